Context: an optimization exercise on an open-source flow, tuned for small area. The choices shown serve that exercise and are no tape-out recipe.
RTL that was checked went through simulation tests only; none was proved equivalent to the original.
Runs are listed by start time; runs that overlapped did not see each other's results, and the first one shown may already differ from the original design.
Not every run is shown, and edits may drop behaviour that the tests do not exercise.
The RTL of runs 7, 12 to 14 and 17 was laid out without a check of its function.
The clock port is modelled as an ideal driver; clocking choices that lean on that would not hold on a real chip.
Power is estimated from default activity; no workload was simulated.

`design/flow/config.mk`:
```
export PLATFORM = sky130hd
export DESIGN_NAME = basys3
export DESIGN_NICKNAME = basys3
export VERILOG_FILES = /design/flow/design.v
export SDC_FILE = /design/flow/constraint.sdc
export NUM_CORES = 4
export LEC_CHECK = 0
export CAP_MARGIN = 20
export CORE_MARGIN = 2
export CORE_UTILIZATION = 40
export SLEW_MARGIN = 20
```
`design/flow/constraint.sdc`:
```
create_clock -name core_clock -period 10.0 [get_ports {clk}]
set_input_delay 2.0000 -clock core_clock [delete_from_list [all_inputs] [get_ports {clk}]]
set_output_delay 2.0000 -clock core_clock [all_outputs]
set_load 0.01 [all_outputs]
```
`design/flow/design.v`:
```
module encoder16to4 (
    input  [15:0] in,
    output [3:0] out
    );
    assign out = (in[15]) ? 4'd15 :
                 (in[14]) ? 4'd14 :
                 (in[13]) ? 4'd13 :
                 (in[12]) ? 4'd12 :
                 (in[11]) ? 4'd11 :
                 (in[10]) ? 4'd10 :
                 (in[9])  ? 4'd9  :
                 (in[8])  ? 4'd8  :
                 (in[7])  ? 4'd7  :
                 (in[6])  ? 4'd6  :
                 (in[5])  ? 4'd5  :
                 (in[4])  ? 4'd4  :
                 (in[3])  ? 4'd3  :
                 (in[2])  ? 4'd2  :
                 (in[1])  ? 4'd1  :
                 (in[0])  ? 4'd0  : 4'd0;
endmodule
`timescale 1ns / 1ps
module inputs(
    input clk,
    input rst,
    input [15:0] sw,
    output reg [15:0] sw_posedge
    );
    reg [1:0] shift_reg [15:0];   
    reg [15:0] sw_debounced;
    reg [15:0] sw_debounced_prev;
    integer i;
    always @(posedge clk) begin
        if (rst) begin
            for (i = 0; i < 16; i = i + 1)
                shift_reg[i] <= 2'b00;
            sw_debounced <= 16'h0000;
            sw_debounced_prev <= 16'h0000;
            sw_posedge <= 16'h0000;
        end
        else begin
        shift_reg[0]  <= {shift_reg[0][0], sw[0]};
        shift_reg[1]  <= {shift_reg[1][0], sw[1]};
        shift_reg[2]  <= {shift_reg[2][0], sw[2]};
        shift_reg[3]  <= {shift_reg[3][0], sw[3]};
        shift_reg[4]  <= {shift_reg[4][0], sw[4]};
        shift_reg[5]  <= {shift_reg[5][0], sw[5]};
        shift_reg[6]  <= {shift_reg[6][0], sw[6]};
        shift_reg[7]  <= {shift_reg[7][0], sw[7]};
        shift_reg[8]  <= {shift_reg[8][0], sw[8]};
        shift_reg[9]  <= {shift_reg[9][0], sw[9]};
        shift_reg[10] <= {shift_reg[10][0], sw[10]};
        shift_reg[11] <= {shift_reg[11][0], sw[11]};
        shift_reg[12] <= {shift_reg[12][0], sw[12]};
        shift_reg[13] <= {shift_reg[13][0], sw[13]};
        shift_reg[14] <= {shift_reg[14][0], sw[14]};
        shift_reg[15] <= {shift_reg[15][0], sw[15]};
        sw_debounced[0]  <= (shift_reg[0]  == 2'b11) ? 1 : (shift_reg[0]  == 2'b00) ? 0 : sw_debounced[0];
        sw_debounced[1]  <= (shift_reg[1]  == 2'b11) ? 1 : (shift_reg[1]  == 2'b00) ? 0 : sw_debounced[1];
        sw_debounced[2]  <= (shift_reg[2]  == 2'b11) ? 1 : (shift_reg[2]  == 2'b00) ? 0 : sw_debounced[2];
        sw_debounced[3]  <= (shift_reg[3]  == 2'b11) ? 1 : (shift_reg[3]  == 2'b00) ? 0 : sw_debounced[3];
        sw_debounced[4]  <= (shift_reg[4]  == 2'b11) ? 1 : (shift_reg[4]  == 2'b00) ? 0 : sw_debounced[4];
        sw_debounced[5]  <= (shift_reg[5]  == 2'b11) ? 1 : (shift_reg[5]  == 2'b00) ? 0 : sw_debounced[5];
        sw_debounced[6]  <= (shift_reg[6]  == 2'b11) ? 1 : (shift_reg[6]  == 2'b00) ? 0 : sw_debounced[6];
        sw_debounced[7]  <= (shift_reg[7]  == 2'b11) ? 1 : (shift_reg[7]  == 2'b00) ? 0 : sw_debounced[7];
        sw_debounced[8]  <= (shift_reg[8]  == 2'b11) ? 1 : (shift_reg[8]  == 2'b00) ? 0 : sw_debounced[8];
        sw_debounced[9]  <= (shift_reg[9]  == 2'b11) ? 1 : (shift_reg[9]  == 2'b00) ? 0 : sw_debounced[9];
        sw_debounced[10] <= (shift_reg[10] == 2'b11) ? 1 : (shift_reg[10] == 2'b00) ? 0 : sw_debounced[10];
        sw_debounced[11] <= (shift_reg[11] == 2'b11) ? 1 : (shift_reg[11] == 2'b00) ? 0 : sw_debounced[11];
        sw_debounced[12] <= (shift_reg[12] == 2'b11) ? 1 : (shift_reg[12] == 2'b00) ? 0 : sw_debounced[12];
        sw_debounced[13] <= (shift_reg[13] == 2'b11) ? 1 : (shift_reg[13] == 2'b00) ? 0 : sw_debounced[13];
        sw_debounced[14] <= (shift_reg[14] == 2'b11) ? 1 : (shift_reg[14] == 2'b00) ? 0 : sw_debounced[14];
        sw_debounced[15] <= (shift_reg[15] == 2'b11) ? 1 : (shift_reg[15] == 2'b00) ? 0 : sw_debounced[15];
        sw_posedge <= sw_debounced & ~sw_debounced_prev;
        sw_debounced_prev <= sw_debounced;
        end
    end
endmodule
`timescale 1ns / 1ps
module clock(
    input clk,
    input rst,
    input reset,
    output reg clk_display,
    output reg clk_blink
    );
    reg [31:0] countDisplay;
    reg [31:0] countBlink;
    parameter DIV_DISPLAY  = 98;       
    parameter DIV_BLINK   = 48_828;   
    always @(posedge clk) begin
        if (rst || reset) begin
            countDisplay <= 0;
            clk_display  <= 0;
        end else begin
            if (countDisplay == DIV_DISPLAY - 1) begin
                countDisplay <= 0;
                clk_display <= 1;
            end else begin
                countDisplay <= countDisplay + 1;
                clk_display <= 0;
            end
        end
    end
    always @(posedge clk) begin
        if (rst || reset) begin
            countBlink <= 0;
            clk_blink  <= 0;
        end else begin
            if (countBlink == DIV_BLINK - 1) begin
                countBlink <= 0;
                clk_blink <= 1;
            end else begin
                countBlink <= countBlink + 1;
                clk_blink <= 0;
            end
        end
    end
endmodule
`timescale 1ns / 1ps
module counter(
    input clk,
    input rst,
    input reset,
    input inc_counter,
    output [3:0] w_ones,
    output [3:0] w_high_score
    );
    reg [3:0] ones;
    reg [3:0] high_score;
    always @(posedge clk) begin
        if (rst) begin
            ones <= 1;
            high_score <= 1;
        end
        else begin
        if (reset) begin
            ones <= 1;   
        end
        if (inc_counter) begin
            if (ones == 8)
                ones <= 1;
            else
                ones <= ones + 1;
        end
        if (ones > high_score) begin
            high_score <= ones;
        end
        end
    end
    assign w_ones = ones;
    assign w_high_score = high_score;
endmodule
`timescale 1ns / 1ps
module seq_gen(
    input clk,
    input rst,
    input clk_blink,
    input reset,
    input start_seq,
    input[3:0] level,
    output[15:0] led
    );
    reg[3:0] index;   
    reg[15:0] led_reg;
    reg playing_seq;
    function [31:0] sequences;
        input [3:0] lvl;
        case (lvl)
            4'd0: sequences = 32'h00000009;
            4'd1: sequences = 32'h000000a2;
            4'd2: sequences = 32'h00000f65;
            4'd3: sequences = 32'h000084a6;
            4'd4: sequences = 32'h000cc027;
            4'd5: sequences = 32'h0014b91a;
            4'd6: sequences = 32'h082ba092;
            4'd7: sequences = 32'h849ea746;
            default: sequences = 32'h00000000;
        endcase
    endfunction
    always @(posedge clk) begin
        if (rst) begin
            index <= 0;
            led_reg <= 0;
            playing_seq <= 0;
        end
        else if (reset) begin
            index <= 0;
            led_reg <= 0;
        end
        else if (start_seq) begin
            playing_seq <= 1;
        end
        else if (clk_blink && playing_seq) begin
            led_reg <= 0;
            if (index > level) begin
                playing_seq <= 0;
                index <= 0;
            end
            else begin
                led_reg[(sequences(level) >> (index * 4)) & 4'hF] <= 1'b1;
                index <= index + 1;
            end
        end
    end
    assign led = led_reg;
endmodule
module player_seq(
    input clk,
    input rst,
    input restart,
    input[15:0] sw,
    input [3:0] level,
    output reg correct,
    output reg incorrect
    );
    reg[3:0] index;  
    reg[31:0] player_input;
    wire[3:0] encoded_sw;
    function [31:0] sequences;
        input [3:0] lvl;
        case (lvl)
            4'd0: sequences = 32'h00000009;
            4'd1: sequences = 32'h000000a2;
            4'd2: sequences = 32'h00000f65;
            4'd3: sequences = 32'h000084a6;
            4'd4: sequences = 32'h000cc027;
            4'd5: sequences = 32'h0014b91a;
            4'd6: sequences = 32'h082ba092;
            4'd7: sequences = 32'h849ea746;
            default: sequences = 32'h00000000;
        endcase
    endfunction
    encoder16to4 encoder_(
        .in (sw),
        .out (encoded_sw)
    );
    always @(posedge clk) begin
        if (rst) begin
            player_input <= 32'h00000000;
            index <= 0;
            correct <= 0;
            incorrect <= 0;
        end
        else begin
        if (restart) begin
            player_input <= 32'h00000000;
            index <= 0;
        end
        else if (index > level) begin
            player_input <= 32'h00000000;
            index <= 0;
            correct <= ((player_input >> (32 - 4*(level+1))) == sequences(level));
            incorrect <= ((player_input >> (32 - 4*(level+1))) != sequences(level));
        end
        else if (sw) begin
            player_input <= (encoded_sw << 28) | (player_input >> 4);
            index <= index + 1;
        end
        if (correct) begin
            correct <= 0;
        end
        if (incorrect) begin
            incorrect <= 0;
        end
        end
    end
endmodule
module tone_generator(
    input clk,
    input rst,
    input correct,
    input incorrect,
    output sound
    );
    parameter DIV_CORRECT = (1 << 5);      
    parameter DIV_INCORRECT = (1 << 8);    
    parameter DIV_PLAYSOUND = 24_414;      
    reg [32:0] sound_counter;
    reg [32:0] play_counter;
    reg play_enable;
    reg sound_enable;
    reg sound_sel;   
    always @(posedge clk) begin
        if (rst) begin
            sound_counter <= 0;
            play_counter <= 0;
            play_enable <= 0;
            sound_enable <= 0;
            sound_sel <= 0;
        end
        else begin
        if (correct) begin
            play_enable <= 1;
            sound_sel <= 1;
        end
        if (incorrect) begin
            play_enable <= 1;
            sound_sel <= 0;
        end
        if (play_counter == DIV_PLAYSOUND - 1) begin
            play_counter <= 0;
            play_enable <= 0;
            sound_counter <= 0;
            sound_enable <= 0;
        end
        if (play_enable) begin
            if (sound_sel) begin
                if (sound_counter == DIV_CORRECT - 1) begin
                    sound_enable <= ~sound_enable;
                    sound_counter <= 0;
                end
                else begin
                    sound_counter <= sound_counter + 1;
                end
            end
            else begin
                if (sound_counter == DIV_INCORRECT - 1) begin
                    sound_enable <= ~sound_enable;
                    sound_counter <= 0;
                end
                else begin
                    sound_counter <= sound_counter + 1;
                end
            end
            play_counter <= play_counter + 1;
        end
        else begin
            sound_counter <= 0;
            play_counter <= 0;
        end
        end
    end
    assign sound = (play_enable & sound_enable);
endmodule
`timescale 1ns / 1ps
`timescale 1ns / 1ps
module seg7_control(
    input clk,
    input rst,
    input clk_display,
    input reset,
    input [3:0] ones,
    output reg [0:6] seg,        
    output reg [3:0] digit       
    );
    parameter CLEAR = 7'b111_1111;   
    parameter ZERO  = 7'b000_0001;   
    parameter ONE   = 7'b100_1111;   
    parameter TWO   = 7'b001_0010;   
    parameter THREE = 7'b000_0110;   
    parameter FOUR  = 7'b100_1100;   
    parameter FIVE  = 7'b010_0100;   
    parameter SIX   = 7'b010_0000;   
    parameter SEVEN = 7'b000_1111;   
    parameter EIGHT = 7'b000_0000;   
    parameter NINE  = 7'b000_0100;   
    parameter L     = 7'b111_0001;
    parameter V     = 7'b100_0001;
    reg [1:0] digit_select;      
    always @(posedge clk) begin
        if(rst || reset) begin
            digit_select <= 0;
        end
        else if (clk_display)
            digit_select <=  digit_select + 1;
    end
    always @(digit_select) begin
        case(digit_select) 
            2'b00 : digit = 4'b1110;    
            2'b01 : digit = 4'b1101;    
            2'b10 : digit = 4'b1011;    
            2'b11 : digit = 4'b0111;    
        endcase
    end
    always @*
        case(digit_select)
            2'b00 : begin        
                case(ones)
                    4'b0000 : seg = ZERO;
                    4'b0001 : seg = ONE;
                    4'b0010 : seg = TWO;
                    4'b0011 : seg = THREE;
                    4'b0100 : seg = FOUR;
                    4'b0101 : seg = FIVE;
                    4'b0110 : seg = SIX;
                    4'b0111 : seg = SEVEN;
                    4'b1000 : seg = EIGHT;
                    4'b1001 : seg = NINE;
                    default : seg = CLEAR;
                endcase
            end
            2'b01 : begin        
                seg = L;
            end
            2'b10 : begin        
                seg = V;
            end
            2'b11 : begin        
                seg = L;
            end
        endcase
endmodule
`timescale 1ns / 1ps
`timescale 1ns / 1ps
module seg7_2_control(
    input [3:0] ones,
    output reg [0:6] seg        
    );
    parameter CLEAR = 7'b111_1111;    
    parameter ZERO  = ~7'b000_0001;   
    parameter ONE   = ~7'b100_1111;   
    parameter TWO   = ~7'b001_0010;   
    parameter THREE = ~7'b000_0110;   
    parameter FOUR  = ~7'b100_1100;   
    parameter FIVE  = ~7'b010_0100;   
    parameter SIX   = ~7'b010_0000;   
    parameter SEVEN = ~7'b000_1111;   
    parameter EIGHT = ~7'b000_0000;   
    parameter NINE  = ~7'b000_0100;   
    always @*
        case(ones)
            4'b0000 : seg = ZERO;
            4'b0001 : seg = ONE;
            4'b0010 : seg = TWO;
            4'b0011 : seg = THREE;
            4'b0100 : seg = FOUR;
            4'b0101 : seg = FIVE;
            4'b0110 : seg = SIX;
            4'b0111 : seg = SEVEN;
            4'b1000 : seg = EIGHT;
            4'b1001 : seg = NINE;
            default : seg = ~CLEAR;
        endcase
endmodule
`timescale 1ns / 1ps
module basys3(
    input clk,
    input rst,
    input [15:0] sw,
    input btn0,
    output [15:0] led,
    output [0:6] seg,
    output [3:0] digit,
    output sound,
    output [0:6] seg2,
    output seg2_sel
    );
    wire [15:0] sw_posedge;
    wire w_display;
    wire w_blink;
    wire [3:0] w_ones;
    wire [3:0] level;
    wire [3:0] w_high_score;
    reg start_seq;
    wire restart_input;
    wire reset_game;
    wire next_level;
    assign level = w_ones - 1;
    assign restart_input = btn0;
    always @(posedge clk) begin
        if (rst) begin
            start_seq <= 1;
        end
        else begin
            if (reset_game || next_level) begin
                start_seq <= 1;
            end
            if (start_seq) begin
                start_seq <= 0;
            end
        end
    end
    inputs inputs_(
        .clk (clk),
        .rst (rst),
        .sw (sw),
        .sw_posedge (sw_posedge)
    );
    clock clock_(
        .clk (clk),
        .rst (rst),
        .reset (reset_game),
        .clk_display (w_display),
        .clk_blink (w_blink)
    );
    seq_gen seq_gen_(
        .clk (clk),
        .rst (rst),
        .clk_blink (w_blink),
        .reset (reset_game),
        .start_seq (start_seq),
        .level (level),
        .led (led)
    );
    player_seq player_seq_(
        .clk (clk),
        .rst (rst),
        .restart (restart_input),
        .sw (sw_posedge),
        .level (level),
        .correct (next_level),
        .incorrect (reset_game)
    );
    tone_generator buzzer(
      .clk (clk),
      .rst (rst),
      .correct (next_level),
      .incorrect (reset_game),
      .sound (sound)
    );
    counter counter_ (
        .clk            (clk),
        .rst            (rst),
        .reset          (reset_game),
        .inc_counter    (next_level),
        .w_ones         (w_ones),
        .w_high_score   (w_high_score)
    );
    seg7_control seg7_(
        .clk (clk),
        .rst (rst),
        .clk_display (w_display),
        .reset (reset_game),
        .ones (w_ones),
        .seg (seg),
        .digit (digit)
    );
    seg7_2_control seg7_2(
        .ones (w_high_score),
        .seg (seg2)
    );
    assign seg2_sel = 0;
endmodule
```
`design/flow/run.sh`:
```
#!/bin/bash
# synth_recipe.tcl (not shown) runs the flow's synth.tcl, then flattens the netlist and writes it again
# the make line also repeats each setting of config.mk as NAME=value (left out here)
make -C /OpenROAD-flow-scripts/flow DESIGN_CONFIG=/design/flow/config.mk WORK_HOME=/design/flow/orfs CLKGATE_MAP_FILE= SYNTH_SCRIPT=/design/flow/synth_recipe.tcl finish
```
==> results of run 1 <==
worst paths after layout:
check | start | endpoint | cells after the start
worst max register to register | counter_.ones[0] | player_seq_.correct | 16
worst max-delay path | counter_.ones[0] | player_seq_.correct | 16
worst min register to register | inputs_.sw_debounced_prev[9] | inputs_.sw_posedge[9] | 1
worst min-delay path | inputs_.sw_debounced_prev[9] | inputs_.sw_posedge[9] | 1
power by group through the flow:
stage	logic (uW)	registers (uW)	clock network [uW]
CTS	61.1	1210	1250
finish	60.6	1210	1210
global route	69.3	1210	1300
floorplan	43.4	1230	0
global placement	60.2	1240	0
detailed placement	60.6	1240	0
layer usage:
layer,routed length [um],global-route usage,up-vias
li1,-,-,5993
met1,16400,0.247,5519
met2,15300,0.291,197
met3,1490,0.0307,46
met4,653,0.0475,0
met5,0,0,-
through the flow:
stage | area (um^2) | util | hold slack (ns)
2_1_floorplan | 14600 | - | 0.367
3_3_place_gp | 15500 | 0.426 | 0.372
3_5_place_dp | 15500 | 0.426 | 0.372
4_1_cts | 16600 | 0.457 | 0.382
5_1_grt | 16600 | 0.457 | 0.390
6_report | 16600 | 0.457 | 0.380
synthesized netlist by cell type, types with 43 or more instances:
cell      number
nor2_1       204
nor2b_1       76
clkbuf_1      54
nand3_1       64
dfxtp_1      299
mux2i_1       43
xor2_1        64
nand2_1      169
inv_1         51
o21ai_0       69
a21oi_1      101
ha_1          69
area by class of cell:
class	instances	area share
Timing Repair Buffer	63	0.0366
Multi-Input combinational cell	1270	0.489
Tap cell	468	0.0352
Sequential cell	299	0.360
Inverter	53	0.0120
Clock inverter	6	0.00444
Clock buffer	55	0.0627
logic make-up after synthesis:
| kind of cell | synth area share |
|---|---|
| other cells | 0.000256 |
| simple gates | 0.250 |
| compound gates | 0.127 |
| xor+xnor | 0.0645 |
| fa+ha+maj | 0.0590 |
| flops | 0.409 |
| buf+inv | 0.0367 |
| mux | 0.0533 |
worst max-delay path: stages (launching register included):
cell and delay [ns]:
dfxtp_2 0.31, buf_4 0.52, inv_2 0.38, ha_1 0.37
inv_1 0.21, ha_1 0.70, buf_4 0.43, inv_1 0.20
ha_1 0.32, nor4_2 0.53, nand3_1 0.20, mux2i_4 0.25
o21ai_2 0.20, o311ai_0 0.41, o2111ai_1 0.23, a2111oi_2 0.33
and4_1 0.25
==> key figures, run 1 <==
GRT
  • Global-route wire length before repair: 56.7 mm
  • GRT overflow: 0
  • Overall routing resource usage: 0.180
  • Via count of the first global-routing pass: 11100
  • Number of antenna violations at the first check in global routing: 0
  • Maximum number of pins on one net before global-route repair: 64

Worst setup path
  • Crit path arrival time: 6.38 ns
  • Critical Path RT: 10.46 ns
  • Worst setup path category: reg2reg
  • Critical Path Sink Type: flop
  • Critical Path Source Type: flop
  • Biggest fanout along the worst timing path: 55
  • Register-to-Register Setup Slack: 4.08 ns

Logic synthesis
  • Proportion of netlist area held by the largest area contributor: 0.409
  • Main flop type after synthesis: dfxtp_1
  • Post-synthesis net count: 1786
  • Cell taking the most area after synthesis: dfxtp_1
  • Synthesized flop and latch total: 299
  • Count of synthesis-stage warnings from yosys: 10
  • Synthesized instance count: 1698
  • Proportion of synthesized chip area in sequential cells: 0.409
  • Synth top area cells: dfxtp_1 (41%), ha_1 (5.9%), nor2_1 (5.2%), nand2_1 (4.3%), xor2_1 (3.8%)
  • Number of different library cells in the post-synthesis netlist: 89
  • Post-Syn Area: 14600 um^2
  • Average instance area after synthesis: 8.62 um^2
  • EDFF count, synth: 0
  • Share of synthesized flip-flops with an asynchronous set or reset: 0

Power
  • Switching part of the total power: 0.216
  • Internal portion of total power: 1950 uW
  • Part of the total power dissipated in the clock network: 0.488
  • Part of the total power dissipated in combinational logic: 0.024
  • Post-layout total power: 2480 uW
  • Sequential power share: 0.488
  • Static power due to leakage: 0.00594 uW
  • Power Density: 149 nW/um^2
  • Max rail drop VDD: 0.113 mV
  • Switch Pwr: 535 uW

Floorplanning
  • Placeable core region: 36300 um^2
  • Number of standard-cell rows in the floorplan: 70
  • Die ar.: 38100 um^2
  • Die extent in y: 195 um
  • Initial cell density of the core: 0.403
  • Ports: 55
  • Die width: 195 um

STA
  • Transition time at the pin with the least slew margin: 0.798 ns
  • Post-layout minimum cycle time: 5.92 ns
  • Clock Skews: 0.0179 ns
  • Highest attainable clock frequency: 169 MHz
  • Final WS setup: 4.08 ns
  • Final worst-path cycle share: 0.592
  • Sum of negative setup slack: 0 ns
  • Total of endpoints with negative setup slack in the final report: 0
  • Unrepaired setup endpoints after global routing: false
  • Worst slew margin: 0.468
  • Final Max Slew Viols: 0
  • Hold Violations, Final: 0

Placement
  • Count of port buffers added during placement: 53
  • Final weighted congestion in routability-driven placement: 0.887
  • Cell Count Post-Placement: 2152
  • Dpl ws: 4.14 ns
  • HPWL after DPL: 23.8 mm

Final layout
  • Number of cells in the finished layout apart from fillers: 2214
  • Area of the multi-input gates: 8120 um^2
  • Leading cell types in the layout, fill and taps excluded: dfxtp_1 (298), nor2_1 (204), nand2_1 (167)
  • Ratio of cells with drive above 1 in the final layout: 0.0653
  • Filler cells: 3571
  • Largest regs: buzzer.play_counter x33, buzzer.sound_counter x33
  • Register Area: 5990 um^2
  • Area growth, synth to finish: 13.5%
  • Most common cell after layout, fill and taps aside: dfxtp_1
  • Number of diodes added for antenna fixing: 0
  • Net total in the final layout: 1810

Routing
  • Average vias per placed instance: 5.31
  • Routed via count: 11800
  • Remaining antenna violation count: 0
  • First-pass iteration count of the detailed router: 5
  • Number of DRC markers after the initial detailed-route iteration: 556
  • Remaining design rule violation count: 0
  • WL/cell: 15.3 um
  • Detailed Route WL: 33.8 mm

Clock tree
  • Max H-tree Level: 2
  • CTS tree: done
  • CTS Hold Bufs: 0
  • Number of sinks driven by the clock tree: 299
  • Clock transition at the registers of the reported paths: 0.06 ns
  • Max Buffers Root-to-Sink: 3
  • Resize count post-CTS: 0
  • Cell chosen for the clock root: clkbuf_16
  • TritonCTS Buffers: 35
  • Post-CTS Repair Setup Buffers: 0
  • Insertion delay to the later sink of the worst-skew pair: 0.53 ns

Hold path
  • Path category of the worst min-delay check: reg2reg

Outcome
  • Outcome: complete, no violations

Job
  • Max_cap viols: 0
==> run 2, diff against run 1 <==
==> design/flow/design.v (replaced) <==
module encoder16to4 (
    input  [15:0] in,
    output [3:0] out
    );
    assign out = (in[15]) ? 4'd15 :
                 (in[14]) ? 4'd14 :
                 (in[13]) ? 4'd13 :
                 (in[12]) ? 4'd12 :
                 (in[11]) ? 4'd11 :
                 (in[10]) ? 4'd10 :
                 (in[9])  ? 4'd9  :
                 (in[8])  ? 4'd8  :
                 (in[7])  ? 4'd7  :
                 (in[6])  ? 4'd6  :
                 (in[5])  ? 4'd5  :
                 (in[4])  ? 4'd4  :
                 (in[3])  ? 4'd3  :
                 (in[2])  ? 4'd2  :
                 (in[1])  ? 4'd1  : 4'd0;
endmodule
`timescale 1ns / 1ps
module inputs(
    input clk,
    input rst,
    input [15:0] sw,
    output press,
    output [3:0] key
    );
    reg [15:0] s1;
    reg [15:0] d;
    reg [2:0] v;
    reg [3:0] k1, k2, k3;
    wire [15:0] rise = sw & s1 & ~d;
    wire [3:0] enc;
    encoder16to4 encoder_(
        .in (rise),
        .out (enc)
    );
    always @(posedge clk) begin
        if (rst) begin
            s1 <= 16'h0000;
            d <= 16'h0000;
            v <= 3'b000;
        end
        else begin
            s1 <= sw;
            d <= (sw & s1) | (d & (sw | s1));
            v <= {v[1:0], |rise};
        end
        k1 <= enc;
        k2 <= k1;
        k3 <= k2;
    end
    assign press = v[2];
    assign key = k3;
endmodule
`timescale 1ns / 1ps
module clock(
    input clk,
    input rst,
    input reset,
    output clk_display,
    output clk_blink
    );
    reg [6:0]  cd;
    reg [15:0] cb;
    localparam [6:0]  D_PULSE = 7'b1111101,  D_MASK = 7'b1101111;
    localparam [15:0] B_PULSE = 16'b0100111010101111, B_MASK = 16'b1111111110110111;
    assign clk_display = (cd & D_MASK) == (D_PULSE & D_MASK);
    assign clk_blink   = (cb & B_MASK) == (B_PULSE & B_MASK);
    always @(posedge clk) begin
        if (rst || reset)
            cd <= 7'd0;
        else if (clk_display)
            cd <= 7'd1;
        else
            cd <= {cd[5:0], ~(cd[6] ^ cd[2])};
    end
    always @(posedge clk) begin
        if (rst || reset)
            cb <= 16'd0;
        else if (clk_blink)
            cb <= 16'd1;
        else
            cb <= {cb[14:0], ~(cb[15] ^ cb[8])};
    end
endmodule
`timescale 1ns / 1ps
module counter(
    input clk,
    input rst,
    input judged,
    input miss,
    output reg [2:0] level,
    output [2:0] level_next,
    output reg [2:0] high
    );
    assign level_next = judged ? (miss ? 3'd0 : level + 3'd1) : level;
    always @(posedge clk) begin
        if (rst) begin
            level <= 0;
            high <= 0;
        end
        else begin
            level <= level_next;
            if (level > high)
                high <= level;
        end
    end
endmodule
`timescale 1ns / 1ps
module seq_table(
    input [2:0] lvl,
    input [2:0] idx,
    output reg [3:0] step
    );
    always @* begin
        case ({lvl, idx})
            6'o00: step = 4'h9;
            6'o10: step = 4'h2;  6'o11: step = 4'ha;
            6'o20: step = 4'h5;  6'o21: step = 4'h6;  6'o22: step = 4'hf;
            6'o30: step = 4'h6;  6'o31: step = 4'ha;  6'o32: step = 4'h4;  6'o33: step = 4'h8;
            6'o40: step = 4'h7;  6'o41: step = 4'h2;  6'o42: step = 4'h0;  6'o43: step = 4'hc;
            6'o44: step = 4'hc;
            6'o50: step = 4'ha;  6'o51: step = 4'h1;  6'o52: step = 4'h9;  6'o53: step = 4'hb;
            6'o54: step = 4'h4;  6'o55: step = 4'h1;
            6'o60: step = 4'h2;  6'o61: step = 4'h9;  6'o62: step = 4'h0;  6'o63: step = 4'ha;
            6'o64: step = 4'hb;  6'o65: step = 4'h2;  6'o66: step = 4'h8;
            6'o70: step = 4'h6;  6'o71: step = 4'h4;  6'o72: step = 4'h7;  6'o73: step = 4'ha;
            6'o74: step = 4'he;  6'o75: step = 4'h9;  6'o76: step = 4'h4;  6'o77: step = 4'h8;
            default: step = 4'h0;
        endcase
    end
endmodule
module seq_gen(
    input clk,
    input rst,
    input clk_blink,
    input reset,
    input start_seq,
    input [2:0] level,
    output [15:0] led
    );
    reg [3:0] index;   
    reg [3:0] num;
    reg lit;
    reg playing_seq;
    wire [3:0] step;
    seq_table table_(
        .lvl (level),
        .idx (index[2:0]),
        .step (step)
    );
    always @(posedge clk) begin
        if (rst) begin
            index <= 0;
            lit <= 0;
            playing_seq <= 0;
        end
        else if (reset) begin
            index <= 0;
            lit <= 0;
        end
        else if (start_seq) begin
            playing_seq <= 1;
        end
        else if (clk_blink && playing_seq) begin
            if (index > {1'b0, level}) begin
                lit <= 0;
                playing_seq <= 0;
                index <= 0;
            end
            else begin
                lit <= 1;
                num <= step;
                index <= index + 1;
            end
        end
    end
    assign led = {15'd0, lit} << num;
endmodule
module player_seq(
    input clk,
    input rst,
    input restart,
    input press,
    input [3:0] key,
    input [2:0] level,
    input [2:0] level_next,
    output reg judged,
    output reg miss
    );
    reg [3:0] index;  
    wire [3:0] step;
    seq_table table_(
        .lvl (level_next),
        .idx (index[2:0]),
        .step (step)
    );
    always @(posedge clk) begin
        if (rst || restart) begin
            index <= 0;
            judged <= 0;
            miss <= 0;
        end
        else if (index > {1'b0, level}) begin
            index <= 0;
            judged <= 1;
        end
        else begin
            judged <= 0;
            if (press) begin
                index <= index + 1;
                miss <= (miss & ~judged) | (key != step);
            end
            else if (judged) begin
                miss <= 0;
            end
        end
    end
endmodule
module tone_generator(
    input clk,
    input rst,
    input correct,
    input incorrect,
    output sound
    );
    localparam [14:0] P_END = 15'b101000100100010, P_MASK = 15'b110111011111111;
    localparam [8:0]  S_HI  = 9'b001001000,        S_HI_MASK = 9'b101110111;
    localparam [8:0]  S_LO  = 9'b111110011,        S_LO_MASK = 9'b100110111;
    reg [8:0]  sound_counter;
    reg [14:0] play_counter;
    reg play_enable;
    reg sound_enable;
    reg sound_sel;   
    wire s_hi = (sound_counter & S_HI_MASK) == (S_HI & S_HI_MASK);
    wire s_lo = (sound_counter & S_LO_MASK) == (S_LO & S_LO_MASK);
    wire hit = sound_sel ? s_hi : s_lo;
    wire play_end = play_enable && ((play_counter & P_MASK) == (P_END & P_MASK));
    always @(posedge clk) begin
        if (!play_enable || hit)
            sound_counter <= 9'd0;
        else if (s_lo)
            sound_counter <= 9'h1ff;
        else
            sound_counter <= {sound_counter[7:0], ~(sound_counter[8] ^ sound_counter[3])};
        if (!play_enable)
            play_counter <= 15'd0;
        else
            play_counter <= {play_counter[13:0], ~(play_counter[14] ^ play_counter[13])};
    end
    always @(posedge clk) begin
        if (rst) begin
            play_enable <= 0;
            sound_enable <= 0;
            sound_sel <= 0;
        end
        else begin
            if (correct) begin
                play_enable <= 1;
                sound_sel <= 1;
            end
            if (incorrect) begin
                play_enable <= 1;
                sound_sel <= 0;
            end
            if (play_end) begin
                play_enable <= 0;
                sound_enable <= 0;
            end
            if (play_enable && hit)
                sound_enable <= ~sound_enable;
        end
    end
    assign sound = play_enable & sound_enable;
endmodule
`timescale 1ns / 1ps
module seg7_control(
    input clk,
    input rst,
    input clk_display,
    input reset,
    input [2:0] level,
    output reg [0:6] seg,        
    output reg [3:0] digit       
    );
    parameter L     = 7'b111_0001;
    parameter V     = 7'b100_0001;
    reg [1:0] digit_select;
    always @(posedge clk) begin
        if (rst || reset)
            digit_select <= 0;
        else if (clk_display)
            digit_select <= digit_select + 1;
    end
    always @* begin
        case (digit_select)
            2'b00 : digit = 4'b1110;
            2'b01 : digit = 4'b1101;
            2'b10 : digit = 4'b1011;
            2'b11 : digit = 4'b0111;
        endcase
    end
    always @* begin
        case (digit_select)
            2'b00 : begin
                case (level)
                    3'd0 : seg = 7'b100_1111;   
                    3'd1 : seg = 7'b001_0010;   
                    3'd2 : seg = 7'b000_0110;   
                    3'd3 : seg = 7'b100_1100;   
                    3'd4 : seg = 7'b010_0100;   
                    3'd5 : seg = 7'b010_0000;   
                    3'd6 : seg = 7'b000_1111;   
                    3'd7 : seg = 7'b000_0000;   
                endcase
            end
            2'b01 : seg = L;
            2'b10 : seg = V;
            2'b11 : seg = L;
        endcase
    end
endmodule
`timescale 1ns / 1ps
module seg7_2_control(
    input [2:0] level,
    output reg [0:6] seg
    );
    always @* begin
        case (level)
            3'd0 : seg = ~7'b100_1111;   
            3'd1 : seg = ~7'b001_0010;   
            3'd2 : seg = ~7'b000_0110;   
            3'd3 : seg = ~7'b100_1100;   
            3'd4 : seg = ~7'b010_0100;   
            3'd5 : seg = ~7'b010_0000;   
            3'd6 : seg = ~7'b000_1111;   
            3'd7 : seg = ~7'b000_0000;   
        endcase
    end
endmodule
`timescale 1ns / 1ps
module basys3(
    input clk,
    input rst,
    input [15:0] sw,
    input btn0,
    output [15:0] led,
    output [0:6] seg,
    output [3:0] digit,
    output sound,
    output [0:6] seg2,
    output seg2_sel
    );
    wire       press;
    wire [3:0] key;
    wire       w_display;
    wire       w_blink;
    wire [2:0] level;
    wire [2:0] level_next;
    wire [2:0] high;
    wire       judged;
    wire       miss;
    wire       next_level = judged & ~miss;
    wire       reset_game = judged & miss;
    reg start_seq;
    always @(posedge clk)
        start_seq <= rst | judged;
    inputs inputs_(
        .clk (clk),
        .rst (rst),
        .sw (sw),
        .press (press),
        .key (key)
    );
    clock clock_(
        .clk (clk),
        .rst (rst),
        .reset (reset_game),
        .clk_display (w_display),
        .clk_blink (w_blink)
    );
    seq_gen seq_gen_(
        .clk (clk),
        .rst (rst),
        .clk_blink (w_blink),
        .reset (reset_game),
        .start_seq (start_seq),
        .level (level),
        .led (led)
    );
    player_seq player_seq_(
        .clk (clk),
        .rst (rst),
        .restart (btn0),
        .press (press),
        .key (key),
        .level (level),
        .level_next (level_next),
        .judged (judged),
        .miss (miss)
    );
    tone_generator buzzer(
        .clk (clk),
        .rst (rst),
        .correct (next_level),
        .incorrect (reset_game),
        .sound (sound)
    );
    counter counter_(
        .clk (clk),
        .rst (rst),
        .judged (judged),
        .miss (miss),
        .level (level),
        .level_next (level_next),
        .high (high)
    );
    seg7_control seg7_(
        .clk (clk),
        .rst (rst),
        .clk_display (w_display),
        .reset (reset_game),
        .level (level),
        .seg (seg),
        .digit (digit)
    );
    seg7_2_control seg7_2(
        .level (high),
        .seg (seg2)
    );
    assign seg2_sel = 0;
endmodule
==> run 2 against run 1 <==
Effect of this change: synthesized cell count decreased by 62%; synthesized area decreased by 59%; power decreased by 49%; clock power decreased by 46%; non-clock buffer count decreased by 7; wire length decreased by 66%; design area decreased by 56%; critical path type is now reg2out; critical endpoint is now led[0]; largest cell class unchanged.
==> key figures, run 2 <==
Hold path
  • Capture endpoint of the worst hold path: inputs_.k3[2]
  • Hold Crit Depth: 0
  • Path category of the worst min-delay check: reg2reg
  • Critical hold path startpoint: inputs_.k2[2]

Placement
  • Final weighted congestion in routability-driven placement: 0.823
  • Dpl ws: 6.16 ns
  • Area post-placement: 6620 um^2
  • HPWL after DPL: 8.07 mm
  • Count of port buffers added during placement: 53

Outcome
  • Outcome: complete, no violations

Job
  • Max_cap viols: 0

Worst setup path
  • Crit path arrival time: 2.07 ns
  • Delay contributed by the slowest stage of the critical path: 0.56 ns
  • Cells traversed along the worst timing path: or3b_2, nor3_1, clkdlybuf4s50_1
  • Worst reg2reg path depth: 8
  • Critical Path RT: 8.00 ns
  • Critical Path Sink Type: primary output
  • Launch point of the worst reg-to-reg path: counter_.level[1]
  • Register-to-Register Setup Slack: 7.10 ns
  • Worst setup path startpoint: seq_gen_.num[2]
  • Biggest fanout along the worst timing path: 4
  • RR Endpoint: seg2[3]
  • Critical Path Source Type: flop
  • Worst setup path category: reg2out
  • Slowest stage cell on the critical path: clkdlybuf4s50_1

Final layout
  • Number of diodes added for antenna fixing: 0
  • Largest regs: clock_.cb x16, inputs_.d x16, inputs_.s1 x16
  • Ratio of cells with drive above 1 in the final layout: 0.0733
  • Leading cell types in the layout, fill and taps excluded: dfxtp_1 (132), nor2_1 (68), clkdlybuf4s50_1 (52)
  • Most common cell after layout, fill and taps aside: dfxtp_1
  • Area growth, synth to finish: 21.3%
  • Post-route standard cell area excluding fillers: 7260 um^2
  • Net total in the final layout: 753

GRT
  • Global-route wire length before repair: 19.4 mm
  • Overall routing resource usage: 0.148
  • GRT overflow: 0
  • Via count of the first global-routing pass: 4312
  • Maximum number of pins on one net before global-route repair: 53
  • Number of antenna violations at the first check in global routing: 0

Logic synthesis
  • Post-synthesis net count: 706
  • Adder-Cell Fraction of Synth Area: 0.0794
  • Count of synthesis-stage warnings from yosys: 10
  • Proportion of synthesized chip area in sequential cells: 0.462
  • EDFF count, synth: 4
  • Basic-gate share of the synthesized area counting and, or, nand and nor cells: 0.216
  • Share of synthesized flip-flops with an asynchronous set or reset: 0
  • Post-Syn Area: 5980 um^2
  • Number of different library cells in the post-synthesis netlist: 71
  • Post-synthesis compound-gate area fraction: 0.146
  • Cell taking the most area after synthesis: dfxtp_1
  • Synthesized flop and latch total: 136
  • Synthesized instance count: 649
  • Combinational family with the most area after synthesis: simple AND/OR/NAND/NOR gates
  • Most common cell in the synthesized netlist: dfxtp_1
  • Average instance area after synthesis: 9.22 um^2
  • XOR/XNOR Fraction of Synth Area: 0.0161
  • Synth top area cells: dfxtp_1 (44%), ha_1 (7.9%), and2_1 (4.4%), nor2_1 (4.3%), a21oi_1 (3.4%)
  • Multiplexer share of the synthesized area: 0.0378
  • Main flop type after synthesis: dfxtp_1
  • Commonest cells in the netlist: dfxtp_1 (132), nor2_1 (68), and2_1 (42)
  • Proportion of netlist area held by the largest area contributor: 0.442

Clock tree
  • CTS Hold Bufs: 0
  • Resize count post-CTS: 0
  • Max Buffers Root-to-Sink: 2
  • Number of sinks driven by the clock tree: 136
  • TritonCTS Buffers: 17
  • Post-CTS Repair Setup Buffers: 0
  • Max H-tree Level: 4
  • CTS tree: done
  • Clock transition at the registers of the reported paths: 0.06 ns
  • Cell chosen for the clock root: clkbuf_16
  • Insertion delay to the later sink of the worst-skew pair: 0.41 ns

STA
  • Transition time at the pin with the least slew margin: 0.765 ns
  • Final WS setup: 5.93 ns
  • Final Max Slew Viols: 0
  • Total of endpoints with negative setup slack in the final report: 0
  • Highest attainable clock frequency: 246 MHz
  • Final worst-path cycle share: 0.407
  • Sum of negative setup slack: 0 ns
  • Post-layout minimum cycle time: 4.07 ns
  • Unrepaired setup endpoints after global routing: false
  • Clock Skews: 0.0112 ns
  • Worst slew margin: 0.489
  • Hold Violations, Final: 0

Power
  • Max rail drop VDD: 0.0926 mV
  • Post-layout total power: 1270 uW
  • Static power due to leakage: 0.00280 uW
  • Power Density: 174 nW/um^2

Floorplanning
  • Ports: 55
  • Placeable core region: 14600 um^2
  • Number of standard-cell rows in the floorplan: 44
  • Die ar.: 16000 um^2
  • Die width: 126 um
  • Die extent in y: 126 um
  • Initial cell density of the core: 0.410

Routing
  • Number of DRC markers after the initial detailed-route iteration: 228
  • Remaining design rule violation count: 0
  • First-pass iteration count of the detailed router: 4
  • Routed via count: 4567
  • Remaining antenna violation count: 0
  • Average vias per placed instance: 5.11
  • WL/cell: 12.8 um
  • Detailed Route WL: 11.5 mm
run 2: cell types whose count changed in the layout (fill, tap and decap cells not counted), moves of 51 or more:
| cell | delta |
|---|---|
| a21oi_1 | -60 |
| dfxtp_1 | -166 |
| nand2_1 | -128 |
| nand3_1 | -53 |
| nor2_1 | -136 |
| nor2b_1 | -51 |
| xor2_1 | -59 |
run 2: final cells by class:
class | instances | area [um^2]
clock buffer | 22 | 495
clock inverter | 10 | 139
fill | 1315 | 7330
inverter | 31 | 116
multi-input combinational | 454 | 2970
sequential | 136 | 2760
tap | 184 | 230
timing repair buffer | 56 | 548
run 2: power breakdown:
group	internal [uW]	total, uW	switching, uW
Combinational	21.7	45.0	23.2
Clock	427	650	223
Sequential	562	570	7.95
run 2: through the flow:
stage / instances / hold slack (ns) / util
3_3_place_gp: 861 / 0.310 / 0.454
2_1_floorplan: 649 / 0.310 / -
6_report: 893 / 0.316 / 0.497
4_1_cts: 893 / 0.319 / 0.497
3_5_place_dp: 861 / 0.312 / 0.454
5_1_grt: 893 / 0.328 / 0.497
run 2: worst max-delay path by stage:
stage / to / slack, ns
finish: led[0] / 5.93
global route: seg[1] / 5.75
CTS: led[0] / 5.90
detailed placement: seq_gen_.num[0] / 6.16
global placement: seq_gen_.num[0] / 6.24
floorplan: led[0] / 6.83
run 2: cell families (layout without fill, tap and decap cells):
logic type               after synthesis  after routing
AO/OA/AOI/OAI                        137            137
XOR/XNOR                              11             11
adder cells (fa/ha/maj)               38             38
buffers and inverters                 59            119
flip-flops                           136            136
multiplexers                          22             22
other                                  1              1
AND/OR/NAND/NOR                      245            245
run 2: worst max-delay path: cells and delay by family, from the launching register on:
kind	cells	cell delay, ns
buffers and inverters	1	0.56
flip-flops	1	0.41
AND/OR/NAND/NOR	2	0.68
run 2: routing by layer:
layer	routed length [um]	part of all wire	vias to the layer above	track usage
met5	0	0	-	0
met4	129	0.011	0	0.0524
met3	435	0.038	15	0.0418
met2	5420	0.47	87	0.247
met1	5480	0.48	2129	0.184
li1	-	-	2336	-
==> run 3, diff against run 2 <==
==> design/flow/flow/run.sh (new file) <==
#!/bin/bash
# Standard layout, with port buffers of the smallest buffer and a clock tree
# of small buffers without dummy loads.
set -euo pipefail
export BUFFER_PORTS_ARGS="-buffer_cell sky130_fd_sc_hd__buf_1"
export CTS_ARGS="-sink_clustering_enable -repair_clock_nets -dont_use_dummy_load -buf_list sky130_fd_sc_hd__clkbuf_2 sky130_fd_sc_hd__clkbuf_4 -sink_clustering_size 16"
bash standard.sh > standard_flow.log 2>&1
==> design/flow/standard.sh (new file) <==
#!/bin/bash
# synth_recipe.tcl (not shown) runs the flow's synth.tcl, then flattens the netlist and writes it again
# the make line also repeats each setting of config.mk as NAME=value (left out here)
make -C /OpenROAD-flow-scripts/flow DESIGN_CONFIG=/design/flow/config.mk WORK_HOME=/design/flow/orfs CLKGATE_MAP_FILE= SYNTH_SCRIPT=/design/flow/synth_recipe.tcl "${@:-finish}"
--- a/design/flow/config.mk
+++ b/design/flow/config.mk
@@ -7,5 +7,5 @@
 export LEC_CHECK = 0
 export CAP_MARGIN = 20
 export CORE_MARGIN = 2
-export CORE_UTILIZATION = 40
+export CORE_UTILIZATION = 60
 export SLEW_MARGIN = 20
removed: design/flow/run.sh
==> run 3 against run 2 <==
Effect of this change: synthesized area stayed put; the run now fails in clock tree synthesis; synthesized cell count unchanged.
==> key figures, run 3 <==
Placement
  • Dpl ws: 6.16 ns
  • Final weighted congestion in routability-driven placement: 0.875
  • HPWL after DPL: 8.04 mm
  • Count of port buffers added during placement: 53
  • Cell Count Post-Placement: 809
  • Area post-placement: 6230 um^2

Logic synthesis
  • Proportion of netlist area held by the largest area contributor: 0.442
  • Synth top area cells: dfxtp_1 (44%), ha_1 (7.9%), and2_1 (4.4%), nor2_1 (4.3%), a21oi_1 (3.4%)
  • Commonest cells in the netlist: dfxtp_1 (132), nor2_1 (68), and2_1 (42)
  • Synthesized flop and latch total: 136
  • Main flop type after synthesis: dfxtp_1
  • Share of synthesized flip-flops with an asynchronous set or reset: 0
  • Most common cell in the synthesized netlist: dfxtp_1
  • Number of different library cells in the post-synthesis netlist: 71
  • Post-Syn Area: 5980 um^2
  • Post-synthesis net count: 706
  • Cell taking the most area after synthesis: dfxtp_1
  • Count of synthesis-stage warnings from yosys: 10
  • Average instance area after synthesis: 9.22 um^2
  • EDFF count, synth: 4
  • Proportion of synthesized chip area in sequential cells: 0.462
  • Synthesized instance count: 649

Outcome
  • Error Message: [ERROR STA-0564] clock_tree_synthesis positional arguments not supported.
  • Outcome: aborted with a tool error
  • Last step reached: clock tree synthesis

Floorplanning
  • Initial cell density of the core: 0.615
  • Ports: 55
  • Die extent in y: 104 um
  • Number of standard-cell rows in the floorplan: 36
  • Die width: 104 um
[run 3: power groups by stage]
stage,clock (uW),combinational [uW],sequential [uW]
3_5_place_dp,0,40.4,582
3_3_place_gp,0,39.0,582
2_1_floorplan,0,31.5,579
[run 3: kinds of logic after synthesis]
kind of cell    synth area share
mux                       0.0378
xor+xnor                  0.0161
fa+ha+maj                 0.0794
compound gates             0.146
other cells             0.000627
flops                      0.462
simple gates               0.216
buf+inv                   0.0429
[run 3: worst max-delay path by stage]
stage,start,end,slack [ns],cells past startpoint
3_5_place_dp,rst,seq_gen_.num[3],6.16,5
2_1_floorplan,seq_gen_.num[2],led[0],6.83,2
3_3_place_gp,rst,seq_gen_.num[2],6.28,5
[run 3: through the flow]
step	power, uW	hold WS [ns]
detailed placement	623	0.312
floorplan	611	0.310
global placement	621	0.310
==> run 4, diff against run 3 <==
==> design/flow/flow/run.sh (replaced) <==
#!/bin/bash
# Standard layout, with port buffers of the smallest buffer and a clock tree
# of small buffers without dummy loads.
set -euo pipefail
export BUFFER_PORTS_ARGS="-buffer_cell sky130_fd_sc_hd__buf_1"
export CTS_ARGS="-sink_clustering_enable -repair_clock_nets -dont_use_dummy_load -buf_list {sky130_fd_sc_hd__clkbuf_2 sky130_fd_sc_hd__clkbuf_4} -sink_clustering_size 16"
bash standard.sh > standard_flow.log 2>&1
==> run 4 against run 3 <==
Effect of this change: synthesized cell count is the same; now clean on timing, DRC and antenna; synthesized area stayed put.
==> key figures, run 4 <==
Outcome
  • Outcome: complete, no violations

STA
  • Hold Violations, Final: 0
  • Final worst-path cycle share: 0.393
  • Total of endpoints with negative setup slack in the final report: 0
  • Transition time at the pin with the least slew margin: 0.930 ns
  • Clock Skews: 0.0413 ns
  • Post-layout minimum cycle time: 3.93 ns
  • Highest attainable clock frequency: 254 MHz
  • Sum of negative setup slack: 0 ns
  • Unrepaired setup endpoints after global routing: false
  • Worst slew margin: 0.376
  • Final Max Slew Viols: 0

Hold path
  • Critical hold path startpoint: inputs_.k2[3]
  • Hold Crit Depth: 0
  • Path category of the worst min-delay check: reg2reg
  • Capture endpoint of the worst hold path: inputs_.k3[3]

Power
  • Part of the total power dissipated in combinational logic: 0.048
  • Max rail drop VDD: 0.0965 mV
  • Post-layout total power: 837 uW
  • Switching part of the total power: 0.217
  • Part of the total power dissipated in the clock network: 0.272
  • Internal portion of total power: 656 uW
  • Sequential power share: 0.680
  • Power Density: 132 nW/um^2
  • Static power due to leakage: 0.00243 uW
  • Switch Pwr: 181 uW

Final layout
  • Number of cells in the finished layout apart from fillers: 826
  • Leading cell types in the layout, fill and taps excluded: dfxtp_1 (132), nor2_1 (68), buf_1 (52)
  • Area growth, synth to finish: 6.17%
  • Largest regs: clock_.cb x16, inputs_.d x16, inputs_.s1 x16
  • Net total in the final layout: 752
  • Post-route standard cell area excluding fillers: 6350 um^2
  • Most common cell after layout, fill and taps aside: dfxtp_1
  • Number of diodes added for antenna fixing: 0
  • Ratio of cells with drive above 1 in the final layout: 0.0534

Job
  • Max_cap viols: 0

Logic synthesis
  • Most common cell in the synthesized netlist: dfxtp_1
  • Proportion of synthesized chip area in sequential cells: 0.462
  • Proportion of netlist area held by the largest area contributor: 0.442
  • Cell taking the most area after synthesis: dfxtp_1
  • Synthesized instance count: 649
  • Post-synthesis net count: 706
  • Commonest cells in the netlist: dfxtp_1 (132), nor2_1 (68), and2_1 (42)
  • EDFF count, synth: 4
  • Count of synthesis-stage warnings from yosys: 10
  • Share of synthesized flip-flops with an asynchronous set or reset: 0
  • Main flop type after synthesis: dfxtp_1
  • Synthesized flop and latch total: 136
  • Number of different library cells in the post-synthesis netlist: 71
  • Synth top area cells: dfxtp_1 (44%), ha_1 (7.9%), and2_1 (4.4%), nor2_1 (4.3%), a21oi_1 (3.4%)
  • Post-Syn Area: 5980 um^2
  • Average instance area after synthesis: 9.22 um^2

Worst setup path
  • Critical Path RT: 8.00 ns
  • Slowest stage cell on the critical path: dfxtp_1
  • Worst setup path category: reg2out
  • Critical Path Sink Type: primary output
  • Register-to-Register Setup Slack: 6.95 ns
  • Launch point of the worst reg-to-reg path: counter_.level[0]
  • Crit path arrival time: 1.93 ns
  • Kind of cell adding the most delay to the critical path: flip-flops
  • RR Endpoint: seg2[3]
  • Critical Path Source Type: flop
  • Biggest fanout along the worst timing path: 8
  • Delay contributed by the slowest stage of the critical path: 0.45 ns
  • Worst reg2reg path depth: 13
  • Cells traversed along the worst timing path: inv_1, ha_1, nor3_1, a21oi_1, buf_1
  • Buffers & Inverters on Critical Path: 2

Clock tree
  • Max H-tree Level: 4
  • TritonCTS Buffers: 17
  • Resize count post-CTS: 0
  • Number of sinks driven by the clock tree: 136
  • Clock transition at the registers of the reported paths: 0.12 ns
  • CTS tree: done
  • Post-CTS Repair Setup Buffers: 0
  • CTS Hold Bufs: 0
  • Max Buffers Root-to-Sink: 2
  • Cell chosen for the clock root: clkbuf_4
  • Insertion delay to the later sink of the worst-skew pair: 0.51 ns

Placement
  • Cell Count Post-Placement: 809
  • Count of port buffers added during placement: 53
  • Area post-placement: 6230 um^2
  • Final weighted congestion in routability-driven placement: 0.875
  • HPWL after DPL: 8.04 mm

Floorplanning
  • Initial cell density of the core: 0.615
  • Die ar.: 10800 um^2
  • Placeable core region: 9730 um^2
  • Die width: 104 um
  • Ports: 55
  • Die extent in y: 104 um
  • Number of standard-cell rows in the floorplan: 36

Routing
  • First-pass iteration count of the detailed router: 5
  • Remaining design rule violation count: 0
  • Average vias per placed instance: 5.47
  • WL/cell: 13.5 um
  • Routed via count: 4521
  • Detailed Route WL: 11.2 mm
  • Remaining antenna violation count: 0
  • Number of DRC markers after the initial detailed-route iteration: 243

GRT
  • Number of antenna violations at the first check in global routing: 0
  • Overall routing resource usage: 0.218
  • Via count of the first global-routing pass: 4236
  • GRT overflow: 0
  • Global-route wire length before repair: 19.3 mm
  • Maximum number of pins on one net before global-route repair: 53
[run 4: power by group through the flow]
stage | Sequential [uW] | Clock [uW] | Combinational (uW)
after floorplan | 579 | 0 | 31.5
after global placement | 582 | 0 | 39.0
after detailed placement | 582 | 0 | 40.4
after CTS | 570 | 240 | 40.7
after global routing | 572 | 263 | 45.9
final | 570 | 228 | 40.1
[run 4: worst reg2reg max path: stages (launching register included)]
cell	delay, ns
dfxtp_1	0.31
buf_4	0.27
clkinv_1	0.36
ha_1	0.30
inv_1	0.05
a21o_1	0.10
a21oi_1	0.06
a31oi_1	0.34
mux2i_1	0.19
nor2_1	0.26
inv_1	0.11
ha_1	0.29
o21bai_1	0.16
a21boi_0	0.15
[run 4: kinds of logic after synthesis]
logic type                 after synthesis  synth area share
buffers and inverters                   59            0.0429
xor gates and xnor gates                11            0.0161
and+or+nand+nor                        245             0.216
AOI/OAI and AO/OA                      137             0.146
muxes                                   22            0.0378
adders and majority gates               38            0.0794
DFF                                    136             0.462
other                                    1          0.000627
[run 4: worst max path at each step]
stage,startpoint,end,slack [ns],cells after the start
2_1_floorplan,seq_gen_.num[2],led[0],6.83,2
3_3_place_gp,rst,seq_gen_.num[2],6.28,5
3_5_place_dp,rst,seq_gen_.num[3],6.16,5
4_1_cts,seg7_.digit_select[0],seg[1],6.03,5
5_1_grt,seg7_.digit_select[0],seg[1],5.91,5
6_report,seg7_.digit_select[0],seg[1],6.07,5
[run 4: final cells by class]
type	instances	area, um^2
well taps	133	166
repair buffers	55	215
fillers	850	3380
inverters	31	116
flip-flops and latches	136	2760
multi-input cells	454	2970
clock buffers	17	128
[run 4: stage by stage]
step | setup slack [ns] | utilization | hold slack (ns)
3_5_place_dp | 6.16 | 0.640 | 0.312
3_3_place_gp | 6.28 | 0.640 | 0.310
6_report | 6.07 | 0.653 | 0.284
4_1_cts | 6.03 | 0.653 | 0.282
2_1_floorplan | 6.83 | - | 0.310
5_1_grt | 5.91 | 0.653 | 0.275
[run 4: metal layers]
metal	up-vias	track usage	wire (um)
li1	2324	-	-
met1	2093	0.280	5200
met2	92	0.355	5290
met3	12	0.0570	530
met4	0	0.0753	156
met5	-	0	0
==> run 5, diff against run 4 <==
==> design/flow/flow/run.sh (replaced) <==
#!/bin/bash
# Standard layout, with port buffers of the smallest buffer and a clock tree
# of small buffers without dummy loads.
set -euo pipefail
export BUFFER_PORTS_ARGS="-buffer_cell sky130_fd_sc_hd__buf_1"
export CTS_ARGS="-sink_clustering_enable -repair_clock_nets -dont_use_dummy_load -buf_list {sky130_fd_sc_hd__clkbuf_8} -sink_clustering_size 40"
bash standard.sh > standard_flow.log 2>&1
--- a/design/flow/config.mk
+++ b/design/flow/config.mk
@@ -7,5 +7,5 @@
 export LEC_CHECK = 0
 export CAP_MARGIN = 20
 export CORE_MARGIN = 2
-export CORE_UTILIZATION = 60
+export CORE_UTILIZATION = 40
 export SLEW_MARGIN = 20
==> run 5 against run 4 <==
Effect of this change: via count down 1.4%; non-clock buffer count is the same; setup slack improved by 0.16 ns; power increased by 10%; core utilization is 21 points lower; largest power group unchanged; design area up 2.7%; register-to-register slack improved by 0.17 ns; sequential power barely moved; global-route usage down 6.6 points; synthesized area is the same.
==> key figures, run 5 <==
Outcome
  • Outcome: complete, no violations

Logic synthesis
  • Synthesized instance count: 649
  • Share of synthesized flip-flops with an asynchronous set or reset: 0
  • Post-Syn Area: 5980 um^2
  • Proportion of netlist area held by the largest area contributor: 0.442
  • Proportion of synthesized chip area in sequential cells: 0.462
  • Synthesized flop and latch total: 136
  • EDFF count, synth: 4
  • Cell taking the most area after synthesis: dfxtp_1
  • Synth top area cells: dfxtp_1 (44%), ha_1 (7.9%), and2_1 (4.4%), nor2_1 (4.3%), a21oi_1 (3.4%)
  • Post-synthesis net count: 706
  • Main flop type after synthesis: dfxtp_1
  • Number of different library cells in the post-synthesis netlist: 71
  • Commonest cells in the netlist: dfxtp_1 (132), nor2_1 (68), and2_1 (42)
  • Count of synthesis-stage warnings from yosys: 10
  • Most common cell in the synthesized netlist: dfxtp_1
  • Average instance area after synthesis: 9.22 um^2

Worst setup path
  • Critical Path Sink Type: primary output
  • Critical Path Source Type: flop
  • Kind of cell adding the most delay to the critical path: flip-flops
  • Cells traversed along the worst timing path: inv_1, ha_1, nor3_1, a21oi_1, buf_1
  • Crit path arrival time: 1.77 ns
  • Worst setup path startpoint: seg7_.digit_select[0]
  • Slowest stage cell on the critical path: dfxtp_1
  • Delay contributed by the slowest stage of the critical path: 0.46 ns
  • Launch point of the worst reg-to-reg path: counter_.level[1]
  • Biggest fanout along the worst timing path: 8
  • Buffers & Inverters on Critical Path: 2
  • Critical Path RT: 8.00 ns
  • Worst setup path category: reg2out

STA
  • Clock Skews: 0.0223 ns
  • Total of endpoints with negative setup slack in the final report: 0
  • Sum of negative setup slack: 0 ns
  • Final WS setup: 6.23 ns
  • Highest attainable clock frequency: 265 MHz
  • Final worst-path cycle share: 0.377
  • Final Max Slew Viols: 0
  • Worst slew margin: 0.379
  • Post-layout minimum cycle time: 3.77 ns
  • Hold Violations, Final: 0
  • Unrepaired setup endpoints after global routing: false
  • Transition time at the pin with the least slew margin: 0.925 ns
  • WHS: 0.322 ns

Placement
  • Cell Count Post-Placement: 860
  • Dpl ws: 6.14 ns
  • Final weighted congestion in routability-driven placement: 0.805
  • HPWL after DPL: 8.01 mm
  • Count of port buffers added during placement: 53

Clock tree
  • TritonCTS Buffers: 17
  • CTS Hold Bufs: 0
  • CTS tree: done
  • Max Buffers Root-to-Sink: 2
  • Clock transition at the registers of the reported paths: 0.06 ns
  • Post-CTS Repair Setup Buffers: 0
  • Insertion delay to the later sink of the worst-skew pair: 0.43 ns
  • Max H-tree Level: 4
  • Cell chosen for the clock root: clkbuf_8
  • Resize count post-CTS: 0
  • Number of sinks driven by the clock tree: 136

Final layout
  • Ratio of cells with drive above 1 in the final layout: 0.0534
  • Number of diodes added for antenna fixing: 0
  • Number of cells in the finished layout apart from fillers: 877
  • Net total in the final layout: 752
  • Leading cell types in the layout, fill and taps excluded: dfxtp_1 (132), nor2_1 (68), buf_1 (52)
  • Area growth, synth to finish: 9.01%
  • Largest regs: clock_.cb x16, inputs_.d x16, inputs_.s1 x16
  • Most common cell after layout, fill and taps aside: dfxtp_1

GRT
  • Met2 GRT Util: 0.247
  • GRT overflow: 0
  • Grt met1 use: 0.189
  • Met3 layer usage reported by global route: 0.0380
  • Maximum number of pins on one net before global-route repair: 53
  • Global-route wire length before repair: 19.8 mm
  • Most heavily used metal layer in global routing: met2
  • Via count of the first global-routing pass: 4373
  • Overall routing resource usage: 0.151
  • Number of antenna violations at the first check in global routing: 0

Power
  • Static power due to leakage: 0.00247 uW
  • Power Density: 142 nW/um^2
  • Post-layout total power: 925 uW
  • Max rail drop VDD: 0.112 mV

Floorplanning
  • Ports: 55
  • Number of standard-cell rows in the floorplan: 44
  • Die extent in y: 126 um
  • Die width: 126 um
  • Placeable core region: 14600 um^2
  • Initial cell density of the core: 0.410
  • Die ar.: 16000 um^2

Routing
  • Remaining antenna violation count: 0
  • Remaining design rule violation count: 0
  • Detailed Route WL: 11.2 mm
  • Routed via count: 4458
  • WL/cell: 12.7 um
  • Average vias per placed instance: 5.08
  • Number of DRC markers after the initial detailed-route iteration: 209
  • First-pass iteration count of the detailed router: 4

Hold path
  • Path category of the worst min-delay check: reg2reg
  • Critical hold path startpoint: inputs_.k2[3]

Job
  • Max_cap viols: 0
-- run 5: area by class of cell --
cell class	instances	area, um^2
sequential	136	2760
fill	1431	8070
tap	184	230
clock buffer	17	234
inverter	31	116
multi-input combinational	454	2970
timing repair buffer	55	215
-- run 5: report_power, final --
part           switching, uW  internal, uW  total [uW]
clock network            165           149         314
registers               7.94           562         570
logic                   23.9          16.8        40.7
total                    197           728         925
-- run 5: path summary, 6_finish.rpt --
kind | to | slack, ns | cells past startpoint
setup / recovery | seg[2] | 6.23 | 5
hold / removal | inputs_.k3[3] | 0.32 | 0
setup reg to reg | seg2[3] | 7.12 | 10
hold reg to reg | inputs_.k3[3] | 0.32 | 0
-- run 5: cells by family (layout without fill, tap and decap cells) --
kind of cell,after synthesis,count (layout),share of synthesized area
AND/OR/NAND/NOR,245,245,0.216
XOR/XNOR,11,11,0.0161
AO/OA/AOI/OAI,137,137,0.146
buffers and inverters,59,103,0.0429
flip-flops,136,136,0.462
multiplexers,22,22,0.0378
other,1,1,0.000627
adder cells (fa/ha/maj),38,38,0.0794
-- run 5: worst reg2reg max path: stages, from the launching register on --
cell	delay, ns
dfxtp_1	0.76
ha_1	0.38
a21o_1	0.16
a21oi_1	0.14
a31oi_1	0.11
mux2i_1	0.21
nor2_1	0.28
inv_1	0.11
ha_1	0.29
o21bai_1	0.16
a21boi_0	0.15
-- run 5: stage by stage --
| step | util | instance area (um^2) |
|---|---|---|
| floorplan | - | 5980 |
| global placement | 0.431 | 6290 |
| detailed placement | 0.431 | 6290 |
| CTS | 0.447 | 6520 |
| global route | 0.447 | 6520 |
| finish | 0.447 | 6520 |
-- run 5: routing by layer --
layer / part of all wire / wire length (um) / vias to the layer above
met5: 0 / 0 / -
met4: 0.022 / 242 / 0
met3: 0.036 / 406 / 20
met2: 0.46 / 5120 / 79
met1: 0.48 / 5400 / 2047
li1: - / - / 2312
==> run 6, diff against run 5 <==
==> design/flow/flow/run.sh (replaced) <==
#!/bin/bash
# Standard layout, with port buffers of the smallest buffer and a clock tree
# of small buffers without dummy loads.
set -euo pipefail
export BUFFER_PORTS_ARGS="-buffer_cell sky130_fd_sc_hd__buf_1"
export CTS_ARGS="-sink_clustering_enable -repair_clock_nets -dont_use_dummy_load -buf_list sky130_fd_sc_hd__clkbuf_4 -sink_clustering_size 20"
bash standard.sh > standard_flow.log 2>&1
==> run 6 against run 5 <==
Effect of this change: global-route usage fell by 0.090 points; synthesized cell count unchanged; core utilization down 0.71 points; combinational power about the same; via count rose by 0.25%; flip-flop and latch count did not move; critical endpoint unchanged; clock power down 26%; sequential power is essentially flat; largest cell class unchanged; die area unchanged.
==> key figures, run 6 <==
Outcome
  • Outcome: complete, no violations

Routing
  • First-pass iteration count of the detailed router: 4
  • Number of DRC markers after the initial detailed-route iteration: 206
  • Routed via count: 4469
  • Remaining design rule violation count: 0
  • Average vias per placed instance: 5.09
  • Detailed Route WL: 11.2 mm
  • Remaining antenna violation count: 0
  • WL/cell: 12.7 um

Worst setup path
  • Biggest fanout along the worst timing path: 8
  • Critical Path Sink Type: primary output
  • Worst reg2reg path depth: 10
  • Cells traversed along the worst timing path: inv_1, ha_1, nor3_1, a21oi_1, buf_1
  • Slowest stage cell on the critical path: dfxtp_1
  • Worst setup path startpoint: seg7_.digit_select[0]
  • Delay contributed by the slowest stage of the critical path: 0.47 ns
  • RR Endpoint: seg2[3]
  • Crit path arrival time: 1.85 ns
  • Register-to-Register Setup Slack: 7.11 ns
  • Launch point of the worst reg-to-reg path: counter_.level[1]
  • Kind of cell adding the most delay to the critical path: flip-flops
  • Crit path depth: 5
  • Buffers & Inverters on Critical Path: 2
  • Worst setup path category: reg2out
  • Critical Path RT: 8.00 ns
  • Critical Path Source Type: flop
  • Setup crit end: seg[2]

Logic synthesis
  • Commonest cells in the netlist: dfxtp_1 (132), nor2_1 (68), and2_1 (42)
  • Post-synthesis compound-gate area fraction: 0.146
  • Synth top area cells: dfxtp_1 (44%), ha_1 (7.9%), and2_1 (4.4%), nor2_1 (4.3%), a21oi_1 (3.4%)
  • Post-synthesis net count: 706
  • Combinational family with the most area after synthesis: simple AND/OR/NAND/NOR gates
  • Adder-Cell Fraction of Synth Area: 0.0794
  • Multiplexer share of the synthesized area: 0.0378
  • Count of synthesis-stage warnings from yosys: 10
  • Synthesized instance count: 649
  • Cell taking the most area after synthesis: dfxtp_1
  • Most common cell in the synthesized netlist: dfxtp_1
  • Proportion of synthesized chip area in sequential cells: 0.462
  • Proportion of netlist area held by the largest area contributor: 0.442
  • Average instance area after synthesis: 9.22 um^2
  • Share of synthesized flip-flops with an asynchronous set or reset: 0
  • Synthesized flop and latch total: 136
  • Number of different library cells in the post-synthesis netlist: 71
  • Main flop type after synthesis: dfxtp_1
  • Basic-gate share of the synthesized area counting and, or, nand and nor cells: 0.216
  • EDFF count, synth: 4
  • XOR/XNOR Fraction of Synth Area: 0.0161
  • Post-Syn Area: 5980 um^2

Power
  • Max rail drop VDD: 0.122 mV
  • Static power due to leakage: 0.00243 uW
  • Power Density: 131 nW/um^2

Floorplanning
  • Die ar.: 16000 um^2
  • Die extent in y: 126 um
  • Number of standard-cell rows in the floorplan: 44
  • Initial cell density of the core: 0.410
  • Placeable core region: 14600 um^2
  • Die width: 126 um
  • Ports: 55

Clock tree
  • Resize count post-CTS: 0
  • Cell chosen for the clock root: clkbuf_4
  • Insertion delay to the later sink of the worst-skew pair: 0.52 ns
  • Max Buffers Root-to-Sink: 2
  • Post-CTS Repair Setup Buffers: 0
  • CTS tree: done
  • CTS Hold Bufs: 0
  • Max H-tree Level: 4
  • Number of sinks driven by the clock tree: 136
  • TritonCTS Buffers: 17
  • Clock transition at the registers of the reported paths: 0.09 ns

Final layout
  • Net total in the final layout: 752
  • Leading cell types in the layout, fill and taps excluded: dfxtp_1 (132), nor2_1 (68), buf_1 (52)
  • Filler cells: 1447
  • Register Area: 2760 um^2
  • Area of the multi-input gates: 2970 um^2
  • Largest regs: clock_.cb x16, inputs_.d x16, inputs_.s1 x16
  • Number of cells in the finished layout apart from fillers: 878
  • Most common cell after layout, fill and taps aside: dfxtp_1
  • Area growth, synth to finish: 7.28%
  • Ratio of cells with drive above 1 in the final layout: 0.0534
  • Post-route standard cell area excluding fillers: 6420 um^2

STA
  • Post-layout minimum cycle time: 3.85 ns
  • Worst slew margin: 0.383
  • Hold Violations, Final: 0
  • Sum of negative setup slack: 0 ns
  • Clock Skews: 0.0324 ns
  • Total of endpoints with negative setup slack in the final report: 0
  • Unrepaired setup endpoints after global routing: false
  • Highest attainable clock frequency: 259 MHz
  • Transition time at the pin with the least slew margin: 0.919 ns
  • Final worst-path cycle share: 0.385
  • WHS: 0.323 ns
  • Final Max Slew Viols: 0

Placement
  • Count of port buffers added during placement: 53
  • Cell Count Post-Placement: 860
  • HPWL after DPL: 8.01 mm
  • Final weighted congestion in routability-driven placement: 0.805
  • Area post-placement: 6290 um^2

GRT
  • Maximum number of pins on one net before global-route repair: 53
  • GRT overflow: 0
  • Via count of the first global-routing pass: 4394
  • Number of antenna violations at the first check in global routing: 1
  • Overall routing resource usage: 0.150
  • Global-route wire length before repair: 19.8 mm

Job
  • Max_cap viols: 0

Hold path
  • Path category of the worst min-delay check: reg2reg
[run 6: changes by cell type in the layout (fill, tap and decap cells not counted), sizes merged]
| cell | previous run | this run |
|---|---|---|
| diode | 0 | 1 |
[run 6: logic make-up after synthesis]
| group | after synthesis |
|---|---|
| compound gates | 137 |
| xor+xnor | 11 |
| fa+ha+maj | 38 |
| buf+inv | 59 |
| flops | 136 |
| mux | 22 |
| other cells | 1 |
| simple gates | 245 |
[run 6: stage by stage]
step,total power [uW],utilization,setup slack (ns)
CTS,856,0.440,6.07
finish,842,0.440,6.15
detailed placement,623,0.431,6.14
global placement,621,0.431,6.25
floorplan,611,-,6.83
global route,888,0.440,5.90
[run 6: how the worst min path moves through the flow]
| stage | cells after the start | to | from |
|---|---|---|---|
| 2_1_floorplan | 0 | inputs_.k2[0] | inputs_.k1[0] |
| 3_3_place_gp | 0 | inputs_.k2[0] | inputs_.k1[0] |
| 3_5_place_dp | 0 | inputs_.k3[2] | inputs_.k2[2] |
| 4_1_cts | 0 | inputs_.k3[3] | inputs_.k2[3] |
| 5_1_grt | 0 | inputs_.k3[3] | inputs_.k2[3] |
| 6_report | 0 | inputs_.k3[3] | inputs_.k2[3] |
[run 6: per-layer routing]
metal	up-vias	global-route usage	part of all wire
li1	2323	-	-
met1	2046	0.188	0.48
met2	84	0.249	0.46
met3	16	0.0380	0.041
met4	0	0.0614	0.018
met5	-	0	0
[run 6: cell type report]
cell class	count	share of cell area
Tap cell	184	0.0359
Clock buffer	17	0.0199
Antenna cell	1	0.000390
Timing Repair Buffer	55	0.0335
Sequential cell	136	0.430
Multi-Input combinational cell	454	0.462
Inverter	31	0.0181
[run 6: worst register-to-register path: stages (launching register included)]
cell	delay, ns
dfxtp_1	0.77
ha_1	0.38
a21o_1	0.16
a21oi_1	0.14
a31oi_1	0.11
mux2i_1	0.21
nor2_1	0.28
inv_1	0.10
ha_1	0.29
o21bai_1	0.16
a21boi_0	0.15
[run 6: power by group]
group          switching (uW)  internal [uW]  total, uW
registers                7.88            561        569
logic                    23.9           16.8       40.7
clock network             154           77.6        232
==> run 7, diff against run 6 <==
--- a/design/flow/design.v
+++ b/design/flow/design.v
@@ -29,6 +29,7 @@
     reg [15:0] s1;
     reg [15:0] d;
     reg [2:0] v;
+    reg r1;
     reg [3:0] k1, k2, k3;
     wire [15:0] rise = sw & s1 & ~d;
     wire [3:0] enc;
@@ -37,16 +38,16 @@
         .out (enc)
     );
     always @(posedge clk) begin
-        if (rst) begin
-            s1 <= 16'h0000;
+        r1 <= rst;
+        if (rst || r1) begin
             d <= 16'h0000;
-            v <= 3'b000;
+            v <= {v[1:0], 1'b0} & {3{~rst}};
         end
         else begin
-            s1 <= sw;
             d <= (sw & s1) | (d & (sw | s1));
             v <= {v[1:0], |rise};
         end
+        s1 <= sw;
         k1 <= enc;
         k2 <= k1;
         k3 <= k2;
@@ -95,7 +96,11 @@
     output [2:0] level_next,
     output reg [2:0] high
     );
-    assign level_next = judged ? (miss ? 3'd0 : level + 3'd1) : level;
+    wire [2:0] level_inc = {level[2] ^ (level[1] & level[0]), level[1] ^ level[0], ~level[0]};
+    assign level_next = judged ? (miss ? 3'd0 : level_inc) : level;
+    wire above = (level[2] & ~high[2]) |
+                 (~(level[2] ^ high[2]) & ((level[1] & ~high[1]) |
+                                           (~(level[1] ^ high[1]) & level[0] & ~high[0])));
     always @(posedge clk) begin
         if (rst) begin
             level <= 0;
@@ -103,7 +108,7 @@
         end
         else begin
             level <= level_next;
-            if (level > high)
+            if (above)
                 high <= level;
         end
     end
@@ -112,25 +117,12 @@
 module seq_table(
     input [2:0] lvl,
     input [2:0] idx,
-    output reg [3:0] step
+    output [3:0] step
     );
-    always @* begin
-        case ({lvl, idx})
-            6'o00: step = 4'h9;
-            6'o10: step = 4'h2;  6'o11: step = 4'ha;
-            6'o20: step = 4'h5;  6'o21: step = 4'h6;  6'o22: step = 4'hf;
-            6'o30: step = 4'h6;  6'o31: step = 4'ha;  6'o32: step = 4'h4;  6'o33: step = 4'h8;
-            6'o40: step = 4'h7;  6'o41: step = 4'h2;  6'o42: step = 4'h0;  6'o43: step = 4'hc;
-            6'o44: step = 4'hc;
-            6'o50: step = 4'ha;  6'o51: step = 4'h1;  6'o52: step = 4'h9;  6'o53: step = 4'hb;
-            6'o54: step = 4'h4;  6'o55: step = 4'h1;
-            6'o60: step = 4'h2;  6'o61: step = 4'h9;  6'o62: step = 4'h0;  6'o63: step = 4'ha;
-            6'o64: step = 4'hb;  6'o65: step = 4'h2;  6'o66: step = 4'h8;
-            6'o70: step = 4'h6;  6'o71: step = 4'h4;  6'o72: step = 4'h7;  6'o73: step = 4'ha;
-            6'o74: step = 4'he;  6'o75: step = 4'h9;  6'o76: step = 4'h4;  6'o77: step = 4'h8;
-            default: step = 4'h0;
-        endcase
-    end
+    assign step[0] = (~idx[0] & ~lvl[0] & ~lvl[2]) | (idx[0] & lvl[0] & ~lvl[1] & lvl[2]) | (~idx[0] & idx[1] & ~idx[2] & lvl[0] & lvl[2]) | (idx[0] & ~idx[1] & idx[2] & lvl[0]) | (~idx[0] & ~idx[1] & ~idx[2] & ~lvl[0] & ~lvl[1]) | (~idx[0] & ~idx[1] & idx[2] & ~lvl[0] & lvl[1]) | (idx[0] & ~idx[1] & ~idx[2] & ~lvl[0] & lvl[1] & lvl[2]);
+    assign step[1] = (~idx[1] & lvl[0] & ~lvl[2]) | (~idx[0] & ~idx[1] & ~idx[2] & lvl[2]) | (~idx[0] & ~idx[1] & idx[2] & lvl[1]) | (idx[1] & ~idx[2] & lvl[0] & lvl[1] & lvl[2]) | (idx[0] & ~idx[1] & ~lvl[2]) | (idx[0] & idx[2] & ~lvl[0]) | (idx[1] & ~lvl[0] & ~lvl[2]) | (idx[0] & idx[1] & lvl[0] & ~lvl[1]) | (idx[0] & idx[1] & ~lvl[0] & lvl[1]) | (idx[0] & ~idx[1] & ~lvl[0] & ~lvl[1]);
+    assign step[2] = (~idx[0] & lvl[0] & lvl[1]) | (~lvl[0] & lvl[1] & ~lvl[2]) | (~idx[0] & idx[2] & ~lvl[1]) | (idx[0] & idx[1] & ~lvl[0] & ~lvl[1]) | (~idx[1] & ~idx[2] & lvl[0] & lvl[1] & lvl[2]) | (~idx[0] & ~idx[1] & ~lvl[0] & ~lvl[1] & lvl[2]);
+    assign step[3] = (idx[0] & idx[1]) | (~idx[0] & idx[2] & ~lvl[0]) | (idx[0] & lvl[0] & ~lvl[2]) | (~idx[1] & idx[2] & lvl[0] & lvl[1]) | (~idx[0] & ~idx[2] & lvl[0] & ~lvl[1] & lvl[2]) | (~lvl[0] & ~lvl[1] & ~lvl[2]) | (idx[1] & ~lvl[0] & ~lvl[2]) | (idx[0] & ~idx[2] & ~lvl[0] & lvl[1] & lvl[2]);
 endmodule
 module seq_gen(
     input clk,
@@ -143,9 +135,16 @@
     );
     reg [3:0] index;   
     reg [3:0] num;
-    reg lit;
     reg playing_seq;
     wire [3:0] step;
+    wire done = index[3] |
+                (index[2] & ~level[2]) |
+                (~(index[2] ^ level[2]) & ((index[1] & ~level[1]) |
+                                           (~(index[1] ^ level[1]) & index[0] & ~level[0])));
+    wire [3:0] index_inc = {index[3] ^ (index[2] & index[1] & index[0]),
+                            index[2] ^ (index[1] & index[0]),
+                            index[1] ^ index[0],
+                            ~index[0]};
     seq_table table_(
         .lvl (level),
         .idx (index[2:0]),
@@ -154,30 +153,26 @@
     always @(posedge clk) begin
         if (rst) begin
             index <= 0;
-            lit <= 0;
             playing_seq <= 0;
         end
         else if (reset) begin
             index <= 0;
-            lit <= 0;
         end
         else if (start_seq) begin
             playing_seq <= 1;
         end
         else if (clk_blink && playing_seq) begin
-            if (index > {1'b0, level}) begin
-                lit <= 0;
+            if (done) begin
                 playing_seq <= 0;
                 index <= 0;
             end
             else begin
-                lit <= 1;
                 num <= step;
-                index <= index + 1;
+                index <= index_inc;
             end
         end
     end
-    assign led = {15'd0, lit} << num;
+    assign led = {15'd0, |index} << num;
 endmodule
 module player_seq(
     input clk,
@@ -190,27 +185,33 @@
     output reg judged,
     output reg miss
     );
-    reg [3:0] index;  
+    reg [2:0] index;  
+    reg over;
     wire [3:0] step;
     seq_table table_(
         .lvl (level_next),
-        .idx (index[2:0]),
+        .idx (index),
         .step (step)
     );
+    wire last = (index == level_next);
+    wire [2:0] index_inc = {index[2] ^ (index[1] & index[0]), index[1] ^ index[0], ~index[0]};
     always @(posedge clk) begin
         if (rst || restart) begin
             index <= 0;
+            over <= 0;
             judged <= 0;
             miss <= 0;
         end
-        else if (index > {1'b0, level}) begin
+        else if (over) begin
             index <= 0;
+            over <= 0;
             judged <= 1;
         end
         else begin
             judged <= 0;
             if (press) begin
-                index <= index + 1;
+                index <= index_inc;
+                over <= last;
                 miss <= (miss & ~judged) | (key != step);
             end
             else if (judged) begin
@@ -282,63 +283,48 @@
     input clk_display,
     input reset,
     input [2:0] level,
-    output reg [0:6] seg,        
-    output reg [3:0] digit       
+    output [0:6] seg,        
+    output [3:0] digit       
     );
-    parameter L     = 7'b111_0001;
-    parameter V     = 7'b100_0001;
     reg [1:0] digit_select;
     always @(posedge clk) begin
         if (rst || reset)
             digit_select <= 0;
         else if (clk_display)
-            digit_select <= digit_select + 1;
-    end
-    always @* begin
-        case (digit_select)
-            2'b00 : digit = 4'b1110;
-            2'b01 : digit = 4'b1101;
-            2'b10 : digit = 4'b1011;
-            2'b11 : digit = 4'b0111;
-        endcase
-    end
-    always @* begin
-        case (digit_select)
-            2'b00 : begin
-                case (level)
-                    3'd0 : seg = 7'b100_1111;   
-                    3'd1 : seg = 7'b001_0010;   
-                    3'd2 : seg = 7'b000_0110;   
-                    3'd3 : seg = 7'b100_1100;   
-                    3'd4 : seg = 7'b010_0100;   
-                    3'd5 : seg = 7'b010_0000;   
-                    3'd6 : seg = 7'b000_1111;   
-                    3'd7 : seg = 7'b000_0000;   
-                endcase
-            end
-            2'b01 : seg = L;
-            2'b10 : seg = V;
-            2'b11 : seg = L;
-        endcase
+            digit_select <= {digit_select[1] ^ digit_select[0], ~digit_select[0]};
     end
+    wire ones = ~digit_select[0] & ~digit_select[1];
+    assign digit[0] = ~ones;
+    assign digit[1] = ~(digit_select[0] & ~digit_select[1]);
+    assign digit[2] = ~(~digit_select[0] & digit_select[1]);
+    assign digit[3] = ~(digit_select[0] & digit_select[1]);
+    wire p0 = (~level[0] & ~level[1] & ~level[2]) | (level[0] & level[1] & ~level[2]);
+    wire p1 = (~level[1] & level[2]);
+    wire p2 = (level[0] & ~level[1] & ~level[2]);
+    wire p3 = (~level[0] & ~level[1] & ~level[2]) | (level[0] & level[1] & ~level[2]) | (~level[0] & level[1] & level[2]);
+    wire p4 = (~level[0]) | (level[1] & ~level[2]);
+    wire p5 = (~level[1] & ~level[2]) | (~level[0] & level[1]);
+    wire p6 = (~level[0] & ~level[1] & ~level[2]) | (~level[0] & level[1] & level[2]);
+    assign seg[0] = ones ? p0 : 1'b1;
+    assign seg[1] = ones ? p1 : digit_select[0];
+    assign seg[2] = ones ? p2 : digit_select[0];
+    assign seg[3] = ones & p3;
+    assign seg[4] = ones & p4;
+    assign seg[5] = ones & p5;
+    assign seg[6] = ones ? p6 : 1'b1;
 endmodule
 `timescale 1ns / 1ps
 module seg7_2_control(
     input [2:0] level,
-    output reg [0:6] seg
+    output [0:6] seg
     );
-    always @* begin
-        case (level)
-            3'd0 : seg = ~7'b100_1111;   
-            3'd1 : seg = ~7'b001_0010;   
-            3'd2 : seg = ~7'b000_0110;   
-            3'd3 : seg = ~7'b100_1100;   
-            3'd4 : seg = ~7'b010_0100;   
-            3'd5 : seg = ~7'b010_0000;   
-            3'd6 : seg = ~7'b000_1111;   
-            3'd7 : seg = ~7'b000_0000;   
-        endcase
-    end
+    assign seg[0] = (level[2]) | (~level[0] & level[1]) | (level[0] & ~level[1]);
+    assign seg[1] = (~level[2]) | (level[1]);
+    assign seg[2] = (level[1]) | (~level[0]) | (level[2]);
+    assign seg[3] = (level[0] & level[2]) | (level[0] & ~level[1]) | (~level[1] & level[2]) | (~level[0] & level[1] & ~level[2]);
+    assign seg[4] = (level[0] & ~level[1]) | (level[0] & level[2]);
+    assign seg[5] = (~level[1] & level[2]) | (level[0] & level[1]);
+    assign seg[6] = (level[0]) | (~level[1] & level[2]) | (level[1] & ~level[2]);
 endmodule
 `timescale 1ns / 1ps
 module basys3(
--- a/design/flow/config.mk
+++ b/design/flow/config.mk
@@ -5,6 +5,7 @@
 export SDC_FILE = /design/flow/constraint.sdc
 export NUM_CORES = 4
 export LEC_CHECK = 0
+export ABC_AREA = 1
 export CAP_MARGIN = 20
 export CORE_MARGIN = 2
 export CORE_UTILIZATION = 40
==> run 7 against run 6 <==
Effect of this change: still clean on timing, DRC and antenna; critical path type unchanged; clock power decreased by 6%; hold slack got worse by 0.023 ns; clock skew increased by 0.0014 ns; non-clock buffer count decreased by 2; global-route usage increased by 0.75 points; register-to-register slack improved by 0.21 ns; setup slack got worse by 0.25 ns; synthesized cell count increased by 8.0%; largest power group unchanged.
==> key figures, run 7 <==
Hold path
  • Critical hold path startpoint: inputs_.k2[2]
  • Capture endpoint of the worst hold path: inputs_.k3[2]
  • Hold Crit Depth: 0
  • Path category of the worst min-delay check: reg2reg

STA
  • Final WS setup: 5.89 ns
  • Final worst-path cycle share: 0.411
  • Final Max Slew Viols: 0
  • Sum of negative setup slack: 0 ns
  • Post-layout minimum cycle time: 4.11 ns
  • Worst slew margin: 0.579
  • Transition time at the pin with the least slew margin: 0.631 ns
  • Highest attainable clock frequency: 243 MHz
  • Clock Skews: 0.0338 ns
  • Unrepaired setup endpoints after global routing: false
  • Total of endpoints with negative setup slack in the final report: 0
  • Hold Violations, Final: 0

Clock tree
  • TritonCTS Buffers: 17
  • Max H-tree Level: 4
  • Cell chosen for the clock root: clkbuf_4
  • Number of sinks driven by the clock tree: 122
  • Resize count post-CTS: 0
  • CTS Hold Bufs: 0
  • Max Buffers Root-to-Sink: 2
  • Insertion delay to the later sink of the worst-skew pair: 0.50 ns
  • CTS tree: done
  • Clock transition at the registers of the reported paths: 0.10 ns
  • Post-CTS Repair Setup Buffers: 0

Power
  • Max rail drop VDD: 0.0980 mV
  • Static power due to leakage: 0.00247 uW
  • Power Density: 134 nW/um^2

Placement
  • Count of port buffers added during placement: 53
  • Final weighted congestion in routability-driven placement: 0.890
  • HPWL after DPL: 7.84 mm
  • Cell Count Post-Placement: 910
  • Dpl ws: 6.29 ns

Logic synthesis
  • Post-Syn Area: 5240 um^2
  • Average instance area after synthesis: 7.47 um^2
  • Synth top area cells: dfxtp_1 (45%), nand2_1 (9.2%), nor2_1 (8.7%), inv_1 (7.7%), ha_1 (5.7%)
  • Post-synthesis net count: 744
  • Main flop type after synthesis: dfxtp_1
  • Share of synthesized flip-flops with an asynchronous set or reset: 0
  • EDFF count, synth: 4
  • Proportion of synthesized chip area in sequential cells: 0.474
  • Most common cell in the synthesized netlist: nand2_1
  • Commonest cells in the netlist: nand2_1 (129), nor2_1 (121), dfxtp_1 (118)
  • Count of synthesis-stage warnings from yosys: 8
  • Synthesized flop and latch total: 122
  • Synthesized instance count: 701
  • Proportion of netlist area held by the largest area contributor: 0.451
  • Number of different library cells in the post-synthesis netlist: 41
  • Cell taking the most area after synthesis: dfxtp_1

Floorplanning
  • Placeable core region: 12700 um^2
  • Initial cell density of the core: 0.412
  • Number of standard-cell rows in the floorplan: 41
  • Ports: 55
  • Die extent in y: 118 um
  • Die ar.: 14000 um^2
  • Die width: 118 um

Worst setup path
  • Launch point of the worst reg-to-reg path: counter_.level[0]
  • Critical Path Source Type: flop
  • Biggest fanout along the worst timing path: 11
  • Critical Path RT: 8.00 ns
  • Worst reg2reg path depth: 13
  • RR Endpoint: player_seq_.miss
  • Worst setup path category: reg2out
  • Critical Path Sink Type: primary output
  • Crit path arrival time: 2.11 ns
  • Register-to-Register Setup Slack: 7.32 ns

Final layout
  • Most common cell after layout, fill and taps aside: nand2_1
  • Number of diodes added for antenna fixing: 0
  • Area growth, synth to finish: 8.69%
  • Number of cells in the finished layout apart from fillers: 927
  • Register Area: 2480 um^2
  • Filler cells: 1341
  • Leading cell types in the layout, fill and taps excluded: nand2_1 (129), nor2_1 (121), dfxtp_1 (118)
  • Net total in the final layout: 800
  • Largest regs: clock_.cb x16, inputs_.d x16, inputs_.s1 x16
  • Ratio of cells with drive above 1 in the final layout: 0.0384
  • Area of the multi-input gates: 2260 um^2

Routing
  • Detailed Route WL: 10.6 mm
  • Remaining antenna violation count: 0
  • Average vias per placed instance: 4.84
  • WL/cell: 11.4 um
  • Routed via count: 4491
  • Number of DRC markers after the initial detailed-route iteration: 171
  • First-pass iteration count of the detailed router: 5
  • Remaining design rule violation count: 0

GRT
  • GRT overflow: 0
  • Number of antenna violations at the first check in global routing: 0
  • Maximum number of pins on one net before global-route repair: 20
  • Overall routing resource usage: 0.158
  • Global-route wire length before repair: 18.1 mm
  • Via count of the first global-routing pass: 4133

Job
  • Max_cap viols: 0

Outcome
  • Outcome: complete, no violations
==> run 7: cell types whose count changed after synthesis, moves of 18 or more <==
cell | before | now
nand2_1 | 39 | 129
inv_1 | 30 | 108
nor2_1 | 68 | 121
and2_1 | 42 | 0
nor2b_1 | 25 | 0
nand3_1 | 11 | 29
==> run 7: worst max-delay path by stage <==
stage                      startpoint               to  slack (ns)  depth (start not counted)
floorplan           seq_gen_.index[0]           led[0]        6.62                          6
global placement                  rst  seq_gen_.num[0]        6.42                          4
detailed placement                rst  seq_gen_.num[2]        6.29                          4
CTS                 seq_gen_.index[0]          led[15]        5.85                          6
global route        seq_gen_.index[0]           led[5]        5.63                          6
finish              seq_gen_.index[0]          led[15]        5.89                          6
==> run 7: layout make-up <==
type                            instances  share of cell area
Clock buffer                           17              0.0224
Inverter                              110              0.0725
Multi-Input combinational cell        453               0.396
Sequential cell                       122               0.436
Tap cell                              172              0.0378
Timing Repair Buffer                   53              0.0349
==> run 7: worst max-delay path, cell delays in order (launching register included) <==
cell,delay (ns)
dfxtp_1,0.57
inv_1,0.16
ha_1,0.24
nand2_1,0.20
nand4_1,0.15
nor2_1,0.13
buf_1,0.17
==> run 7: routing by layer <==
metal	global-route usage	wire, um	vias up
met3	0.0463	543	14
met4	0.0677	172	0
met5	0	0	-
met2	0.260	4850	123
li1	-	-	2340
met1	0.191	5030	2014
==> run 7: logic make-up (layout without fill, tap and decap cells) <==
family | count (synthesis) | in the layout | share of synthesized area
and+or+nand+nor | 323 | 323 | 0.259
AOI/OAI and AO/OA | 105 | 105 | 0.114
buffers and inverters | 126 | 180 | 0.0953
DFF | 122 | 122 | 0.474
adders and majority gates | 24 | 24 | 0.0573
other | 1 | 1 | 0.000716
==> run 7: stage by stage <==
step | power (uW) | utilization | instance area (um^2) | hold slack, ns
after detailed placement | 555 | 0.438 | 5570 | 0.312
after CTS | 773 | 0.448 | 5690 | 0.300
after global placement | 553 | 0.438 | 5570 | 0.312
final | 761 | 0.448 | 5690 | 0.301
after global routing | 802 | 0.448 | 5690 | 0.300
after floorplan | 543 | - | 5240 | 0.310
==> run 7: where the power goes <==
part           leakage (uW)  switching [uW]  internal, uW
clock             0.0000782             140          77.6
combinational       0.00139            22.8          11.9
sequential          0.00100            5.86           503
==> run 8, diff against run 7 <==
--- a/design/flow/design.v
+++ b/design/flow/design.v
@@ -96,11 +96,7 @@
     output [2:0] level_next,
     output reg [2:0] high
     );
-    wire [2:0] level_inc = {level[2] ^ (level[1] & level[0]), level[1] ^ level[0], ~level[0]};
-    assign level_next = judged ? (miss ? 3'd0 : level_inc) : level;
-    wire above = (level[2] & ~high[2]) |
-                 (~(level[2] ^ high[2]) & ((level[1] & ~high[1]) |
-                                           (~(level[1] ^ high[1]) & level[0] & ~high[0])));
+    assign level_next = judged ? (miss ? 3'd0 : level + 3'd1) : level;
     always @(posedge clk) begin
         if (rst) begin
             level <= 0;
@@ -108,7 +104,7 @@
         end
         else begin
             level <= level_next;
-            if (above)
+            if (level > high)
                 high <= level;
         end
     end
@@ -137,14 +133,6 @@
     reg [3:0] num;
     reg playing_seq;
     wire [3:0] step;
-    wire done = index[3] |
-                (index[2] & ~level[2]) |
-                (~(index[2] ^ level[2]) & ((index[1] & ~level[1]) |
-                                           (~(index[1] ^ level[1]) & index[0] & ~level[0])));
-    wire [3:0] index_inc = {index[3] ^ (index[2] & index[1] & index[0]),
-                            index[2] ^ (index[1] & index[0]),
-                            index[1] ^ index[0],
-                            ~index[0]};
     seq_table table_(
         .lvl (level),
         .idx (index[2:0]),
@@ -162,13 +150,13 @@
             playing_seq <= 1;
         end
         else if (clk_blink && playing_seq) begin
-            if (done) begin
+            if (index > {1'b0, level}) begin
                 playing_seq <= 0;
                 index <= 0;
             end
             else begin
                 num <= step;
-                index <= index_inc;
+                index <= index + 1;
             end
         end
     end
@@ -185,33 +173,27 @@
     output reg judged,
     output reg miss
     );
-    reg [2:0] index;  
-    reg over;
+    reg [3:0] index;  
     wire [3:0] step;
     seq_table table_(
         .lvl (level_next),
-        .idx (index),
+        .idx (index[2:0]),
         .step (step)
     );
-    wire last = (index == level_next);
-    wire [2:0] index_inc = {index[2] ^ (index[1] & index[0]), index[1] ^ index[0], ~index[0]};
     always @(posedge clk) begin
         if (rst || restart) begin
             index <= 0;
-            over <= 0;
             judged <= 0;
             miss <= 0;
         end
-        else if (over) begin
+        else if (index > {1'b0, level}) begin
             index <= 0;
-            over <= 0;
             judged <= 1;
         end
         else begin
             judged <= 0;
             if (press) begin
-                index <= index_inc;
-                over <= last;
+                index <= index + 1;
                 miss <= (miss & ~judged) | (key != step);
             end
             else if (judged) begin
@@ -291,7 +273,7 @@
         if (rst || reset)
             digit_select <= 0;
         else if (clk_display)
-            digit_select <= {digit_select[1] ^ digit_select[0], ~digit_select[0]};
+            digit_select <= digit_select + 1;
     end
     wire ones = ~digit_select[0] & ~digit_select[1];
     assign digit[0] = ~ones;
--- a/design/flow/config.mk
+++ b/design/flow/config.mk
@@ -5,7 +5,6 @@
 export SDC_FILE = /design/flow/constraint.sdc
 export NUM_CORES = 4
 export LEC_CHECK = 0
-export ABC_AREA = 1
 export CAP_MARGIN = 20
 export CORE_MARGIN = 2
 export CORE_UTILIZATION = 40
==> run 8 against run 7 <==
Effect of this change: clock-buffer cell count did not move; fmax fell by 6.9%; first-iteration DRC count rose by 18%; cell count fell by 13%; sequential share of layout area fell by 0.11 points; global-route usage fell by 1.0 points; critical path type unchanged; critical endpoint is now led[0]; highest routed layer unchanged.
==> key figures, run 8 <==
STA
  • Hold Violations, Final: 0
  • Transition time at the pin with the least slew margin: 0.892 ns
  • Final Max Slew Viols: 0
  • Highest attainable clock frequency: 227 MHz
  • Sum of negative setup slack: 0 ns
  • Final WS setup: 5.59 ns
  • Total of endpoints with negative setup slack in the final report: 0
  • Unrepaired setup endpoints after global routing: false
  • Clock Skews: 0.0367 ns
  • Post-layout minimum cycle time: 4.41 ns
  • Worst slew margin: 0.405
  • Final worst-path cycle share: 0.441

Logic synthesis
  • Main flop type after synthesis: dfxtp_1
  • Synthesized instance count: 585
  • Cell taking the most area after synthesis: dfxtp_1
  • EDFF count, synth: 4
  • Number of different library cells in the post-synthesis netlist: 60
  • Post-Syn Area: 5240 um^2
  • Most common cell in the synthesized netlist: dfxtp_1
  • Proportion of synthesized chip area in sequential cells: 0.474
  • Average instance area after synthesis: 8.96 um^2
  • Post-synthesis net count: 632
  • Synthesized flop and latch total: 122
  • Synth top area cells: dfxtp_1 (45%), ha_1 (6.7%), and2_1 (5.1%), nand2_1 (4.6%), o21ai_0 (3.7%)
  • Count of synthesis-stage warnings from yosys: 8
  • Share of synthesized flip-flops with an asynchronous set or reset: 0
  • Proportion of netlist area held by the largest area contributor: 0.451
  • Commonest cells in the netlist: dfxtp_1 (118), nand2_1 (64), nor2_1 (48)

Clock tree
  • TritonCTS Buffers: 17
  • CTS Hold Bufs: 0
  • Max Buffers Root-to-Sink: 2
  • Post-CTS Repair Setup Buffers: 0
  • Resize count post-CTS: 0
  • Insertion delay to the later sink of the worst-skew pair: 0.53 ns
  • CTS tree: done
  • Cell chosen for the clock root: clkbuf_4
  • Number of sinks driven by the clock tree: 122
  • Clock transition at the registers of the reported paths: 0.11 ns
  • Max H-tree Level: 4

Power
  • Part of the total power dissipated in the clock network: 0.288
  • Switching part of the total power: 0.221
  • Static power due to leakage: 0.00219 uW
  • Switch Pwr: 168 uW
  • Sequential power share: 0.669
  • Max rail drop VDD: 0.103 mV
  • Part of the total power dissipated in combinational logic: 0.043
  • Internal portion of total power: 593 uW
  • Power Density: 133 nW/um^2

Worst setup path
  • Critical Path RT: 8.00 ns
  • Cells traversed along the worst timing path: inv_1, ha_1, nor3b_1, or2_2, nor4_1, buf_1
  • Crit path arrival time: 2.41 ns
  • RR Endpoint: player_seq_.miss
  • Critical Path Sink Type: primary output
  • Worst setup path startpoint: seq_gen_.index[0]
  • Launch point of the worst reg-to-reg path: counter_.level[0]
  • Worst reg2reg path depth: 8
  • Kind of cell adding the most delay to the critical path: simple AND/OR/NAND/NOR gates
  • Delay contributed by the slowest stage of the critical path: 0.52 ns
  • Register-to-Register Setup Slack: 6.86 ns
  • Worst setup path category: reg2out
  • Biggest fanout along the worst timing path: 10
  • Critical Path Source Type: flop
  • Slowest stage cell on the critical path: dfxtp_1
  • Buffers & Inverters on Critical Path: 2

GRT
  • Global-route wire length before repair: 16.9 mm
  • GRT overflow: 0
  • Overall routing resource usage: 0.148
  • Maximum number of pins on one net before global-route repair: 30
  • Number of antenna violations at the first check in global routing: 0
  • Via count of the first global-routing pass: 3780

Final layout
  • Largest regs: clock_.cb x16, inputs_.d x16, inputs_.s1 x16
  • Net total in the final layout: 687
  • Area growth, synth to finish: 8.95%
  • Most common cell after layout, fill and taps aside: dfxtp_1
  • Filler cells: 1299
  • Leading cell types in the layout, fill and taps excluded: dfxtp_1 (118), nand2_1 (64), buf_1 (53)
  • Number of cells in the finished layout apart from fillers: 810
  • Number of diodes added for antenna fixing: 0
  • Ratio of cells with drive above 1 in the final layout: 0.0455

Outcome
  • Outcome: complete, no violations

Floorplanning
  • Initial cell density of the core: 0.412
  • Placeable core region: 12700 um^2
  • Die extent in y: 118 um
  • Number of standard-cell rows in the floorplan: 41
  • Die width: 118 um
  • Die ar.: 14000 um^2
  • Ports: 55

Placement
  • Count of port buffers added during placement: 53
  • HPWL after DPL: 7.17 mm
  • Final weighted congestion in routability-driven placement: 0.883
  • Dpl ws: 6.12 ns
  • Cell Count Post-Placement: 793

Routing
  • Routed via count: 4079
  • Average vias per placed instance: 5.04
  • WL/cell: 12.2 um
  • First-pass iteration count of the detailed router: 5
  • Number of DRC markers after the initial detailed-route iteration: 202
  • Remaining design rule violation count: 0
  • Remaining antenna violation count: 0
  • Detailed Route WL: 9.85 mm

Hold path
  • Path category of the worst min-delay check: reg2reg
  • Capture endpoint of the worst hold path: inputs_.k3[0]
  • Critical hold path startpoint: inputs_.k2[0]
  • Hold Crit Depth: 0

Job
  • Max_cap viols: 0
run 8: changes by cell type after synthesis, moves of 9 or more:
cell | previous run | this run
nand4_1 | 16 | 7
nor2_1 | 121 | 48
nand2b_1 | 0 | 9
inv_1 | 108 | 26
nand3_1 | 29 | 14
nand2_1 | 129 | 64
and2_1 | 0 | 43
run 8: cell families after synthesis:
| group | share of synthesized area |
|---|---|
| AND/OR/NAND/NOR | 0.255 |
| adder cells (fa/ha/maj) | 0.0669 |
| other | 0.000716 |
| XOR/XNOR | 0.0167 |
| flip-flops | 0.474 |
| buffers and inverters | 0.0339 |
| multiplexers | 0.0153 |
| AO/OA/AOI/OAI | 0.137 |
run 8: power by group through the flow:
stage / registers [uW] / clock network [uW] / logic [uW]
2_1_floorplan: 519 / 0 / 23.4
3_3_place_gp: 520 / 0 / 32.3
3_5_place_dp: 521 / 0 / 33.0
4_1_cts: 510 / 232 / 33.1
5_1_grt: 512 / 250 / 37.9
6_report: 509 / 219 / 32.5
run 8: per-stage QoR:
stage	util	total power [uW]	hold slack (ns)	instance area [um^2]
detailed placement	0.439	554	0.312	5580
finish	0.449	761	0.333	5710
global route	0.449	800	0.333	5710
global placement	0.439	552	0.313	5580
floorplan	-	542	0.310	5240
CTS	0.449	775	0.333	5710
run 8: area by class of cell:
cell class                 count  area [um^2]  share of cell area
multi-input combinational    419         2580               0.452
inverter                      26         97.6              0.0171
timing repair buffer          54          206              0.0362
clock buffer                  17          128              0.0224
tap                          172          215              0.0377
sequential                   122         2480               0.435
run 8: layer usage:
layer	track usage	part of all wire
met4	0.0714	0.021
met3	0.0454	0.056
met5	0	0
met2	0.222	0.44
met1	0.192	0.49
run 8: worst max path at each step:
stage	to	slack (ns)	cells after the start
6_report	led[0]	5.59	6
5_1_grt	seg[3]	5.35	5
4_1_cts	led[0]	5.56	6
3_5_place_dp	led[0]	6.12	6
3_3_place_gp	seg[6]	6.20	5
2_1_floorplan	led[0]	6.33	5
==> run 9, diff against run 8 <==
==> design/flow/flow/run.sh (replaced) <==
#!/bin/bash
# Standard layout, with port buffers of the smallest buffer and a clock tree
# of small buffers without dummy loads.
set -euo pipefail
export BUFFER_PORTS_ARGS="-buffer_cell sky130_fd_sc_hd__buf_1"
export CTS_ARGS="-sink_clustering_enable -repair_clock_nets -dont_use_dummy_load -buf_list {sky130_fd_sc_hd__clkbuf_8} -sink_clustering_size 35 -sink_clustering_max_diameter 200 -sink_clustering_levels 1"
bash standard.sh > standard_flow.log 2>&1
==> run 9 against run 8 <==
Effect of this change: still clean; clock power increased by 37%; hold slack worse by 0.0065 ns; first-iteration DRC count shrank 14%; synthesized area unchanged; clock-buffer cell count is the same; clock skew fell by 0.013 ns; die area is the same; non-clock buffer count stayed put; register-to-register slack is essentially flat; critical path depth unchanged; critical path type unchanged; largest power group unchanged.
==> key figures, run 9 <==
Outcome
  • Outcome: complete, no violations

Logic synthesis
  • Number of different library cells in the post-synthesis netlist: 60
  • Count of synthesis-stage warnings from yosys: 8
  • Cell taking the most area after synthesis: dfxtp_1
  • Average instance area after synthesis: 8.96 um^2
  • Post-Syn Area: 5240 um^2
  • Main flop type after synthesis: dfxtp_1
  • Share of synthesized flip-flops with an asynchronous set or reset: 0
  • Post-synthesis net count: 632
  • Proportion of netlist area held by the largest area contributor: 0.451
  • Synthesized flop and latch total: 122
  • EDFF count, synth: 4
  • Commonest cells in the netlist: dfxtp_1 (118), nand2_1 (64), nor2_1 (48)
  • Most common cell in the synthesized netlist: dfxtp_1
  • Synthesized instance count: 585
  • Proportion of synthesized chip area in sequential cells: 0.474
  • Synth top area cells: dfxtp_1 (45%), ha_1 (6.7%), and2_1 (5.1%), nand2_1 (4.6%), o21ai_0 (3.7%)

Worst setup path
  • Critical Path Source Type: flop
  • Crit path arrival time: 2.33 ns
  • Launch point of the worst reg-to-reg path: counter_.level[0]
  • Critical Path RT: 8.00 ns
  • Register-to-Register Setup Slack: 6.85 ns
  • Biggest fanout along the worst timing path: 10
  • Worst setup path category: reg2out
  • Worst reg2reg path depth: 8
  • Critical Path Sink Type: primary output
  • RR Endpoint: player_seq_.miss

Clock tree
  • CTS Hold Bufs: 0
  • Insertion delay to the later sink of the worst-skew pair: 0.43 ns
  • CTS tree: done
  • Post-CTS Repair Setup Buffers: 0
  • Cell chosen for the clock root: clkbuf_8
  • Max Buffers Root-to-Sink: 2
  • Resize count post-CTS: 0
  • TritonCTS Buffers: 17
  • Clock transition at the registers of the reported paths: 0.07 ns
  • Max H-tree Level: 4
  • Number of sinks driven by the clock tree: 122

Final layout
  • Net total in the final layout: 687
  • Most common cell after layout, fill and taps aside: dfxtp_1
  • Area growth, synth to finish: 11.0%
  • Largest regs: clock_.cb x16, inputs_.d x16, inputs_.s1 x16
  • Number of cells in the finished layout apart from fillers: 810
  • Leading cell types in the layout, fill and taps excluded: dfxtp_1 (118), nand2_1 (64), buf_1 (53)
  • Ratio of cells with drive above 1 in the final layout: 0.0455
  • Number of diodes added for antenna fixing: 0

GRT
  • Met3 layer usage reported by global route: 0.0454
  • Grt met1 use: 0.194
  • GRT overflow: 0
  • Overall routing resource usage: 0.149
  • Most heavily used metal layer in global routing: met2
  • Maximum number of pins on one net before global-route repair: 30
  • Met2 GRT Util: 0.225
  • Via count of the first global-routing pass: 3804
  • Global-route wire length before repair: 17.1 mm
  • Number of antenna violations at the first check in global routing: 0

STA
  • Worst slew margin: 0.403
  • Unrepaired setup endpoints after global routing: false
  • Post-layout minimum cycle time: 4.33 ns
  • Hold Violations, Final: 0
  • Clock Skews: 0.0240 ns
  • Highest attainable clock frequency: 231 MHz
  • Final worst-path cycle share: 0.433
  • Final Max Slew Viols: 0
  • Sum of negative setup slack: 0 ns
  • Total of endpoints with negative setup slack in the final report: 0
  • Transition time at the pin with the least slew margin: 0.894 ns
  • WHS: 0.326 ns

Routing
  • Average vias per placed instance: 5.05
  • WL/cell: 12.2 um
  • First-pass iteration count of the detailed router: 4
  • Remaining design rule violation count: 0
  • Number of DRC markers after the initial detailed-route iteration: 174
  • Remaining antenna violation count: 0
  • Routed via count: 4094
  • Detailed Route WL: 9.87 mm

Hold path
  • Capture endpoint of the worst hold path: inputs_.k3[0]
  • Hold Crit Depth: 0
  • Critical hold path startpoint: inputs_.k2[0]
  • Path category of the worst min-delay check: reg2reg

Floorplanning
  • Initial cell density of the core: 0.412
  • Ports: 55
  • Number of standard-cell rows in the floorplan: 41
  • Die extent in y: 118 um
  • Die ar.: 14000 um^2
  • Die width: 118 um
  • Placeable core region: 12700 um^2

Job
  • Max_cap viols: 0

Power
  • Sequential power share: 0.606
  • Switching part of the total power: 0.210
  • Static power due to leakage: 0.00223 uW
  • Max rail drop VDD: 0.115 mV
  • Power Density: 145 nW/um^2
  • Part of the total power dissipated in the clock network: 0.356
  • Part of the total power dissipated in combinational logic: 0.039
  • Switch Pwr: 177 uW
  • Internal portion of total power: 666 uW
  • Post-layout total power: 843 uW

Placement
  • HPWL after DPL: 7.17 mm
  • Cell Count Post-Placement: 793
  • Count of port buffers added during placement: 53
  • Final weighted congestion in routability-driven placement: 0.883
## run 9: cell counts after synthesis
Identical to the previous run, type by type.
## run 9: metal layers
layer / wire length (um) / vias to the layer above
met5: 0 / -
met1: 4770 / 1837
li1: - / 2125
met4: 170 / 0
met2: 4330 / 115
met3: 599 / 17
## run 9: power by group through the flow
stage | Clock [uW] | Combinational (uW) | Sequential (uW)
6_report | 300 | 32.6 | 510
5_1_grt | 335 | 38.0 | 512
3_5_place_dp | 0 | 33.0 | 521
2_1_floorplan | 0 | 23.4 | 519
3_3_place_gp | 0 | 32.3 | 520
4_1_cts | 315 | 33.1 | 510
## run 9: worst max-delay path: stages, from the launching register on
cell,delay [ns]
dfxtp_1,0.52
inv_1,0.20
ha_1,0.29
nor3b_1,0.18
or2_2,0.34
nor4_1,0.20
buf_1,0.19
## run 9: how the worst max path moves through the flow
stage / startpoint / slack [ns] / to
4_1_cts: seq_gen_.index[0] / 5.66 / led[0]
5_1_grt: counter_.level[0] / 5.46 / seg[3]
3_3_place_gp: counter_.level[0] / 6.20 / seg[6]
6_report: seq_gen_.index[0] / 5.67 / led[0]
3_5_place_dp: seq_gen_.index[0] / 6.12 / led[0]
2_1_floorplan: seq_gen_.index[0] / 6.33 / led[0]
## run 9: per-stage QoR
step | util | area, um^2 | setup slack (ns)
CTS | 0.457 | 5820 | 5.66
global route | 0.457 | 5820 | 5.46
global placement | 0.439 | 5580 | 6.20
detailed placement | 0.439 | 5580 | 6.12
finish | 0.457 | 5820 | 5.67
floorplan | - | 5240 | 6.33
## run 9: logic make-up after synthesis
family	count (synthesis)	share of synthesized area
and+or+nand+nor	251	0.255
DFF	122	0.474
AOI/OAI and AO/OA	121	0.137
buffers and inverters	44	0.0339
adders and majority gates	28	0.0669
xor gates and xnor gates	10	0.0167
muxes	8	0.0153
other	1	0.000716
## run 9: cell type report
class | instances | area [um^2]
Sequential cell | 122 | 2480
Timing Repair Buffer | 54 | 206
Tap cell | 172 | 215
Clock buffer | 17 | 234
Fill cell | 1284 | 6910
Multi-Input combinational cell | 419 | 2580
Inverter | 26 | 97.6
==> run 10, diff against run 9 <==
==> design/flow/flow/run.sh (replaced) <==
#!/bin/bash
# Standard layout, with port buffers of the smallest buffer and a clock tree
# of small buffers without dummy loads.
set -euo pipefail
export BUFFER_PORTS_ARGS="-buffer_cell sky130_fd_sc_hd__buf_1"
export CTS_ARGS="-repair_clock_nets -dont_use_dummy_load -buf_list {sky130_fd_sc_hd__clkbuf_8 sky130_fd_sc_hd__clkbuf_16} -distance_between_buffers 500"
bash standard.sh > standard_flow.log 2>&1
==> run 10 against run 9 <==
Effect of this change: synthesized cell count stayed put; clock skew hardly changed; combinational power hardly changed; critical path type unchanged; power is 19% higher; setup slack better by 0.025 ns; flip-flop and latch count stayed put; wire length hardly changed; sequential share of layout area is 1.4 points lower; largest power group unchanged; cell count stayed put; register-to-register slack better by 0.02 ns.
==> key figures, run 10 <==
Outcome
  • Outcome: complete, no violations

STA
  • Post-layout minimum cycle time: 4.30 ns
  • Sum of negative setup slack: 0 ns
  • Worst slew margin: 0.403
  • Hold Violations, Final: 0
  • Final WS setup: 5.70 ns
  • Transition time at the pin with the least slew margin: 0.894 ns
  • Highest attainable clock frequency: 232 MHz
  • Final worst-path cycle share: 0.430
  • Unrepaired setup endpoints after global routing: false
  • WHS: 0.324 ns
  • Final Max Slew Viols: 0
  • Total of endpoints with negative setup slack in the final report: 0
  • Clock Skews: 0.0235 ns

Logic synthesis
  • EDFF count, synth: 4
  • Post-synthesis net count: 632
  • Share of synthesized flip-flops with an asynchronous set or reset: 0
  • Combinational family with the most area after synthesis: simple AND/OR/NAND/NOR gates
  • Synthesized flop and latch total: 122
  • Commonest cells in the netlist: dfxtp_1 (118), nand2_1 (64), nor2_1 (48)
  • Most common cell in the synthesized netlist: dfxtp_1
  • Synth top area cells: dfxtp_1 (45%), ha_1 (6.7%), and2_1 (5.1%), nand2_1 (4.6%), o21ai_0 (3.7%)
  • Main flop type after synthesis: dfxtp_1
  • Proportion of synthesized chip area in sequential cells: 0.474
  • Number of different library cells in the post-synthesis netlist: 60
  • Average instance area after synthesis: 8.96 um^2
  • Post-Syn Area: 5240 um^2
  • XOR/XNOR Fraction of Synth Area: 0.0167
  • Count of synthesis-stage warnings from yosys: 8
  • Basic-gate share of the synthesized area counting and, or, nand and nor cells: 0.255
  • Multiplexer share of the synthesized area: 0.0153
  • Synthesized instance count: 585
  • Cell taking the most area after synthesis: dfxtp_1
  • Post-synthesis compound-gate area fraction: 0.137
  • Adder-Cell Fraction of Synth Area: 0.0669
  • Proportion of netlist area held by the largest area contributor: 0.451

Floorplanning
  • Die ar.: 14000 um^2
  • Die width: 118 um
  • Placeable core region: 12700 um^2
  • Die extent in y: 118 um
  • Ports: 55
  • Initial cell density of the core: 0.412
  • Number of standard-cell rows in the floorplan: 41

Clock tree
  • Clock transition at the registers of the reported paths: 0.05 ns
  • Max Buffers Root-to-Sink: 2
  • Insertion delay to the later sink of the worst-skew pair: 0.41 ns
  • Cell chosen for the clock root: clkbuf_16
  • CTS Hold Bufs: 0
  • Number of sinks driven by the clock tree: 122
  • TritonCTS Buffers: 17
  • Max H-tree Level: 4
  • CTS tree: done
  • Resize count post-CTS: 0
  • Post-CTS Repair Setup Buffers: 0

Routing
  • Detailed Route WL: 9.87 mm
  • First-pass iteration count of the detailed router: 4
  • Routed via count: 4074
  • Remaining antenna violation count: 0
  • WL/cell: 12.2 um
  • Remaining design rule violation count: 0
  • Average vias per placed instance: 5.03
  • Number of DRC markers after the initial detailed-route iteration: 186

Power
  • Max rail drop VDD: 0.0999 mV
  • Static power due to leakage: 0.00232 uW
  • Power Density: 167 nW/um^2

Final layout
  • Largest regs: clock_.cb x16, inputs_.d x16, inputs_.s1 x16
  • Post-layout util: 0.472
  • Leading cell types in the layout, fill and taps excluded: dfxtp_1 (118), nand2_1 (64), buf_1 (53)
  • Area growth, synth to finish: 14.6%
  • Net total in the final layout: 687
  • Number of diodes added for antenna fixing: 0
  • Most common cell after layout, fill and taps aside: dfxtp_1
  • Ratio of cells with drive above 1 in the final layout: 0.0455

Placement
  • Dpl ws: 6.12 ns
  • HPWL after DPL: 7.17 mm
  • Final weighted congestion in routability-driven placement: 0.883
  • Count of port buffers added during placement: 53

Worst setup path
  • Critical Path Source Type: flop
  • Critical Path Sink Type: primary output
  • Worst reg2reg path depth: 8
  • Biggest fanout along the worst timing path: 10
  • Critical Path RT: 8.00 ns
  • Crit path arrival time: 2.30 ns
  • Register-to-Register Setup Slack: 6.87 ns
  • Launch point of the worst reg-to-reg path: counter_.level[0]
  • RR Endpoint: player_seq_.miss
  • Worst setup path startpoint: seq_gen_.index[0]
  • Worst setup path category: reg2out

Job
  • Max_cap viols: 0

GRT
  • Global-route wire length before repair: 17.0 mm
  • Maximum number of pins on one net before global-route repair: 30
  • Number of antenna violations at the first check in global routing: 0
  • Via count of the first global-routing pass: 3792
  • GRT overflow: 0
  • Overall routing resource usage: 0.150

Hold path
  • Capture endpoint of the worst hold path: inputs_.k2[1]
  • Critical hold path startpoint: inputs_.k1[1]
  • Hold Crit Depth: 0
  • Path category of the worst min-delay check: reg2reg
==> run 10: cell types whose count changed in the layout (fill, tap and decap cells not counted) <==
cell       change
clkbuf_16     +17
clkbuf_8      -17
==> run 10: layer usage <==
layer  global-route usage  part of all wire
met1                0.192              0.49
met2                0.225              0.45
met3               0.0598             0.056
met4               0.0632             0.012
met5                    0                 0
==> run 10: layout make-up <==
cell class                      count  area, um^2
Multi-Input combinational cell    419        2580
Sequential cell                   122        2480
Tap cell                          172         215
Clock buffer                       17         425
Inverter                           26        97.6
Fill cell                        1261        6720
Timing Repair Buffer               54         206
==> run 10: cell families after synthesis <==
family,Yosys count
fa+ha+maj,28
other cells,1
mux,8
flops,122
compound gates,121
xor+xnor,10
buf+inv,44
simple gates,251
==> run 10: worst max path at each step <==
stage / endpoint / slack [ns] / cells past startpoint
6_report: led[0] / 5.70 / 6
5_1_grt: seg[3] / 5.48 / 5
4_1_cts: led[0] / 5.68 / 6
3_5_place_dp: led[0] / 6.12 / 6
3_3_place_gp: seg[6] / 6.20 / 5
2_1_floorplan: led[0] / 6.33 / 5
==> run 10: report_power, final <==
group / leakage, uW / internal, uW / total [uW] / switching (uW)
clock: 0.000209 / 291 / 461 / 170
combinational: 0.00111 / 13.5 / 32.5 / 19.1
sequential: 0.00100 / 505 / 512 / 6.95
total: 0.00232 / 810 / 1010 / 196
==> run 10: worst max-delay path, cell delays in order, from the launching register on <==
cell and delay (ns):
dfxtp_1 0.51, inv_1 0.20, ha_1 0.29, nor3b_1 0.19, or2_2 0.34, nor4_1 0.20
buf_1 0.19
==> run 10: metrics by stage <==
stage / cells / power (uW) / cell area, um^2
2_1_floorplan: 585 / 542 / 5240
3_3_place_gp: 793 / 552 / 5580
3_5_place_dp: 793 / 554 / 5580
4_1_cts: 810 / 1020 / 6010
5_1_grt: 810 / 1050 / 6010
6_report: 810 / 1010 / 6010
==> run 11, diff against run 10 <==
==> design/flow/flow/run.sh (replaced) <==
#!/bin/bash
# Standard layout, with port buffers of the smallest buffer and a clock tree
# of small buffers without dummy loads.
set -euo pipefail
export BUFFER_PORTS_ARGS="-buffer_cell sky130_fd_sc_hd__buf_1"
export CTS_ARGS="-sink_clustering_enable -repair_clock_nets -dont_use_dummy_load -buf_list sky130_fd_sc_hd__clkbuf_8 -sink_clustering_size 30"
export PRE_CTS_TCL="$(pwd)/flow/pre_cts.tcl"
bash standard.sh > standard_flow.log 2>&1
==> design/flow/flow/pre_cts.tcl (new file) <==
configure_cts_characterization -max_cap 0.12 -max_slew 0.12
==> run 11 against run 10 <==
Effect of this change: power down 16%; first-iteration DRC count down 6.5%; clock skew is essentially flat; setup slack lost 0.025 ns; register-to-register slack worse by 0.02 ns; largest cell class unchanged; clock power decreased by 35%; critical path depth unchanged; cell count did not move; sequential share of layout area is 1.4 points higher; sequential power is essentially flat; non-clock buffer count unchanged.
==> key figures, run 11 <==
Outcome
  • Outcome: complete, no violations

Routing
  • Total length of routed met3 wires: 599 um
  • First-pass iteration count of the detailed router: 4
  • Routed via count: 4094
  • WL/cell: 12.2 um
  • Detailed Route WL: 9.87 mm
  • Number of DRC markers after the initial detailed-route iteration: 174
  • Met2 Routed Length: 4.33 mm
  • Total routed wire length on the met1 layer: 4.77 mm
  • Highest routed metal layer: met4
  • Average vias per placed instance: 5.05
  • Remaining antenna violation count: 0
  • Remaining design rule violation count: 0

Floorplanning
  • Ports: 55
  • Die width: 118 um
  • Die ar.: 14000 um^2
  • Number of standard-cell rows in the floorplan: 41
  • Initial cell density of the core: 0.412
  • Placeable core region: 12700 um^2
  • Die extent in y: 118 um

STA
  • Final worst-path cycle share: 0.433
  • Hold Violations, Final: 0
  • Worst slew margin: 0.403
  • Highest attainable clock frequency: 231 MHz
  • WHS: 0.326 ns
  • Unrepaired setup endpoints after global routing: false
  • Clock Skews: 0.0240 ns
  • Final Max Slew Viols: 0
  • Transition time at the pin with the least slew margin: 0.894 ns
  • Sum of negative setup slack: 0 ns
  • Post-layout minimum cycle time: 4.33 ns
  • Total of endpoints with negative setup slack in the final report: 0

Placement
  • HPWL after DPL: 7.17 mm
  • Final weighted congestion in routability-driven placement: 0.883
  • Count of port buffers added during placement: 53

Clock tree
  • Insertion delay to the later sink of the worst-skew pair: 0.43 ns
  • CTS tree: done
  • Number of sinks driven by the clock tree: 122
  • Post-CTS Repair Setup Buffers: 0
  • Resize count post-CTS: 0
  • CTS Hold Bufs: 0
  • Clock transition at the registers of the reported paths: 0.07 ns
  • TritonCTS Buffers: 17

Final layout
  • Number of diodes added for antenna fixing: 0
  • Area of the multi-input gates: 2580 um^2
  • Most common cell after layout, fill and taps aside: dfxtp_1
  • Filler cells: 1284
  • Area growth, synth to finish: 11.0%
  • Register Area: 2480 um^2
  • Leading cell types in the layout, fill and taps excluded: dfxtp_1 (118), nand2_1 (64), buf_1 (53)
  • Largest regs: clock_.cb x16, inputs_.d x16, inputs_.s1 x16
  • Ratio of cells with drive above 1 in the final layout: 0.0455
  • Net total in the final layout: 687

Logic synthesis
  • Post-Syn Area: 5240 um^2
  • Commonest cells in the netlist: dfxtp_1 (118), nand2_1 (64), nor2_1 (48)
  • Most common cell in the synthesized netlist: dfxtp_1
  • Post-synthesis net count: 632
  • Number of different library cells in the post-synthesis netlist: 60
  • Count of synthesis-stage warnings from yosys: 8
  • Cell taking the most area after synthesis: dfxtp_1
  • Synthesized flop and latch total: 122
  • Synth top area cells: dfxtp_1 (45%), ha_1 (6.7%), and2_1 (5.1%), nand2_1 (4.6%), o21ai_0 (3.7%)
  • Proportion of netlist area held by the largest area contributor: 0.451
  • Synthesized instance count: 585
  • Share of synthesized flip-flops with an asynchronous set or reset: 0
  • Main flop type after synthesis: dfxtp_1
  • EDFF count, synth: 4
  • Proportion of synthesized chip area in sequential cells: 0.474
  • Average instance area after synthesis: 8.96 um^2

Job
  • Max_cap viols: 0

Power
  • Max rail drop VDD: 0.115 mV
  • Power Density: 145 nW/um^2
  • Static power due to leakage: 0.00223 uW

Worst setup path
  • Worst setup path category: reg2out
  • Buffers & Inverters on Critical Path: 2
  • Delay contributed by the slowest stage of the critical path: 0.52 ns
  • Critical Path Source Type: flop
  • Crit path arrival time: 2.33 ns
  • Cells traversed along the worst timing path: inv_1, ha_1, nor3b_1, or2_2, nor4_1, buf_1
  • Kind of cell adding the most delay to the critical path: simple AND/OR/NAND/NOR gates
  • Critical Path Sink Type: primary output
  • Slowest stage cell on the critical path: dfxtp_1
  • Biggest fanout along the worst timing path: 10
  • Critical Path RT: 8.00 ns
  • Register-to-Register Setup Slack: 6.85 ns

Hold path
  • Path category of the worst min-delay check: reg2reg

GRT
  • GRT overflow: 0
  • Overall routing resource usage: 0.149
  • Global-route wire length before repair: 17.1 mm
  • Maximum number of pins on one net before global-route repair: 30
  • Via count of the first global-routing pass: 3804
  • Number of antenna violations at the first check in global routing: 0
[run 11: metrics by stage]
stage	instance area, um^2	utilization	cells	setup WS (ns)	total power [uW]
finish	5820	0.457	810	5.67	843
floorplan	5240	-	585	6.33	542
global route	5820	0.457	810	5.46	885
detailed placement	5580	0.439	793	6.12	554
CTS	5820	0.457	810	5.66	858
global placement	5580	0.439	793	6.20	552
[run 11: path summary, 6_finish.rpt]
| kind | end | cells past startpoint | start |
|---|---|---|---|
| setup reg to reg | player_seq_.miss | 8 | counter_.level[0] |
| hold / removal | inputs_.k3[0] | 0 | inputs_.k2[0] |
| setup / recovery | led[0] | 6 | seq_gen_.index[0] |
| hold reg to reg | inputs_.k3[0] | 0 | inputs_.k2[0] |
[run 11: final cells by class]
| type | count | share of cell area |
|---|---|---|
| timing repair buffer | 54 | 0.0355 |
| inverter | 26 | 0.0168 |
| multi-input combinational | 419 | 0.444 |
| clock buffer | 17 | 0.0402 |
| tap | 172 | 0.0370 |
| sequential | 122 | 0.427 |
[run 11: logic make-up (layout without fill, tap and decap cells)]
logic type                 Yosys count  count (layout)  synth area share
xor gates and xnor gates            10              10            0.0167
DFF                                122             122             0.474
adders and majority gates           28              28            0.0669
muxes                                8               8            0.0153
and+or+nand+nor                    251             251             0.255
other                                1               1          0.000716
AOI/OAI and AO/OA                  121             121             0.137
buffers and inverters               44              97            0.0339
[run 11: power by group]
group / leakage (uW) / switching, uW / internal (uW) / total [uW]
registers: 0.00100 / 6.89 / 504 / 510
clock network: 0.000122 / 151 / 149 / 300
logic: 0.00111 / 19.1 / 13.5 / 32.6
total: 0.00223 / 177 / 666 / 843
[run 11: per-layer routing]
metal	vias to the layer above	track usage
li1	2125	-
met1	1837	0.194
met3	17	0.0454
met5	-	0
met4	0	0.0677
met2	115	0.225
==> run 12, diff against run 11 <==
--- a/design/flow/design.v
+++ b/design/flow/design.v
@@ -63,27 +63,21 @@
     output clk_display,
     output clk_blink
     );
-    reg [6:0]  cd;
-    reg [15:0] cb;
-    localparam [6:0]  D_PULSE = 7'b1111101,  D_MASK = 7'b1101111;
-    localparam [15:0] B_PULSE = 16'b0100111010101111, B_MASK = 16'b1111111110110111;
+    localparam [6:0]  D_PULSE = 7'b1111101,  D_MASK = 7'b1101111,  D_INV = 7'b1010101;
+    localparam [15:0] B_PULSE = 16'b0100111010101111, B_MASK = 16'b1111111110110111,
+                      B_INV = 16'b1010101010101010;
+    reg [6:0]  cd_q;
+    reg [15:0] cb_q;
+    wire [6:0]  cd = cd_q ^ D_INV;
+    wire [15:0] cb = cb_q ^ B_INV;
     assign clk_display = (cd & D_MASK) == (D_PULSE & D_MASK);
     assign clk_blink   = (cb & B_MASK) == (B_PULSE & B_MASK);
+    wire clear = rst | reset;
+    wire [6:0]  cd_next = (clear | clk_display) ? {6'd0, ~clear} : {cd[5:0], ~(cd[6] ^ cd[2])};
+    wire [15:0] cb_next = (clear | clk_blink) ? {15'd0, ~clear} : {cb[14:0], ~(cb[15] ^ cb[8])};
     always @(posedge clk) begin
-        if (rst || reset)
-            cd <= 7'd0;
-        else if (clk_display)
-            cd <= 7'd1;
-        else
-            cd <= {cd[5:0], ~(cd[6] ^ cd[2])};
-    end
-    always @(posedge clk) begin
-        if (rst || reset)
-            cb <= 16'd0;
-        else if (clk_blink)
-            cb <= 16'd1;
-        else
-            cb <= {cb[14:0], ~(cb[15] ^ cb[8])};
+        cd_q <= cd_next ^ D_INV;
+        cb_q <= cb_next ^ B_INV;
     end
 endmodule
 `timescale 1ns / 1ps
@@ -212,8 +206,12 @@
     localparam [14:0] P_END = 15'b101000100100010, P_MASK = 15'b110111011111111;
     localparam [8:0]  S_HI  = 9'b001001000,        S_HI_MASK = 9'b101110111;
     localparam [8:0]  S_LO  = 9'b111110011,        S_LO_MASK = 9'b100110111;
-    reg [8:0]  sound_counter;
-    reg [14:0] play_counter;
+    localparam [8:0]  S_INV = 9'b101010101;
+    localparam [14:0] P_INV = 15'b101010101010101;
+    reg [8:0]  sound_q;
+    reg [14:0] play_q;
+    wire [8:0]  sound_counter = sound_q ^ S_INV;
+    wire [14:0] play_counter = play_q ^ P_INV;
     reg play_enable;
     reg sound_enable;
     reg sound_sel;   
@@ -221,17 +219,14 @@
     wire s_lo = (sound_counter & S_LO_MASK) == (S_LO & S_LO_MASK);
     wire hit = sound_sel ? s_hi : s_lo;
     wire play_end = play_enable && ((play_counter & P_MASK) == (P_END & P_MASK));
+    wire [8:0] sound_next = (!play_enable || hit) ? 9'd0 :
+                            s_lo ? 9'h1ff :
+                            {sound_counter[7:0], ~(sound_counter[8] ^ sound_counter[3])};
+    wire [14:0] play_next = !play_enable ? 15'd0 :
+                            {play_counter[13:0], ~(play_counter[14] ^ play_counter[13])};
     always @(posedge clk) begin
-        if (!play_enable || hit)
-            sound_counter <= 9'd0;
-        else if (s_lo)
-            sound_counter <= 9'h1ff;
-        else
-            sound_counter <= {sound_counter[7:0], ~(sound_counter[8] ^ sound_counter[3])};
-        if (!play_enable)
-            play_counter <= 15'd0;
-        else
-            play_counter <= {play_counter[13:0], ~(play_counter[14] ^ play_counter[13])};
+        sound_q <= sound_next ^ S_INV;
+        play_q <= play_next ^ P_INV;
     end
     always @(posedge clk) begin
         if (rst) begin
@@ -268,18 +263,19 @@
     output [0:6] seg,        
     output [3:0] digit       
     );
-    reg [1:0] digit_select;
+    reg [1:0] g;
     always @(posedge clk) begin
         if (rst || reset)
-            digit_select <= 0;
+            g <= 2'b00;
         else if (clk_display)
-            digit_select <= digit_select + 1;
+            g <= {g[0], ~g[1]};
     end
-    wire ones = ~digit_select[0] & ~digit_select[1];
+    wire ones = ~g[0] & ~g[1];
+    wire v = g[0] & g[1];
     assign digit[0] = ~ones;
-    assign digit[1] = ~(digit_select[0] & ~digit_select[1]);
-    assign digit[2] = ~(~digit_select[0] & digit_select[1]);
-    assign digit[3] = ~(digit_select[0] & digit_select[1]);
+    assign digit[1] = ~(g[0] & ~g[1]);
+    assign digit[2] = ~v;
+    assign digit[3] = ~(~g[0] & g[1]);
     wire p0 = (~level[0] & ~level[1] & ~level[2]) | (level[0] & level[1] & ~level[2]);
     wire p1 = (~level[1] & level[2]);
     wire p2 = (level[0] & ~level[1] & ~level[2]);
@@ -288,8 +284,8 @@
     wire p5 = (~level[1] & ~level[2]) | (~level[0] & level[1]);
     wire p6 = (~level[0] & ~level[1] & ~level[2]) | (~level[0] & level[1] & level[2]);
     assign seg[0] = ones ? p0 : 1'b1;
-    assign seg[1] = ones ? p1 : digit_select[0];
-    assign seg[2] = ones ? p2 : digit_select[0];
+    assign seg[1] = ones ? p1 : ~v;
+    assign seg[2] = ones ? p2 : ~v;
     assign seg[3] = ones & p3;
     assign seg[4] = ones & p4;
     assign seg[5] = ones & p5;
==> design/flow/flow/run.sh (replaced) <==
#!/bin/bash
# Standard layout, with port buffers of the smallest buffer and a clock tree
# of small buffers without dummy loads.
set -euo pipefail
export BUFFER_PORTS_ARGS="-buffer_cell sky130_fd_sc_hd__buf_1"
export CTS_ARGS="-sink_clustering_enable -repair_clock_nets -dont_use_dummy_load -buf_list sky130_fd_sc_hd__clkbuf_4 -sink_clustering_size 20"
bash standard.sh > standard_flow.log 2>&1
removed: design/flow/flow/pre_cts.tcl
==> run 12 against run 11 <==
Effect of this change: still clean on timing, DRC and antenna; cell count fell by 1.6%; fmax fell by 5.0%; flip-flop and latch count did not move; critical path depth fell by 1; register-to-register slack got worse by 0.18 ns; synthesized cell count fell by 1.5%; largest cell class unchanged.
==> key figures, run 12 <==
GRT
  • Overall routing resource usage: 0.150
  • Global-route wire length before repair: 16.4 mm
  • Maximum number of pins on one net before global-route repair: 25
  • Via count of the first global-routing pass: 3753
  • GRT overflow: 0
  • Number of antenna violations at the first check in global routing: 1

Final layout
  • Largest regs: clock_.cb_q x16, inputs_.d x16, inputs_.s1 x16
  • Most common cell after layout, fill and taps aside: dfxtp_1
  • Number of cells in the finished layout apart from fillers: 797
  • Leading cell types in the layout, fill and taps excluded: dfxtp_1 (118), nor2_1 (73), nand2_1 (71)
  • Area growth, synth to finish: 8.77%
  • Ratio of cells with drive above 1 in the final layout: 0.0465
  • Net total in the final layout: 669

Clock tree
  • CTS Hold Bufs: 0
  • Post-CTS Repair Setup Buffers: 0
  • Clock transition at the registers of the reported paths: 0.08 ns
  • Number of sinks driven by the clock tree: 122
  • Cell chosen for the clock root: clkbuf_4
  • Resize count post-CTS: 0
  • Max Buffers Root-to-Sink: 2
  • Insertion delay to the later sink of the worst-skew pair: 0.49 ns
  • CTS tree: done
  • Max H-tree Level: 4
  • TritonCTS Buffers: 17

Routing
  • Remaining design rule violation count: 0
  • First-pass iteration count of the detailed router: 4
  • Number of DRC markers after the initial detailed-route iteration: 251
  • Detailed Route WL: 9.76 mm
  • Met2 Routed Length: 4.52 mm
  • Routed via count: 4031
  • Highest routed metal layer: met4
  • Average vias per placed instance: 5.06
  • Remaining antenna violation count: 0
  • Total length of routed met3 wires: 519 um
  • WL/cell: 12.2 um
  • Total routed wire length on the met1 layer: 4.56 mm

Logic synthesis
  • Post-synthesis net count: 619
  • Most common cell in the synthesized netlist: dfxtp_1
  • Main flop type after synthesis: dfxtp_1
  • Share of synthesized flip-flops with an asynchronous set or reset: 0
  • Number of different library cells in the post-synthesis netlist: 62
  • Cell taking the most area after synthesis: dfxtp_1
  • Count of synthesis-stage warnings from yosys: 8
  • EDFF count, synth: 4
  • Proportion of netlist area held by the largest area contributor: 0.461
  • Commonest cells in the netlist: dfxtp_1 (118), nor2_1 (73), nand2_1 (71)
  • Average instance area after synthesis: 8.89 um^2
  • Post-Syn Area: 5120 um^2
  • Synth top area cells: dfxtp_1 (46%), ha_1 (5.9%), nor2_1 (5.4%), nand2_1 (5.2%), a21oi_1 (3.8%)
  • Proportion of synthesized chip area in sequential cells: 0.485
  • Synthesized instance count: 576
  • Synthesized flop and latch total: 122

STA
  • Sum of negative setup slack: 0 ns
  • Unrepaired setup endpoints after global routing: false
  • Post-layout minimum cycle time: 4.55 ns
  • Clock Skews: 0.0443 ns
  • Highest attainable clock frequency: 220 MHz
  • Transition time at the pin with the least slew margin: 0.841 ns
  • Total of endpoints with negative setup slack in the final report: 0
  • Final Max Slew Viols: 0
  • Hold Violations, Final: 0
  • WHS: 0.332 ns
  • Worst slew margin: 0.438
  • Final worst-path cycle share: 0.455

Worst setup path
  • Critical Path Source Type: flop
  • Crit path arrival time: 2.55 ns
  • Biggest fanout along the worst timing path: 24
  • Worst setup path category: reg2out
  • Critical Path Sink Type: primary output
  • Critical Path RT: 8.00 ns

Placement
  • Final weighted congestion in routability-driven placement: 0.799
  • Cell Count Post-Placement: 779
  • HPWL after DPL: 7.09 mm
  • Count of port buffers added during placement: 53

Floorplanning
  • Die extent in y: 117 um
  • Placeable core region: 12600 um^2
  • Ports: 55
  • Die width: 117 um
  • Initial cell density of the core: 0.407
  • Die ar.: 13700 um^2
  • Number of standard-cell rows in the floorplan: 41

Power
  • Power Density: 136 nW/um^2
  • Static power due to leakage: 0.00202 uW
  • Max rail drop VDD: 0.0964 mV

Outcome
  • Outcome: complete, no violations

Job
  • Max_cap viols: 0

Hold path
  • Path category of the worst min-delay check: reg2reg
run 12: cell count changes in the layout (fill, tap and decap cells not counted), moves of 4 or more:
cell | previous run | this run
nor3_1 | 18 | 12
nand2b_1 | 9 | 17
nand2_1 | 64 | 71
nor2b_1 | 8 | 16
and2_1 | 43 | 7
nand3b_1 | 9 | 13
clkbuf_8 | 17 | 0
inv_1 | 26 | 14
nor2_1 | 48 | 73
ha_1 | 28 | 24
nand3_1 | 14 | 7
clkbuf_4 | 0 | 17
run 12: kinds of logic (layout without fill, tap and decap cells):
| family | Yosys count | in the layout | share of synthesized area |
|---|---|---|---|
| multiplexers | 7 | 7 | 0.0142 |
| adder cells (fa/ha/maj) | 24 | 24 | 0.0587 |
| flip-flops | 122 | 122 | 0.485 |
| other | 1 | 2 | 0.000732 |
| XOR/XNOR | 12 | 12 | 0.0205 |
| buffers and inverters | 36 | 84 | 0.0288 |
| AO/OA/AOI/OAI | 122 | 122 | 0.145 |
| AND/OR/NAND/NOR | 252 | 252 | 0.247 |
run 12: per-layer routing:
| metal | vias up | track usage |
|---|---|---|
| met5 | - | 0 |
| met4 | 0 | 0.0588 |
| met3 | 10 | 0.0510 |
| met2 | 106 | 0.245 |
| met1 | 1827 | 0.183 |
| li1 | 2088 | - |
run 12: cell type report:
| cell class | count | area [um^2] |
|---|---|---|
| Antenna cell | 1 | 2.50 |
| Clock buffer | 17 | 128 |
| Fill cell | 1267 | 7000 |
| Inverter | 14 | 52.6 |
| Multi-Input combinational cell | 418 | 2490 |
| Sequential cell | 122 | 2480 |
| Tap cell | 172 | 215 |
| Timing Repair Buffer | 53 | 199 |
run 12: worst paths after layout:
path                startpoint  slack, ns                to  depth (start not counted)
min              inputs_.k1[1]       0.33     inputs_.k2[1]                          0
max reg2reg  counter_.level[0]       6.67  player_seq_.miss                          9
min reg2reg      inputs_.k1[1]       0.33     inputs_.k2[1]                          0
max          counter_.level[0]       5.45            seg[0]                          5
run 12: stage by stage:
stage           util  total power, uW  worst slack [ns]  instance area [um^2]
6_report       0.443              760              5.45                  5570
5_1_grt        0.443              801              5.21                  5570
4_1_cts        0.443              773              5.40                  5570
3_5_place_dp   0.433              553              5.93                  5440
3_3_place_gp   0.433              552              5.99                  5440
2_1_floorplan      -              542              6.25                  5120
run 12: power by group:
| group | internal (uW) | switching (uW) |
|---|---|---|
| clock | 77.9 | 140 |
| sequential | 503 | 7.03 |
| combinational | 12.8 | 19.5 |
run 12: worst max-delay path, stage by stage, from the launching register on:
cell and delay, ns:
dfxtp_1 0.88, inv_1 0.34, ha_1 0.31, nor2b_1 0.14, or3_1 0.31, buf_1 0.13
==> run 13, diff against run 12 <==
==> design/flow/flow/run.sh (replaced) <==
#!/bin/bash
# Standard layout, with port buffers of the smallest buffer and a clock tree
# of small buffers without dummy loads.
set -euo pipefail
export BUFFER_PORTS_ARGS="-buffer_cell sky130_fd_sc_hd__buf_1"
export CTS_ARGS="-sink_clustering_enable -repair_clock_nets -dont_use_dummy_load -buf_list sky130_fd_sc_hd__clkbuf_4 -root_buf sky130_fd_sc_hd__clkbuf_8 -sink_clustering_size 20"
bash standard.sh > standard_flow.log 2>&1
==> run 13 against run 12 <==
Effect of this change: largest cell class unchanged; synthesized area unchanged; clock-buffer cell count unchanged; clock power rose by 3%; global-route usage unchanged; highest routed layer unchanged; clock skew up 0.0015 ns; still clean; hold slack hardly changed; sequential share of layout area barely moved; power up 0.77%; via count grew 0.12%; die area is the same; critical endpoint unchanged.
==> key figures, run 13 <==
Outcome
  • Outcome: complete, no violations

Placement
  • Final weighted congestion in routability-driven placement: 0.799
  • Count of port buffers added during placement: 53
  • HPWL after DPL: 7.09 mm

GRT
  • Via count of the first global-routing pass: 3753
  • Global-route wire length before repair: 16.4 mm
  • Maximum number of pins on one net before global-route repair: 25
  • Met3 layer usage reported by global route: 0.0510
  • Grt met1 use: 0.183
  • Number of antenna violations at the first check in global routing: 0
  • Met2 GRT Util: 0.245
  • Most heavily used metal layer in global routing: met2
  • Overall routing resource usage: 0.150
  • GRT overflow: 0

Clock tree
  • Cell chosen for the clock root: clkbuf_8
  • CTS Hold Bufs: 0
  • CTS tree: done
  • Resize count post-CTS: 0
  • Insertion delay to the later sink of the worst-skew pair: 0.40 ns
  • Max Buffers Root-to-Sink: 2
  • Clock transition at the registers of the reported paths: 0.08 ns
  • Post-CTS Repair Setup Buffers: 0
  • Number of sinks driven by the clock tree: 122
  • TritonCTS Buffers: 17
  • Max H-tree Level: 4

STA
  • Sum of negative setup slack: 0 ns
  • Hold Violations, Final: 0
  • Highest attainable clock frequency: 224 MHz
  • Worst slew margin: 0.437
  • Unrepaired setup endpoints after global routing: false
  • Final worst-path cycle share: 0.447
  • Final Max Slew Viols: 0
  • Total of endpoints with negative setup slack in the final report: 0
  • Transition time at the pin with the least slew margin: 0.843 ns
  • Clock Skews: 0.0457 ns
  • Post-layout minimum cycle time: 4.47 ns

Logic synthesis
  • Synthesized instance count: 576
  • Count of synthesis-stage warnings from yosys: 8
  • Synthesized flop and latch total: 122
  • Post-Syn Area: 5120 um^2
  • Number of different library cells in the post-synthesis netlist: 62
  • Cell taking the most area after synthesis: dfxtp_1
  • Main flop type after synthesis: dfxtp_1
  • Post-synthesis compound-gate area fraction: 0.145
  • Synth top area cells: dfxtp_1 (46%), ha_1 (5.9%), nor2_1 (5.4%), nand2_1 (5.2%), a21oi_1 (3.8%)
  • EDFF count, synth: 4
  • Combinational family with the most area after synthesis: simple AND/OR/NAND/NOR gates
  • Basic-gate share of the synthesized area counting and, or, nand and nor cells: 0.247
  • Average instance area after synthesis: 8.89 um^2
  • Adder-Cell Fraction of Synth Area: 0.0587
  • Post-synthesis net count: 619
  • Proportion of netlist area held by the largest area contributor: 0.461
  • XOR/XNOR Fraction of Synth Area: 0.0205
  • Multiplexer share of the synthesized area: 0.0142
  • Proportion of synthesized chip area in sequential cells: 0.485
  • Share of synthesized flip-flops with an asynchronous set or reset: 0
  • Commonest cells in the netlist: dfxtp_1 (118), nor2_1 (73), nand2_1 (71)
  • Most common cell in the synthesized netlist: dfxtp_1

Routing
  • Detailed Route WL: 9.76 mm
  • Number of DRC markers after the initial detailed-route iteration: 242
  • Remaining design rule violation count: 0
  • First-pass iteration count of the detailed router: 5
  • WL/cell: 12.3 um
  • Average vias per placed instance: 5.07
  • Routed via count: 4036
  • Remaining antenna violation count: 0

Power
  • Max rail drop VDD: 0.0975 mV
  • Power Density: 137 nW/um^2
  • Static power due to leakage: 0.00202 uW

Hold path
  • Critical hold path startpoint: inputs_.k1[1]
  • Path category of the worst min-delay check: reg2reg

Worst setup path
  • Critical Path Sink Type: primary output
  • Crit path arrival time: 2.47 ns
  • Launch point of the worst reg-to-reg path: counter_.level[0]
  • Critical Path Source Type: flop
  • Worst setup path category: reg2out
  • Critical Path RT: 8.00 ns
  • Worst setup path startpoint: counter_.level[0]
  • Biggest fanout along the worst timing path: 24

Final layout
  • Leading cell types in the layout, fill and taps excluded: dfxtp_1 (118), nor2_1 (73), nand2_1 (71)
  • Filler cells: 1266
  • Post-layout util: 0.443
  • Number of diodes added for antenna fixing: 0
  • Area growth, synth to finish: 8.85%
  • Most common cell after layout, fill and taps aside: dfxtp_1
  • Largest regs: clock_.cb_q x16, inputs_.d x16, inputs_.s1 x16
  • Net total in the final layout: 669
  • Ratio of cells with drive above 1 in the final layout: 0.0465

Floorplanning
  • Ports: 55
  • Placeable core region: 12600 um^2
  • Number of standard-cell rows in the floorplan: 41
  • Die ar.: 13700 um^2
  • Die width: 117 um
  • Initial cell density of the core: 0.407
  • Die extent in y: 117 um

Job
  • Max_cap viols: 0
-- run 13: changes by cell type in the layout (fill, tap and decap cells not counted) --
cell / delta
clkbuf_4: -1
diode_2: -1
clkbuf_8: +1
-- run 13: cell type report --
type	instances	area, um^2	area share
Clock buffer	17	134	0.0240
Inverter	14	52.6	0.00943
Multi-Input combinational cell	418	2490	0.447
Sequential cell	122	2480	0.445
Tap cell	172	215	0.0386
Timing Repair Buffer	53	199	0.0357
-- run 13: final timing paths --
kind,endpoint,slack (ns),depth (start not counted)
setup reg to reg,player_seq_.miss,6.66,9
setup / recovery,seg[0],5.53,5
hold reg to reg,inputs_.k2[1],0.33,0
hold / removal,inputs_.k2[1],0.33,0
-- run 13: report_power, final --
part	internal [uW]	switching, uW	leakage, uW	total, uW
Clock	83.3	140	0.0000808	224
Combinational	12.8	19.5	0.000936	32.3
Sequential	503	7.04	0.00100	510
-- run 13: logic make-up after synthesis --
logic type / after synthesis
other: 1
adders and majority gates: 24
muxes: 7
and+or+nand+nor: 252
buffers and inverters: 36
DFF: 122
xor gates and xnor gates: 12
AOI/OAI and AO/OA: 122
-- run 13: stage by stage --
stage / total power [uW] / hold WS [ns] / setup slack [ns] / std cells / cell area, um^2
after detailed placement: 553 / 0.312 / 5.93 / 779 / 5440
after CTS: 778 / 0.335 / 5.51 / 796 / 5570
final: 766 / 0.332 / 5.53 / 796 / 5570
after global placement: 552 / 0.311 / 5.99 / 779 / 5440
after global routing: 806 / 0.332 / 5.32 / 796 / 5570
after floorplan: 542 / 0.310 / 6.25 / 576 / 5120
-- run 13: critical path, stage by stage (launching register included) --
cell and delay [ns]:
dfxtp_1 0.88, inv_1 0.34, ha_1 0.31, nor2b_1 0.14, or3_1 0.31, buf_1 0.13
-- run 13: per-layer routing --
metal | vias up | wire length [um]
li1 | 2089 | -
met1 | 1837 | 4570
met2 | 100 | 4510
met3 | 10 | 518
met4 | 0 | 160
met5 | - | 0
==> run 14, diff against run 13 <==
--- a/design/flow/design.v
+++ b/design/flow/design.v
@@ -90,7 +90,11 @@
     output [2:0] level_next,
     output reg [2:0] high
     );
-    assign level_next = judged ? (miss ? 3'd0 : level + 3'd1) : level;
+    wire [2:0] level_inc = {level[2] ^ (level[1] & level[0]), level[1] ^ level[0], ~level[0]};
+    assign level_next = judged ? (miss ? 3'd0 : level_inc) : level;
+    wire above = (level[2] & ~high[2]) |
+                 (~(level[2] ^ high[2]) & ((level[1] & ~high[1]) |
+                                           (~(level[1] ^ high[1]) & level[0] & ~high[0])));
     always @(posedge clk) begin
         if (rst) begin
             level <= 0;
@@ -98,7 +102,7 @@
         end
         else begin
             level <= level_next;
-            if (level > high)
+            if (above)
                 high <= level;
         end
     end
@@ -127,6 +131,14 @@
     reg [3:0] num;
     reg playing_seq;
     wire [3:0] step;
+    wire done = index[3] |
+                (index[2] & ~level[2]) |
+                (~(index[2] ^ level[2]) & ((index[1] & ~level[1]) |
+                                           (~(index[1] ^ level[1]) & index[0] & ~level[0])));
+    wire [3:0] index_inc = {index[3] ^ (index[2] & index[1] & index[0]),
+                            index[2] ^ (index[1] & index[0]),
+                            index[1] ^ index[0],
+                            ~index[0]};
     seq_table table_(
         .lvl (level),
         .idx (index[2:0]),
@@ -144,13 +156,13 @@
             playing_seq <= 1;
         end
         else if (clk_blink && playing_seq) begin
-            if (index > {1'b0, level}) begin
+            if (done) begin
                 playing_seq <= 0;
                 index <= 0;
             end
             else begin
                 num <= step;
-                index <= index + 1;
+                index <= index_inc;
             end
         end
     end
@@ -167,27 +179,33 @@
     output reg judged,
     output reg miss
     );
-    reg [3:0] index;  
+    reg [2:0] index;  
+    reg over;
     wire [3:0] step;
     seq_table table_(
         .lvl (level_next),
-        .idx (index[2:0]),
+        .idx (index),
         .step (step)
     );
+    wire last = (index == level_next);
+    wire [2:0] index_inc = {index[2] ^ (index[1] & index[0]), index[1] ^ index[0], ~index[0]};
     always @(posedge clk) begin
         if (rst || restart) begin
             index <= 0;
+            over <= 0;
             judged <= 0;
             miss <= 0;
         end
-        else if (index > {1'b0, level}) begin
+        else if (over) begin
             index <= 0;
+            over <= 0;
             judged <= 1;
         end
         else begin
             judged <= 0;
             if (press) begin
-                index <= index + 1;
+                index <= index_inc;
+                over <= last;
                 miss <= (miss & ~judged) | (key != step);
             end
             else if (judged) begin
==> design/flow/flow/run.sh (replaced) <==
#!/bin/bash
# The standard layout (standard.sh), with three changes made through the
# ORFS hooks it reads from the environment:
#  - port buffers are the smallest buffer, buf_1, instead of the one
#    buffer_ports picks by itself;
#  - the clock tree is built of clkbuf_4 without dummy loads;
#  - after clock tree synthesis, flow/post_cts.tcl upsizes the few tree
#    buffers whose flip-flops would see a slow clock edge.
# standard.sh writes each tool's log under orfs/logs; its own output goes to
# standard_flow.log.
set -euo pipefail
export BUFFER_PORTS_ARGS="-buffer_cell sky130_fd_sc_hd__buf_1"
export CTS_ARGS="-sink_clustering_enable -repair_clock_nets -dont_use_dummy_load -buf_list sky130_fd_sc_hd__clkbuf_4 -sink_clustering_size 20"
export POST_CTS_TCL="$(pwd)/flow/post_cts.tcl"
bash standard.sh > standard_flow.log 2>&1
==> design/flow/flow/post_cts.tcl (new file) <==
estimate_parasitics -placement
set upsized 0
foreach inst [get_cells *] {
  if {[get_property $inst ref_name] ne "sky130_fd_sc_hd__clkbuf_4"} { continue }
  set out [get_pins -of_objects $inst -filter "direction == output"]
  set net [get_nets -of_objects $out]
  set sinks [get_pins -of_objects $net -filter "direction == input"]
  # only buffers that drive flip-flops
  set ffs 0
  foreach p $sinks { if {[get_property $p name] eq "CLK"} { incr ffs } }
  if {$ffs == 0} { continue }
  set worst 0.0
  foreach p $sinks {
    foreach prop {slew_max_rise slew_max_fall} {
      set s [get_property $p $prop]
      if {[string is double -strict $s] && $s > $worst} { set worst $s }
    }
  }
  if {$worst > 0.09} {
    puts "upsizing [get_property $inst name]: [llength $sinks] sinks, slew $worst"
    replace_cell $inst [get_lib_cells sky130_fd_sc_hd__clkbuf_8]
    incr upsized
  }
}
puts "upsized $upsized clock buffers"
if {$upsized > 0} {
  detailed_placement
  estimate_parasitics -placement
}
==> run 14 against run 13 <==
Effect of this change: still clean on timing, DRC and antenna; critical path depth unchanged; hold slack worse by 0.015 ns; cell count up 1.5%; combinational power up 4%; first-iteration DRC count down 19%; wire length up 6.5%; global-route usage up 0.83 points; flip-flop and latch count unchanged; critical endpoint unchanged; largest power group unchanged.
==> key figures, run 14 <==
Routing
  • Total routed wire length on the met1 layer: 5.00 mm
  • WL/cell: 12.9 um
  • Number of DRC markers after the initial detailed-route iteration: 197
  • Met2 Routed Length: 4.71 mm
  • Routed via count: 4191
  • Highest routed metal layer: met4
  • Average vias per placed instance: 5.19
  • Detailed Route WL: 10.4 mm
  • Total length of routed met3 wires: 567 um
  • Remaining design rule violation count: 0
  • Remaining antenna violation count: 0
  • First-pass iteration count of the detailed router: 6

Logic synthesis
  • Synth top area cells: dfxtp_1 (46%), nand2_1 (5.7%), nor2_1 (4.9%), ha_1 (4.8%), a21oi_1 (3.9%)
  • Number of different library cells in the post-synthesis netlist: 65
  • EDFF count, synth: 4
  • Post-Syn Area: 5170 um^2
  • Share of synthesized flip-flops with an asynchronous set or reset: 0
  • Commonest cells in the netlist: dfxtp_1 (118), nand2_1 (79), nor2_1 (68)
  • Synthesized instance count: 587
  • Count of synthesis-stage warnings from yosys: 8
  • Cell taking the most area after synthesis: dfxtp_1
  • Main flop type after synthesis: dfxtp_1
  • Average instance area after synthesis: 8.82 um^2
  • Proportion of netlist area held by the largest area contributor: 0.456
  • Post-synthesis net count: 626
  • Synthesized flop and latch total: 122
  • Proportion of synthesized chip area in sequential cells: 0.480
  • Most common cell in the synthesized netlist: dfxtp_1

Worst setup path
  • Delay contributed by the slowest stage of the critical path: 0.90 ns
  • Cells traversed along the worst timing path: inv_1, ha_1, nor2b_1, or3_1, buf_1
  • Slowest stage cell on the critical path: dfxtp_1
  • Kind of cell adding the most delay to the critical path: flip-flops
  • Biggest fanout along the worst timing path: 26
  • Critical Path RT: 8.00 ns
  • Worst setup path category: reg2out
  • Crit path arrival time: 2.67 ns
  • Critical Path Source Type: flop
  • Critical Path Sink Type: primary output
  • Buffers & Inverters on Critical Path: 2

GRT
  • GRT overflow: 0
  • Via count of the first global-routing pass: 3982
  • Global-route wire length before repair: 18.1 mm
  • Overall routing resource usage: 0.158
  • Maximum number of pins on one net before global-route repair: 27
  • Number of antenna violations at the first check in global routing: 0

Placement
  • Final weighted congestion in routability-driven placement: 0.846
  • Count of port buffers added during placement: 53
  • Cell Count Post-Placement: 791
  • HPWL after DPL: 7.43 mm
  • Area post-placement: 5500 um^2
  • Dpl ws: 5.90 ns

STA
  • Final worst-path cycle share: 0.467
  • Worst slew margin: 0.412
  • Post-layout minimum cycle time: 4.67 ns
  • Unrepaired setup endpoints after global routing: false
  • Final WS setup: 5.33 ns
  • Total of endpoints with negative setup slack in the final report: 0
  • Final Max Slew Viols: 0
  • Transition time at the pin with the least slew margin: 0.881 ns
  • Sum of negative setup slack: 0 ns
  • Clock Skews: 0.0270 ns
  • Hold Violations, Final: 0
  • Highest attainable clock frequency: 214 MHz

Final layout
  • Ratio of cells with drive above 1 in the final layout: 0.0393
  • Number of cells in the finished layout apart from fillers: 808
  • Net total in the final layout: 677
  • Number of diodes added for antenna fixing: 0
  • Most common cell after layout, fill and taps aside: dfxtp_1
  • Leading cell types in the layout, fill and taps excluded: dfxtp_1 (118), nand2_1 (79), nor2_1 (68)
  • Post-route standard cell area excluding fillers: 5670 um^2
  • Largest regs: clock_.cb_q x16, inputs_.d x16, inputs_.s1 x16
  • Area growth, synth to finish: 9.53%
  • Post-layout util: 0.449

Outcome
  • Outcome: complete, no violations

Power
  • Power Density: 140 nW/um^2
  • Static power due to leakage: 0.00203 uW
  • Max rail drop VDD: 0.107 mV

Floorplanning
  • Die ar.: 13900 um^2
  • Ports: 55
  • Initial cell density of the core: 0.410
  • Die extent in y: 118 um
  • Die width: 118 um
  • Placeable core region: 12600 um^2
  • Number of standard-cell rows in the floorplan: 41

Hold path
  • Path category of the worst min-delay check: reg2reg

Clock tree
  • CTS tree: done
  • Number of sinks driven by the clock tree: 122
  • Insertion delay to the later sink of the worst-skew pair: 0.55 ns
  • Clock transition at the registers of the reported paths: 0.08 ns

Job
  • Max_cap viols: 0
run 14: cell count changes after synthesis, sizes merged, moves of 3 or more:
| cell | change |
|---|---|
| a21o | -3 |
| and2 | -3 |
| nor4b | +4 |
| mux2i | +3 |
| o21ai | +3 |
| nor2 | -6 |
| nand2 | +7 |
| ha | -4 |
| nand3 | -3 |
| a2111oi | +3 |
| a31oi | -3 |
| inv | +3 |
run 14: worst paths after layout:
path | startpoint | to | slack (ns) | cells after the start
setup / recovery | counter_.level[0] | seg[0] | 5.33 | 5
hold / removal | inputs_.k2[0] | inputs_.k3[0] | 0.32 | 0
setup reg to reg | counter_.level[0] | player_seq_.miss | 6.47 | 8
hold reg to reg | inputs_.k2[0] | inputs_.k3[0] | 0.32 | 0
run 14: routing by layer:
metal | vias to the layer above | global-route usage
li1 | 2139 | -
met1 | 1943 | 0.196
met4 | 0 | 0.0670
met2 | 98 | 0.249
met5 | - | 0
met3 | 11 | 0.0552
run 14: logic make-up after synthesis:
kind of cell             Yosys count  synth area share
flip-flops                       122             0.480
AO/OA/AOI/OAI                    129             0.155
adder cells (fa/ha/maj)           20            0.0484
other                              1          0.000725
AND/OR/NAND/NOR                  255             0.248
buffers and inverters             39            0.0305
multiplexers                       9            0.0177
XOR/XNOR                          12            0.0203
run 14: where the power goes:
part           switching (uW)  leakage [uW]  internal (uW)
Combinational            19.5      0.000936           14.1
Clock                     147     0.0000937            102
Sequential               7.01       0.00100            503
Total                     174       0.00203            619
run 14: metrics by stage:
stage,hold WS [ns],power [uW]
after global placement,0.311,553
final,0.317,793
after floorplan,0.310,543
after global routing,0.314,836
after detailed placement,0.312,555
run 14: layout make-up:
class / instances / area [um^2]
clock buffers: 17 / 165
inverters: 17 / 63.8
repair buffers: 54 / 206
flip-flops and latches: 122 / 2480
fillers: 1247 / 6950
multi-input cells: 426 / 2530
well taps: 172 / 215
==> run 15, diff against run 14 <==
--- a/design/flow/design.v
+++ b/design/flow/design.v
@@ -127,9 +127,10 @@
     input [2:0] level,
     output [15:0] led
     );
-    reg [3:0] index;   
+    localparam [3:0] IDLE = 4'b1100;
+    reg [3:0] index;
     reg [3:0] num;
-    reg playing_seq;
+    wire playing_seq = (index != IDLE);
     wire [3:0] step;
     wire done = index[3] |
                 (index[2] & ~level[2]) |
@@ -146,19 +147,19 @@
     );
     always @(posedge clk) begin
         if (rst) begin
-            index <= 0;
-            playing_seq <= 0;
+            index <= IDLE;
         end
         else if (reset) begin
-            index <= 0;
+            if (playing_seq)
+                index <= 0;
         end
         else if (start_seq) begin
-            playing_seq <= 1;
+            if (!playing_seq)
+                index <= 0;
         end
         else if (clk_blink && playing_seq) begin
             if (done) begin
-                playing_seq <= 0;
-                index <= 0;
+                index <= IDLE;
             end
             else begin
                 num <= step;
@@ -166,7 +167,7 @@
             end
         end
     end
-    assign led = {15'd0, |index} << num;
+    assign led = {15'd0, playing_seq && index != 0} << num;
 endmodule
 module player_seq(
     input clk,
==> run 15 against run 14 <==
Effect of this change: largest power group unchanged; setup slack better by 0.11 ns; first-iteration DRC count is 2.5% higher; hold slack better by 0.0026 ns; clock-buffer cell count stayed put; critical endpoint unchanged; clock skew is 0.0033 ns higher; fmax is 2.5% higher; cell count is 1.5% lower; critical path type unchanged; still clean; global-route usage is 0.48 points lower; largest cell class is now flip-flops and latches; core utilization is 0.53 points lower; highest routed layer unchanged; sequential power hardly changed.
==> key figures, run 15 <==
Final layout
  • Filler cells: 1304
  • Ratio of cells with drive above 1 in the final layout: 0.0578
  • Net total in the final layout: 664
  • Largest regs: clock_.cb_q x16, inputs_.d x16, inputs_.s1 x16
  • Area growth, synth to finish: 9.31%
  • Leading cell types in the layout, fill and taps excluded: dfxtp_1 (117), nand2_1 (80), nor2_1 (72)
  • Most common cell after layout, fill and taps aside: dfxtp_1

GRT
  • Global-route wire length before repair: 16.3 mm
  • Overall routing resource usage: 0.153
  • Via count of the first global-routing pass: 3602
  • Number of antenna violations at the first check in global routing: 1
  • GRT overflow: 0
  • Maximum number of pins on one net before global-route repair: 24

Routing
  • Remaining design rule violation count: 0
  • Average vias per placed instance: 5.10
  • Routed via count: 4057
  • Remaining antenna violation count: 0
  • Number of DRC markers after the initial detailed-route iteration: 202
  • Detailed Route WL: 9.85 mm
  • First-pass iteration count of the detailed router: 4
  • WL/cell: 12.4 um

Worst setup path
  • Critical Path Source Type: flop
  • Buffers & Inverters on Critical Path: 2
  • Slowest stage cell on the critical path: dfxtp_1
  • Biggest fanout along the worst timing path: 18
  • Worst setup path category: reg2out
  • Launch point of the worst reg-to-reg path: counter_.level[0]
  • Cells traversed along the worst timing path: inv_1, ha_1, nor2b_1, or3_1, buf_1
  • Kind of cell adding the most delay to the critical path: flip-flops
  • Critical Path Sink Type: primary output
  • Critical Path RT: 8.00 ns
  • Worst reg2reg path depth: 9
  • Register-to-Register Setup Slack: 6.55 ns
  • RR Endpoint: player_seq_.miss
  • Crit path arrival time: 2.55 ns
  • Delay contributed by the slowest stage of the critical path: 0.78 ns
  • Worst setup path startpoint: counter_.level[0]

Logic synthesis
  • Synthesized flop and latch total: 121
  • Cell taking the most area after synthesis: dfxtp_1
  • Proportion of netlist area held by the largest area contributor: 0.461
  • Number of different library cells in the post-synthesis netlist: 65
  • Post-Syn Area: 5080 um^2
  • Proportion of synthesized chip area in sequential cells: 0.484
  • Combinational family with the most area after synthesis: simple AND/OR/NAND/NOR gates
  • Post-synthesis compound-gate area fraction: 0.151
  • XOR/XNOR Fraction of Synth Area: 0.0258
  • Basic-gate share of the synthesized area counting and, or, nand and nor cells: 0.242
  • Synthesized instance count: 571
  • Most common cell in the synthesized netlist: dfxtp_1
  • EDFF count, synth: 4
  • Count of synthesis-stage warnings from yosys: 8
  • Synth top area cells: dfxtp_1 (46%), nand2_1 (5.9%), nor2_1 (5.3%), ha_1 (4.9%), a21oi_1 (4.6%)
  • Post-synthesis net count: 610
  • Multiplexer share of the synthesized area: 0.0121
  • Share of synthesized flip-flops with an asynchronous set or reset: 0
  • Commonest cells in the netlist: dfxtp_1 (117), nand2_1 (80), nor2_1 (72)
  • Adder-Cell Fraction of Synth Area: 0.0492
  • Main flop type after synthesis: dfxtp_1
  • Average instance area after synthesis: 8.90 um^2

STA
  • WHS: 0.320 ns
  • Transition time at the pin with the least slew margin: 0.710 ns
  • Final worst-path cycle share: 0.455
  • Unrepaired setup endpoints after global routing: false
  • Sum of negative setup slack: 0 ns
  • Highest attainable clock frequency: 220 MHz
  • Final Max Slew Viols: 0
  • Post-layout minimum cycle time: 4.55 ns
  • Worst slew margin: 0.526
  • Clock Skews: 0.0303 ns
  • Total of endpoints with negative setup slack in the final report: 0
  • Hold Violations, Final: 0

Floorplanning
  • Number of standard-cell rows in the floorplan: 41
  • Placeable core region: 12500 um^2
  • Die extent in y: 117 um
  • Ports: 55
  • Die width: 117 um
  • Die ar.: 13600 um^2
  • Initial cell density of the core: 0.406

Hold path
  • Path category of the worst min-delay check: reg2reg
  • Hold Crit Depth: 0
  • Capture endpoint of the worst hold path: inputs_.k3[3]
  • Critical hold path startpoint: inputs_.k2[3]

Power
  • Static power due to leakage: 0.00203 uW
  • Part of the total power dissipated in combinational logic: 0.061
  • Switching part of the total power: 0.232
  • Sequential power share: 0.634
  • Max rail drop VDD: 0.108 mV
  • Part of the total power dissipated in the clock network: 0.305
  • Switch Pwr: 187 uW
  • Power Density: 145 nW/um^2
  • Internal portion of total power: 618 uW

Job
  • Max_cap viols: 0

Clock tree
  • CTS tree: done
  • Insertion delay to the later sink of the worst-skew pair: 0.53 ns
  • Number of sinks driven by the clock tree: 121
  • Clock transition at the registers of the reported paths: 0.08 ns

Placement
  • Count of port buffers added during placement: 53
  • Final weighted congestion in routability-driven placement: 0.915
  • HPWL after DPL: 7.05 mm

Outcome
  • Outcome: complete, no violations
## run 15: logic make-up after synthesis
kind of cell,after synthesis
and+or+nand+nor,247
AOI/OAI and AO/OA,126
DFF,121
buffers and inverters,35
adders and majority gates,20
xor gates and xnor gates,15
muxes,6
other,1
## run 15: final cells by class
type	count	area, um^2	share of cell area
antenna	1	2.50	0.000450
clock buffer	17	159	0.0286
inverter	16	62.6	0.0113
multi-input combinational	415	2450	0.441
sequential	121	2460	0.443
tap	172	215	0.0387
timing repair buffer	54	206	0.0372
## run 15: metal layers
layer | track usage | wire length (um)
met1 | 0.190 | 4650
met2 | 0.237 | 4510
met3 | 0.0560 | 512
met4 | 0.0753 | 174
met5 | 0 | 0
## run 15: how the worst max path moves through the flow
stage	end	slack, ns	cells after the start
3_5_place_dp	seg[0]	6.02	5
6_report	seg[0]	5.45	5
5_1_grt	seg[0]	5.23	5
3_3_place_gp	seg[0]	6.12	5
2_1_floorplan	seg[0]	6.27	7
## run 15: per-stage QoR
stage	instance area [um^2]	power [uW]	worst slack, ns	utilization	std cells
finish	5560	805	5.45	0.444	796
global route	5560	851	5.23	0.444	796
detailed placement	5390	571	6.02	0.431	778
global placement	5390	569	6.12	0.431	778
floorplan	5080	556	6.27	-	571
## run 15: power by group through the flow
stage	Sequential (uW)	Clock [uW]	Combinational, uW
2_1_floorplan	517	0	38.8
3_3_place_gp	521	0	48.4
3_5_place_dp	521	0	49.7
5_1_grt	512	282	57.0
6_report	510	245	49.4
==> run 16, diff against run 15 <==
--- a/design/flow/config.mk
+++ b/design/flow/config.mk
@@ -5,6 +5,7 @@
 export SDC_FILE = /design/flow/constraint.sdc
 export NUM_CORES = 4
 export LEC_CHECK = 0
+export ABC_AREA = 1
 export CAP_MARGIN = 20
 export CORE_MARGIN = 2
 export CORE_UTILIZATION = 40
==> run 16 against run 15 <==
Effect of this change: sequential share of layout area barely moved; non-clock buffer count fell by 1; clock-buffer cell count did not move; cell count rose by 12%; synthesized area fell by 0.30%; core utilization barely moved; clock power fell by 4%; power fell by 1.2%; synthesized cell count rose by 16%; flip-flop and latch count did not move; largest power group unchanged; highest routed layer unchanged.
==> key figures, run 16 <==
GRT
  • Global-route wire length before repair: 17.1 mm
  • Via count of the first global-routing pass: 3990
  • Overall routing resource usage: 0.160
  • Number of antenna violations at the first check in global routing: 0
  • GRT overflow: 0
  • Maximum number of pins on one net before global-route repair: 18

Placement
  • Area post-placement: 5410 um^2
  • Final weighted congestion in routability-driven placement: 0.859
  • HPWL after DPL: 7.48 mm
  • Count of port buffers added during placement: 53
  • Cell Count Post-Placement: 871

STA
  • Post-layout minimum cycle time: 4.32 ns
  • Highest attainable clock frequency: 231 MHz
  • Sum of negative setup slack: 0 ns
  • Total of endpoints with negative setup slack in the final report: 0
  • Transition time at the pin with the least slew margin: 0.885 ns
  • Clock Skews: 0.0283 ns
  • Final worst-path cycle share: 0.432
  • Worst slew margin: 0.408
  • Final Max Slew Viols: 0
  • Hold Violations, Final: 0
  • Unrepaired setup endpoints after global routing: false

Floorplanning
  • Number of standard-cell rows in the floorplan: 41
  • Initial cell density of the core: 0.405
  • Die extent in y: 117 um
  • Ports: 55
  • Placeable core region: 12500 um^2
  • Die ar.: 13600 um^2
  • Die width: 117 um

Hold path
  • Path category of the worst min-delay check: reg2reg

Logic synthesis
  • Share of synthesized flip-flops with an asynchronous set or reset: 0
  • Proportion of synthesized chip area in sequential cells: 0.486
  • Most common cell in the synthesized netlist: nand2_1
  • Commonest cells in the netlist: nand2_1 (137), dfxtp_1 (117), nor2_1 (102)
  • Number of different library cells in the post-synthesis netlist: 44
  • Cell taking the most area after synthesis: dfxtp_1
  • Main flop type after synthesis: dfxtp_1
  • Synthesized instance count: 660
  • Post-synthesis net count: 699
  • Average instance area after synthesis: 7.68 um^2
  • Synthesized flop and latch total: 121
  • EDFF count, synth: 4
  • Proportion of netlist area held by the largest area contributor: 0.462
  • Synth top area cells: dfxtp_1 (46%), nand2_1 (10%), nor2_1 (7.6%), inv_1 (5.0%), ha_1 (4.9%)
  • Count of synthesis-stage warnings from yosys: 8
  • Post-Syn Area: 5070 um^2

Final layout
  • Area growth, synth to finish: 9.70%
  • Most common cell after layout, fill and taps aside: nand2_1
  • Number of cells in the finished layout apart from fillers: 888
  • Ratio of cells with drive above 1 in the final layout: 0.0461
  • Post-layout util: 0.444
  • Net total in the final layout: 757
  • Largest regs: clock_.cb_q x16, inputs_.d x16, inputs_.s1 x16
  • Post-route standard cell area excluding fillers: 5560 um^2
  • Number of diodes added for antenna fixing: 0
  • Leading cell types in the layout, fill and taps excluded: nand2_1 (137), dfxtp_1 (117), nor2_1 (102)

Worst setup path
  • Critical Path RT: 8.00 ns
  • Crit path arrival time: 2.32 ns
  • Biggest fanout along the worst timing path: 13
  • Worst setup path category: reg2out
  • Critical Path Sink Type: primary output
  • Critical Path Source Type: flop

Routing
  • Remaining antenna violation count: 0
  • WL/cell: 11.2 um
  • Detailed Route WL: 9.92 mm
  • First-pass iteration count of the detailed router: 4
  • Remaining design rule violation count: 0
  • Routed via count: 4295
  • Average vias per placed instance: 4.84
  • Number of DRC markers after the initial detailed-route iteration: 195

Clock tree
  • Number of sinks driven by the clock tree: 121
  • CTS tree: done
  • Clock transition at the registers of the reported paths: 0.08 ns
  • Insertion delay to the later sink of the worst-skew pair: 0.50 ns

Power
  • Post-layout total power: 796 uW
  • Max rail drop VDD: 0.100 mV
  • Power Density: 143 nW/um^2
  • Static power due to leakage: 0.00231 uW

Outcome
  • Outcome: complete, no violations

Job
  • Max_cap viols: 0
==> run 16: changes by cell type in the layout (fill, tap and decap cells not counted), sizes merged, moves of 17 or more <==
cell,delta
nand2,+60
nand3,+26
nor2,+31
a21oi,-24
nor3,+17
inv,+58
==> run 16: cells by family (layout without fill, tap and decap cells) <==
family,Yosys count,after routing,synth area share
AOI/OAI and AO/OA,106,106,0.123
xor gates and xnor gates,2,2,0.00346
adders and majority gates,20,20,0.0494
buffers and inverters,88,144,0.0706
DFF,121,121,0.486
other,1,1,0.000740
and+or+nand+nor,322,322,0.267
==> run 16: where the power goes <==
part	internal, uW	leakage [uW]	switching [uW]	total (uW)
logic	18.1	0.00123	33.5	51.5
clock network	94.2	0.0000886	141	235
registers	500	0.000994	8.67	509
total	612	0.00231	183	796
==> run 16: area by class of cell <==
| type | count | area [um^2] |
|---|---|---|
| Fill cell | 1303 | 6960 |
| Tap cell | 172 | 215 |
| Multi-Input combinational cell | 451 | 2250 |
| Inverter | 74 | 283 |
| Clock buffer | 17 | 153 |
| Timing Repair Buffer | 53 | 199 |
| Sequential cell | 121 | 2460 |
==> run 16: critical path, cell delays in order, from the launching register on <==
cell	delay (ns)
dfxtp_1	0.58
inv_1	0.14
ha_1	0.26
nand3_1	0.13
nand2_1	0.11
nor2_1	0.14
nand2_1	0.12
nor3_1	0.16
buf_1	0.18
==> run 16: routing by layer <==
layer / vias up / routed length, um / GRT usage
met5: - / 0 / 0
met4: 0 / 103 / 0.0612
met3: 9 / 616 / 0.0602
met2: 105 / 4430 / 0.260
met1: 1927 / 4760 / 0.193
li1: 2254 / - / -
==> run 16: final timing paths <==
| check | startpoint | endpoint | slack, ns | cells past startpoint |
|---|---|---|---|---|
| max | seq_gen_.index[0] | led[12] | 5.68 | 8 |
| min | inputs_.k2[1] | inputs_.k3[1] | 0.32 | 0 |
| max reg2reg | counter_.level[0] | player_seq_.miss | 7.34 | 14 |
| min reg2reg | inputs_.k2[1] | inputs_.k3[1] | 0.32 | 0 |
==> run 16: stage by stage <==
step,hold WS [ns],worst slack [ns]
floorplan,0.310,6.38
global placement,0.311,6.30
detailed placement,0.312,6.23
global route,0.323,5.38
finish,0.322,5.68
==> run 17, diff against run 16 <==
--- a/design/flow/design.v
+++ b/design/flow/design.v
@@ -90,11 +90,7 @@
     output [2:0] level_next,
     output reg [2:0] high
     );
-    wire [2:0] level_inc = {level[2] ^ (level[1] & level[0]), level[1] ^ level[0], ~level[0]};
-    assign level_next = judged ? (miss ? 3'd0 : level_inc) : level;
-    wire above = (level[2] & ~high[2]) |
-                 (~(level[2] ^ high[2]) & ((level[1] & ~high[1]) |
-                                           (~(level[1] ^ high[1]) & level[0] & ~high[0])));
+    assign level_next = judged ? (miss ? 3'd0 : level + 3'd1) : level;
     always @(posedge clk) begin
         if (rst) begin
             level <= 0;
@@ -102,7 +98,7 @@
         end
         else begin
             level <= level_next;
-            if (above)
+            if (level > high)
                 high <= level;
         end
     end
@@ -132,14 +128,6 @@
     reg [3:0] num;
     wire playing_seq = (index != IDLE);
     wire [3:0] step;
-    wire done = index[3] |
-                (index[2] & ~level[2]) |
-                (~(index[2] ^ level[2]) & ((index[1] & ~level[1]) |
-                                           (~(index[1] ^ level[1]) & index[0] & ~level[0])));
-    wire [3:0] index_inc = {index[3] ^ (index[2] & index[1] & index[0]),
-                            index[2] ^ (index[1] & index[0]),
-                            index[1] ^ index[0],
-                            ~index[0]};
     seq_table table_(
         .lvl (level),
         .idx (index[2:0]),
@@ -158,16 +146,16 @@
                 index <= 0;
         end
         else if (clk_blink && playing_seq) begin
-            if (done) begin
+            if (index > {1'b0, level}) begin
                 index <= IDLE;
             end
             else begin
                 num <= step;
-                index <= index_inc;
+                index <= index + 1;
             end
         end
     end
-    assign led = {15'd0, playing_seq && index != 0} << num;
+    assign led = (playing_seq && index != 0) ? 16'd1 << num : 16'd0;
 endmodule
 module player_seq(
     input clk,
@@ -180,33 +168,27 @@
     output reg judged,
     output reg miss
     );
-    reg [2:0] index;  
-    reg over;
+    reg [3:0] index;  
     wire [3:0] step;
     seq_table table_(
         .lvl (level_next),
-        .idx (index),
+        .idx (index[2:0]),
         .step (step)
     );
-    wire last = (index == level_next);
-    wire [2:0] index_inc = {index[2] ^ (index[1] & index[0]), index[1] ^ index[0], ~index[0]};
     always @(posedge clk) begin
         if (rst || restart) begin
             index <= 0;
-            over <= 0;
             judged <= 0;
             miss <= 0;
         end
-        else if (over) begin
+        else if (index > {1'b0, level}) begin
             index <= 0;
-            over <= 0;
             judged <= 1;
         end
         else begin
             judged <= 0;
             if (press) begin
-                index <= index_inc;
-                over <= last;
+                index <= index + 1;
                 miss <= (miss & ~judged) | (key != step);
             end
             else if (judged) begin
--- a/design/flow/config.mk
+++ b/design/flow/config.mk
@@ -5,7 +5,6 @@
 export SDC_FILE = /design/flow/constraint.sdc
 export NUM_CORES = 4
 export LEC_CHECK = 0
-export ABC_AREA = 1
 export CAP_MARGIN = 20
 export CORE_MARGIN = 2
 export CORE_UTILIZATION = 40
==> run 17 against run 16 <==
Effect of this change: still clean; clock power up 6%; sequential power up 0.8%; clock-buffer cell count unchanged; clock skew up 0.0050 ns; global-route usage down 0.47 points; register-to-register slack worse by 0.62 ns; cell count down 8.8%; design area up 2.2%; non-clock buffer count up 2; critical path type unchanged; highest routed layer unchanged.
==> key figures, run 17 <==
Outcome
  • Outcome: complete, no violations

Power
  • Power Density: 146 nW/um^2
  • Part of the total power dissipated in the clock network: 0.301
  • Switch Pwr: 199 uW
  • Internal portion of total power: 631 uW
  • Part of the total power dissipated in combinational logic: 0.082
  • Static power due to leakage: 0.00209 uW
  • Max rail drop VDD: 0.124 mV
  • Sequential power share: 0.617
  • Switching part of the total power: 0.240

STA
  • Hold Violations, Final: 0
  • Worst slew margin: 0.412
  • Final worst-path cycle share: 0.447
  • Transition time at the pin with the least slew margin: 0.874 ns
  • Post-layout minimum cycle time: 4.47 ns
  • Highest attainable clock frequency: 224 MHz
  • Unrepaired setup endpoints after global routing: false
  • Total of endpoints with negative setup slack in the final report: 0
  • Sum of negative setup slack: 0 ns
  • Clock Skews: 0.0333 ns
  • Final Max Slew Viols: 0

Logic synthesis
  • Post-synthesis net count: 629
  • Proportion of synthesized chip area in sequential cells: 0.476
  • Share of synthesized flip-flops with an asynchronous set or reset: 0
  • Average instance area after synthesis: 8.83 um^2
  • Most common cell in the synthesized netlist: dfxtp_1
  • Synthesized instance count: 586
  • Proportion of netlist area held by the largest area contributor: 0.453
  • Number of different library cells in the post-synthesis netlist: 62
  • Synthesized flop and latch total: 121
  • Synth top area cells: dfxtp_1 (45%), ha_1 (5.8%), nand2_1 (5.5%), nor2_1 (5.2%), a21oi_1 (3.9%)
  • Count of synthesis-stage warnings from yosys: 8
  • Cell taking the most area after synthesis: dfxtp_1
  • EDFF count, synth: 4
  • Main flop type after synthesis: dfxtp_1
  • Commonest cells in the netlist: dfxtp_1 (117), nand2_1 (76), nor2_1 (72)
  • Post-Syn Area: 5170 um^2

Final layout
  • Leading cell types in the layout, fill and taps excluded: dfxtp_1 (117), nand2_1 (76), nor2_1 (72)
  • Ratio of cells with drive above 1 in the final layout: 0.0470
  • Post-layout util: 0.450
  • Largest regs: clock_.cb_q x16, inputs_.d x16, inputs_.s1 x16
  • Area growth, synth to finish: 9.80%
  • Filler cells: 1258
  • Net total in the final layout: 683
  • Area of the multi-input gates: 2550 um^2
  • Number of diodes added for antenna fixing: 0
  • Register Area: 2460 um^2
  • Most common cell after layout, fill and taps aside: dfxtp_1

Floorplanning
  • Die width: 118 um
  • Ports: 55
  • Die extent in y: 118 um
  • Die ar.: 13900 um^2
  • Initial cell density of the core: 0.410
  • Number of standard-cell rows in the floorplan: 41
  • Placeable core region: 12600 um^2

Placement
  • HPWL after DPL: 7.44 mm
  • Count of port buffers added during placement: 53
  • Final weighted congestion in routability-driven placement: 0.916

Routing
  • Remaining antenna violation count: 0
  • Remaining design rule violation count: 0
  • Average vias per placed instance: 5.11
  • Routed via count: 4143
  • Number of DRC markers after the initial detailed-route iteration: 191
  • First-pass iteration count of the detailed router: 5
  • Detailed Route WL: 10.4 mm
  • WL/cell: 12.8 um

Worst setup path
  • Biggest fanout along the worst timing path: 19
  • Critical Path Source Type: flop
  • Critical Path Sink Type: primary output
  • Slowest stage cell on the critical path: dfxtp_1
  • Worst setup path category: reg2out
  • Delay contributed by the slowest stage of the critical path: 0.72 ns
  • Critical Path RT: 8.00 ns
  • Register-to-Register Setup Slack: 6.72 ns
  • Crit path arrival time: 2.47 ns
  • Cells traversed along the worst timing path: inv_1, ha_1, nor2b_1, or3_1, buf_1

GRT
  • Maximum number of pins on one net before global-route repair: 32
  • Number of antenna violations at the first check in global routing: 0
  • Overall routing resource usage: 0.155
  • Via count of the first global-routing pass: 3856
  • Global-route wire length before repair: 17.6 mm
  • GRT overflow: 0

Clock tree
  • Number of sinks driven by the clock tree: 121
  • CTS tree: done
  • Clock transition at the registers of the reported paths: 0.09 ns
  • Insertion delay to the later sink of the worst-skew pair: 0.53 ns

Hold path
  • Path category of the worst min-delay check: reg2reg

Job
  • Max_cap viols: 0
## run 17: cell count changes after synthesis, moves of 11 or more
| cell | before | now |
|---|---|---|
| nor2b_1 | 0 | 17 |
| nand3b_1 | 0 | 11 |
| inv_1 | 67 | 17 |
| nor2_1 | 102 | 72 |
| nand2_1 | 137 | 76 |
| a21oi_1 | 22 | 40 |
| nor3_1 | 26 | 11 |
| a21boi_0 | 16 | 1 |
| nand3_1 | 31 | 10 |
## run 17: path summary, 6_finish.rpt
kind / start / end / cells after the start
worst min-delay path: inputs_.k2[3] / inputs_.k3[3] / 0
worst max-delay path: counter_.level[1] / seg[0] / 5
worst min register to register: inputs_.k2[3] / inputs_.k3[3] / 0
worst max register to register: counter_.level[1] / player_seq_.miss / 9
## run 17: per-stage QoR
step,total power [uW],worst slack (ns),instances,hold slack [ns],cell area [um^2]
finish,830,5.53,810,0.327,5680
global route,875,5.30,810,0.331,5680
detailed placement,593,6.10,793,0.312,5510
global placement,592,6.15,793,0.311,5510
floorplan,573,6.37,586,0.310,5170
## run 17: cell type report
class | count | area share
repair buffers | 55 | 0.0377
flip-flops and latches | 121 | 0.434
inverters | 18 | 0.0119
multi-input cells | 427 | 0.450
well taps | 172 | 0.0379
clock buffers | 17 | 0.0291
## run 17: routing by layer
metal | part of all wire | global-route usage | vias to the layer above
li1 | - | - | 2134
met1 | 0.47 | 0.198 | 1888
met2 | 0.45 | 0.241 | 105
met3 | 0.055 | 0.0460 | 16
met4 | 0.021 | 0.0738 | 0
met5 | 0 | 0 | -
## run 17: power groups by stage
stage	combinational [uW]	clock [uW]	sequential, uW
floorplan	53.9	0	519
global placement	68.5	0	524
detailed placement	69.0	0	524
global route	79.4	281	515
finish	68.2	250	513
## run 17: cell families after synthesis
family                   after synthesis  synth area share
buffers and inverters                 38            0.0300
adder cells (fa/ha/maj)               24            0.0581
AND/OR/NAND/NOR                      244             0.230
XOR/XNOR                              15            0.0254
AO/OA/AOI/OAI                        136             0.166
other                                  1          0.000725
flip-flops                           121             0.476
multiplexers                           7            0.0138
## run 17: critical path: cells and delay by family, from the launching register on
family	cells	cell delay, ns
buffers and inverters	2	0.46
AND/OR/NAND/NOR	2	0.48
adder cells (fa/ha/maj)	1	0.28
flip-flops	1	0.72
==> run 18, diff against run 17 <==
==> design/flow/design.v: back to that of run 15 <==
--- a/design/flow/config.mk
+++ b/design/flow/config.mk
@@ -9,3 +9,4 @@
 export CORE_MARGIN = 2
 export CORE_UTILIZATION = 40
 export SLEW_MARGIN = 20
+export SYNTH_HIERARCHICAL = 1
==> run 18 against run 17 <==
Effect of this change: critical path depth up 1; register-to-register slack better by 0.07 ns; combinational power down about 30%; core utilization down 0.91 points; die area up 4.6%; critical path type unchanged; critical endpoint is now led[12]; largest power group unchanged; highest routed layer unchanged.
==> key figures, run 18 <==
Logic synthesis
  • EDFF count, synth: 4
  • Synth top area cells: dfxtp_1 (43%), nand2_1 (3.8%), and3b_1 (3.4%), nor2_1 (3.0%), o21ai_0 (2.7%)
  • Share of synthesized flip-flops with an asynchronous set or reset: 0
  • Average instance area after synthesis: 9.51 um^2
  • Combinational family with the most area after synthesis: simple AND/OR/NAND/NOR gates
  • Proportion of synthesized chip area in sequential cells: 0.454
  • Post-Syn Area: 5420 um^2
  • XOR/XNOR Fraction of Synth Area: 0.0291
  • Adder-Cell Fraction of Synth Area: 0.0185
  • Count of synthesis-stage warnings from yosys: 14
  • Basic-gate share of the synthesized area counting and, or, nand and nor cells: 0.300
  • Commonest cells in the netlist: dfxtp_1 (117), nand2_1 (55), nor2_1 (43)
  • Post-synthesis compound-gate area fraction: 0.134
  • Synthesized flop and latch total: 121
  • Post-synthesis net count: 597
  • Synthesized instance count: 570
  • Multiplexer share of the synthesized area: 0.0134
  • Most common cell in the synthesized netlist: dfxtp_1
  • Cell taking the most area after synthesis: dfxtp_1
  • Number of different library cells in the post-synthesis netlist: 78
  • Main flop type after synthesis: dfxtp_1
  • Proportion of netlist area held by the largest area contributor: 0.432

Final layout
  • Filler cells: 1298
  • Area of the multi-input gates: 2690 um^2
  • Largest regs: clock_.cb_q x16, inputs_.d x16, inputs_.s1 x16
  • Ratio of cells with drive above 1 in the final layout: 0.0905
  • Area growth, synth to finish: 7.76%
  • Post-layout util: 0.441
  • Leading cell types in the layout, fill and taps excluded: dfxtp_1 (117), nand2_1 (55), buf_1 (53)
  • Register Area: 2460 um^2
  • Net total in the final layout: 648
  • Most common cell after layout, fill and taps aside: dfxtp_1

Placement
  • Final weighted congestion in routability-driven placement: 0.744
  • HPWL after DPL: 6.76 mm
  • Count of port buffers added during placement: 53

Worst setup path
  • Register-to-Register Setup Slack: 6.79 ns
  • Worst setup path category: reg2out
  • Critical Path RT: 8.00 ns
  • Delay contributed by the slowest stage of the critical path: 0.76 ns
  • Critical Path Sink Type: primary output
  • Cells traversed along the worst timing path: inv_1, ha_1, nand2_1, nand2_1, nor4_1, buf_1
  • Slowest stage cell on the critical path: dfxtp_1
  • Crit path arrival time: 2.34 ns
  • Critical Path Source Type: flop
  • Biggest fanout along the worst timing path: 23
  • Cell type with the highest occurrence count on the critical path: nand2_1

Routing
  • Routed via count: 4106
  • Remaining antenna violation count: 0
  • Number of DRC markers after the initial detailed-route iteration: 194
  • WL/cell: 12.4 um
  • Average vias per placed instance: 5.16
  • Remaining design rule violation count: 0
  • First-pass iteration count of the detailed router: 4
  • Detailed Route WL: 9.86 mm

Clock tree
  • Insertion delay to the later sink of the worst-skew pair: 0.53 ns
  • CTS tree: done
  • Number of sinks driven by the clock tree: 121
  • Clock transition at the registers of the reported paths: 0.07 ns

STA
  • Hold Violations, Final: 0
  • Unrepaired setup endpoints after global routing: false
  • Total of endpoints with negative setup slack in the final report: 0
  • Worst slew margin: 0.449
  • Highest attainable clock frequency: 230 MHz
  • Final worst-path cycle share: 0.434
  • Sum of negative setup slack: 0 ns
  • Post-layout minimum cycle time: 4.34 ns
  • Clock Skews: 0.0275 ns
  • Transition time at the pin with the least slew margin: 0.825 ns
  • Final Max Slew Viols: 0

GRT
  • Global-route wire length before repair: 17.2 mm
  • Number of antenna violations at the first check in global routing: 1
  • Overall routing resource usage: 0.147
  • Via count of the first global-routing pass: 3822
  • Maximum number of pins on one net before global-route repair: 37
  • GRT overflow: 0

Power
  • Power Density: 137 nW/um^2
  • Max rail drop VDD: 0.139 mV
  • Static power due to leakage: 0.00212 uW

Outcome
  • Outcome: complete, no violations

Floorplanning
  • Number of standard-cell rows in the floorplan: 42
  • Die extent in y: 120 um
  • Ports: 55
  • Placeable core region: 13200 um^2
  • Initial cell density of the core: 0.409
  • Die ar.: 14500 um^2
  • Die width: 120 um

Hold path
  • Path category of the worst min-delay check: reg2reg

Job
  • Max_cap viols: 0
-- run 18: changes by cell type after synthesis, moves of 7 or more --
cell      previous run  this run
a21oi_1             40        24
and3b_1              1        21
buf_6                0        10
clkbuf_1            14         3
ha_1                24         8
nand2_1             76        55
nand2b_1             9        23
nand3_1             10        18
nor2_1              72        43
nor3_1              11        18
nor4_2               0        10
nor4b_1              7         0
o21ai_0             37        29
-- run 18: path summary, 6_finish.rpt --
check | start | to | cells past startpoint
worst max-delay path | seq_gen_.index[0] | led[12] | 6
worst min-delay path | inputs_.k1[2] | inputs_.k2[2] | 0
worst max register to register | counter_.level[0] | player_seq_.miss | 9
worst min register to register | inputs_.k1[2] | inputs_.k2[2] | 0
-- run 18: cells by family (layout without fill, tap and decap cells) --
logic type | count (synthesis) | count (layout)
adder cells (fa/ha/maj) | 8 | 8
AO/OA/AOI/OAI | 107 | 107
flip-flops | 121 | 121
AND/OR/NAND/NOR | 263 | 263
multiplexers | 7 | 7
other | 1 | 2
buffers and inverters | 45 | 94
XOR/XNOR | 18 | 18
-- run 18: where the power goes --
part           switching (uW)  internal, uW  total [uW]
sequential               9.36           500         509
clock                     143           102         245
combinational            26.5          20.9        47.4
total                     179           623         802
-- run 18: stage by stage --
step / instance area [um^2] / power, uW / setup slack, ns / hold WS [ns] / instances
floorplan: 5420 / 554 / 6.73 / 0.310 / 570
global placement: 5670 / 566 / 6.37 / 0.311 / 778
detailed placement: 5670 / 568 / 6.22 / 0.312 / 778
global route: 5840 / 846 / 5.39 / 0.335 / 796
finish: 5840 / 802 / 5.66 / 0.322 / 796
-- run 18: layout make-up --
class	instances	area share
sequential	121	0.422
antenna	1	0.000429
multi-input combinational	404	0.460
clock buffer	17	0.0283
timing repair buffer	55	0.0366
tap	176	0.0377
inverter	22	0.0150
-- run 18: per-layer routing --
layer	global-route usage	share of wire
met5	0	0
met4	0.0480	0.011
met3	0.0538	0.048
met2	0.239	0.47
met1	0.179	0.47
-- run 18: critical path: cells and delay by family, from the launching register on --
family                     cells  cell delay, ns
adders and majority gates      1            0.26
and+or+nand+nor                3            0.51
buffers and inverters          2            0.29
DFF                            1            0.76
-- run 18: Yosys stat by module (local to each module, per instance), a selection --
| module | copies in the design | flip-flops and latches | area [um^2] |
|---|---|---|---|
| inputs | 1 | 48 | 1420 |
| tone_generator | 1 | 27 | 847 |
| clock | 1 | 23 | 771 |
| seq_gen | 1 | 8 | 571 |
| seq_table | 2 | 0 | 363 |
| player_seq | 1 | 6 | 303 |
| seg7_control | 1 | 2 | 189 |
| encoder16to4 | 1 | 0 | 141 |
| seg7_2_control | 1 | 0 | 76.3 |
| basys3 | 1 | 1 | 53.8 |
==> run 19, diff against run 18 <==
--- a/design/flow/design.v
+++ b/design/flow/design.v
@@ -118,6 +118,16 @@
     assign step[2] = (~idx[0] & lvl[0] & lvl[1]) | (~lvl[0] & lvl[1] & ~lvl[2]) | (~idx[0] & idx[2] & ~lvl[1]) | (idx[0] & idx[1] & ~lvl[0] & ~lvl[1]) | (~idx[1] & ~idx[2] & lvl[0] & lvl[1] & lvl[2]) | (~idx[0] & ~idx[1] & ~lvl[0] & ~lvl[1] & lvl[2]);
     assign step[3] = (idx[0] & idx[1]) | (~idx[0] & idx[2] & ~lvl[0]) | (idx[0] & lvl[0] & ~lvl[2]) | (~idx[1] & idx[2] & lvl[0] & lvl[1]) | (~idx[0] & ~idx[2] & lvl[0] & ~lvl[1] & lvl[2]) | (~lvl[0] & ~lvl[1] & ~lvl[2]) | (idx[1] & ~lvl[0] & ~lvl[2]) | (idx[0] & ~idx[2] & ~lvl[0] & lvl[1] & lvl[2]);
 endmodule
+module seq_table_lit(
+    input [2:0] lvl,
+    input [2:0] idx,
+    output [3:0] step
+    );
+    assign step[0] = (idx[0] & ~lvl[0] & ~lvl[2]) | (~idx[0] & lvl[0] & ~lvl[1] & lvl[2]) | (idx[0] & idx[1] & ~idx[2] & lvl[0] & lvl[2]) | (~idx[0] & idx[1] & idx[2] & lvl[0]) | (~idx[1] & ~idx[2] & ~lvl[0] & ~lvl[1]) | (~idx[0] & ~idx[2] & ~lvl[0] & lvl[1] & lvl[2]) | (idx[0] & ~idx[1] & idx[2] & ~lvl[0] & lvl[1]);
+    assign step[1] = (idx[0] & ~idx[1] & ~idx[2] & lvl[0]) | (~idx[1] & idx[2] & lvl[1] & lvl[2]) | (~idx[0] & idx[1] & ~lvl[2]) | (~idx[1] & ~idx[2] & ~lvl[0] & lvl[2]) | (idx[1] & ~lvl[0] & ~lvl[2]) | (~idx[0] & idx[2] & ~lvl[0] & lvl[1]) | (~idx[0] & idx[1] & ~lvl[0] & ~lvl[1]) | (~idx[0] & ~idx[1] & lvl[0] & ~lvl[1]) | (idx[0] & ~idx[2] & lvl[0] & lvl[1] & lvl[2]);
+    assign step[2] = (idx[0] & lvl[0] & lvl[1]) | (~lvl[0] & lvl[1] & ~lvl[2]) | (~idx[1] & ~lvl[0] & ~lvl[1] & lvl[2]) | (idx[0] & idx[2] & ~lvl[1]) | (idx[1] & ~idx[2] & lvl[0] & lvl[1] & lvl[2]);
+    assign step[3] = (~idx[0] & ~idx[1]) | (idx[0] & idx[2] & ~lvl[0]) | (~idx[0] & lvl[0] & ~lvl[2]) | (idx[0] & ~idx[2] & lvl[0] & ~lvl[1] & lvl[2]) | (~lvl[0] & ~lvl[1] & ~lvl[2]) | (~idx[1] & idx[2] & lvl[1]) | (idx[0] & idx[1] & ~lvl[0] & ~lvl[2]) | (~idx[0] & idx[2] & lvl[0] & lvl[1]) | (~idx[0] & ~idx[2] & ~lvl[0] & lvl[1] & lvl[2]);
+endmodule
 module seq_gen(
     input clk,
     input rst,
@@ -129,9 +139,10 @@
     );
     localparam [3:0] IDLE = 4'b1100;
     reg [3:0] index;
-    reg [3:0] num;
+    reg [2:0] level_lit;
     wire playing_seq = (index != IDLE);
-    wire [3:0] step;
+    wire lit = playing_seq && (index != 0);
+    wire [3:0] num;
     wire done = index[3] |
                 (index[2] & ~level[2]) |
                 (~(index[2] ^ level[2]) & ((index[1] & ~level[1]) |
@@ -140,10 +151,10 @@
                             index[2] ^ (index[1] & index[0]),
                             index[1] ^ index[0],
                             ~index[0]};
-    seq_table table_(
-        .lvl (level),
+    seq_table_lit table_(
+        .lvl (level_lit),
         .idx (index[2:0]),
-        .step (step)
+        .step (num)
     );
     always @(posedge clk) begin
         if (rst) begin
@@ -162,12 +173,12 @@
                 index <= IDLE;
             end
             else begin
-                num <= step;
+                level_lit <= level;
                 index <= index_inc;
             end
         end
     end
-    assign led = {15'd0, playing_seq && index != 0} << num;
+    assign led = lit ? 16'd1 << num : 16'd0;
 endmodule
 module player_seq(
     input clk,
--- a/design/flow/config.mk
+++ b/design/flow/config.mk
@@ -9,4 +9,3 @@
 export CORE_MARGIN = 2
 export CORE_UTILIZATION = 40
 export SLEW_MARGIN = 20
-export SYNTH_HIERARCHICAL = 1
==> run 19 against run 18 <==
Effect of this change: still clean on timing, DRC and antenna; hold slack got worse by 0.0064 ns; setup slack worse by 0.51 ns; synthesized cell count up 0.70%; combinational power fell by 13%; core utilization is 0.28 points higher; fmax fell by 11%; critical endpoint is now led[4]; largest cell class is now flip-flops and latches; largest power group unchanged; highest routed layer unchanged.
==> key figures, run 19 <==
Placement
  • Cell Count Post-Placement: 780
  • Final weighted congestion in routability-driven placement: 0.869
  • Dpl ws: 5.73 ns
  • HPWL after DPL: 6.84 mm
  • Count of port buffers added during placement: 53
  • Area post-placement: 5360 um^2

STA
  • Total of endpoints with negative setup slack in the final report: 0
  • Final WS setup: 5.15 ns
  • Hold Violations, Final: 0
  • WHS: 0.315 ns
  • Sum of negative setup slack: 0 ns
  • Highest attainable clock frequency: 206 MHz
  • Transition time at the pin with the least slew margin: 0.922 ns
  • Post-layout minimum cycle time: 4.85 ns
  • Clock Skews: 0.0228 ns
  • Worst slew margin: 0.386
  • Final Max Slew Viols: 0
  • Unrepaired setup endpoints after global routing: false
  • Final worst-path cycle share: 0.485

Worst setup path
  • Slowest stage cell on the critical path: dfxtp_1
  • Crit path depth: 8
  • RR Endpoint: player_seq_.miss
  • Worst setup path category: reg2out
  • Register-to-Register Setup Slack: 6.92 ns
  • Critical Path Sink Type: primary output
  • Biggest fanout along the worst timing path: 14
  • Critical Path Source Type: flop
  • Delay contributed by the slowest stage of the critical path: 0.61 ns
  • Kind of cell adding the most delay to the critical path: simple AND/OR/NAND/NOR gates
  • Buffers & Inverters on Critical Path: 1
  • Crit path arrival time: 2.85 ns
  • Critical Path RT: 8.00 ns
  • Launch point of the worst reg-to-reg path: counter_.level[0]
  • Setup crit end: led[4]
  • Worst setup path startpoint: seq_gen_.index[2]
  • Worst reg2reg path depth: 9
  • Cells traversed along the worst timing path: nand2b_1, nor3b_1, a21oi_1, o22ai_1, or4_1, or2_2, nor2_1, buf_1

Final layout
  • Ratio of cells with drive above 1 in the final layout: 0.0480
  • Largest regs: clock_.cb_q x16, inputs_.d x16, inputs_.s1 x16
  • Area growth, synth to finish: 9.54%
  • Most common cell after layout, fill and taps aside: dfxtp_1
  • Leading cell types in the layout, fill and taps excluded: dfxtp_1 (117), nand2_1 (75), nor2_1 (72)
  • Net total in the final layout: 667
  • Post-route standard cell area excluding fillers: 5530 um^2
  • Number of cells in the finished layout apart from fillers: 797
  • Number of diodes added for antenna fixing: 0

Clock tree
  • Number of sinks driven by the clock tree: 120
  • CTS tree: done
  • Insertion delay to the later sink of the worst-skew pair: 0.51 ns
  • Clock transition at the registers of the reported paths: 0.07 ns

Logic synthesis
  • Count of synthesis-stage warnings from yosys: 8
  • Synthesized instance count: 574
  • Cell taking the most area after synthesis: dfxtp_1
  • Share of synthesized flip-flops with an asynchronous set or reset: 0
  • Synthesized flop and latch total: 120
  • Average instance area after synthesis: 8.80 um^2
  • Post-Syn Area: 5050 um^2
  • Proportion of synthesized chip area in sequential cells: 0.482
  • Main flop type after synthesis: dfxtp_1
  • Proportion of netlist area held by the largest area contributor: 0.464
  • Post-synthesis net count: 614
  • Synth top area cells: dfxtp_1 (46%), nand2_1 (5.6%), nor2_1 (5.4%), ha_1 (5.2%), a21oi_1 (4.1%)
  • EDFF count, synth: 3
  • Number of different library cells in the post-synthesis netlist: 62
  • Most common cell in the synthesized netlist: dfxtp_1
  • Commonest cells in the netlist: dfxtp_1 (117), nand2_1 (75), nor2_1 (72)

Outcome
  • Outcome: complete, no violations

GRT
  • Global-route wire length before repair: 16.1 mm
  • Via count of the first global-routing pass: 3701
  • GRT overflow: 0
  • Number of antenna violations at the first check in global routing: 0
  • Overall routing resource usage: 0.150
  • Maximum number of pins on one net before global-route repair: 24

Power
  • Power Density: 144 nW/um^2
  • Max rail drop VDD: 0.0874 mV
  • Static power due to leakage: 0.00207 uW

Floorplanning
  • Ports: 55
  • Initial cell density of the core: 0.405
  • Number of standard-cell rows in the floorplan: 41
  • Die ar.: 13500 um^2
  • Die extent in y: 116 um
  • Die width: 116 um
  • Placeable core region: 12500 um^2

Routing
  • WL/cell: 12.0 um
  • Number of DRC markers after the initial detailed-route iteration: 272
  • Detailed Route WL: 9.55 mm
  • Remaining antenna violation count: 0
  • Average vias per placed instance: 4.96
  • Remaining design rule violation count: 0
  • First-pass iteration count of the detailed router: 5
  • Routed via count: 3952

Job
  • Max_cap viols: 0

Hold path
  • Path category of the worst min-delay check: reg2reg
==> run 19: worst min path at each step <==
| stage | cells past startpoint | startpoint | slack, ns | to |
|---|---|---|---|---|
| 2_1_floorplan | 0 | inputs_.k1[0] | 0.31 | inputs_.k2[0] |
| 3_3_place_gp | 0 | inputs_.k2[1] | 0.31 | inputs_.k3[1] |
| 3_5_place_dp | 0 | inputs_.k1[1] | 0.31 | inputs_.k2[1] |
| 5_1_grt | 0 | inputs_.k2[2] | 0.32 | inputs_.k3[2] |
| 6_report | 0 | inputs_.k2[2] | 0.32 | inputs_.k3[2] |
==> run 19: power breakdown <==
| group | switching, uW | internal [uW] | total [uW] |
|---|---|---|---|
| sequential | 8.31 | 495 | 503 |
| combinational | 24.4 | 16.7 | 41.1 |
| clock | 145 | 107 | 251 |
==> run 19: cell type report <==
type                            instances  area (um^2)
Tap cell                              172          215
Clock buffer                           17          171
Sequential cell                       120         2430
Multi-Input combinational cell        412         2420
Fill cell                            1227         6930
Timing Repair Buffer                   54          206
Inverter                               22         82.6
==> run 19: metal layers <==
layer / wire [um] / part of all wire / global-route usage
met1: 4530 / 0.47 / 0.174
met2: 4460 / 0.47 / 0.259
met3: 461 / 0.048 / 0.0493
met4: 91 / 0.0095 / 0.0532
met5: 0 / 0 / 0
==> run 19: metrics by stage <==
stage | utilization | total power, uW
5_1_grt | 0.444 | 832
3_5_place_dp | 0.430 | 555
2_1_floorplan | - | 542
3_3_place_gp | 0.430 | 554
6_report | 0.444 | 796
==> run 19: cell families after synthesis <==
logic type | after synthesis | share of synthesized area
AO/OA/AOI/OAI | 121 | 0.144
XOR/XNOR | 14 | 0.0243
adder cells (fa/ha/maj) | 21 | 0.0520
buffers and inverters | 42 | 0.0384
flip-flops | 120 | 0.482
multiplexers | 8 | 0.0164
other | 1 | 0.000743
AND/OR/NAND/NOR | 247 | 0.242
==> run 20, diff against run 19 <==
--- a/design/flow/config.mk
+++ b/design/flow/config.mk
@@ -5,6 +5,7 @@
 export SDC_FILE = /design/flow/constraint.sdc
 export NUM_CORES = 4
 export LEC_CHECK = 0
+export ABC_AREA = 1
 export CAP_MARGIN = 20
 export CORE_MARGIN = 2
 export CORE_UTILIZATION = 40
==> run 20 against run 19 <==
Effect of this change: die area is 2.5% higher; synthesized cell count is 16% higher; power is 1.4% higher; sequential power hardly changed; clock skew is 0.0063 ns higher; non-clock buffer count is 1 lower; critical path depth is 2 higher; clock-buffer cell count stayed put; core utilization is 0.79 points higher; critical endpoint is now led[5]; largest power group unchanged; highest routed layer unchanged.
==> key figures, run 20 <==
Power
  • Power Density: 142 nW/um^2
  • Max rail drop VDD: 0.0911 mV
  • Static power due to leakage: 0.00237 uW

Final layout
  • Post-layout util: 0.452
  • Leading cell types in the layout, fill and taps excluded: nand2_1 (140), dfxtp_1 (117), nor2_1 (110)
  • Most common cell after layout, fill and taps aside: nand2_1
  • Number of diodes added for antenna fixing: 0
  • Number of cells in the finished layout apart from fillers: 901
  • Ratio of cells with drive above 1 in the final layout: 0.0850
  • Filler cells: 1298
  • Net total in the final layout: 771
  • Area growth, synth to finish: 10.0%
  • Post-route standard cell area excluding fillers: 5700 um^2
  • Largest regs: clock_.cb_q x16, inputs_.d x16, inputs_.s1 x16

Worst setup path
  • Cells traversed along the worst timing path: inv_1, ha_1, nand2_1, o21ai_0, a2111oi_4, inv_2, nor2_2, nand2_1, nor2_1, buf_1
  • Critical Path Sink Type: primary output
  • Critical Path RT: 8.00 ns
  • Critical Path Source Type: flop
  • Worst reg2reg path depth: 15
  • Slowest stage cell on the critical path: dfxtp_1
  • Biggest fanout along the worst timing path: 9
  • Worst setup path category: reg2out
  • Cell type with the highest occurrence count on the critical path: nand2_1
  • Delay contributed by the slowest stage of the critical path: 0.50 ns
  • Crit path arrival time: 2.60 ns

Logic synthesis
  • Share of synthesized flip-flops with an asynchronous set or reset: 0
  • Commonest cells in the netlist: nand2_1 (140), dfxtp_1 (117), nor2_1 (110)
  • Post-Syn Area: 5180 um^2
  • Cell taking the most area after synthesis: dfxtp_1
  • Proportion of netlist area held by the largest area contributor: 0.452
  • Post-synthesis net count: 708
  • Synthesized instance count: 668
  • Average instance area after synthesis: 7.76 um^2
  • Main flop type after synthesis: dfxtp_1
  • Number of different library cells in the post-synthesis netlist: 47
  • Most common cell in the synthesized netlist: nand2_1
  • Synth top area cells: dfxtp_1 (45%), nand2_1 (10%), nor2_1 (8.0%), ha_1 (5.1%), inv_1 (5.1%)
  • EDFF count, synth: 3
  • Proportion of synthesized chip area in sequential cells: 0.469
  • Count of synthesis-stage warnings from yosys: 8
  • Synthesized flop and latch total: 120

Floorplanning
  • Die ar.: 13900 um^2
  • Die width: 118 um
  • Ports: 55
  • Die extent in y: 118 um
  • Initial cell density of the core: 0.411
  • Number of standard-cell rows in the floorplan: 41
  • Placeable core region: 12600 um^2

STA
  • Unrepaired setup endpoints after global routing: false
  • Total of endpoints with negative setup slack in the final report: 0
  • Sum of negative setup slack: 0 ns
  • Transition time at the pin with the least slew margin: 0.998 ns
  • Final worst-path cycle share: 0.460
  • Final Max Slew Viols: 0
  • Worst slew margin: 0.332
  • Post-layout minimum cycle time: 4.60 ns
  • Hold Violations, Final: 0
  • Highest attainable clock frequency: 217 MHz
  • Clock Skews: 0.0291 ns
  • Final WS setup: 5.40 ns

GRT
  • Number of antenna violations at the first check in global routing: 0
  • Global-route wire length before repair: 18.6 mm
  • Met3 layer usage reported by global route: 0.0528
  • Met2 GRT Util: 0.270
  • Grt met1 use: 0.196
  • Overall routing resource usage: 0.163
  • Maximum number of pins on one net before global-route repair: 18
  • Via count of the first global-routing pass: 4192
  • GRT overflow: 0
  • Most heavily used metal layer in global routing: met2

Clock tree
  • CTS tree: done
  • Insertion delay to the later sink of the worst-skew pair: 0.53 ns
  • Clock transition at the registers of the reported paths: 0.07 ns
  • Number of sinks driven by the clock tree: 120

Placement
  • Count of port buffers added during placement: 53
  • Dpl ws: 5.94 ns
  • HPWL after DPL: 7.85 mm
  • Area post-placement: 5540 um^2
  • Final weighted congestion in routability-driven placement: 0.893
  • Cell Count Post-Placement: 884

Hold path
  • Path category of the worst min-delay check: reg2reg
  • Hold Crit Depth: 0

Routing
  • Average vias per placed instance: 4.87
  • Remaining design rule violation count: 0
  • First-pass iteration count of the detailed router: 4
  • Number of DRC markers after the initial detailed-route iteration: 218
  • WL/cell: 11.6 um
  • Remaining antenna violation count: 0
  • Detailed Route WL: 10.5 mm
  • Routed via count: 4387

Outcome
  • Outcome: complete, no violations

Job
  • Max_cap viols: 0
-- run 20: cell types whose count changed in the layout (fill, tap and decap cells not counted), sizes merged, moves of 7 or more --
cell / delta
nor2: +45
a21oi: -18
nor2b: -15
a21boi: +14
nand2: +78
xnor2: -9
nand3b: -10
nand2b: -14
nand3: +27
nand4: +7
inv: +58
-- run 20: where the power goes --
group          internal (uW)  switching (uW)
clock network           98.0             145
registers                495            9.22
logic                   20.2            38.8
total                    613             193
-- run 20: metrics by stage --
step           power, uW  hold slack, ns
2_1_floorplan        557           0.310
3_3_place_gp         572           0.311
3_5_place_dp         575           0.312
5_1_grt              850           0.327
6_report             806           0.318
-- run 20: routing by layer --
layer	wire, um	share of wire
met4	175	0.017
met3	537	0.051
met2	4880	0.47
met5	0	0
met1	4890	0.47
-- run 20: worst paths after layout --
path | from | endpoint | slack [ns]
max | seq_gen_.index[1] | led[5] | 5.40
min | inputs_.k2[3] | inputs_.k3[3] | 0.32
max reg2reg | counter_.level[1] | player_seq_.miss | 7.62
min reg2reg | inputs_.k2[3] | inputs_.k3[3] | 0.32
-- run 20: cell type report --
| cell class | instances | area [um^2] | share of cell area |
|---|---|---|---|
| Clock buffer | 17 | 159 | 0.0279 |
| Tap cell | 172 | 215 | 0.0378 |
| Timing Repair Buffer | 53 | 199 | 0.0349 |
| Inverter | 81 | 307 | 0.0538 |
| Sequential cell | 120 | 2430 | 0.427 |
| Multi-Input combinational cell | 458 | 2390 | 0.419 |
-- run 20: kinds of logic (layout without fill, tap and decap cells) --
family / Yosys count / count (layout) / share of synthesized area
flip-flops: 120 / 120 / 0.469
XOR/XNOR: 2 / 2 / 0.00338
AND/OR/NAND/NOR: 331 / 331 / 0.278
AO/OA/AOI/OAI: 103 / 103 / 0.128
adder cells (fa/ha/maj): 21 / 21 / 0.0507
buffers and inverters: 90 / 151 / 0.0698
other: 1 / 1 / 0.000724
-- run 20: critical path, delay by kind of cell (launching register included) --
family | cells | cell delay (ns)
flops | 1 | 0.50
simple gates | 4 | 0.36
fa+ha+maj | 1 | 0.25
buf+inv | 3 | 0.39
compound gates | 2 | 0.59
==> run 21, diff against run 20 <==
--- a/design/flow/flow/post_cts.tcl
+++ b/design/flow/flow/post_cts.tcl
@@ -16,7 +16,7 @@
       if {[string is double -strict $s] && $s > $worst} { set worst $s }
     }
   }
-  if {$worst > 0.09} {
+  if {$worst > 0.105} {
     puts "upsizing [get_property $inst name]: [llength $sinks] sinks, slew $worst"
     replace_cell $inst [get_lib_cells sky130_fd_sc_hd__clkbuf_8]
     incr upsized
--- a/design/flow/config.mk
+++ b/design/flow/config.mk
@@ -5,7 +5,6 @@
 export SDC_FILE = /design/flow/constraint.sdc
 export NUM_CORES = 4
 export LEC_CHECK = 0
-export ABC_AREA = 1
 export CAP_MARGIN = 20
 export CORE_MARGIN = 2
 export CORE_UTILIZATION = 40
==> run 21 against run 20 <==
Effect of this change: still clean on timing, DRC and antenna; fmax fell by 5.1%; core utilization decreased by 1.1 points; combinational power is about 30% lower; non-clock buffer count increased by 1; die area is 2.4% lower; first-iteration DRC count increased by 19%; register-to-register slack worse by 0.71 ns; hold slack better by 0.0059 ns; synthesized area shrank 2.5%; wire length shrank 9.1%; flip-flop and latch count unchanged; global-route usage shrank 1.4 points; critical endpoint is now led[4].
==> key figures, run 21 <==
Outcome
  • Outcome: complete, no violations

Final layout
  • Area growth, synth to finish: 8.80%
  • Ratio of cells with drive above 1 in the final layout: 0.0480
  • Register Area: 2430 um^2
  • Number of diodes added for antenna fixing: 0
  • Leading cell types in the layout, fill and taps excluded: dfxtp_1 (117), nand2_1 (75), nor2_1 (72)
  • Filler cells: 1231
  • Post-route standard cell area excluding fillers: 5490 um^2
  • Largest regs: clock_.cb_q x16, inputs_.d x16, inputs_.s1 x16
  • Most common cell after layout, fill and taps aside: dfxtp_1
  • Net total in the final layout: 667
  • Area of the multi-input gates: 2420 um^2

STA
  • Highest attainable clock frequency: 206 MHz
  • Hold Violations, Final: 0
  • Final Max Slew Viols: 0
  • Clock Skews: 0.0269 ns
  • Worst slew margin: 0.387
  • Sum of negative setup slack: 0 ns
  • WHS: 0.324 ns
  • Post-layout minimum cycle time: 4.85 ns
  • Transition time at the pin with the least slew margin: 0.920 ns
  • Unrepaired setup endpoints after global routing: false
  • Final worst-path cycle share: 0.485
  • Total of endpoints with negative setup slack in the final report: 0

Logic synthesis
  • EDFF count, synth: 3
  • Post-synthesis net count: 614
  • Average instance area after synthesis: 8.80 um^2
  • Adder-Cell Fraction of Synth Area: 0.0520
  • Main flop type after synthesis: dfxtp_1
  • Basic-gate share of the synthesized area counting and, or, nand and nor cells: 0.242
  • Number of different library cells in the post-synthesis netlist: 62
  • Most common cell in the synthesized netlist: dfxtp_1
  • Proportion of netlist area held by the largest area contributor: 0.464
  • Combinational family with the most area after synthesis: simple AND/OR/NAND/NOR gates
  • Proportion of synthesized chip area in sequential cells: 0.482
  • Cell taking the most area after synthesis: dfxtp_1
  • XOR/XNOR Fraction of Synth Area: 0.0243
  • Count of synthesis-stage warnings from yosys: 8
  • Post-synthesis compound-gate area fraction: 0.144
  • Commonest cells in the netlist: dfxtp_1 (117), nand2_1 (75), nor2_1 (72)
  • Synthesized instance count: 574
  • Post-Syn Area: 5050 um^2
  • Multiplexer share of the synthesized area: 0.0164
  • Synth top area cells: dfxtp_1 (46%), nand2_1 (5.6%), nor2_1 (5.4%), ha_1 (5.2%), a21oi_1 (4.1%)
  • Synthesized flop and latch total: 120
  • Share of synthesized flip-flops with an asynchronous set or reset: 0

Worst setup path
  • Worst reg2reg path depth: 9
  • Kind of cell adding the most delay to the critical path: simple AND/OR/NAND/NOR gates
  • Register-to-Register Setup Slack: 6.91 ns
  • Buffers & Inverters on Critical Path: 1
  • Crit path depth: 8
  • Setup crit end: led[4]
  • Biggest fanout along the worst timing path: 14
  • Critical Path Source Type: flop
  • Delay contributed by the slowest stage of the critical path: 0.63 ns
  • Slowest stage cell on the critical path: dfxtp_1
  • Worst setup path category: reg2out
  • Cells traversed along the worst timing path: nand2b_1, nor3b_1, a21oi_1, o22ai_1, or4_1, or2_2, nor2_1, buf_1
  • Crit path arrival time: 2.85 ns
  • RR Endpoint: player_seq_.miss
  • Launch point of the worst reg-to-reg path: counter_.level[0]
  • Critical Path RT: 8.00 ns
  • Worst setup path startpoint: seq_gen_.index[2]
  • Critical Path Sink Type: primary output

GRT
  • Maximum number of pins on one net before global-route repair: 24
  • Number of antenna violations at the first check in global routing: 0
  • Overall routing resource usage: 0.149
  • GRT overflow: 0
  • Via count of the first global-routing pass: 3695
  • Global-route wire length before repair: 16.1 mm

Routing
  • Routed via count: 3961
  • First-pass iteration count of the detailed router: 5
  • WL/cell: 12.0 um
  • Average vias per placed instance: 4.97
  • Remaining antenna violation count: 0
  • Remaining design rule violation count: 0
  • Detailed Route WL: 9.53 mm
  • Number of DRC markers after the initial detailed-route iteration: 259

Clock tree
  • CTS tree: done
  • Number of sinks driven by the clock tree: 120
  • Insertion delay to the later sink of the worst-skew pair: 0.49 ns
  • Clock transition at the registers of the reported paths: 0.10 ns

Floorplanning
  • Placeable core region: 12500 um^2
  • Initial cell density of the core: 0.405
  • Ports: 55
  • Die ar.: 13500 um^2
  • Die width: 116 um
  • Die extent in y: 116 um
  • Number of standard-cell rows in the floorplan: 41

Placement
  • Final weighted congestion in routability-driven placement: 0.869
  • HPWL after DPL: 6.84 mm
  • Area post-placement: 5360 um^2
  • Count of port buffers added during placement: 53

Power
  • Switch Pwr: 175 uW
  • Max rail drop VDD: 0.0874 mV
  • Internal portion of total power: 593 uW
  • Part of the total power dissipated in combinational logic: 0.054
  • Power Density: 140 nW/um^2
  • Sequential power share: 0.655
  • Switching part of the total power: 0.228
  • Static power due to leakage: 0.00205 uW
  • Part of the total power dissipated in the clock network: 0.291

Hold path
  • Path category of the worst min-delay check: reg2reg

Job
  • Max_cap viols: 0
-- run 21: changes by cell type in the layout (fill, tap and decap cells not counted), moves of 7 or more --
| cell | previous run | this run |
|---|---|---|
| inv_2 | 9 | 0 |
| nor2b_1 | 0 | 15 |
| nor2_1 | 110 | 72 |
| inv_1 | 70 | 22 |
| a21oi_1 | 20 | 41 |
| a21boi_0 | 15 | 1 |
| nand2_1 | 140 | 75 |
| xnor2_1 | 1 | 10 |
| nor2_2 | 8 | 1 |
| nand2_2 | 10 | 0 |
| nand3_1 | 32 | 8 |
| nand3b_1 | 1 | 11 |
| nand2b_1 | 0 | 14 |
-- run 21: worst min path at each step --
stage	from	end	slack (ns)	depth (start not counted)
6_report	inputs_.k1[3]	inputs_.k2[3]	0.32	0
5_1_grt	inputs_.k1[3]	inputs_.k2[3]	0.32	0
3_5_place_dp	inputs_.k1[1]	inputs_.k2[1]	0.31	0
3_3_place_gp	inputs_.k2[1]	inputs_.k3[1]	0.31	0
2_1_floorplan	inputs_.k1[0]	inputs_.k2[0]	0.31	0
-- run 21: kinds of logic after synthesis --
| kind of cell | after synthesis |
|---|---|
| and+or+nand+nor | 247 |
| AOI/OAI and AO/OA | 121 |
| DFF | 120 |
| buffers and inverters | 42 |
| adders and majority gates | 21 |
| xor gates and xnor gates | 14 |
| muxes | 8 |
| other | 1 |
-- run 21: metrics by stage --
stage	worst slack, ns	util	std cells	total power (uW)
floorplan	6.09	-	574	542
global route	4.96	0.441	797	803
global placement	5.82	0.430	780	554
finish	5.15	0.441	797	768
detailed placement	5.73	0.430	780	555
-- run 21: layout make-up --
type / instances / share of cell area
tap: 172 / 0.0392
inverter: 22 / 0.0150
clock buffer: 17 / 0.0244
multi-input combinational: 412 / 0.441
timing repair buffer: 54 / 0.0376
sequential: 120 / 0.443
-- run 21: worst reg2reg max path, stage by stage (launching register included) --
cell	delay (ns)
dfxtp_1	0.48
ha_1	0.29
ha_1	0.30
nor3b_1	0.05
a21oi_1	0.72
mux2_2	0.42
o22ai_1	0.21
xnor2_1	0.15
nand3_1	0.09
o31a_1	0.28
-- run 21: metal layers --
| layer | vias up | global-route usage | wire [um] |
|---|---|---|---|
| met2 | 102 | 0.259 | 4410 |
| met1 | 1783 | 0.174 | 4530 |
| met3 | 12 | 0.0477 | 467 |
| li1 | 2064 | - | - |
| met4 | 0 | 0.0532 | 119 |
| met5 | - | 0 | 0 |
-- run 21: power groups by stage --
stage	sequential, uW	clock [uW]	combinational, uW
after floorplan	511	0	31.0
after global placement	513	0	40.4
after detailed placement	514	0	41.4
after global routing	504	252	47.3
final	503	224	41.1

[what the ideal ports hide]
In the flow no input, the clock included, has a driving cell. The finished layouts below were timed again as built, in two steps. Step 1 assumes that a clkbuf_16 drives the clock port and a buf_2 every other input. Step 2 adds t to the input delays and takes it off the output delays; t is the mean of the earliest and latest rising clock arrival at the registers after step 1. Input paths then give back, and output paths get back, about the clock's delay inside the block. Three values: ideal ports, drivers, drivers and shift; two values: the first two.
| run | t (ns) | setup WS [ns] | hold WS [ns] | worst setup path after step 2 | cell pins on the clock port's net |
|---|---|---|---|---|---|
| run 1 | 0.569 | 4.077 / 4.077 / 4.077 | 0.380 / 0.380 / 0.380 | register to register | 1 |
| run 2 | 0.445 | 5.933 / 5.892 / 6.153 | 0.316 / 0.316 / 0.316 | input to register | 1 |
| run 4 | 0.518 | 6.071 / 6.040 / 6.178 | 0.284 / 0.284 / 0.284 | input to register | 1 |
| run 5 | 0.458 | 6.226 / 6.192 / 6.154 | 0.322 / 0.322 / 0.322 | input to register | 1 |
| run 6 | 0.536 | 6.145 / 6.112 / 6.153 | 0.323 / 0.323 / 0.323 | input to register | 1 |
| run 7 | 0.518 | 5.893 / 5.860 / 6.331 | 0.301 / 0.301 / 0.301 | input to register | 1 |
| run 8 | 0.538 | 5.587 / 5.556 / 6.094 | 0.333 / 0.333 / 0.333 | register to output | 1 |
| run 9 | 0.444 | 5.674 / 5.643 / 6.087 | 0.326 / 0.326 / 0.326 | register to output | 1 |
| run 10 | 0.432 | 5.699 / 5.663 / 6.095 | 0.324 / 0.324 / 0.324 | register to output | 1 |
| run 11 | 0.444 | 5.674 / 5.643 / 6.087 | 0.326 / 0.326 / 0.326 | register to output | 1 |
| run 12 | 0.493 | 5.446 / 5.413 / 5.906 | 0.332 / 0.332 / 0.332 | register to output | 1 |
| run 13 | 0.407 | 5.529 / 5.495 / 5.903 | 0.332 / 0.332 / 0.332 | register to output | 1 |
| run 14 | 0.567 | 5.332 / 5.301 / 5.868 | 0.317 / 0.317 / 0.317 | register to output | 1 |
| run 15 | 0.552 | 5.445 / 5.412 / 5.964 | 0.320 / 0.320 / 0.320 | register to output | 1 |
| run 16 | 0.516 | 5.680 / 5.649 / 6.165 | 0.322 / 0.322 / 0.322 | register to output | 1 |
| run 17 | 0.544 | 5.535 / 5.503 / 6.047 | 0.327 / 0.327 / 0.327 | register to output | 1 |
| run 18 | 0.549 | 5.657 / 5.623 / 6.172 | 0.322 / 0.322 / 0.322 | register to output | 1 |
| run 19 | 0.528 | 5.145 / 5.113 / 5.642 | 0.315 / 0.315 / 0.315 | register to output | 1 |
| run 20 | 0.550 | 5.395 / 5.364 / 5.915 | 0.318 / 0.318 / 0.318 | register to output | 1 |
| run 21 | 0.512 | 5.150 / 5.119 / 5.631 | 0.324 / 0.324 / 0.324 | register to output | 1 |
After both steps every run listed still meets setup and hold. The setup slack of run 5, which loses most, moves by -0.034 ns with the drivers and by -0.072 ns with both steps.
